Source: an optimization exercise on an open RTL-to-GDS flow (aim: small area). Production flows keep margins and buffers that such runs may drop. The RTL was checked by simulation tests, not by an equivalence proof against the original design. Runs are listed by start time; runs that overlapped did not see each other's results, and the first one shown may already differ from the original design. The series may have gaps, and a smaller design here may also do less where the tests do not look.

## flow/constraint.sdc

```tcl
create_clock -name core_clock -period 20.0 [get_ports {clk}]
set_input_delay 4.0000 -clock core_clock [delete_from_list [all_inputs] [get_ports {clk}]]
set_output_delay 4.0000 -clock core_clock [all_outputs]
set_load 0.01 [all_outputs]
```

## flow/design.v

```verilog
module line_drawer2
(
	output logic [10:0] x, y,
    output logic done, colour,
	input logic [10:0] x0, y0, x1, y1,
    input logic start, clear,
	input logic clk, reset
);
    logic initRegs, doClear, doLoop;
    logic loopFinished;
    LineDrawerCTRL CTRL(.done, .colour, .initRegs, .doClear, .doLoop, .start, .clear, .loopFinished, .clk, .reset);
    LineDrawerDPTH DPTH(.x, .y, .loopFinished, .x0, .y0, .x1, .y1, .initRegs, .doClear, .doLoop, .clk, .reset);
endmodule
module LineDrawerCTRL
(
    output logic done, colour,
    output logic initRegs, doClear, doLoop,
    input logic start, clear,
    input logic loopFinished,  
	input logic clk, reset
);
    typedef enum { READY, INITLINE, LOOPLINE, INITCLEAR, LOOPCLEAR, DONE, XXX } LineState;
    LineState Present, Next;
    always_ff @(posedge clk)  
        if(reset) Present <= READY;
        else Present <= Next;
    always_comb  
    begin
        Next = XXX;
        case(Present)
            READY:
                if(start & clear) Next = INITCLEAR;
                else if(start & ~clear) Next = INITLINE;
                else Next = READY;  
            INITLINE: Next = LOOPLINE;
            LOOPLINE:
                if(loopFinished) Next = DONE;
                else Next = LOOPLINE;  
            INITCLEAR: Next = LOOPCLEAR;
            LOOPCLEAR:
                if(loopFinished) Next = DONE;
                else Next = LOOPCLEAR;  
            DONE:
                if(start) Next = DONE;  
                else Next = READY;
            default: Next = XXX;
        endcase
    end
    always_comb  
    begin
        done = Present == DONE;
        initRegs = Present == INITCLEAR || Present == INITLINE;
        doClear = Present == INITCLEAR || Present == LOOPCLEAR;
        doLoop = Present == LOOPCLEAR || Present == LOOPLINE;
        colour = ~doClear;
    end
endmodule
module LineDrawerDPTH
(
    output logic [10:0] x, y,
    output logic loopFinished,
	input logic [10:0] x0, y0, x1, y1,
    input logic initRegs, doClear, doLoop,
	input logic clk, reset
);
    logic signed [11:0] DistX, DistY;  
    logic signed [12:0] Error;
    logic signed [13:0] Error2;  
    logic StepXPsv, StepYPsv;  
    localparam WIDTH = 320;
    localparam HEIGHT = 240;
    always_ff @(posedge clk)
    begin
        if(reset)
        begin
            x <= '0;
            y <= '0;
        end
        else
        begin
        if(initRegs)
        begin
            StepXPsv <= (x0 < x1);
            StepYPsv <= (y0 < y1);
            x <= doClear ? '0 : x0;
            y <= doClear ? '0 : y0;
            Error <= DistX + DistY;
        end
        if(doLoop && ~doClear)
        begin
            if(Error2 >= DistY)
            begin
                Error <= Error + DistY;
                x <= (StepXPsv ? x + 1'd1 : x - 1'd1);
            end
            if(Error2 <= DistX)
            begin
                Error <= Error + DistX;
                y <= (StepYPsv ? y + 1'd1 : y - 1'd1);
            end
            if(Error2 >= DistY && Error2 <= DistX) Error <= Error + DistY + DistX;
        end
        if(doLoop && doClear)
        begin
            if(x == WIDTH - 1)
            begin
                x <= '0;
                y <= y + 1'd1;
            end
            else x <= x + 1'd1;
        end
        end
    end
    always_comb
    begin
        DistX = (x1 > x0) ? (x1 - x0) : (x0 - x1);
        DistY = (y1 > y0) ? (y0 - y1) : (y1 - y0);  
        Error2 = Error * 2'd2;
        if(doClear) loopFinished = (x == WIDTH - 1 && y == HEIGHT - 1);
        else loopFinished = (x == x1 && y == y1);
    end
endmodule
module Animation
#(parameter CLOCKDIV = 18, parameter SQSIZE = 64)
(
    output logic [10:0] x, y, 
    output logic colour, GameClock,
    input logic forceClear,
    input logic clk, rst,
	 input logic [7:0] xin, yin, titlex, titley,
	 input logic [79:0] ex, ey
);
    typedef enum { CLEAR, DRAWIN, DRAWLEFT, DRAWTOP, DRAWRIGHT, DRAWBOTTOM, FINISH, WAIT, XXX,
						DrawMarisa, DrawMarisa1, DrawMarisa2, DrawMarisa3, DrawMarisa4, DrawMarisa5, DrawMarisa6, DrawMarisa7, DrawMarisa8, DrawMarisa9, 
						DrawMarisa10, DrawMarisa11, DrawMarisa12, DrawMarisa13, DrawMarisa14, DrawMarisa15, DrawMarisa16, DrawMarisa17, DrawMarisa18, DrawMarisa19, 
						DrawMarisa20, DrawMarisa21, DrawMarisa22, DrawMarisa23, DrawMarisa24, DrawMarisa25, DrawMarisa26, DrawMarisa27, DrawMarisa28, DrawMarisa29, 
						DrawMarisa30, DrawMarisa31, DrawMarisa32, DrawMarisa33, DrawMarisa34,							 
						danmaku11, danmaku12, danmaku13, danmaku14, danmaku51, danmaku52, danmaku53, danmaku54, 
						danmaku21, danmaku22, danmaku23, danmaku24, danmaku61, danmaku62, danmaku63, danmaku64,
						danmaku31, danmaku32, danmaku33, danmaku34, danmaku71, danmaku72, danmaku73, danmaku74,
						danmaku41, danmaku42, danmaku43, danmaku44, danmaku81, danmaku82, danmaku83, danmaku84,	 
						rom1, rom2, rom3, rom4, rom5, rom6, rom7, rom8, rom9, rom10, rom11, rom12, rom13, rom14,	 
						fpga1, fpga2, fpga3, fpga4, fpga5, fpga6, fpga7, fpga8, fpga9, fpga10, 
						fpga11, fpga12, fpga13, fpga14, fpga15, fpga16, fpga17, fpga18, fpga19, fpga20, fpga21,	 
						uw1, uw2, uw3, uw4, uw5, uw6, uw7, uw8, uw9, uw10, 
						uw11, uw12, uw13, uw14, uw15, uw16, uw17, uw18, uw19, uw20, 
						uw21, uw22, uw23, uw24, uw25, uw26, uw27, uw28, uw29, uw30, 
						uw31, uw32, uw33, uw34, uw35, uw36, uw37, uw38, uw39, uw40, uw41, uw42,							 
						name1, name2, name3, name4, name5, name6, name7, name8, name9, name10, 
						name11, name12, name13, name14, name15, name16, name17, name18, name19, name20,
						name21, name22, name23, name24, name25, name26, name27, name28, name29, name30,
						name31, name32, name33, name34, 																				 
						kiri1, kiri2, kiri3, kiri4, kiri5, kiri6, kiri7, kiri8, kiri9, kiri10, 
						kiri11, kiri12, kiri13, kiri14, kiri15, kiri16, kiri17, kiri18, kiri19, kiri20, 
						kiri21, kiri22, kiri23, kiri24, kiri25, kiri26, kiri27, kiri28, kiri29, kiri30, 
						kiri31, kiri32, kiri33, kiri34, kiri35, kiri36, kiri37, kiri38, kiri39, kiri40, 
						kiri41, kiri42, kiri43, kiri44, kiri45, kiri46, kiri47, kiri48, kiri49, kiri50, 
						kiri51, kiri52, kiri53, kiri54, kiri55, kiri56, kiri57, kiri58, kiri59, kiri60, 
						kiri61, kiri62, kiri63, kiri64, kiri65, 																				 
						f1, f2, f3, f4, f5, f6, f7, f8, f9, f10,
						f11, f12, f13, f14, f15, f16, f17, f18, f19, f20,
						f21, f22, f23, f24, f25, f26, f27, f28, f29, f30,
						f31, f32, f33, f34, f35, f36, f37, f38, f39, f40,
						f41, f42, f43, f44, f45, f46, f47, 																			 
						ad1, ad2, ad3, ad4, ad5, ad6, ad7, ad8, ad9, ad10,
						ad11, ad12, ad13, ad14, ad15, ad16, ad17, ad18, ad19, ad20,
						ad21, ad22, ad23, ad24, ad25, ad26, ad27, ad28, ad29, ad30,
						ad31, ad32, ad33, ad34, ad35 																					 
							} AniState;
    AniState Present, Next;
    localparam HALFSQ = SQSIZE / 2;
    logic [10:0] x0, y0, x1, y1;  
	 logic [$clog2(SQSIZE * 4)-1:0] InternalEndpoint;  
    logic [CLOCKDIV-1:0] FrameClock;  
    logic nextFrame, done, start, clear;
    logic movingUp, movingLeft;  
    logic ColourOut;  
    line_drawer2 lines(.x, .y, .done, .colour(ColourOut), .x0, .y0, .x1, .y1, .start, .clear, .clk, .reset(rst));
	 always_ff @(posedge clk)  
        if(rst) Present <= DRAWIN;
        else Present <= Next;
    always_comb  
    begin
        Next = XXX;
        case(Present)
            CLEAR: if(done && ~forceClear) Next = DRAWIN;
                   else Next = CLEAR;  
            DRAWIN: if(done) Next = DRAWLEFT;
                    else Next = DRAWIN;  
            DRAWLEFT: if(done) Next = DRAWTOP;
                      else Next = DRAWLEFT;  
            DRAWTOP: if(done) Next = DRAWRIGHT;
                     else Next = DRAWTOP;  
            DRAWRIGHT: if(done) Next = DRAWBOTTOM;
                       else Next = DRAWRIGHT;  
            DRAWBOTTOM: if(done) Next = DrawMarisa;
                        else Next = DRAWBOTTOM;  
				DrawMarisa: if(done) Next = DrawMarisa1;
								else Next = DrawMarisa;
				DrawMarisa1: if(done) Next = DrawMarisa2;
								else Next = DrawMarisa1;
				DrawMarisa2: if(done) Next = DrawMarisa3;
								else Next = DrawMarisa2;
				DrawMarisa3: if(done) Next = DrawMarisa4;
								else Next = DrawMarisa3;
				DrawMarisa4: if(done) Next = DrawMarisa5;
								else Next = DrawMarisa4;
				DrawMarisa5: if(done) Next = DrawMarisa6;
								else Next = DrawMarisa5;
				DrawMarisa6: if(done) Next = DrawMarisa7;
								else Next = DrawMarisa6;
				DrawMarisa7: if(done) Next = DrawMarisa8;
								else Next = DrawMarisa7;
				DrawMarisa8: if(done) Next = DrawMarisa9;
								else Next = DrawMarisa8;
				DrawMarisa9: if(done) Next = DrawMarisa10;
								else Next = DrawMarisa9;
				DrawMarisa10: if(done) Next = DrawMarisa11;
								else Next = DrawMarisa10;
				DrawMarisa11: if(done) Next = DrawMarisa12;
								else Next = DrawMarisa11;
				DrawMarisa12: if(done) Next = DrawMarisa13;
								else Next = DrawMarisa12;
				DrawMarisa13: if(done) Next = DrawMarisa14;
								else Next = DrawMarisa13;
				DrawMarisa14: if(done) Next = DrawMarisa15;
								else Next = DrawMarisa14;
				DrawMarisa15: if(done) Next = DrawMarisa16;
								else Next = DrawMarisa15;
				DrawMarisa16: if(done) Next = DrawMarisa17;
								else Next = DrawMarisa16;
				DrawMarisa17: if(done) Next = DrawMarisa18;
								else Next = DrawMarisa17;
				DrawMarisa18: if(done) Next = DrawMarisa19;
								else Next = DrawMarisa18;
				DrawMarisa19: if(done) Next = DrawMarisa20;
								else Next = DrawMarisa19;
				DrawMarisa20: if(done) Next = DrawMarisa21;
								else Next = DrawMarisa20;
				DrawMarisa21: if(done) Next = DrawMarisa22;
								else Next = DrawMarisa21;
				DrawMarisa22: if(done) Next = DrawMarisa23;
								else Next = DrawMarisa22;
				DrawMarisa23: if(done) Next = DrawMarisa24;
								else Next = DrawMarisa23;
				DrawMarisa24: if(done) Next = DrawMarisa25;
								else Next = DrawMarisa24;
				DrawMarisa25: if(done) Next = DrawMarisa26;
								else Next = DrawMarisa25;
				DrawMarisa26: if(done) Next = DrawMarisa27;
								else Next = DrawMarisa26;
				DrawMarisa27: if(done) Next = DrawMarisa28;
								else Next = DrawMarisa27;
				DrawMarisa28: if(done) Next = DrawMarisa29;
								else Next = DrawMarisa28;
				DrawMarisa29: if(done) Next = DrawMarisa30;
								else Next = DrawMarisa29;
				DrawMarisa30: if(done) Next = DrawMarisa31;
								else Next = DrawMarisa30;
				DrawMarisa31: if(done) Next = DrawMarisa32;
								else Next = DrawMarisa31;
				DrawMarisa32: if(done) Next = DrawMarisa33;
								else Next = DrawMarisa32;
				DrawMarisa33: if(done) Next = DrawMarisa34;
								else Next = DrawMarisa33;
				DrawMarisa34: if(done) Next = danmaku11;
								else Next = DrawMarisa34;
				danmaku11: if(done) Next = danmaku12;
								else Next = danmaku11;
				danmaku12: if(done) Next = danmaku13;
								else Next = danmaku12;
				danmaku13: if(done) Next = danmaku14;
								else Next = danmaku13;
				danmaku14: if(done) Next = danmaku21;
								else Next = danmaku14;
				danmaku21: if(done) Next = danmaku22;
								else Next = danmaku21;
				danmaku22: if(done) Next = danmaku23;
								else Next = danmaku22;
				danmaku23: if(done) Next = danmaku24;
								else Next = danmaku23;
				danmaku24: if(done) Next = danmaku31;
								else Next = danmaku24;
				danmaku31: if(done) Next = danmaku32;
								else Next = danmaku31;
				danmaku32: if(done) Next = danmaku33;
								else Next = danmaku32;
				danmaku33: if(done) Next = danmaku34;
								else Next = danmaku33;
				danmaku34: if(done) Next = danmaku41;
								else Next = danmaku34;
				danmaku41: if(done) Next = danmaku42;
								else Next = danmaku41;
				danmaku42: if(done) Next = danmaku43;
								else Next = danmaku42;
				danmaku43: if(done) Next = danmaku44;
								else Next = danmaku43;
				danmaku44: if(done) Next = danmaku51;
								else Next = danmaku44;
				danmaku51: if(done) Next = danmaku52;
								else Next = danmaku51;
				danmaku52: if(done) Next = danmaku53;
								else Next = danmaku52;
				danmaku53: if(done) Next = danmaku54;
								else Next = danmaku53;
				danmaku54: if(done) Next = danmaku61;
								else Next = danmaku54;
				danmaku61: if(done) Next = danmaku62;
								else Next = danmaku61;
				danmaku62: if(done) Next = danmaku63;
								else Next = danmaku62;
				danmaku63: if(done) Next = danmaku64;
								else Next = danmaku63;
				danmaku64: if(done) Next = danmaku71;
								else Next = danmaku64;
				danmaku71: if(done) Next = danmaku72;
								else Next = danmaku71;
				danmaku72: if(done) Next = danmaku73;
								else Next = danmaku72;
				danmaku73: if(done) Next = danmaku74;
								else Next = danmaku73;
				danmaku74: if(done) Next = danmaku81;
								else Next = danmaku74;
				danmaku81: if(done) Next = danmaku82;
								else Next = danmaku81;
				danmaku82: if(done) Next = danmaku83;
								else Next = danmaku82;
				danmaku83: if(done) Next = danmaku84;
								else Next = danmaku83;
				danmaku84: if(done) Next = rom1;
								else Next = danmaku84;
				rom1: if(done) Next = rom2;
								else Next = rom1;
				rom2: if(done) Next = rom3;
								else Next = rom2;
				rom3: if(done) Next = rom4;
								else Next = rom3;
				rom4: if(done) Next = rom5;
								else Next = rom4;
				rom5: if(done) Next = rom6;
								else Next = rom5;
				rom6: if(done) Next = rom7;
								else Next = rom6;
				rom7: if(done) Next = rom8;
								else Next = rom7;
				rom8: if(done) Next = rom9;
								else Next = rom8;
				rom9: if(done) Next = rom10;
								else Next = rom9;
				rom10: if(done) Next = rom11;
								else Next = rom10;
				rom11: if(done) Next = rom12;
								else Next = rom11;
				rom12: if(done) Next = rom13;
								else Next = rom12;
				rom13: if(done) Next = rom14;
								else Next = rom13;
				rom14: if(done) Next = fpga1;
								else Next = rom14;				
				fpga1: if(done) Next = fpga2;
								else Next = fpga1;
				fpga2: if(done) Next = fpga3;
								else Next = fpga2;
				fpga3: if(done) Next = fpga4;
								else Next = fpga3;
				fpga4: if(done) Next = fpga5;
								else Next = fpga4;
				fpga5: if(done) Next = fpga6;
								else Next = fpga5;
				fpga6: if(done) Next = fpga7;
								else Next = fpga6;
				fpga7: if(done) Next = fpga8;
								else Next = fpga7;
				fpga8: if(done) Next = fpga9;
								else Next = fpga8;
				fpga9: if(done) Next = fpga10;
								else Next = fpga9;
				fpga10: if(done) Next = fpga11;
								else Next = fpga10;
				fpga11: if(done) Next = fpga12;
								else Next = fpga11;
				fpga12: if(done) Next = fpga13;
								else Next = fpga12;
				fpga13: if(done) Next = fpga14;
								else Next = fpga13;
				fpga14: if(done) Next = fpga15;
								else Next = fpga14;
				fpga15: if(done) Next = fpga16;
								else Next = fpga15;
				fpga16: if(done) Next = fpga17;
								else Next = fpga16;
				fpga17: if(done) Next = fpga18;
								else Next = fpga17;
				fpga18: if(done) Next = fpga19;
								else Next = fpga18;
				fpga19: if(done) Next = fpga20;
								else Next = fpga19;
				fpga20: if(done) Next = fpga21;
								else Next = fpga20;
				fpga21: if(done) Next = uw1;
								else Next = fpga21;
				uw1: if(done) Next = uw2;
								else Next = uw1;
				uw2: if(done) Next = uw3;
								else Next = uw2;
				uw3: if(done) Next = uw4;
								else Next = uw3;
				uw4: if(done) Next = uw5;
								else Next = uw4;
				uw5: if(done) Next = uw6;
								else Next = uw5;
				uw6: if(done) Next = uw7;
								else Next = uw6;
				uw7: if(done) Next = uw8;
								else Next = uw7;
				uw8: if(done) Next = uw9;
								else Next = uw8;
				uw9: if(done) Next = uw10;
								else Next = uw9;
				uw10: if(done) Next = uw11;
								else Next = uw10;
				uw11: if(done) Next = uw12;
								else Next = uw11;
				uw12: if(done) Next = uw13;
								else Next = uw12;
				uw13: if(done) Next = uw14;
								else Next = uw13;
				uw14: if(done) Next = uw15;
								else Next = uw14;
				uw15: if(done) Next = uw16;
								else Next = uw15;
				uw16: if(done) Next = uw17;
								else Next = uw16;
				uw17: if(done) Next = uw18;
								else Next = uw17;
				uw18: if(done) Next = uw19;
								else Next = uw18;
				uw19: if(done) Next = uw20;
								else Next = uw19;
				uw20: if(done) Next = uw21;
								else Next = uw20;
				uw21: if(done) Next = uw22;
								else Next = uw21;
				uw22: if(done) Next = uw23;
								else Next = uw22;
				uw23: if(done) Next = uw24;
								else Next = uw23;
				uw24: if(done) Next = uw25;
								else Next = uw24;
				uw25: if(done) Next = uw26;
								else Next = uw25;
				uw26: if(done) Next = uw27;
								else Next = uw26;
				uw27: if(done) Next = uw28;
								else Next = uw27;
				uw28: if(done) Next = uw29;
								else Next = uw28;
				uw29: if(done) Next = uw30;
								else Next = uw29;
				uw30: if(done) Next = uw31;
								else Next = uw30;
				uw31: if(done) Next = uw32;
								else Next = uw31;
				uw32: if(done) Next = uw33;
								else Next = uw32;
				uw33: if(done) Next = uw34;
								else Next = uw33;
				uw34: if(done) Next = uw35;
								else Next = uw34;
				uw35: if(done) Next = uw36;
								else Next = uw35;
				uw36: if(done) Next = uw37;
								else Next = uw36;
				uw37: if(done) Next = uw38;
								else Next = uw37;
				uw38: if(done) Next = uw39;
								else Next = uw38;
				uw39: if(done) Next = uw40;
								else Next = uw39;
				uw40: if(done) Next = uw41;
								else Next = uw40;
				uw41: if(done) Next = uw42;
								else Next = uw41;
				uw42: if(done) Next = name1;
								else Next = uw42;
				name1: if(done) Next = name2;
								else Next = name1;
				name2: if(done) Next = name3;
								else Next = name2;
				name3: if(done) Next = name4;
								else Next = name3;
				name4: if(done) Next = name5;
								else Next = name4;
				name5: if(done) Next = name6;
								else Next = name5;
				name6: if(done) Next = name7;
								else Next = name6;
				name7: if(done) Next = name8;
								else Next = name7;
				name8: if(done) Next = name9;
								else Next = name8;
				name9: if(done) Next = name10;
								else Next = name9;
				name10: if(done) Next = name11;
								else Next = name10;
				name11: if(done) Next = name12;
								else Next = name11;
				name12: if(done) Next = name13;
								else Next = name12;
				name13: if(done) Next = name14;
								else Next = name13;
				name14: if(done) Next = name15;
								else Next = name14;
				name15: if(done) Next = name16;
								else Next = name15;
				name16: if(done) Next = name17;
								else Next = name16;
				name17: if(done) Next = name18;
								else Next = name17;
				name18: if(done) Next = name19;
								else Next = name18;
				name19: if(done) Next = name20;
								else Next = name19;
				name20: if(done) Next = name21;
								else Next = name20;
				name21: if(done) Next = name22;
								else Next = name21;
				name22: if(done) Next = name23;
								else Next = name22;
				name23: if(done) Next = name24;
								else Next = name23;
				name24: if(done) Next = name25;
								else Next = name24;
				name25: if(done) Next = name26;
								else Next = name25;
				name26: if(done) Next = name27;
								else Next = name26;
				name27: if(done) Next = name28;
								else Next = name27;
				name28: if(done) Next = name29;
								else Next = name28;
				name29: if(done) Next = name30;
								else Next = name29;
				name30: if(done) Next = name31;
								else Next = name30;
				name31: if(done) Next = name32;
								else Next = name31;
				name32: if(done) Next = name33;
								else Next = name32;
				name33: if(done) Next = name34;
								else Next = name33;
				name34: if(done) Next = kiri1;
								else Next = name34;
				kiri1: if(done) Next = kiri2;
								else Next = kiri1;
				kiri2: if(done) Next = kiri3;
								else Next = kiri2;
				kiri3: if(done) Next = kiri4;
								else Next = kiri3;
				kiri4: if(done) Next = kiri5;
								else Next = kiri4;
				kiri5: if(done) Next = kiri6;
								else Next = kiri5;
				kiri6: if(done) Next = kiri7;
								else Next = kiri6;
				kiri7: if(done) Next = kiri8;
								else Next = kiri7;
				kiri8: if(done) Next = kiri9;
								else Next = kiri8;
				kiri9: if(done) Next = kiri10;
								else Next = kiri9;
				kiri10: if(done) Next = kiri11;
								else Next = kiri10;
				kiri11: if(done) Next = kiri12;
								else Next = kiri11;
				kiri12: if(done) Next = kiri13;
								else Next = kiri12;
				kiri13: if(done) Next = kiri14;
								else Next = kiri13;
				kiri14: if(done) Next = kiri15;
								else Next = kiri14;
				kiri15: if(done) Next = kiri16;
								else Next = kiri15;
				kiri16: if(done) Next = kiri17;
								else Next = kiri16;
				kiri17: if(done) Next = kiri18;
								else Next = kiri17;
				kiri18: if(done) Next = kiri19;
								else Next = kiri18;
				kiri19: if(done) Next = kiri20;
								else Next = kiri19;
				kiri20: if(done) Next = kiri21;
								else Next = kiri20;
				kiri21: if(done) Next = kiri22;
								else Next = kiri21;
				kiri22: if(done) Next = kiri23;
								else Next = kiri22;
				kiri23: if(done) Next = kiri24;
								else Next = kiri23;
				kiri24: if(done) Next = kiri25;
								else Next = kiri24;
				kiri25: if(done) Next = kiri26;
								else Next = kiri25;
				kiri26: if(done) Next = kiri27;
								else Next = kiri26;
				kiri27: if(done) Next = kiri28;
								else Next = kiri27;
				kiri28: if(done) Next = kiri29;
								else Next = kiri28;
				kiri29: if(done) Next = kiri30;
								else Next = kiri29;
				kiri30: if(done) Next = kiri31;
								else Next = kiri30;
				kiri31: if(done) Next = kiri32;
								else Next = kiri31;
				kiri32: if(done) Next = kiri33;
								else Next = kiri32;
				kiri33: if(done) Next = kiri34;
								else Next = kiri33;
				kiri34: if(done) Next = kiri35;
								else Next = kiri34;
				kiri35: if(done) Next = kiri36;
								else Next = kiri35;
				kiri36: if(done) Next = kiri37;
								else Next = kiri36;
				kiri37: if(done) Next = kiri38;
								else Next = kiri37;
				kiri38: if(done) Next = kiri39;
								else Next = kiri38;
				kiri39: if(done) Next = kiri40;
								else Next = kiri39;
				kiri40: if(done) Next = kiri41;
								else Next = kiri40;
				kiri41: if(done) Next = kiri42;
								else Next = kiri41;
				kiri42: if(done) Next = kiri43;
								else Next = kiri42;
				kiri43: if(done) Next = kiri44;
								else Next = kiri43;
				kiri44: if(done) Next = kiri45;
								else Next = kiri44;
				kiri45: if(done) Next = kiri46;
								else Next = kiri45;
				kiri46: if(done) Next = kiri47;
								else Next = kiri46;
				kiri47: if(done) Next = kiri48;
								else Next = kiri47;
				kiri48: if(done) Next = kiri49;
								else Next = kiri48;
				kiri49: if(done) Next = kiri50;
								else Next = kiri49;
				kiri50: if(done) Next = kiri51;
								else Next = kiri50;
				kiri51: if(done) Next = kiri52;
								else Next = kiri51;
				kiri52: if(done) Next = kiri53;
								else Next = kiri52;
				kiri53: if(done) Next = kiri54;
								else Next = kiri53;
				kiri54: if(done) Next = kiri55;
								else Next = kiri54;
				kiri55: if(done) Next = kiri56;
								else Next = kiri55;
				kiri56: if(done) Next = kiri57;
								else Next = kiri56;
				kiri57: if(done) Next = kiri58;
								else Next = kiri57;
				kiri58: if(done) Next = kiri59;
								else Next = kiri58;
				kiri59: if(done) Next = kiri60;
								else Next = kiri59;
				kiri60: if(done) Next = kiri61;
								else Next = kiri60;
				kiri61: if(done) Next = kiri62;
								else Next = kiri61;
				kiri62: if(done) Next = kiri63;
								else Next = kiri62;
				kiri63: if(done) Next = kiri64;
								else Next = kiri63;
				kiri64: if(done) Next = kiri65;
								else Next = kiri64;
				kiri65: if(done) Next = f1;
								else Next = kiri65;
				f1: if(done) Next = f2;
								else Next = f1;
				f2: if(done) Next = f3;
								else Next = f2;
				f3: if(done) Next = f4;
								else Next = f3;
				f4: if(done) Next = f5;
								else Next = f4;
				f5: if(done) Next = f6;
								else Next = f5;
				f6: if(done) Next = f7;
								else Next = f6;
				f7: if(done) Next = f8;
								else Next = f7;
				f8: if(done) Next = f9;
								else Next = f8;
				f9: if(done) Next = f10;
								else Next = f9;
				f10: if(done) Next = f11;
								else Next = f10;
				f11: if(done) Next = f12;
								else Next = f11;
				f12: if(done) Next = f13;
								else Next = f12;
				f13: if(done) Next = f14;
								else Next = f13;
				f14: if(done) Next = f15;
								else Next = f14;
				f15: if(done) Next = f16;
								else Next = f15;
				f16: if(done) Next = f17;
								else Next = f16;
				f17: if(done) Next = f18;
								else Next = f17;
				f18: if(done) Next = f19;
								else Next = f18;
				f19: if(done) Next = f20;
								else Next = f19;
				f20: if(done) Next = f21;
								else Next = f20;
				f21: if(done) Next = f22;
								else Next = f21;
				f22: if(done) Next = f23;
								else Next = f22;
				f23: if(done) Next = f24;
								else Next = f23;
				f24: if(done) Next = f25;
								else Next = f24;
				f25: if(done) Next = f26;
								else Next = f25;
				f26: if(done) Next = f27;
								else Next = f26;
				f27: if(done) Next = f28;
								else Next = f27;
				f28: if(done) Next = f29;
								else Next = f28;
				f29: if(done) Next = f30;
								else Next = f29;
				f30: if(done) Next = f31;
								else Next = f30;
				f31: if(done) Next = f32;
								else Next = f31;
				f32: if(done) Next = f33;
								else Next = f32;
				f33: if(done) Next = f34;
								else Next = f33;
				f34: if(done) Next = f35;
								else Next = f34;
				f35: if(done) Next = f36;
								else Next = f35;
				f36: if(done) Next = f37;
								else Next = f36;
				f37: if(done) Next = f38;
								else Next = f37;
				f38: if(done) Next = f39;
								else Next = f38;
				f39: if(done) Next = f40;
								else Next = f39;
				f40: if(done) Next = f41;
								else Next = f40;
				f41: if(done) Next = f42;
								else Next = f41;
				f42: if(done) Next = f43;
								else Next = f42;
				f43: if(done) Next = f44;
								else Next = f43;
				f44: if(done) Next = f45;
								else Next = f44;
				f45: if(done) Next = f46;
								else Next = f45;
				f46: if(done) Next = f47;
								else Next = f46;
				f47: if(done) Next = ad1;
								else Next = f47;
				ad1: if(done) Next = ad2;
								else Next = ad1;
				ad2: if(done) Next = ad3;
								else Next = ad2;
				ad3: if(done) Next = ad4;
								else Next = ad3;
				ad4: if(done) Next = ad5;
								else Next = ad4;
				ad5: if(done) Next = ad6;
								else Next = ad5;		
				ad6: if(done) Next = ad7;
								else Next = ad6;
				ad7: if(done) Next = ad8;
								else Next = ad7;
				ad8: if(done) Next = ad9;
								else Next = ad8;
				ad9: if(done) Next = ad10;
								else Next = ad9;
				ad10: if(done) Next = ad11;
								else Next = ad10;	
				ad11: if(done) Next = ad12;
								else Next = ad11;
				ad12: if(done) Next = ad13;
								else Next = ad12;
				ad13: if(done) Next = ad14;
								else Next = ad13;
				ad14: if(done) Next = ad15;
								else Next = ad14;
				ad15: if(done) Next = ad16;
								else Next = ad15;	
				ad16: if(done) Next = ad17;
								else Next = ad16;
				ad17: if(done) Next = ad18;
								else Next = ad17;
				ad18: if(done) Next = ad19;
								else Next = ad18;
				ad19: if(done) Next = ad20;
								else Next = ad19;
				ad20: if(done) Next = ad21;
								else Next = ad20;	
				ad21: if(done) Next = ad22;
								else Next = ad21;
				ad22: if(done) Next = ad23;
								else Next = ad22;
				ad23: if(done) Next = ad24;
								else Next = ad23;
				ad24: if(done) Next = ad25;
								else Next = ad24;
				ad25: if(done) Next = ad26;
								else Next = ad25;	
				ad26: if(done) Next = ad27;
								else Next = ad26;
				ad27: if(done) Next = ad28;
								else Next = ad27;
				ad28: if(done) Next = ad29;
								else Next = ad28;
				ad29: if(done) Next = ad30;
								else Next = ad29;
				ad30: if(done) Next = ad31;
								else Next = ad30;	
				ad31: if(done) Next = ad32;
								else Next = ad31;
				ad32: if(done) Next = ad33;
								else Next = ad32;
				ad33: if(done) Next = ad34;
								else Next = ad33;
				ad34: if(done) Next = ad35;
								else Next = ad34;
				ad35: if(done) Next = FINISH;
								else Next = ad35;				
            FINISH: Next = WAIT;
            WAIT: if(nextFrame) Next = CLEAR;
                  else Next = WAIT;  
            default: Next = XXX;
        endcase
    end
    always_comb  
    begin
		  GameClock = nextFrame;
        colour = ColourOut & (x < 320 && y < 240);  
        clear = Present == CLEAR;
        start = (Present == CLEAR || Present == DRAWIN || Present == DRAWLEFT || Present == DRAWTOP || Present == DRAWRIGHT || Present == DRAWBOTTOM
					  || Present == DrawMarisa || Present == DrawMarisa1 || Present == DrawMarisa2 || Present == DrawMarisa3 || Present == DrawMarisa4 || Present == DrawMarisa5 || Present == DrawMarisa6 || Present == DrawMarisa7 || Present == DrawMarisa8 || Present == DrawMarisa9 
					  || Present == DrawMarisa10 || Present == DrawMarisa11 || Present == DrawMarisa12 || Present == DrawMarisa13|| Present == DrawMarisa14 || Present == DrawMarisa15 || Present == DrawMarisa16 || Present == DrawMarisa17 || Present == DrawMarisa18 || Present == DrawMarisa19 
					  || Present == DrawMarisa20 || Present == DrawMarisa21 || Present == DrawMarisa22 || Present == DrawMarisa23|| Present == DrawMarisa24 || Present == DrawMarisa25 || Present == DrawMarisa26 || Present == DrawMarisa27 || Present == DrawMarisa28 || Present == DrawMarisa29 
					  || Present == DrawMarisa30 || Present == DrawMarisa31 || Present == DrawMarisa32 || Present == DrawMarisa33|| Present == DrawMarisa34 
					  || Present == danmaku11 || Present == danmaku12 || Present == danmaku13 || Present == danmaku14 || Present == danmaku21 || Present == danmaku22 || Present == danmaku23 || Present == danmaku24 || Present == danmaku31 || Present == danmaku32 
					  || Present == danmaku33 || Present == danmaku34 || Present == danmaku41 || Present == danmaku42 || Present == danmaku43 || Present == danmaku44 || Present == danmaku51 || Present == danmaku52 || Present == danmaku53 || Present == danmaku54 
					  || Present == danmaku61 || Present == danmaku62 || Present == danmaku63 || Present == danmaku64 || Present == danmaku71 || Present == danmaku72 || Present == danmaku73 || Present == danmaku74 || Present == danmaku81 || Present == danmaku82 
					  || Present == danmaku83 || Present == danmaku84
					  || Present == rom1 || Present == rom2 || Present == rom3 || Present == rom4 || Present == rom5 || Present == rom6 || Present == rom7 || Present == rom8 || Present == rom9 || Present == rom10 
					  || Present == rom11 || Present == rom12 || Present == rom13 || Present == rom14 
					  || Present == fpga1 || Present == fpga2 || Present == fpga3 || Present == fpga4 || Present == fpga5 || Present == fpga6 || Present == fpga7 || Present == fpga8 || Present == fpga9 || Present == fpga10 
					  || Present == fpga11 || Present == fpga12 || Present == fpga13 || Present == fpga14 || Present == fpga15 || Present == fpga16 || Present == fpga17 || Present == fpga18 || Present == fpga19 || Present == fpga20 || Present == fpga21 
					  || Present == uw1 || Present == uw2 || Present == uw3 || Present == uw4 || Present == uw5 || Present == uw6 || Present == uw7 || Present == uw8 || Present == uw9 || Present == uw10 
					  || Present == uw11 || Present == uw12 || Present == uw13 || Present == uw14 || Present == uw15 || Present == uw16 || Present == uw17 || Present == uw18 || Present == uw19 || Present == uw20 
					  || Present == uw21 || Present == uw22 || Present == uw23 || Present == uw24 || Present == uw25 || Present == uw26 || Present == uw27 || Present == uw28 || Present == uw29 || Present == uw30 
					  || Present == uw31 || Present == uw32 || Present == uw33 || Present == uw34 || Present == uw35 || Present == uw36 || Present == uw37 || Present == uw38 || Present == uw39 || Present == uw40 
					  || Present == uw41 || Present == uw42 
					  || Present == name1 || Present == name2 || Present == name3 || Present == name4 || Present == name5 || Present == name6 || Present == name7 || Present == name8 || Present == name9 || Present == name10 
					  || Present == name11 || Present == name12 || Present == name13 || Present == name14 || Present == name15 || Present == name16 || Present == name17 || Present == name18 || Present == name19 || Present == name20 
					  || Present == name21 || Present == name22 || Present == name23 || Present == name24 || Present == name25 || Present == name26 || Present == name27 || Present == name28 || Present == name29 || Present == name30 
					  || Present == name31 || Present == name32 || Present == name33 || Present == name34 
					  || Present == kiri1 || Present == kiri2 || Present == kiri3 || Present == kiri4 || Present == kiri5 || Present == kiri6 || Present == kiri7 || Present == kiri8 || Present == kiri9 || Present == kiri10  
					  || Present == kiri11 || Present == kiri12 || Present == kiri13 || Present == kiri14 || Present == kiri15 || Present == kiri16 || Present == kiri17 || Present == kiri18 || Present == kiri19 || Present == kiri20  
					  || Present == kiri21 || Present == kiri22 || Present == kiri23 || Present == kiri24 || Present == kiri25 || Present == kiri26 || Present == kiri27 || Present == kiri28 || Present == kiri29 || Present == kiri30  
					  || Present == kiri31 || Present == kiri32 || Present == kiri33 || Present == kiri34 || Present == kiri35 || Present == kiri36 || Present == kiri37 || Present == kiri38 || Present == kiri39 || Present == kiri40  
					  || Present == kiri41 || Present == kiri42 || Present == kiri43 || Present == kiri44 || Present == kiri45 || Present == kiri46 || Present == kiri47 || Present == kiri48 || Present == kiri49 || Present == kiri50  
					  || Present == kiri51 || Present == kiri52 || Present == kiri53 || Present == kiri54 || Present == kiri55 || Present == kiri56 || Present == kiri57 || Present == kiri58 || Present == kiri59 || Present == kiri60  
					  || Present == kiri61 || Present == kiri62 || Present == kiri63 || Present == kiri64 || Present == kiri65 
					  || Present == f1 || Present == f2 || Present == f3 || Present == f4 || Present == f5 || Present == f6 || Present == f7 || Present == f8 || Present == f9 || Present == f10
					  || Present == f11 || Present == f12 || Present == f13 || Present == f14 || Present == f15 || Present == f16 || Present == f17 || Present == f18 || Present == f19 || Present == f20
					  || Present == f21 || Present == f22 || Present == f23 || Present == f24 || Present == f25 || Present == f26 || Present == f27 || Present == f28 || Present == f29 || Present == f30
					  || Present == f31 || Present == f32 || Present == f33 || Present == f34 || Present == f35 || Present == f36 || Present == f37 || Present == f38 || Present == f39 || Present == f40
					  || Present == f41 || Present == f42 || Present == f43 || Present == f44 || Present == f45 || Present == f46 || Present == f47 
					  || Present == ad1 || Present == ad2 || Present == ad3 || Present == ad4 || Present == ad5 || Present == ad6 || Present == ad7 || Present == ad8 || Present == ad9 || Present == ad10 
					  || Present == ad11 || Present == ad12 || Present == ad13 || Present == ad14 || Present == ad15 || Present == ad16 || Present == ad17 || Present == ad18 || Present == ad19 || Present == ad20 
					  || Present == ad21 || Present == ad22 || Present == ad23 || Present == ad24 || Present == ad25 || Present == ad26 || Present == ad27 || Present == ad28 || Present == ad29 || Present == ad30 
					  || Present == ad31 || Present == ad32 || Present == ad33 || Present == ad34 || Present == ad35 
					  ) & ~done;
        nextFrame = FrameClock[CLOCKDIV-1];
        x0 = '0;
        x1 = '0;
        y0 = '0;
        y1 = '0;
        case(Present)
            DRAWIN:
            begin
				x0 = 200;
				y0 = 0;
				x1 = 200;
				y1 = 239;
            end
            DRAWLEFT:
            begin
				x0 = 0;
				x1 = 0;
				y0 = 0;
				y1 = 239;
            end
            DRAWRIGHT:
            begin
				x0 = 319;
				x1 = 319;
				y0 = 0;
				y1 = 239;
            end
            DRAWTOP:
            begin
				x0 = 0;
				x1 = 319;
				y0 = 0;
				y1 = 0;
            end
            DRAWBOTTOM:
            begin
				x0 = 0;
				x1 = 319;
				y0 = 239;
				y1 = 239;
            end
				DrawMarisa:  
				begin
					x0 = xin;
					x1 = xin;
					y0 = yin;
					y1 = yin;
				end
				DrawMarisa1:
				begin
					x0 = xin;
					x1 = xin-2;
					y0 = yin-16;
					y1 = yin-9;
				end
				DrawMarisa2:
				begin
					x0 = xin;
					x1 = xin+2;
					y0 = yin-16;
					y1 = yin-9;
				end
				DrawMarisa3:
				begin
					x0 = xin-1;
					x1 = xin+1;
					y0 = yin-8;
					y1 = yin-8;
				end
				DrawMarisa4:
				begin
					x0 = xin-2;
					x1 = xin-6;
					y0 = yin-12;
					y1 = yin-8;
				end
				DrawMarisa5:
				begin
					x0 = xin+2;
					x1 = xin+6;
					y0 = yin-12;
					y1 = yin-8;
				end
				DrawMarisa6:
				begin
					x0 = xin-6;
					x1 = xin-3;
					y0 = yin-8;
					y1 = yin-5;
				end
				DrawMarisa7:
				begin
					x0 = xin+6;
					x1 = xin+3;
					y0 = yin-8;
					y1 = yin-5;
				end
				DrawMarisa8:
				begin
					x0 = xin-3;
					x1 = xin+3;
					y0 = yin-5;
					y1 = yin-5;
				end
				DrawMarisa9: 
				begin
					x0 = xin-2;
					x1 = xin-5;
					y0 = yin-5;
					y1 = yin+1;
				end
				DrawMarisa10:
				begin
					x0 = xin+2;
					x1 = xin+5;
					y0 = yin-5;
					y1 = yin+1;
				end
				DrawMarisa11:
				begin
					x0 = xin;
					x1 = xin-4;
					y0 = yin-2;
					y1 = yin+2;
				end
				DrawMarisa12:
				begin
					x0 = xin;
					x1 = xin+4;
					y0 = yin-2;
					y1 = yin+2;
				end
				DrawMarisa13:
				begin
					x0 = xin-1;
					x1 = xin-5;
					y0 = yin+1;
					y1 = yin+9;
				end
				DrawMarisa14:
				begin
					x0 = xin+1;
					x1 = xin+5;
					y0 = yin+1;
					y1 = yin+9;
				end
				DrawMarisa15:
				begin
					x0 = xin-3;
					x1 = xin-2;
					y0 = yin+10;
					y1 = yin+11;
				end
				DrawMarisa16:
				begin
					x0 = xin+3;
					x1 = xin+2;
					y0 = yin+10;
					y1 = yin+11;
				end
				DrawMarisa17:  
				begin
					x0 = xin-1;
					x1 = xin-1;
					y0 = yin+10;
					y1 = yin+12;
				end
				DrawMarisa18:
				begin
					x0 = xin;
					x1 = xin;
					y0 = yin+10;
					y1 = yin+21;
				end
				DrawMarisa19:
				begin
					x0 = xin+1;
					x1 = xin+1;
					y0 = yin+10;
					y1 = yin+12;
				end
				DrawMarisa20:
				begin
					x0 = xin-2;
					x1 = xin-2;
					y0 = yin+11;
					y1 = yin+14;
				end
				DrawMarisa21:
				begin
					x0 = xin+2;
					x1 = xin+2;
					y0 = yin+11;
					y1 = yin+14;
				end
				DrawMarisa22:
				begin
					x0 = xin-3;
					x1 = xin-3;
					y0 = yin+13;
					y1 = yin+19;
				end
				DrawMarisa23:
				begin
					x0 = xin+3;
					x1 = xin+3;
					y0 = yin+13;
					y1 = yin+19;
				end
				DrawMarisa24:
				begin
					x0 = xin-4;
					x1 = xin-4;
					y0 = yin+19;
					y1 = yin+19;
				end
				DrawMarisa25:
				begin
					x0 = xin+4;
					x1 = xin+4;
					y0 = yin+19;
					y1 = yin+19;
				end
				DrawMarisa26: 
				begin
					x0 = xin-1;
					x1 = xin-1;
					y0 = yin+22;
					y1 = yin+23;
				end
				DrawMarisa27:
				begin
					x0 = xin+1;
					x1 = xin+1;
					y0 = yin+22;
					y1 = yin+23;
				end
				DrawMarisa28:
				begin
					x0 = xin-2;
					x1 = xin-2;
					y0 = yin+24;
					y1 = yin+28;
				end
				DrawMarisa29:
				begin
					x0 = xin+2;
					x1 = xin+2;
					y0 = yin+24;
					y1 = yin+28;
				end
				DrawMarisa30:
				begin
					x0 = xin;
					x1 = xin;
					y0 = yin+24;
					y1 = yin+29;
				end
				DrawMarisa31:
				begin
					x0 = xin-1;
					x1 = xin-1;
					y0 = yin+29;
					y1 = yin+31;
				end
				DrawMarisa32:
				begin
					x0 = xin-3;
					x1 = xin-3;
					y0 = yin+29;
					y1 = yin+30;
				end
				DrawMarisa33:
				begin
					x0 = xin+1;
					x1 = xin+1;
					y0 = yin+29;
					y1 = yin+30;
				end
				DrawMarisa34:
				begin
					x0 = xin+3;
					x1 = xin+3;
					y0 = yin+29;
					y1 = yin+30;
				end
				danmaku11:
				begin
					x0 = ex[8*1 +: 8]-5;
					x1 = ex[8*1 +: 8]-5;
					y0 = ey[8*1 +: 8]-5;
					y1 = ey[8*1 +: 8]+5;
				end
				danmaku12:
				begin
					x0 = ex[8*1 +: 8]-5;
					x1 = ex[8*1 +: 8]+5;
					y0 = ey[8*1 +: 8]-5;
					y1 = ey[8*1 +: 8]-5;
				end
				danmaku13:
				begin
					x0 = ex[8*1 +: 8]+5;
					x1 = ex[8*1 +: 8]-5;
					y0 = ey[8*1 +: 8]+5;
					y1 = ey[8*1 +: 8]+5;
				end
				danmaku14:
				begin
					x0 = ex[8*1 +: 8]+5;
					x1 = ex[8*1 +: 8]+5;
					y0 = ey[8*1 +: 8]+5;
					y1 = ey[8*1 +: 8]-5;
				end
				danmaku21:
				begin
					x0 = ex[8*2 +: 8]-5;
					x1 = ex[8*2 +: 8]-5;
					y0 = ey[8*2 +: 8]-5;
					y1 = ey[8*2 +: 8]+5;
				end
				danmaku22:
				begin
					x0 = ex[8*2 +: 8]-5;
					x1 = ex[8*2 +: 8]+5;
					y0 = ey[8*2 +: 8]-5;
					y1 = ey[8*2 +: 8]-5;
				end
				danmaku23:
				begin
					x0 = ex[8*2 +: 8]+5;
					x1 = ex[8*2 +: 8]-5;
					y0 = ey[8*2 +: 8]+5;
					y1 = ey[8*2 +: 8]+5;
				end
				danmaku24:
				begin
					x0 = ex[8*2 +: 8]+5;
					x1 = ex[8*2 +: 8]+5;
					y0 = ey[8*2 +: 8]+5;
					y1 = ey[8*2 +: 8]-5;
				end
				danmaku31:
				begin
					x0 = ex[8*3 +: 8]-5;
					x1 = ex[8*3 +: 8]-5;
					y0 = ey[8*3 +: 8]-5;
					y1 = ey[8*3 +: 8]+5;
				end
				danmaku32:
				begin
					x0 = ex[8*3 +: 8]-5;
					x1 = ex[8*3 +: 8]+5;
					y0 = ey[8*3 +: 8]-5;
					y1 = ey[8*3 +: 8]-5;
				end
				danmaku33:
				begin
					x0 = ex[8*3 +: 8]+5;
					x1 = ex[8*3 +: 8]-5;
					y0 = ey[8*3 +: 8]+5;
					y1 = ey[8*3 +: 8]+5;
				end
				danmaku34:
				begin
					x0 = ex[8*3 +: 8]+5;
					x1 = ex[8*3 +: 8]+5;
					y0 = ey[8*3 +: 8]+5;
					y1 = ey[8*3 +: 8]-5;
				end
				danmaku41:
				begin
					x0 = ex[8*4 +: 8]-5;
					x1 = ex[8*4 +: 8]-5;
					y0 = ey[8*4 +: 8]-5;
					y1 = ey[8*4 +: 8]+5;
				end
				danmaku42:
				begin
					x0 = ex[8*4 +: 8]-5;
					x1 = ex[8*4 +: 8]+5;
					y0 = ey[8*4 +: 8]-5;
					y1 = ey[8*4 +: 8]-5;
				end
				danmaku43:
				begin
					x0 = ex[8*4 +: 8]+5;
					x1 = ex[8*4 +: 8]-5;
					y0 = ey[8*4 +: 8]+5;
					y1 = ey[8*4 +: 8]+5;
				end
				danmaku44:
				begin
					x0 = ex[8*4 +: 8]+5;
					x1 = ex[8*4 +: 8]+5;
					y0 = ey[8*4 +: 8]+5;
					y1 = ey[8*4 +: 8]-5;
				end
				danmaku51:
				begin
					x0 = ex[8*5 +: 8]-5;
					x1 = ex[8*5 +: 8]-5;
					y0 = ey[8*5 +: 8]-5;
					y1 = ey[8*5 +: 8]+5;
				end
				danmaku52:
				begin
					x0 = ex[8*5 +: 8]-5;
					x1 = ex[8*5 +: 8]+5;
					y0 = ey[8*5 +: 8]-5;
					y1 = ey[8*5 +: 8]-5;
				end
				danmaku53:
				begin
					x0 = ex[8*5 +: 8]+5;
					x1 = ex[8*5 +: 8]-5;
					y0 = ey[8*5 +: 8]+5;
					y1 = ey[8*5 +: 8]+5;
				end
				danmaku54:
				begin
					x0 = ex[8*5 +: 8]+5;
					x1 = ex[8*5 +: 8]+5;
					y0 = ey[8*5 +: 8]+5;
					y1 = ey[8*5 +: 8]-5;
				end
				danmaku61:
				begin
					x0 = ex[8*6 +: 8]-5;
					x1 = ex[8*6 +: 8]-5;
					y0 = ey[8*6 +: 8]-5;
					y1 = ey[8*6 +: 8]+5;
				end
				danmaku62:
				begin
					x0 = ex[8*6 +: 8]-5;
					x1 = ex[8*6 +: 8]+5;
					y0 = ey[8*6 +: 8]-5;
					y1 = ey[8*6 +: 8]-5;
				end
				danmaku63:
				begin
					x0 = ex[8*6 +: 8]+5;
					x1 = ex[8*6 +: 8]-5;
					y0 = ey[8*6 +: 8]+5;
					y1 = ey[8*6 +: 8]+5;
				end
				danmaku64:
				begin
					x0 = ex[8*6 +: 8]+5;
					x1 = ex[8*6 +: 8]+5;
					y0 = ey[8*6 +: 8]+5;
					y1 = ey[8*6 +: 8]-5;
				end
				danmaku71:
				begin
					x0 = ex[8*7 +: 8]-5;
					x1 = ex[8*7 +: 8]-5;
					y0 = ey[8*7 +: 8]-5;
					y1 = ey[8*7 +: 8]+5;
				end
				danmaku72:
				begin
					x0 = ex[8*7 +: 8]-5;
					x1 = ex[8*7 +: 8]+5;
					y0 = ey[8*7 +: 8]-5;
					y1 = ey[8*7 +: 8]-5;
				end
				danmaku73:
				begin
					x0 = ex[8*7 +: 8]+5;
					x1 = ex[8*7 +: 8]-5;
					y0 = ey[8*7 +: 8]+5;
					y1 = ey[8*7 +: 8]+5;
				end
				danmaku74:
				begin
					x0 = ex[8*7 +: 8]+5;
					x1 = ex[8*7 +: 8]+5;
					y0 = ey[8*7 +: 8]+5;
					y1 = ey[8*7 +: 8]-5;
				end
				danmaku81:
				begin
					x0 = ex[8*8 +: 8]-5;
					x1 = ex[8*8 +: 8]-5;
					y0 = ey[8*8 +: 8]-5;
					y1 = ey[8*8 +: 8]+5;
				end
				danmaku82:
				begin
					x0 = ex[8*8 +: 8]-5;
					x1 = ex[8*8 +: 8]+5;
					y0 = ey[8*8 +: 8]-5;
					y1 = ey[8*8 +: 8]-5;
				end
				danmaku83:
				begin
					x0 = ex[8*8 +: 8]+5;
					x1 = ex[8*8 +: 8]-5;
					y0 = ey[8*8 +: 8]+5;
					y1 = ey[8*8 +: 8]+5;
				end
				danmaku84:
				begin
					x0 = ex[8*8 +: 8]+5;
					x1 = ex[8*8 +: 8]+5;
					y0 = ey[8*8 +: 8]+5;
					y1 = ey[8*8 +: 8]-5;
				end
				rom1:  
				begin
					x0 = ex[8*9 +: 8];
					x1 = ex[8*9 +: 8]+80;
					y0 = ey[8*9 +: 8];
					y1 = ey[8*9 +: 8];
				end
				rom2:
				begin
					x0 = ex[8*9 +: 8];
					x1 = ex[8*9 +: 8];
					y0 = ey[8*9 +: 8];
					y1 = ey[8*9 +: 8]+40;
				end
				rom3:
				begin
					x0 = ex[8*9 +: 8]+80;
					x1 = ex[8*9 +: 8]+80;
					y0 = ey[8*9 +: 8]+40;
					y1 = ey[8*9 +: 8];
				end
				rom4:
				begin
					x0 = ex[8*9 +: 8]+80;
					x1 = ex[8*9 +: 8];
					y0 = ey[8*9 +: 8]+40;
					y1 = ey[8*9 +: 8]+40;
				end
				rom5:  
				begin
					x0 = ex[8*9 +: 8]+10;
					x1 = ex[8*9 +: 8]+10;
					y0 = ey[8*9 +: 8]+10;
					y1 = ey[8*9 +: 8]+30;
				end
				rom6:
				begin
					x0 = ex[8*9 +: 8]+10;
					x1 = ex[8*9 +: 8]+28;
					y0 = ey[8*9 +: 8]+15;
					y1 = ey[8*9 +: 8]+10;
				end
				rom7:   
				begin
					x0 = ex[8*9 +: 8]+30;
					x1 = ex[8*9 +: 8]+48;
					y0 = ey[8*9 +: 8]+10;
					y1 = ey[8*9 +: 8]+10;
				end
				rom8:
				begin
					x0 = ex[8*9 +: 8]+30;
					x1 = ex[8*9 +: 8]+30;
					y0 = ey[8*9 +: 8]+10;
					y1 = ey[8*9 +: 8]+30;
				end
				rom9:
				begin
					x0 = ex[8*9 +: 8]+48;
					x1 = ex[8*9 +: 8]+48;
					y0 = ey[8*9 +: 8]+30;
					y1 = ey[8*9 +: 8]+10;
				end
				rom10:
				begin
					x0 = ex[8*9 +: 8]+48;
					x1 = ex[8*9 +: 8]+30;
					y0 = ey[8*9 +: 8]+30;
					y1 = ey[8*9 +: 8]+30;
				end
				rom11:  
				begin
					x0 = ex[8*9 +: 8]+50;
					x1 = ex[8*9 +: 8]+55;
					y0 = ey[8*9 +: 8]+30;
					y1 = ey[8*9 +: 8]+10;
				end
				rom12:
				begin
					x0 = ex[8*9 +: 8]+55;
					x1 = ex[8*9 +: 8]+60;
					y0 = ey[8*9 +: 8]+10;
					y1 = ey[8*9 +: 8]+30;
				end
				rom13:
				begin
					x0 = ex[8*9 +: 8]+60;
					x1 = ex[8*9 +: 8]+65;
					y0 = ey[8*9 +: 8]+30;
					y1 = ey[8*9 +: 8]+10;
				end
				rom14:
				begin
					x0 = ex[8*9 +: 8]+65;
					x1 = ex[8*9 +: 8]+70;
					y0 = ey[8*9 +: 8]+10;
					y1 = ey[8*9 +: 8]+30;
				end
				fpga1: 
				begin
					x0 = ex[8*0 +: 8];
					x1 = ex[8*0 +: 8]+70;
					y0 = ey[8*0 +: 8];
					y1 = ey[8*0 +: 8];
				end
				fpga2:
				begin
					x0 = ex[8*0 +: 8];
					x1 = ex[8*0 +: 8];
					y0 = ey[8*0 +: 8];
					y1 = ey[8*0 +: 8]+70;
				end
				fpga3:
				begin
					x0 = ex[8*0 +: 8]+70;
					x1 = ex[8*0 +: 8]+70;
					y0 = ey[8*0 +: 8]+70;
					y1 = ey[8*0 +: 8];
				end
				fpga4:
				begin
					x0 = ex[8*0 +: 8]+70;
					x1 = ex[8*0 +: 8];
					y0 = ey[8*0 +: 8]+70;
					y1 = ey[8*0 +: 8]+70;
				end
				fpga5:  
				begin
					x0 = ex[8*0 +: 8]+10;
					x1 = ex[8*0 +: 8]+30;
					y0 = ey[8*0 +: 8]+10;
					y1 = ey[8*0 +: 8]+10;
				end
				fpga6:
				begin
					x0 = ex[8*0 +: 8]+10;
					x1 = ex[8*0 +: 8]+10;
					y0 = ey[8*0 +: 8]+10;
					y1 = ey[8*0 +: 8]+30;
				end
				fpga7:
				begin
					x0 = ex[8*0 +: 8]+10;
					x1 = ex[8*0 +: 8]+30;
					y0 = ey[8*0 +: 8]+20;
					y1 = ey[8*0 +: 8]+20;
				end
				fpga8:  
				begin
					x0 = ex[8*0 +: 8]+40;
					x1 = ex[8*0 +: 8]+40;
					y0 = ey[8*0 +: 8]+10;
					y1 = ey[8*0 +: 8]+30;
				end
				fpga9:
				begin
					x0 = ex[8*0 +: 8]+40;
					x1 = ex[8*0 +: 8]+60;
					y0 = ey[8*0 +: 8]+10;
					y1 = ey[8*0 +: 8]+13;
				end
				fpga10:
				begin
					x0 = ex[8*0 +: 8]+60;
					x1 = ex[8*0 +: 8]+60;
					y0 = ey[8*0 +: 8]+13;
					y1 = ey[8*0 +: 8]+17;
				end
				fpga11:
				begin
					x0 = ex[8*0 +: 8]+60;
					x1 = ex[8*0 +: 8]+40;
					y0 = ey[8*0 +: 8]+17;
					y1 = ey[8*0 +: 8]+20;
				end
				fpga12:  
				begin
					x0 = ex[8*0 +: 8]+20+10;
					x1 = ex[8*0 +: 8]+10+10;
					y0 = ey[8*0 +: 8]+7+40;
					y1 = ey[8*0 +: 8]+40;
				end
				fpga13:
				begin
					x0 = ex[8*0 +: 8]+10+10;
					x1 = ex[8*0 +: 8]+10;
					y0 = ey[8*0 +: 8]+40;
					y1 = ey[8*0 +: 8]+7+40;
				end
				fpga14:
				begin
					x0 = ex[8*0 +: 8]+10;
					x1 = ex[8*0 +: 8]+10;
					y0 = ey[8*0 +: 8]+7+40;
					y1 = ey[8*0 +: 8]+13+40;
				end
				fpga15:
				begin
					x0 = ex[8*0 +: 8]+10;
					x1 = ex[8*0 +: 8]+10+10;
					y0 = ey[8*0 +: 8]+13+40;
					y1 = ey[8*0 +: 8]+20+40;
				end
				fpga16:
				begin
					x0 = ex[8*0 +: 8]+10+10;
					x1 = ex[8*0 +: 8]+20+10;
					y0 = ey[8*0 +: 8]+20+40;
					y1 = ey[8*0 +: 8]+13+40;
				end
				fpga17:
				begin
					x0 = ex[8*0 +: 8]+20+10;
					x1 = ex[8*0 +: 8]+20+10;
					y0 = ey[8*0 +: 8]+13+40;
					y1 = ey[8*0 +: 8]+20+40;
				end
				fpga18:
				begin
					x0 = ex[8*0 +: 8]+20+10;
					x1 = ex[8*0 +: 8]+10+10;
					y0 = ey[8*0 +: 8]+13+40;
					y1 = ey[8*0 +: 8]+13+40;
				end
				fpga19:  
				begin
					x0 = ex[8*0 +: 8]+40;
					x1 = ex[8*0 +: 8]+50;
					y0 = ey[8*0 +: 8]+60;
					y1 = ey[8*0 +: 8]+40;
				end
				fpga20:
				begin
					x0 = ex[8*0 +: 8]+50;
					x1 = ex[8*0 +: 8]+60;
					y0 = ey[8*0 +: 8]+40;
					y1 = ey[8*0 +: 8]+60;
				end
				fpga21:
				begin
					x0 = ex[8*0 +: 8]+45;
					x1 = ex[8*0 +: 8]+55;
					y0 = ey[8*0 +: 8]+50;
					y1 = ey[8*0 +: 8]+50;
				end
				uw1:  
				begin 
					x0 = 230;
					x1 = 230;
					y0 = 40;
					y1 = 70;
				end
				uw2:
				begin
					x0 = 230;
					x1 = 240;
					y0 = 70;
					y1 = 80;
				end
				uw3:
				begin
					x0 = 240;
					x1 = 248;
					y0 = 80;
					y1 = 80;
				end
				uw4:
				begin
					x0 = 248;
					x1 = 258;
					y0 = 80;
					y1 = 70;
				end
				uw5:
				begin
					x0 = 258;
					x1 = 258;
					y0 = 70;
					y1 = 40;
				end
				uw6:   
				begin
					x0 = 262;
					x1 = 269;
					y0 = 40;
					y1 = 80;
				end
				uw7:
				begin
					x0 = 269;
					x1 = 276;
					y0 = 80;
					y1 = 40;
				end
				uw8:
				begin
					x0 = 276;
					x1 = 283;
					y0 = 40;
					y1 = 80;
				end
				uw9:
				begin
					x0 = 283;
					x1 = 290;
					y0 = 80;
					y1 = 40;
				end
				uw10:  
				begin
					x0 = 217;
					x1 = 217;
					y0 = 90;
					y1 = 110;
				end
				uw11:
				begin
					x0 = 217;
					x1 = 228;
					y0 = 90;
					y1 = 90;
				end
				uw12:
				begin
					x0 = 217;
					x1 = 225;
					y0 = 100;
					y1 = 100;
				end
				uw13:
				begin
					x0 = 217;
					x1 = 228;
					y0 = 110;
					y1 = 110;
				end
				uw14:  
				begin
					x0 = 232;
					x1 = 232;
					y0 = 90;
					y1 = 110;
				end
				uw15:
				begin
					x0 = 232;
					x1 = 243;
					y0 = 90;
					y1 = 90;
				end
				uw16:
				begin
					x0 = 232;
					x1 = 243;
					y0 = 110;
					y1 = 110;
				end
				uw17:  
				begin
					x0 = 247;
					x1 = 247;
					y0 = 90;
					y1 = 110;
				end
				uw18:
				begin
					x0 = 247;
					x1 = 258;
					y0 = 90;
					y1 = 90;
				end
				uw19:
				begin
					x0 = 247;
					x1 = 258;
					y0 = 100;
					y1 = 100;
				end
				uw20:
				begin
					x0 = 247;
					x1 = 258;
					y0 = 110;
					y1 = 110;
				end
				uw21:  
				begin
					x0 = 262;
					x1 = 273;
					y0 = 90;
					y1 = 90;
				end
				uw22:
				begin
					x0 = 262;
					x1 = 273;
					y0 = 100;
					y1 = 100;
				end
				uw23:
				begin
					x0 = 262;
					x1 = 273;
					y0 = 110;
					y1 = 110;
				end
				uw24:
				begin
					x0 = 273;
					x1 = 273;
					y0 = 90;
					y1 = 110;
				end
				uw25:  
				begin
					x0 = 277;
					x1 = 288;
					y0 = 90;
					y1 = 90;
				end
				uw26:
				begin
					x0 = 288;
					x1 = 284;
					y0 = 90;
					y1 = 110;
				end
				uw27:  
				begin
					x0 = 297;
					x1 = 297;
					y0 = 90;
					y1 = 110;
				end
				uw28:  
				begin
					x0 = 232;
					x1 = 243;
					y0 = 120;
					y1 = 120;
				end
				uw29:
				begin
					x0 = 243;
					x1 = 243;
					y0 = 120;
					y1 = 130;
				end
				uw30:
				begin
					x0 = 243;
					x1 = 232;
					y0 = 130;
					y1 = 130;
				end
				uw31:
				begin
					x0 = 232;
					x1 = 232;
					y0 = 130;
					y1 = 140;
				end
				uw32:
				begin
					x0 = 232;
					x1 = 243;
					y0 = 140;
					y1 = 140;
				end
				uw33:  
				begin
					x0 = 247;
					x1 = 258;
					y0 = 120;
					y1 = 120;
				end
				uw34:
				begin
					x0 = 258;
					x1 = 258;
					y0 = 120;
					y1 = 140;
				end
				uw35:
				begin
					x0 = 258;
					x1 = 247;
					y0 = 140;
					y1 = 140;
				end
				uw36:
				begin
					x0 = 247;
					x1 = 247;
					y0 = 140;
					y1 = 120;
				end
				uw37:  
				begin
					x0 = 262;
					x1 = 273;
					y0 = 120;
					y1 = 120;
				end
				uw38:
				begin
					x0 = 273;
					x1 = 272;
					y0 = 120;
					y1 = 130;
				end
				uw39:
				begin
					x0 = 273;
					x1 = 262;
					y0 = 130;
					y1 = 130;
				end
				uw40:
				begin
					x0 = 262;
					x1 = 262;
					y0 = 130;
					y1 = 140;
				end
				uw41:
				begin
					x0 = 263;
					x1 = 273;
					y0 = 140;
					y1 = 140;
				end
				uw42:  
				begin
					x0 = 282;
					x1 = 282;
					y0 = 120;
					y1 = 140;
				end
				name1:  
				begin
					x0 = 217;
					x1 = 228;
					y0 = 150;
					y1 = 150;
				end
				name2:
				begin
					x0 = 228;
					x1 = 217;
					y0 = 150;
					y1 = 170;
				end
				name3:
				begin
					x0 = 217;
					x1 = 228;
					y0 = 170;
					y1 = 170;
				end
				name4:  
				begin
					x0 = 232;
					x1 = 232;
					y0 = 150;
					y1 = 170;
				end
				name5:
				begin
					x0 = 243;
					x1 = 243;
					y0 = 150;
					y1 = 170;
				end
				name6:
				begin
					x0 = 232;
					x1 = 243;
					y0 = 160;
					y1 = 160;
				end
				name7:  
				begin
					x0 = 247;
					x1 = 252;
					y0 = 170;
					y1 = 150;
				end
				name8:
				begin
					x0 = 252;
					x1 = 258;
					y0 = 150;
					y1 = 170;
				end
				name9:
				begin
					x0 = 250;
					x1 = 255;
					y0 = 160;
					y1 = 160;
				end
				name10:  
				begin
					x0 = 262;
					x1 = 262;
					y0 = 170;
					y1 = 150;
				end
				name11:
				begin
					x0 = 262;
					x1 = 273;
					y0 = 150;
					y1 = 170;
				end
				name12:
				begin
					x0 = 273;
					x1 = 273;
					y0 = 150;
					y1 = 170;
				end
				name13:  
				begin
					x0 = 288;
					x1 = 282;
					y0 = 157;
					y1 = 150;
				end
				name14:
				begin
					x0 = 282;
					x1 = 277;
					y0 = 150;
					y1 = 157;
				end
				name15:
				begin
					x0 = 277;
					x1 = 277;
					y0 = 157;
					y1 = 163;
				end
				name16:
				begin
					x0 = 277;
					x1 = 282;
					y0 = 163;
					y1 = 170;
				end
				name17:
				begin
					x0 = 282;
					x1 = 288;
					y0 = 170;
					y1 = 163;
				end
				name18:
				begin
					x0 = 288;
					x1 = 282;
					y0 = 163;
					y1 = 163;
				end
				name19:
				begin
					x0 = 288;
					x1 = 288;
					y0 = 163;
					y1 = 170;
				end
				name20:  
				begin
					x0 = 232;
					x1 = 237;
					y0 = 180;
					y1 = 190;
				end
				name21:
				begin
					x0 = 237;
					x1 = 243;
					y0 = 190;
					y1 = 180;
				end
				name22:
				begin
					x0 = 237;
					x1 = 237;
					y0 = 190;
					y1 = 200;
				end
				name23:  
				begin
					x0 = 252;
					x1 = 252;
					y0 = 180;
					y1 = 200;
				end
				name24:
				begin
					x0 = 250;
					x1 = 254;
					y0 = 180;
					y1 = 180;
				end
				name25:
				begin
					x0 = 250;
					x1 = 254;
					y0 = 200;
					y1 = 200;
				end
				name26:  
				begin
					x0 = 262;
					x1 = 273;
					y0 = 180;
					y1 = 180;
				end
				name27:
				begin
					x0 = 262;
					x1 = 273;
					y0 = 190;
					y1 = 190;
				end
				name28:
				begin
					x0 = 262;
					x1 = 262;
					y0 = 180;
					y1 = 200;
				end
				name29:  
				begin
					x0 = 277;
					x1 = 282;
					y0 = 200;
					y1 = 180;
				end
				name30:
				begin
					x0 = 282;
					x1 = 288;
					y0 = 180;
					y1 = 200;
				end
				name31:
				begin
					x0 = 280;
					x1 = 285;
					y0 = 190;
					y1 = 190;
				end
				name32:  
				begin
					x0 = 292;
					x1 = 292;
					y0 = 180;
					y1 = 200;
				end
				name33:
				begin
					x0 = 292;
					x1 = 303;
					y0 = 180;
					y1 = 200;
				end
				name34:
				begin
					x0 = 303;
					x1 = 303;
					y0 = 180;
					y1 = 200;
				end
				kiri1:  
				begin
					x0 = titlex+2;
					x1 = titlex+2;
					y0 = titley;
					y1 = titley+20;
				end
				kiri2:
				begin
					x0 = titlex+2;
					x1 = titlex+18;
					y0 = titley+12;
					y1 = titley;
				end
				kiri3:
				begin
					x0 = titlex+6;
					x1 = titlex+18;
					y0 = titley+9;
					y1 = titley+20;
				end
				kiri4:  
				begin
					x0 = titlex+30;
					x1 = titlex+30;
					y0 = titley;
					y1 = titley+2;
				end
				kiri5:
				begin
					x0 = titlex+30;
					x1 = titlex+30;
					y0 = titley+6;
					y1 = titley+20;
				end
				kiri6:  
				begin
					x0 = titlex+42;
					x1 = titlex+42;
					y0 = titley;
					y1 = titley+20;
				end
				kiri7:
				begin
					x0 = titlex+42;
					x1 = titlex+58;
					y0 = titley+5;
					y1 = titley;
				end
				kiri8:  
				begin
					x0 = titlex+70;
					x1 = titlex+70;
					y0 = titley;
					y1 = titley+2;
				end
				kiri9:
				begin
					x0 = titlex+70;
					x1 = titlex+70;
					y0 = titley+6;
					y1 = titley+20;
				end
				kiri10:  
				begin
					x0 = titlex+98;
					x1 = titlex+90;
					y0 = titley+7;
					y1 = titley;
				end
				kiri11:
				begin
					x0 = titlex+90;
					x1 = titlex+82;
					y0 = titley;
					y1 = titley+7;
				end
				kiri12:
				begin
					x0 = titlex+82;
					x1 = titlex+98;
					y0 = titley+7;
					y1 = titley+13;
				end
				kiri13:
				begin
					x0 = titlex+98;
					x1 = titlex+90;
					y0 = titley+13;
					y1 = titley+20;
				end
				kiri14:
				begin
					x0 = titlex+90;
					x1 = titlex+82;
					y0 = titley+20;
					y1 = titley+13;
				end
				kiri15:  
				begin
					x0 = titlex+102;
					x1 = titlex+110;
					y0 = titley+7;
					y1 = titley;
				end
				kiri16:
				begin
					x0 = titlex+110;
					x1 = titlex+118;
					y0 = titley;
					y1 = titley+7;
				end
				kiri17:
				begin
					x0 = titlex+118;
					x1 = titlex+118;
					y0 = titley+7;
					y1 = titley+20;
				end
				kiri18:
				begin
					x0 = titlex+102;
					x1 = titlex+110;
					y0 = titley+13;
					y1 = titley+7;
				end
				kiri19:
				begin
					x0 = titlex+110;
					x1 = titlex+118;
					y0 = titley+7;
					y1 = titley+13;
				end
				kiri20:
				begin
					x0 = titlex+118;
					x1 = titlex+110;
					y0 = titley+13;
					y1 = titley+20;
				end
				kiri21:
				begin
					x0 = titlex+110;
					x1 = titlex+102;
					y0 = titley+20;
					y1 = titley+13;
				end
				kiri22:  
				begin
					x0 = titlex+122;
					x1 = titlex+126;
					y0 = titley+20;
					y1 = titley;
				end
				kiri23:
				begin
					x0 = titlex+126;
					x1 = titlex+130;
					y0 = titley;
					y1 = titley+20;
				end
				kiri24:
				begin
					x0 = titlex+130;
					x1 = titlex+138;
					y0 = titley+20;
					y1 = titley;
				end
				kiri25:
				begin
					x0 = titlex+138;
					x1 = titlex+142;
					y0 = titley;
					y1 = titley+20;
				end
				kiri26:  
				begin
					x0 = titlex+142;
					x1 = titlex+150;
					y0 = titley+7;
					y1 = titley;
				end
				kiri27:
				begin
					x0 = titlex+150;
					x1 = titlex+158;
					y0 = titley;
					y1 = titley+7;
				end
				kiri28:
				begin
					x0 = titlex+158;
					x1 = titlex+150;
					y0 = titley+7;
					y1 = titley+13;
				end
				kiri29:
				begin
					x0 = titlex+150;
					x1 = titlex+142;
					y0 = titley+13;
					y1 = titley+7;
				end
				kiri30:
				begin
					x0 = titlex+142;
					x1 = titlex+142;
					y0 = titley+7;
					y1 = titley+13;
				end
				kiri31:
				begin
					x0 = titlex+142;
					x1 = titlex+150;
					y0 = titley+13;
					y1 = titley+20;
				end
				kiri32:
				begin
					x0 = titlex+150;
					x1 = titlex+158;
					y0 = titley+20;
					y1 = titley+13;
				end
				kiri33:   
				begin
					x0 = titlex+2;
					x1 = titlex+6;
					y0 = titley+50;
					y1 = titley+30;
				end
				kiri34:
				begin
					x0 = titlex+6;
					x1 = titlex+10;
					y0 = titley+30;
					y1 = titley+50;
				end
				kiri35:
				begin
					x0 = titlex+10;
					x1 = titlex+14;
					y0 = titley+50;
					y1 = titley+30;
				end
				kiri36:
				begin
					x0 = titlex+14;
					x1 = titlex+18;
					y0 = titley+30;
					y1 = titley+50;
				end
				kiri37:  
				begin
					x0 = titlex+22;
					x1 = titlex+30;
					y0 = titley+37;
					y1 = titley+30;
				end
				kiri38:
				begin
					x0 = titlex+30;
					x1 = titlex+38;
					y0 = titley+30;
					y1 = titley+37;
				end
				kiri39:
				begin
					x0 = titlex+38;
					x1 = titlex+38;
					y0 = titley+37;
					y1 = titley+50;
				end
				kiri40:
				begin
					x0 = titlex+38;
					x1 = titlex+30;
					y0 = titley+43;
					y1 = titley+37;
				end
				kiri41:
				begin
					x0 = titlex+30;
					x1 = titlex+22;
					y0 = titley+37;
					y1 = titley+43;
				end
				kiri42:
				begin
					x0 = titlex+22;
					x1 = titlex+30;
					y0 = titley+43;
					y1 = titley+50;
				end
				kiri43:
				begin
					x0 = titlex+30;
					x1 = titlex+38;
					y0 = titley+50;
					y1 = titley+43;
				end
				kiri44:  
				begin
					x0 = titlex+42;
					x1 = titlex+42;
					y0 = titley+30;
					y1 = titley+50;
				end
				kiri45:
				begin
					x0 = titlex+42;
					x1 = titlex+58;
					y0 = titley+35;
					y1 = titley+30;
				end
				kiri46:  
				begin
					x0 = titlex+70;
					x1 = titlex+70;
					y0 = titley+30;
					y1 = titley+32;
				end
				kiri47:
				begin
					x0 = titlex+70;
					x1 = titlex+70;
					y0 = titley+36;
					y1 = titley+50;
				end
				kiri48:  
				begin
					x0 = titlex+98;
					x1 = titlex+90;
					y0 = titley+37;
					y1 = titley+30;
				end
				kiri49:
				begin
					x0 = titlex+90;
					x1 = titlex+82;
					y0 = titley+30;
					y1 = titley+37;
				end
				kiri50:
				begin
					x0 = titlex+82;
					x1 = titlex+98;
					y0 = titley+37;
					y1 = titley+43;
				end
				kiri51:
				begin
					x0 = titlex+98;
					x1 = titlex+90;
					y0 = titley+43;
					y1 = titley+50;
				end
				kiri52:
				begin
					x0 = titlex+90;
					x1 = titlex+82;
					y0 = titley+50;
					y1 = titley+43;
				end
				kiri53:  
				begin
					x0 = titlex+102;
					x1 = titlex+110;
					y0 = titley+37;
					y1 = titley+30;
				end
				kiri54:
				begin
					x0 = titlex+110;
					x1 = titlex+118;
					y0 = titley+30;
					y1 = titley+37;
				end
				kiri55:
				begin
					x0 = titlex+118;
					x1 = titlex+118;
					y0 = titley+37;
					y1 = titley+50;
				end
				kiri56:
				begin
					x0 = titlex+118;
					x1 = titlex+110;
					y0 = titley+43;
					y1 = titley+37;
				end
				kiri57:
				begin
					x0 = titlex+110;
					x1 = titlex+102;
					y0 = titley+37;
					y1 = titley+43;
				end
				kiri58:
				begin
					x0 = titlex+102;
					x1 = titlex+110;
					y0 = titley+43;
					y1 = titley+50;
				end
				kiri59:
				begin
					x0 = titlex+110;
					x1 = titlex+118;
					y0 = titley+50;
					y1 = titley+43;
				end
				kiri60:  
				begin
					x0 = titlex+130;
					x1 = titlex+125;
					y0 = titley+30;
					y1 = titley+35;
				end
				kiri61:  
				begin
					x0 = titlex+158;
					x1 = titlex+150;
					y0 = titley+37;
					y1 = titley+30;
				end
				kiri62:
				begin
					x0 = titlex+150;
					x1 = titlex+142;
					y0 = titley+30;
					y1 = titley+37;
				end
				kiri63:
				begin
					x0 = titlex+142;
					x1 = titlex+158;
					y0 = titley+37;
					y1 = titley+43;
				end
				kiri64:
				begin
					x0 = titlex+158;
					x1 = titlex+150;
					y0 = titley+43;
					y1 = titley+50;
				end
				kiri65:
				begin
					x0 = titlex+150;
					x1 = titlex+142;
					y0 = titley+50;
					y1 = titley+43;
				end
				f1:  
				begin
					x0 = titlex+2;
					x1 = titlex+38;
					y0 = titley+60;
					y1 = titley+60;
				end
				f2:
				begin
					x0 = titlex+38;
					x1 = titlex+38;
					y0 = titley+60;
					y1 = titley+66;
				end
				f3:
				begin
					x0 = titlex+38;
					x1 = titlex+8;
					y0 = titley+66;
					y1 = titley+66;
				end
				f4:
				begin
					x0 = titlex+8;
					x1 = titlex+8;
					y0 = titley+66;
					y1 = titley+74;
				end
				f5:
				begin
					x0 = titlex+8;
					x1 = titlex+38;
					y0 = titley+74;
					y1 = titley+74;
				end
				f6:
				begin
					x0 = titlex+38;
					x1 = titlex+38;
					y0 = titley+74;
					y1 = titley+80;
				end
				f7:
				begin
					x0 = titlex+38;
					x1 = titlex+8;
					y0 = titley+80;
					y1 = titley+80;
				end
				f8:
				begin
					x0 = titlex+8;
					x1 = titlex+8;
					y0 = titley+80;
					y1 = titley+100;
				end
				f9:
				begin
					x0 = titlex+8;
					x1 = titlex+2;
					y0 = titley+100;
					y1 = titley+100;
				end
				f10:
				begin
					x0 = titlex+2;
					x1 = titlex+2;
					y0 = titley+100;
					y1 = titley+60;
				end
				f11:  
				begin
					x0 = titlex+42;
					x1 = titlex+78;
					y0 = titley+60;
					y1 = titley+60;
				end
				f12:
				begin
					x0 = titlex+78;
					x1 = titlex+78;
					y0 = titley+60;
					y1 = titley+80;
				end
				f13:
				begin
					x0 = titlex+78;
					x1 = titlex+48;
					y0 = titley+80;
					y1 = titley+80;
				end
				f14:
				begin
					x0 = titlex+48;
					x1 = titlex+48;
					y0 = titley+80;
					y1 = titley+100;
				end
				f15:
				begin
					x0 = titlex+48;
					x1 = titlex+42;
					y0 = titley+100;
					y1 = titley+100;
				end
				f16:
				begin
					x0 = titlex+42;
					x1 = titlex+42;
					y0 = titley+100;
					y1 = titley+60;
				end
				f17:
				begin
					x0 = titlex+48;
					x1 = titlex+72;
					y0 = titley+66;
					y1 = titley+66;
				end
				f18:
				begin
					x0 = titlex+72;
					x1 = titlex+72;
					y0 = titley+66;
					y1 = titley+74;
				end
				f19:
				begin
					x0 = titlex+72;
					x1 = titlex+48;
					y0 = titley+74;
					y1 = titley+74;
				end
				f20:
				begin
					x0 = titlex+48;
					x1 = titlex+48;
					y0 = titley+74;
					y1 = titley+66;
				end
				f21:  
				begin
					x0 = titlex+118;
					x1 = titlex+100;
					y0 = titley+68;
					y1 = titley+60;
				end
				f22:
				begin
					x0 = titlex+100;
					x1 = titlex+82;
					y0 = titley+60;
					y1 = titley+74;
				end
				f23:
				begin
					x0 = titlex+82;
					x1 = titlex+82;
					y0 = titley+74;
					y1 = titley+86;
				end
				f24:
				begin
					x0 = titlex+82;
					x1 = titlex+100;
					y0 = titley+86;
					y1 = titley+100;
				end
				f25:
				begin
					x0 = titlex+100;
					x1 = titlex+112;
					y0 = titley+100;
					y1 = titley+92;
				end
				f26:
				begin
					x0 = titlex+112;
					x1 = titlex+112;
					y0 = titley+92;
					y1 = titley+100;
				end
				f27:
				begin
					x0 = titlex+112;
					x1 = titlex+118;
					y0 = titley+100;
					y1 = titley+100;
				end
				f28:
				begin
					x0 = titlex+118;
					x1 = titlex+118;
					y0 = titley+100;
					y1 = titley+80;
				end
				f29:
				begin
					x0 = titlex+118;
					x1 = titlex+100;
					y0 = titley+80;
					y1 = titley+80;
				end
				f30:
				begin
					x0 = titlex+100;
					x1 = titlex+100;
					y0 = titley+80;
					y1 = titley+86;
				end
				f31:
				begin
					x0 = titlex+100;
					x1 = titlex+112;
					y0 = titley+86;
					y1 = titley+86;
				end
				f32:
				begin
					x0 = titlex+112;
					x1 = titlex+100;
					y0 = titley+86;
					y1 = titley+94;
				end
				f33:
				begin
					x0 = titlex+100;
					x1 = titlex+88;
					y0 = titley+94;
					y1 = titley+86;
				end
				f34:
				begin
					x0 = titlex+88;
					x1 = titlex+88;
					y0 = titley+86;
					y1 = titley+74;
				end
				f35:
				begin
					x0 = titlex+88;
					x1 = titlex+100;
					y0 = titley+74;
					y1 = titley+66;
				end
				f36:
				begin
					x0 = titlex+100;
					x1 = titlex+118;
					y0 = titley+66;
					y1 = titley+74;
				end
				f37:
				begin
					x0 = titlex+118;
					x1 = titlex+118;
					y0 = titley+74;
					y1 = titley+68;
				end
				f38:  
				begin
					x0 = titlex+140;
					x1 = titlex+122;
					y0 = titley+60;
					y1 = titley+100;
				end
				f39:
				begin
					x0 = titlex+122;
					x1 = titlex+128;
					y0 = titley+100;
					y1 = titley+100;
				end
				f40:
				begin
					x0 = titlex+128;
					x1 = titlex+132;
					y0 = titley+100;
					y1 = titley+87;
				end
				f41:
				begin
					x0 = titlex+132;
					x1 = titlex+148;
					y0 = titley+87;
					y1 = titley+89;
				end
				f42:
				begin
					x0 = titlex+148;
					x1 = titlex+152;
					y0 = titley+89;
					y1 = titley+100;
				end
				f43:
				begin
					x0 = titlex+152;
					x1 = titlex+158;
					y0 = titley+100;
					y1 = titley+100;
				end
				f44:
				begin
					x0 = titlex+158;
					x1 = titlex+140;
					y0 = titley+100;
					y1 = titley+60;
				end
				f45:
				begin
					x0 = titlex+140;
					x1 = titlex+134;
					y0 = titley+66;
					y1 = titley+83;
				end
				f46:
				begin
					x0 = titlex+134;
					x1 = titlex+146;
					y0 = titley+83;
					y1 = titley+83;
				end
				f47:
				begin
					x0 = titlex+146;
					x1 = titlex+140;
					y0 = titley+83;
					y1 = titley+66;
				end
				ad1:  
				begin
					x0 = titlex+2;
					x1 = titlex+10;
					y0 = titley+130;
					y1 = titley+110;
				end
				ad2:
				begin
					x0 = titlex+10;
					x1 = titlex+18;
					y0 = titley+110;
					y1 = titley+130;
				end
				ad3:
				begin
					x0 = titlex+6;
					x1 = titlex+14;
					y0 = titley+120;
					y1 = titley+120;
				end
				ad4:  
				begin
					x0 = titlex+22;
					x1 = titlex+30;
					y0 = titley+125;
					y1 = titley+120;
				end
				ad5:
				begin
					x0 = titlex+30;
					x1 = titlex+38;
					y0 = titley+120;
					y1 = titley+125;
				end
				ad6:
				begin
					x0 = titlex+38;
					x1 = titlex+30;
					y0 = titley+125;
					y1 = titley+130;
				end
				ad7:
				begin
					x0 = titlex+30;
					x1 = titlex+22;
					y0 = titley+130;
					y1 = titley+125;
				end
				ad8:
				begin
					x0 = titlex+38;
					x1 = titlex+38;
					y0 = titley+110;
					y1 = titley+130;
				end
				ad9:  
				begin
					x0 = titlex+42;
					x1 = titlex+50;
					y0 = titley+110;
					y1 = titley+130;
				end
				ad10:
				begin
					x0 = titlex+50;
					x1 = titlex+58;
					y0 = titley+130;
					y1 = titley+110;
				end
				ad11:  
				begin
					x0 = titlex+62;
					x1 = titlex+70;
					y0 = titley+117;
					y1 = titley+110;
				end
				ad12:
				begin
					x0 = titlex+70;
					x1 = titlex+78;
					y0 = titley+110;
					y1 = titley+117;
				end
				ad13:
				begin
					x0 = titlex+78;
					x1 = titlex+70;
					y0 = titley+117;
					y1 = titley+123;
				end
				ad14:
				begin
					x0 = titlex+70;
					x1 = titlex+62;
					y0 = titley+123;
					y1 = titley+117;
				end
				ad15:
				begin
					x0 = titlex+62;
					x1 = titlex+62;
					y0 = titley+117;
					y1 = titley+123;
				end
				ad16:
				begin
					x0 = titlex+62;
					x1 = titlex+70;
					y0 = titley+123;
					y1 = titley+130;
				end
				ad17:
				begin
					x0 = titlex+70;
					x1 = titlex+78;
					y0 = titley+130;
					y1 = titley+123;
				end
				ad18:   
				begin
					x0 = titlex+82;
					x1 = titlex+82;
					y0 = titley+110;
					y1 = titley+130;
				end
				ad19:
				begin
					x0 = titlex+82;
					x1 = titlex+98;
					y0 = titley+110;
					y1 = titley+130;
				end
				ad20:
				begin
					x0 = titlex+98;
					x1 = titlex+98;
					y0 = titley+110;
					y1 = titley+130;
				end
				ad21:  
				begin
					x0 = titlex+110;
					x1 = titlex+110;
					y0 = titley+110;
					y1 = titley+130;
				end
				ad22:
				begin
					x0 = titlex+106;
					x1 = titlex+114;
					y0 = titley+117;
					y1 = titley+117;
				end
				ad23:
				begin
					x0 = titlex+110;
					x1 = titlex+114;
					y0 = titley+130;
					y1 = titley+130;
				end
				ad24:  
				begin
					x0 = titlex+122;
					x1 = titlex+122;
					y0 = titley+110;
					y1 = titley+130;
				end
				ad25:
				begin
					x0 = titlex+122;
					x1 = titlex+138;
					y0 = titley+130;
					y1 = titley+130;
				end
				ad26:
				begin
					x0 = titlex+138;
					x1 = titlex+138;
					y0 = titley+110;
					y1 = titley+130;
				end
				ad27:  
				begin
					x0 = titlex+142;
					x1 = titlex+142;
					y0 = titley+110;
					y1 = titley+130;
				end
				ad28:
				begin
					x0 = titlex+142;
					x1 = titlex+158;
					y0 = titley+115;
					y1 = titley+110;
				end
				ad29:  
				begin
					x0 = titlex+162;
					x1 = titlex+170;
					y0 = titley+117;
					y1 = titley+110;
				end
				ad30:
				begin
					x0 = titlex+170;
					x1 = titlex+178;
					y0 = titley+110;
					y1 = titley+117;
				end
				ad31:
				begin
					x0 = titlex+178;
					x1 = titlex+170;
					y0 = titley+117;
					y1 = titley+123;
				end
				ad32:
				begin
					x0 = titlex+170;
					x1 = titlex+162;
					y0 = titley+123;
					y1 = titley+117;
				end
				ad33:
				begin
					x0 = titlex+162;
					x1 = titlex+162;
					y0 = titley+117;
					y1 = titley+123;
				end
				ad34:
				begin
					x0 = titlex+162;
					x1 = titlex+170;
					y0 = titley+123;
					y1 = titley+130;
				end
				ad35:
				begin
					x0 = titlex+170;
					x1 = titlex+178;
					y0 = titley+130;
					y1 = titley+123;
				end
        endcase
    end
    always_ff @(posedge clk)  
    begin
        if(rst)
        begin
            InternalEndpoint <= '0;
            FrameClock <= '0;
        end
        else
        begin
            if(FrameClock[CLOCKDIV-1]) FrameClock <= '0;
            else FrameClock <= FrameClock + 1'd1;
            if(Present == FINISH)
            begin
                if(InternalEndpoint == (SQSIZE * 4)) InternalEndpoint <= '0;
                else InternalEndpoint <= InternalEndpoint + 1'd1;
            end
        end
    end
endmodule
```

## flow/run.sh

```bash
#!/bin/bash
# synth_recipe.tcl (not shown) runs the flow's synth.tcl, then flattens the netlist and writes it again
# the make line also repeats each setting of config.mk as NAME=value (left out here)
make -C /OpenROAD-flow-scripts/flow DESIGN_CONFIG=/design/flow/config.mk WORK_HOME=/design/flow/orfs CLKGATE_MAP_FILE= SYNTH_SCRIPT=/design/flow/synth_recipe.tcl finish
```

## flow/config.mk

```make
export PLATFORM = sky130hd
export DESIGN_NAME = Animation
export DESIGN_NICKNAME = Animation
export VERILOG_FILES = /design/flow/design.v
export SDC_FILE = /design/flow/constraint.sdc
export NUM_CORES = 8
export LEC_CHECK = 0
export CAP_MARGIN = 40
export CORE_MARGIN = 2
export CORE_UTILIZATION = 15
export PLACE_DENSITY = 0.3
export SLEW_MARGIN = 20
```

==> reports/qor.yml, run 1 <==
placed_design:
  gp_congestion: 1.14
  dp.cells: 12800
  port_buffers: 218
  pre_cts_ws_ns: 4.03
  dp_hpwl_mm: 632
finish:
  multi_input_area_mm2: 0.0464
  drive_gt1_share_pct: 17.0
  register_area_mm2: 0.00152
  fin_nets: 8930
  stdcell_count: 13000
  fin_util_pct: 19.5
  area_growth_pct: 29.6
  nFillCells: 38500
clock_network:
  postCtsSetupBuffers: 0
  root_buffer: "clkbuf_16"
  cts_resized: 0
  cts-htree-levels: 3
  cts_tree: "yes"
  numCtsBuffers: 9
  clkLatencyLatePin_ns: 0.37
  path_clk_slew_ns: 0.07
  hold_buffers: 0
  clkSinkCount: 67
  clockBufferDepth: 2
run_status:
  outcome: "timing/DRC/antenna clean"
synth:
  async_flop_share_pct: 0
  ys.flop_type: "dfxtp_1"
  synth_cell_types: 135
  syn_inst: 7844
  yosys_warnings: 3
  ys_ff_latch: 67
  avgSynthCellArea_um2: 6.44
  syn-cell-area_mm2: 0.0505
  yosysSeqAreaShare_pct: 2.95
  synth_enable_flop_cells: 15
setup_path:
  end_kind: "flop"
  critical_path_class: "in2reg"
  cp_max_fo: 17
  start_kind: "input pin"
  critical_path.max_stage_delay_ns: 0.74
  crit_top_cell: "a21oi_1"
  critPathBufInv: 9
  cp_top_family: "compound AO/OA/AOI/OAI gates"
  cp.arrival_ns: 16.36
  required_ns: 20.28
  crit_slowest_cell: "clkinv_1"
routing:
  dr.pass1.iters: 12
  drtIter0Drc: 16700
  ant_nets: 0
  drc: 0
  vias: 87800
  wl_per_cell_um: 60.8
  drt_wl_total_mm: 790
  detail_route.vias_per_cell: 6.75
grt:
  grt_pass1_vias: 77000
  met3_usage_pct: 17.1
  grt_antenna_before_repair: 185
  grt_max_degree: 95
  grt.busiest_layer: "met2"
  track_usage_pct: 44.4
  overflow: 0
  grtUsageMet1_pct: 50.6
  grt_pass1_wl_mm: 969
  grt_use_met2_pct: 61.7
timing:
  hold_violations: 0
  finClkSkew_ns: 0.0126
  finalCritPeriodShare_pct: 80.4
  layout_setup_ws_ns: 3.92
  rsz0062_at_grt: "false"
  fin_crit_ns: 16.08
  slew_violations: 0
  final-setup-viol-count: 0
  worstMarginPinSlew_ns: 1.31
  max_freq_mhz: 62.2
  setup_tns_ns: 0
  slew_headroom_pct: 12.5
die:
  die-area_mm2: 0.341
  num_io_pins: 219
  initial_utilization_pct: 15.0
  die_y_um: 584
  core_region_area_mm2: 0.336
  die_x_um: 584
  rows: 213
worst_hold_path:
  hold_path.class: "reg2reg"
run:
  cap_violations: 0
[worst paths after layout]
check	endpoint	slack, ns	depth (start not counted)	from
max reg2reg	lines.DPTH.x[8]$_SDFF_PP0_	6.08	45	Present[6]$_SDFF_PP0_
max	lines.DPTH.y[10]$_SDFF_PP0_	3.92	42	titlex[4]
min reg2reg	FrameClock[0]$_SDFF_PP0_	0.45	1	FrameClock[0]$_SDFF_PP0_
min	FrameClock[0]$_SDFF_PP0_	0.45	1	FrameClock[0]$_SDFF_PP0_
[cell families (layout without fill, tap and decap cells)]
kind of cell | Yosys count | after routing | share of synthesized area (%)
AO/OA/AOI/OAI | 2926 | 2926 | 39.3
AND/OR/NAND/NOR | 2798 | 2798 | 27.8
buffers and inverters | 955 | 1525 | 8.01
XOR/XNOR | 699 | 699 | 12.2
adder cells (fa/ha/maj) | 326 | 326 | 8.25
multiplexers | 73 | 73 | 1.51
flip-flops | 67 | 67 | 2.95
other | 0 | 180 | 0
[flip-flops by register name, summed over array words and instances, names as in the netlist]
register	count
lines.CTRL.Present	3
lines.DPTH.y	11
Present	9
lines.DPTH.StepYPsv	1
lines.DPTH.StepXPsv	1
lines.DPTH.Error	13
lines.DPTH.x	11
FrameClock	18
[Yosys cell counts (91+ instances only)]
cell	number	area [um2]
nor2_1	754	2830
nand2_1	696	2610
a21oi_1	623	3120
o21ai_0	538	2690
xnor2_1	478	4190
clkbuf_1	438	1640
o22ai_1	350	2190
ha_1	314	3930
inv_1	263	987
nor3_1	248	1240
nand3_1	231	1160
xor2_1	217	1900
nor4_1	149	932
nand4_1	144	901
a22oi_1	137	1030
a221oi_1	106	928
a31oi_1	93	582
buf_2	91	455
[cell usage in the layout (no fill, tap or decap), types with 47 or more instances in the layout]
master and n:
or3_1 49, o221ai_1 75, xnor2_1 463, o211ai_1 79, ha_1 314, o22ai_1 345, mux2i_1 55, or4_1 47
diode_2 180, a31oi_1 88, a211oi_1 84, nor2_1 727, a221oi_1 104, and3_1 59, a21o_1 83, a22oi_1 135
nor4_1 125, inv_1 263, clkdlybuf4s50_1 209, o21ai_0 514, a32oi_1 47, nor3_1 219, nand2b_1 59, o2111ai_1 88
nand3_1 227, buf_4 855, xor2_1 211, a2111oi_0 56, a21oi_1 609, nand4_1 144, nand2_1 692, buf_2 56
nor2b_1 77
[layer usage]
| layer | part of all wire [%] | wire [um] |
|---|---|---|
| met5 | 0.060 | 471 |
| met4 | 12 | 97000 |
| met3 | 11 | 88500 |
| met2 | 40 | 312000 |
| met1 | 37 | 292000 |
[per-stage QoR]
step	area (um2)	hold slack [ns]
floorplan	50500	0.413
global placement	61800	0.422
detailed placement	64000	0.435
CTS	64300	0.449
global route	65100	0.489
finish	65500	0.446
[worst register-to-register path: cells and delay by family, from the launching register on]
family                   cells  cell delay, ns
AO/OA/AOI/OAI               18            4.30
multiplexers                 2            0.74
AND/OR/NAND/NOR             13            4.46
adder cells (fa/ha/maj)      3            0.96
XOR/XNOR                     2            0.55
buffers and inverters        7            2.47
flip-flops                   1            0.31
[layout make-up]
cell class | count | area share, %
multi-input combinational | 6822 | 70.9
antenna | 180 | 0.688
clock inverter | 5 | 0.0593
clock buffer | 11 | 0.421
inverter | 282 | 1.62
timing repair buffer | 1227 | 15.6
tap | 4407 | 8.42
sequential | 67 | 2.32
Power of run 1 is not shown: the default activity estimate is doubtful for this run.
==> run 2: changes to the inputs <==
==> flow/design.v (replaced) <==
module line_drawer2
(
    output logic [8:0] px, py,
    output logic on,
    input logic show, clk, active,
    input logic [5:0] c,
    input logic load, vis, xmaj, sx, sy,
    input logic [5:0] n, m,
    input logic [8:0] bx, by
);
    logic signed [6:0] h;
    logic minor, xs, ys, fwd, upd, back, step, dx, dy;
    logic [6:0] c1, n1, n2;
    assign c1 = {1'b0, c};
    assign n1 = {1'b0, n} + 7'd1;
    assign n2 = {1'b0, n} + 7'd2;
    assign minor = h[6];
    assign xs = xmaj | minor;
    assign ys = ~xmaj | minor;
    assign fwd = (c != 6'd0) & (c1 <= n1);
    assign upd = (c != 6'd0) & (c1 <= {1'b0, n});
    assign back = (c1 == n2);
    assign dx = sx ^ back;
    assign dy = sy ^ back;
    assign on = active & vis & show & (c != 6'd0);
    always_ff @(posedge clk)
        if (active) begin
            if (c == 6'd0) begin
                h <= 7'(({1'b0, n} + 7'd1) >> 1) - 7'({1'b0, m}) - 7'd1;
                if (load) begin
                    px <= bx;
                    py <= by;
                end
            end else begin
                if (upd) h <= h + (minor ? 7'({1'b0, n}) : 7'd0) - 7'({1'b0, m});
                if ((fwd | back) & xs) px <= dx ? px + 9'd1 : px - 9'd1;
                if ((fwd | back) & ys) py <= dy ? py + 9'd1 : py - 9'd1;
            end
        end
endmodule
module Animation
(
    output logic [10:0] x, y,
    output logic colour, GameClock,
    input logic forceClear,
    input logic clk, rst,
    input logic [7:0] xin, yin, titlex, titley,
    input logic [79:0] ex, ey
);
    logic [17:0] FrameClock;    
    logic first;                
    always_ff @(posedge clk)
        if (rst) begin
            FrameClock <= '0;
            first <= 1'b1;
        end else begin
            FrameClock <= FrameClock[17] ? 18'd0 : FrameClock + 18'd1;
            if (FrameClock[17]) first <= 1'b0;
        end
    assign GameClock = FrameClock[17];
    logic [8:0] cx;
    logic [7:0] cy;
    logic drawing, show, border;
    assign cx = FrameClock[16:8];
    assign cy = FrameClock[7:0];
    assign drawing = ~FrameClock[17] & FrameClock[16] & (FrameClock[15] | FrameClock[14]);
    assign show = first | ~forceClear;
    assign border = (cx == 9'd0) | (cx == 9'd200) | (cx == 9'd319) | (cy == 8'd0) | (cy == 8'd239);
    logic [19:0] w;
    always_comb begin
        case (FrameClock[15:6])
            10'd256: w = 20'ha0a2d;
            10'd257: w = 20'h49405;
            10'd258: w = 20'h01405;
            10'd259: w = 20'h71405;
            10'd260: w = 20'h09405;
            10'd261: w = 20'h61405;
            10'd262: w = 20'h31405;
            10'd263: w = 20'h41405;
            10'd264: w = 20'ha0a2d;
            10'd265: w = 20'h49405;
            10'd266: w = 20'h01405;
            10'd267: w = 20'h71405;
            10'd268: w = 20'h09405;
            10'd269: w = 20'h61405;
            10'd270: w = 20'h31405;
            10'd271: w = 20'h41405;
            10'd272: w = 20'ha0a2d;
            10'd273: w = 20'h49405;
            10'd274: w = 20'h01405;
            10'd275: w = 20'h71405;
            10'd276: w = 20'h09405;
            10'd277: w = 20'h61405;
            10'd278: w = 20'h31405;
            10'd279: w = 20'h41405;
            10'd280: w = 20'ha0a2d;
            10'd281: w = 20'h49405;
            10'd282: w = 20'h01405;
            10'd283: w = 20'h71405;
            10'd284: w = 20'h09405;
            10'd285: w = 20'h61405;
            10'd286: w = 20'h31405;
            10'd287: w = 20'h41405;
            10'd288: w = 20'ha0a2d;
            10'd289: w = 20'h49405;
            10'd290: w = 20'h01405;
            10'd291: w = 20'h71405;
            10'd292: w = 20'h09405;
            10'd293: w = 20'h61405;
            10'd294: w = 20'h31405;
            10'd295: w = 20'h41405;
            10'd296: w = 20'ha0a2d;
            10'd297: w = 20'h49405;
            10'd298: w = 20'h01405;
            10'd299: w = 20'h71405;
            10'd300: w = 20'h09405;
            10'd301: w = 20'h61405;
            10'd302: w = 20'h31405;
            10'd303: w = 20'h41405;
            10'd304: w = 20'ha0a2d;
            10'd305: w = 20'h49405;
            10'd306: w = 20'h01405;
            10'd307: w = 20'h71405;
            10'd308: w = 20'h09405;
            10'd309: w = 20'h61405;
            10'd310: w = 20'h31405;
            10'd311: w = 20'h41405;
            10'd312: w = 20'ha0a2d;
            10'd313: w = 20'h49405;
            10'd314: w = 20'h01405;
            10'd315: w = 20'h71405;
            10'd316: w = 20'h09405;
            10'd317: w = 20'h61405;
            10'd318: w = 20'h31405;
            10'd319: w = 20'h41405;
            10'd320: w = 20'hcbc00;
            10'd321: w = 20'h79450;
            10'd322: w = 20'h71000;
            10'd323: w = 20'h71450;
            10'd324: w = 20'h43c00;
            10'd325: w = 20'h30800;
            10'd326: w = 20'h5d038;
            10'd327: w = 20'h55038;
            10'd328: w = 20'h5d038;
            10'd329: w = 20'h55038;
            10'd330: w = 20'h0e558;
            10'd331: w = 20'h4a800;
            10'd332: w = 20'h71600;
            10'd333: w = 20'h30800;
            10'd334: w = 20'h71600;
            10'd335: w = 20'h19448;
            10'd336: w = 20'h4a800;
            10'd337: w = 20'h01448;
            10'd338: w = 20'h61600;
            10'd339: w = 20'h49400;
            10'd340: w = 20'h30200;
            10'd341: w = 20'h71400;
            10'd342: w = 20'h09400;
            10'd343: w = 20'h4a800;
            10'd344: w = 20'h21600;
            10'd345: w = 20'h42800;
            10'd346: w = 20'h5a858;
            10'd347: w = 20'h29650;
            10'd348: w = 20'h71600;
            10'd349: w = 20'h19438;
            10'd350: w = 20'h70a00;
            10'd351: w = 20'h09440;
            10'd352: w = 20'h52828;
            10'd353: w = 20'h5a830;
            10'd354: w = 20'h12820;
            10'd355: w = 20'h4a800;
            10'd356: w = 20'h02800;
            10'd357: w = 20'h5a858;
            10'd358: w = 20'h02800;
            10'd359: w = 20'h4a800;
            10'd360: w = 20'h04a78;
            10'd361: w = 20'h48e00;
            10'd362: w = 20'h01a00;
            10'd363: w = 20'h40e30;
            10'd364: w = 20'h48e28;
            10'd365: w = 20'h48c00;
            10'd366: w = 20'h58e28;
            10'd367: w = 20'h50e30;
            10'd368: w = 20'h60c00;
            10'd369: w = 20'h2a888;
            10'd370: w = 20'h4a800;
            10'd371: w = 20'h01400;
            10'd372: w = 20'h71600;
            10'd373: w = 20'h22a50;
            10'd374: w = 20'h4a800;
            10'd375: w = 20'h20400;
            10'd376: w = 20'h70800;
            10'd377: w = 20'h22250;
            10'd378: w = 20'h49400;
            10'd379: w = 20'h02828;
            10'd380: w = 20'h59428;
            10'd381: w = 20'h51430;
            10'd382: w = 20'h30e00;
            10'd383: w = 20'h70800;
            10'd384: w = 20'h01438;
            10'd385: w = 20'h52828;
            10'd386: w = 20'h5a830;
            10'd387: w = 20'h01440;
            10'd388: w = 20'h70a00;
            10'd389: w = 20'h21850;
            10'd390: w = 20'h4a800;
            10'd391: w = 20'h21650;
            10'd392: w = 20'h71600;
            10'd393: w = 20'h21650;
            10'd394: w = 20'h4a800;
            10'd395: w = 20'h02878;
            10'd396: w = 20'h71600;
            10'd397: w = 20'h4a858;
            10'd398: w = 20'h71600;
            10'd399: w = 20'h16420;
            10'd400: w = 20'h71600;
            10'd401: w = 20'h49400;
            10'd402: w = 20'h61600;
            10'd403: w = 20'h49400;
            10'd404: w = 20'h71600;
            10'd405: w = 20'h12820;
            10'd406: w = 20'h71600;
            10'd407: w = 20'h4a800;
            10'd408: w = 20'h61600;
            10'd409: w = 20'h42800;
            10'd410: w = 20'h31e00;
            10'd411: w = 20'h71600;
            10'd412: w = 20'h49408;
            10'd413: w = 20'h03cc8;
            10'd414: w = 20'h71600;
            10'd415: w = 20'h30800;
            10'd416: w = 20'h71600;
            10'd417: w = 20'h11420;
            10'd418: w = 20'h71600;
            10'd419: w = 20'h4a820;
            10'd420: w = 20'h12868;
            10'd421: w = 20'h4a800;
            10'd422: w = 20'h246a0;
            10'd423: w = 20'h71600;
            10'd424: w = 20'h4a800;
            10'd425: w = 20'h234a0;
            10'd426: w = 20'h71600;
            10'd427: w = 20'h23400;
            10'd428: w = 20'h4a800;
            10'd429: w = 20'h71600;
            10'd430: w = 20'h02858;
            10'd431: w = 20'h71600;
            10'd432: w = 20'h23400;
            10'd433: w = 20'h4a800;
            10'd434: w = 20'h71600;
            10'd435: w = 20'h21650;
            10'd436: w = 20'h71000;
            10'd437: w = 20'h01440;
            10'd438: w = 20'h71600;
            10'd439: w = 20'he0001;
            10'd440: w = 20'h28209;
            10'd441: w = 20'h49021;
            10'd442: w = 20'h38409;
            10'd443: w = 20'h78209;
            10'd444: w = 20'h48601;
            10'd445: w = 20'h20209;
            10'd446: w = 20'h48c01;
            10'd447: w = 20'h20201;
            10'd448: w = 20'h60001;
            10'd449: w = 20'h38619;
            10'd450: w = 20'h48201;
            10'd451: w = 20'h28209;
            10'd452: w = 20'h48801;
            10'd453: w = 20'h28209;
            10'd454: w = 20'h48201;
            10'd455: w = 20'h30409;
            10'd456: w = 20'h48401;
            10'd457: w = 20'h30411;
            10'd458: w = 20'h48201;
            10'd459: w = 20'h30409;
            10'd460: w = 20'h48201;
            10'd461: w = 20'h00c19;
            10'd462: w = 20'h48a01;
            10'd463: w = 20'h10a11;
            10'd464: w = 20'h48801;
            10'd465: w = 20'h00c09;
            10'd466: w = 20'h48201;
            10'd467: w = 20'h10819;
            10'd468: w = 20'h60001;
            10'd469: w = 20'h00c09;
            10'd470: w = 20'h48c01;
            10'd471: w = 20'h01221;
            10'd472: w = 20'h48401;
            10'd473: w = 20'h10409;
            10'd474: w = 20'h49601;
            10'd475: w = 20'h11609;
            10'd476: w = 20'h48401;
            10'd477: w = 20'h30411;
            10'd478: w = 20'h68209;
            10'd479: w = 20'h48601;
            10'd480: w = 20'h01a09;
            10'd481: w = 20'h59021;
            10'd482: w = 20'h01629;
            10'd483: w = 20'h68821;
            10'd484: w = 20'h30821;
            10'd485: w = 20'h78821;
            10'd486: w = 20'h00e31;
            10'd487: w = 20'h48c19;
            10'd488: w = 20'h30e31;
            10'd489: w = 20'h58c19;
            10'd490: w = 20'h01231;
            10'd491: w = 20'h70401;
            10'd492: w = 20'h00819;
            10'd493: w = 20'h68821;
            10'd494: w = 20'h78619;
            10'd495: w = 20'h70c01;
            10'd496: w = 20'h00e09;
            10'd497: w = 20'h78821;
            10'd498: w = 20'h68619;
            10'd499: w = 20'h01619;
            10'd500: w = 20'h48e11;
            10'd501: w = 20'h10e11;
            10'd502: w = 20'h58e11;
            10'd503: w = 20'hf5002;
            10'd504: w = 20'h75002;
            10'd505: w = 20'h2bcf2;
            10'd506: w = 20'h5282a;
            10'd507: w = 20'h5a82a;
            10'd508: w = 20'h5282a;
            10'd509: w = 20'h5a82a;
            10'd510: w = 20'h39452;
            10'd511: w = 20'h45002;
            10'd512: w = 20'h2c0f2;
            10'd513: w = 20'h42802;
            10'd514: w = 20'h22402;
            10'd515: w = 20'h72402;
            10'd516: w = 20'h22402;
            10'd517: w = 20'h4a802;
            10'd518: w = 20'h32402;
            10'd519: w = 20'h62402;
            10'd520: w = 20'h228a2;
            10'd521: w = 20'h4a802;
            10'd522: w = 20'h01e02;
            10'd523: w = 20'h7242a;
            10'd524: w = 20'h23852;
            10'd525: w = 20'h4d002;
            10'd526: w = 20'h37a02;
            10'd527: w = 20'h32602;
            10'd528: w = 20'h65002;
            10'd529: w = 20'h65002;
            10'd530: w = 20'hf4603;
            10'd531: w = 20'h74603;
            10'd532: w = 20'h2bc53;
            10'd533: w = 20'h4a803;
            10'd534: w = 20'h0a253;
            10'd535: w = 20'h6143b;
            10'd536: w = 20'h6943b;
            10'd537: w = 20'h48c03;
            10'd538: w = 20'h7943b;
            10'd539: w = 20'h7143b;
            10'd540: w = 20'h48e03;
            10'd541: w = 20'h00e03;
            10'd542: w = 20'h61403;
            10'd543: w = 20'h3a83b;
            10'd544: w = 20'h52853;
            10'd545: w = 20'h5a853;
            10'd546: w = 20'h39453;
            10'd547: w = 20'h44603;
            10'd548: w = 20'h44603;
            10'd549: w = 20'h2bc53;
            10'd550: w = 20'h7a81b;
            10'd551: w = 20'h48803;
            10'd552: w = 20'h6a81b;
            10'd553: w = 20'h23c53;
            10'd554: w = 20'h72803;
            10'd555: w = 20'h22803;
            10'd556: w = 20'h4a803;
            10'd557: w = 20'h01403;
            10'd558: w = 20'h72803;
            10'd559: w = 20'h23ca3;
            10'd560: w = 20'h4c603;
            10'd561: w = 20'h4c603;
            10'd562: w = 20'h35aa3;
            10'd563: w = 20'h71403;
            10'd564: w = 20'h1a87b;
            10'd565: w = 20'h64603;
            10'd566: w = 20'h64603;
            10'd567: w = 20'hb0404;
            10'd568: w = 20'h4a804;
            10'd569: w = 20'h01004;
            10'd570: w = 20'h72064;
            10'd571: w = 20'h2984c;
            10'd572: w = 20'h7985c;
            10'd573: w = 20'h11c64;
            10'd574: w = 20'h49c04;
            10'd575: w = 20'h39854;
            10'd576: w = 20'h4a804;
            10'd577: w = 20'h09404;
            10'd578: w = 20'h74804;
            10'd579: w = 20'h4a804;
            10'd580: w = 20'h63c04;
            10'd581: w = 20'h4a804;
            10'd582: w = 20'h60c04;
            10'd583: w = 20'h45004;
            10'd584: w = 20'h38c34;
            10'd585: w = 20'h73004;
            10'd586: w = 20'h49004;
            10'd587: w = 20'h63004;
            10'd588: w = 20'h41004;
            10'd589: w = 20'h234bc;
            10'd590: w = 20'h7903c;
            10'd591: w = 20'h7103c;
            10'd592: w = 20'h61034;
            10'd593: w = 20'h69034;
            10'd594: w = 20'h00c04;
            10'd595: w = 20'h7103c;
            10'd596: w = 20'h7903c;
            10'd597: w = 20'h49a04;
            10'd598: w = 20'h11e24;
            10'd599: w = 20'h7202c;
            10'd600: w = 20'h31804;
            10'd601: w = 20'h48404;
            10'd602: w = 20'h08804;
            10'd603: w = 20'h49c04;
            10'd604: w = 20'h1b064;
            10'd605: w = 20'h49804;
            10'd606: w = 20'h7a474;
            10'd607: w = 20'h71844;
            10'd608: w = 20'h49004;
            10'd609: w = 20'h70c04;
            10'd610: w = 20'h42804;
            10'd611: w = 20'h62404;
            10'd612: w = 20'h48c04;
            10'd613: w = 20'h71804;
            10'd614: w = 20'h69844;
            10'd615: w = 20'h61844;
            10'd616: w = 20'h41804;
            10'd617: w = 20'h71844;
            10'd618: w = 20'h7a444;
            10'd619: w = 20'h40c04;
            10'd620: w = 20'h62444;
            10'd621: w = 20'h6a474;
            10'd622: w = 20'h13ea4;
            10'd623: w = 20'h7903c;
            10'd624: w = 20'h7103c;
            10'd625: w = 20'h61034;
            10'd626: w = 20'h69034;
            10'd627: w = 20'h00c24;
            10'd628: w = 20'h6103c;
            10'd629: w = 20'h6903c;
            10'd630: w = 20'h7a034;
            10'd631: w = 20'h6903c;
            10'd632: w = 20'h6103c;
            10'd633: w = 20'h32834;
            10'd634: w = 20'h7103c;
            10'd635: w = 20'h7903c;
            10'd636: w = 20'h49a04;
            10'd637: w = 20'h12864;
            10'd638: w = 20'h68a2c;
            10'd639: w = 20'h01e1c;
            10'd640: w = 20'h52824;
            10'd641: w = 20'h5a824;
            10'd642: w = 20'h52844;
            10'd643: w = 20'h5a824;
            10'd644: w = 20'h01a04;
            10'd645: w = 20'h7103c;
            10'd646: w = 20'h7903c;
            10'd647: w = 20'h69034;
            10'd648: w = 20'h61034;
            10'd649: w = 20'h48c04;
            10'd650: w = 20'h7903c;
            10'd651: w = 20'h7103c;
            10'd652: w = 20'h0b004;
            10'd653: w = 20'h6103c;
            10'd654: w = 20'h6903c;
            10'd655: w = 20'h7a034;
            10'd656: w = 20'h6903c;
            10'd657: w = 20'h6103c;
            10'd658: w = 20'h25124;
            10'd659: w = 20'h7103c;
            10'd660: w = 20'h7903c;
            10'd661: w = 20'h49a04;
            10'd662: w = 20'h2203c;
            10'd663: w = 20'h71034;
            10'd664: w = 20'h79034;
            10'd665: w = 20'h6903c;
            10'd666: w = 20'h6103c;
            10'd667: w = 20'h00c24;
            10'd668: w = 20'h6103c;
            10'd669: w = 20'h6903c;
            10'd670: w = 20'h7a034;
            10'd671: w = 20'h6903c;
            10'd672: w = 20'h6103c;
            10'd673: w = 20'h2183c;
            10'd674: w = 20'h49c04;
            10'd675: w = 20'h02804;
            10'd676: w = 20'h48404;
            10'd677: w = 20'h23814;
            10'd678: w = 20'h4a804;
            10'd679: w = 20'h01e04;
            10'd680: w = 20'h7202c;
            10'd681: w = 20'h23804;
            10'd682: w = 20'h48404;
            10'd683: w = 20'h0e0e4;
            10'd684: w = 20'h52824;
            10'd685: w = 20'h5a824;
            10'd686: w = 20'h52824;
            10'd687: w = 20'h5a824;
            10'd688: w = 20'h2a054;
            10'd689: w = 20'h74804;
            10'd690: w = 20'h48c04;
            10'd691: w = 20'h63c04;
            10'd692: w = 20'h49004;
            10'd693: w = 20'h73c04;
            10'd694: w = 20'h48c04;
            10'd695: w = 20'h63c04;
            10'd696: w = 20'h4a804;
            10'd697: w = 20'h60c04;
            10'd698: w = 20'h45004;
            10'd699: w = 20'h1e524;
            10'd700: w = 20'h4a804;
            10'd701: w = 20'h2202c;
            10'd702: w = 20'h7102c;
            10'd703: w = 20'h7902c;
            10'd704: w = 20'h6902c;
            10'd705: w = 20'h6102c;
            10'd706: w = 20'h2202c;
            10'd707: w = 20'h71004;
            10'd708: w = 20'h29854;
            10'd709: w = 20'h52844;
            10'd710: w = 20'h5a844;
            10'd711: w = 20'h330a4;
            10'd712: w = 20'h5a844;
            10'd713: w = 20'h52844;
            10'd714: w = 20'h18e24;
            10'd715: w = 20'h7103c;
            10'd716: w = 20'h7903c;
            10'd717: w = 20'h69034;
            10'd718: w = 20'h61034;
            10'd719: w = 20'h48c04;
            10'd720: w = 20'h7903c;
            10'd721: w = 20'h7103c;
            10'd722: w = 20'h11a24;
            10'd723: w = 20'h4a804;
            10'd724: w = 20'h02804;
            10'd725: w = 20'h5a884;
            10'd726: w = 20'h11a44;
            10'd727: w = 20'h71004;
            10'd728: w = 20'h00e24;
            10'd729: w = 20'h4a804;
            10'd730: w = 20'h70804;
            10'd731: w = 20'h02884;
            10'd732: w = 20'h4a804;
            10'd733: w = 20'h330a4;
            10'd734: w = 20'h4a804;
            10'd735: w = 20'h72004;
            10'd736: w = 20'h11e24;
            10'd737: w = 20'h7202c;
            10'd738: w = 20'h18e24;
            10'd739: w = 20'h7103c;
            10'd740: w = 20'h7903c;
            10'd741: w = 20'h69034;
            10'd742: w = 20'h61034;
            10'd743: w = 20'h48c04;
            10'd744: w = 20'h7903c;
            10'd745: w = 20'h7103c;
            10'd746: w = 20'h2486c;
            10'd747: w = 20'h4a804;
            10'd748: w = 20'h02824;
            10'd749: w = 20'h4a804;
            10'd750: w = 20'h03c84;
            10'd751: w = 20'h70c04;
            10'd752: w = 20'h51a24;
            10'd753: w = 20'h7a014;
            10'd754: w = 20'h59624;
            10'd755: w = 20'h70c04;
            10'd756: w = 20'h45094;
            10'd757: w = 20'h4d094;
            10'd758: w = 20'h12264;
            10'd759: w = 20'h71804;
            10'd760: w = 20'h42234;
            10'd761: w = 20'h4a234;
            default: w = 20'h00000;
        endcase
    end
    logic load, vis, xmaj, sx, sy;
    logic [5:0] n, m;
    logic [2:0] grp;
    assign {load, vis, xmaj, sx, sy, n, m, grp} = w;
    logic [7:0] bx, by;
    logic [2:0] k;
    assign k = FrameClock[11:9];
    always_comb begin
        case (grp)
            3'd0: begin bx = 8'd230; by = 8'd40; end
            3'd1: begin bx = xin; by = yin; end
            3'd2: begin bx = ex[8*9 +: 8]; by = ey[8*9 +: 8]; end
            3'd3: begin bx = ex[8*0 +: 8]; by = ey[8*0 +: 8]; end
            3'd4: begin bx = titlex; by = titley; end
            default: begin bx = ex[8*k + 8 +: 8]; by = ey[8*k + 8 +: 8]; end
        endcase
    end
    logic [8:0] px, py;
    logic on;
    line_drawer2 pen(.px, .py, .on, .show, .clk, .active(drawing), .c(FrameClock[5:0]),
                     .load, .vis, .xmaj, .sx, .sy, .n, .m, .bx({1'b0, bx}), .by({1'b0, by}));
    always_comb begin
        if (on) begin
            x = {2'b00, px};
            y = {2'b00, py};
            colour = 1'b1;
        end else begin
            x = {2'b00, cx};
            y = {2'b00, FrameClock[17], cy};
            colour = border & show;
        end
    end
endmodule
--- a/flow/config.mk
+++ b/flow/config.mk
@@ -5,8 +5,10 @@
 export SDC_FILE = /design/flow/constraint.sdc
 export NUM_CORES = 8
 export LEC_CHECK = 0
+export ABC_AREA = 1
 export CAP_MARGIN = 40
 export CORE_MARGIN = 2
 export CORE_UTILIZATION = 15
 export PLACE_DENSITY = 0.3
 export SLEW_MARGIN = 20
+export SYNTH_MEMORY_MAX_BITS = 65536
==> run 2 against run 1 <==
  * Still clean on timing, DRC and antenna
  * Critical path depth down 36
  * Wire length fell by 87%
  * Clock-buffer cell count fell by 2
==> reports/qor.yml, run 2 <==
routing:
  wl_met1_mm: 45.5  # -84%
  drt_wl_total_mm: 104  # -87%
  dr.pass1.iters: 5  # -7
  top_layer_used: "met5"
  dr_wl_met3_mm: 7.28  # -92%
  drtIter0Drc: 2004  # -88%
  route.met2.wl_mm: 45.3  # -85%
  vias: 18200  # -79%
  detail_route.vias_per_cell: 5.12  # -24%
  ant_nets: 0  # unchanged
  wl_per_cell_um: 29.3  # -52%
  drc: 0  # unchanged
timing:
  rsz0062_at_grt: "false"
  slew_violations: 0  # unchanged
  hold-worst-slack_ns: 0.469  # +0.0222 ns
  setup_tns_ns: 0  # unchanged
  slew_headroom_pct: 44.8  # +32 points
  finalCritPeriodShare_pct: 50.6  # -30 points
  worstMarginPinSlew_ns: 0.818  # -0.495 ns
  max_freq_mhz: 98.9  # +59%
  hold_violations: 0  # unchanged
  final-setup-viol-count: 0  # unchanged
  finClkSkew_ns: 0.00815  # -0.00444 ns
  fin_crit_ns: 10.11  # -5.97 ns
synth:
  synthTopCellsByArea: "nand2_1 22%, nand3_1 9.7%, o21ai_0 8.3%"
  syn-cell-area_mm2: 0.0124  # -75%
  yosysSeqAreaShare_pct: 12.3  # +9.4 points
  synth_enable_flop_cells: 25  # +10
  yosys_warnings: 2  # -1
  ys.flop_type: "dfxtp_1"
  syn_inst: 2320  # -70%
  async_flop_share_pct: 0  # unchanged
  synth_top_area_cell: "nand2_1"
  ys_ff_latch: 64  # -4.5%
  yosysMostFrequentCell: "nand2_1"
  yosys-top-cells-count: "727 x nand2_1, 248 x nor2_1, 240 x nand3_1"
  avgSynthCellArea_um2: 5.35  # -17%
  synth_top_area_share_pct: 22.0  # +14 points
  synth_cell_types: 56  # -59%
finish:
  fin_nets: 2729  # -69%
  layout_common_cells: "727 x nand2_1, 247 x nor2_1, 239 x nand3_1"
  drive_gt1_share_pct: 5.69  # -11 points
  area_growth_pct: 29.1
  final_common_cell: "nand2_1"
  fin_util_pct: 19.6  # +0.060 points
  nFillCells: 9702  # -75%
  largest_reg_flops: 20  # +2
grt:
  overflow: 0  # unchanged
  grt_pass1_vias: 17700  # -77%
  grt_antenna_before_repair: 4  # -98%
  grt_max_degree: 66  # -31%
  grt_pass1_wl_mm: 144  # -85%
  track_usage_pct: 23.7  # -21 points
setup_path:
  reg2reg_depth: 17  # -62%
  start_kind: "input pin"
  critical_path_class: "in2out"
  cp_max_fo: 19  # +2
  required_ns: 16.00  # -4.28 ns
  end_kind: "output pin"
  cp.arrival_ns: 6.11  # -10.25 ns
  r2r_slack_ns: 14.64  # +8.56 ns
clock_network:
  clkSinkCount: 64  # -4.5%
  root_buffer: "clkbuf_16"
  postCtsSetupBuffers: 0  # unchanged
  cts_tree: "yes"
  numCtsBuffers: 9  # unchanged
  path_clk_slew_ns: 0.06  # about the same
  clockBufferDepth: 2  # unchanged
  hold_buffers: 0  # unchanged
  clkLatencyLatePin_ns: 0.35  # -0.02 ns
  cts_resized: 0  # unchanged
  cts-htree-levels: 3  # unchanged
die:
  core_region_area_mm2: 0.0820  # -76%
  die-area_mm2: 0.0851  # -75%
  initial_utilization_pct: 15.1  # +0.097 points
  rows: 105  # -51%
  num_io_pins: 219  # unchanged
  die_x_um: 292  # -50%
  die_y_um: 292  # -50%
placed_design:
  port_buffers: 214  # -1.8%
  gp_congestion: 1.01  # -12%
  dp_hpwl_mm: 80.2  # -87%
run_status:
  outcome: "timing/DRC/antenna clean"
worst_hold_path:
  hold_path.class: "reg2reg"
  hold_path_depth: 2  # +1
run:
  cap_violations: 0  # unchanged
run 2: changes by cell type in the layout (fill, tap and decap cells not counted), moves of 177 or more:
cell,before,now
a21oi_1,609,125
buf_4,855,42
diode_2,180,3
ha_1,314,54
nor2_1,727,247
nor3_1,219,18
o21ai_0,514,205
o22ai_1,345,28
xnor2_1,463,1
xor2_1,211,14
run 2: area by class of cell:
class	count	area (um2)	area share (%)
clock buffers	9	225	1.41
multi-input cells	1916	9510	59.3
inverters	220	826	5.15
repair buffers	262	2540	15.9
diodes	3	7.51	0.0468
well taps	1070	1340	8.35
clock inverters	7	46.3	0.289
flip-flops and latches	64	1530	9.56
run 2: cell families after synthesis:
logic type,Yosys count,synth area share (%)
simple gates,1337,46.1
buf+inv,343,11.4
mux,1,0.0806
other cells,1,0.0302
xor+xnor,15,1.06
flops,64,12.3
compound gates,498,22.4
fa+ha+maj,61,6.57
run 2: metrics by stage:
stage	std cells	setup WS (ns)	cell area, um2
after floorplan	2323	11.18	12400
after global placement	3522	9.62	15600
after detailed placement	3531	9.86	15700
after CTS	3547	9.85	16000
after global routing	3549	9.66	16000
final	3551	9.89	16000
run 2: final timing paths:
check | start | end
worst max-delay path | forceClear | x[6]
worst min-delay path | first$_SDFFE_PP1P_ | first$_SDFFE_PP1P_
worst min register to register | first$_SDFFE_PP1P_ | first$_SDFFE_PP1P_
worst max register to register | FrameClock[9]$_SDFF_PP0_ | w[10]$_DFF_P_
run 2: layer usage:
layer	global-route usage [%]	vias up
met1	31.8	8800
met2	37.2	1076
met3	3.10	255
met4	11.7	2
li1	-	8060
met5	0	-
run 2: critical path: stages:
cell and delay [ns]:
clkdlybuf4s50_1 0.41, nand2_1 0.09, nand4_1 0.48, buf_6 0.36
o21ai_0 0.20, clkdlybuf4s50_1 0.57
Power of run 2 is not shown: the default activity estimate is doubtful for this run.
==> run 3: changes to the inputs <==
==> flow/design.v (replaced) <==
module line_drawer2
(
    output logic [8:0] px, py,
    output logic on,
    input logic clk, zero, clearing, drawing, show,
    input logic [5:0] c,
    input logic load, vis, xmaj, sx, sy,
    input logic [5:0] n, m,
    input logic [7:0] bx, by
);
    logic [6:0] h, t;
    logic c0, minor, fwd, upd, back, ld, mv, xs, ys, dx, dy;
    logic [8:0] pxn, pyn;
    assign c0 = (c == 6'd0);
    assign t = {1'b0, c} + {1'b1, ~n};           
    assign fwd = t[6] | (t == 7'd0);             
    assign upd = t[6];                           
    assign back = (t == 7'd1);                   
    assign minor = h[6];
    assign ld = zero | (drawing & c0 & load);
    assign mv = clearing | (drawing & ~c0 & (fwd | back));
    assign xs = clearing ? (py[7:0] == 8'hff) : (xmaj | minor);
    assign ys = clearing | ~xmaj | minor;
    assign dx = clearing | (sx ^ back);
    assign dy = clearing | (sy ^ back);
    assign pxn = px + {{8{~dx}}, 1'b1};
    assign pyn = py + {{8{~dy}}, 1'b1};
    assign on = drawing & vis & show & ~c0;
    always_ff @(posedge clk) begin
        if (ld) begin
            px <= {1'b0, bx};
            py <= {1'b0, by};
        end else if (mv) begin
            if (xs) px <= pxn;
            if (ys) py <= {pyn[8] & ~clearing, pyn[7:0]};
        end
        if (drawing) begin
            if (c0) h <= {2'b00, n[5:1]} + {1'b1, ~m} + {6'd0, n[0]};
            else if (upd) h <= h + (minor ? {1'b0, n} : 7'd0) + {1'b1, ~m} + 7'd1;
        end
    end
endmodule
module Animation
(
    output logic [10:0] x, y,
    output logic colour, GameClock,
    input logic forceClear,
    input logic clk, rst,
    input logic [7:0] xin, yin, titlex, titley,
    input logic [79:0] ex, ey
);
    logic [17:0] FrameClock;    
    logic first;                
    always_ff @(posedge clk)
        if (rst) begin
            FrameClock <= '0;
            first <= 1'b1;
        end else begin
            FrameClock <= FrameClock[17] ? 18'd0 : FrameClock + 18'd1;
            if (FrameClock[17]) first <= 1'b0;
        end
    assign GameClock = FrameClock[17];
    logic clearing, drawing, zero, show;
    assign drawing = ~FrameClock[17] & FrameClock[16] & (FrameClock[15] | FrameClock[14]);
    assign clearing = ~FrameClock[17] & ~drawing;
    assign zero = rst | FrameClock[17];
    assign show = first | ~forceClear;
    logic [20-1:0] w;
    always_comb begin
        case (FrameClock[15:6])
            10'd256: w = 20'h2f540;
            10'd257: w = 20'h5d038;
            10'd258: w = 20'h55038;
            10'd259: w = 20'h5d038;
            10'd260: w = 20'h55038;
            10'd261: w = 20'h0e558;
            10'd262: w = 20'h4a800;
            10'd263: w = 20'h71600;
            10'd264: w = 20'h30800;
            10'd265: w = 20'h71600;
            10'd266: w = 20'h19448;
            10'd267: w = 20'h4a800;
            10'd268: w = 20'h01448;
            10'd269: w = 20'h61600;
            10'd270: w = 20'h49400;
            10'd271: w = 20'h30200;
            10'd272: w = 20'h71400;
            10'd273: w = 20'h09400;
            10'd274: w = 20'h4a800;
            10'd275: w = 20'h21600;
            10'd276: w = 20'h42800;
            10'd277: w = 20'h5a858;
            10'd278: w = 20'h29650;
            10'd279: w = 20'h71600;
            10'd280: w = 20'h19438;
            10'd281: w = 20'h70a00;
            10'd282: w = 20'h09440;
            10'd283: w = 20'h52828;
            10'd284: w = 20'h5a830;
            10'd285: w = 20'h12820;
            10'd286: w = 20'h4a800;
            10'd287: w = 20'h02800;
            10'd288: w = 20'h5a858;
            10'd289: w = 20'h02800;
            10'd290: w = 20'h4a800;
            10'd291: w = 20'h04a78;
            10'd292: w = 20'h48e00;
            10'd293: w = 20'h01a00;
            10'd294: w = 20'h40e30;
            10'd295: w = 20'h48e28;
            10'd296: w = 20'h48c00;
            10'd297: w = 20'h58e28;
            10'd298: w = 20'h50e30;
            10'd299: w = 20'h60c00;
            10'd300: w = 20'h2a888;
            10'd301: w = 20'h4a800;
            10'd302: w = 20'h01400;
            10'd303: w = 20'h71600;
            10'd304: w = 20'h22a50;
            10'd305: w = 20'h4a800;
            10'd306: w = 20'h20400;
            10'd307: w = 20'h70800;
            10'd308: w = 20'h22250;
            10'd309: w = 20'h49400;
            10'd310: w = 20'h02828;
            10'd311: w = 20'h59428;
            10'd312: w = 20'h51430;
            10'd313: w = 20'h30e00;
            10'd314: w = 20'h70800;
            10'd315: w = 20'h01438;
            10'd316: w = 20'h52828;
            10'd317: w = 20'h5a830;
            10'd318: w = 20'h01440;
            10'd319: w = 20'h70a00;
            10'd320: w = 20'h21850;
            10'd321: w = 20'h4a800;
            10'd322: w = 20'h21650;
            10'd323: w = 20'h71600;
            10'd324: w = 20'h21650;
            10'd325: w = 20'h4a800;
            10'd326: w = 20'h02878;
            10'd327: w = 20'h71600;
            10'd328: w = 20'h4a858;
            10'd329: w = 20'h71600;
            10'd330: w = 20'h16420;
            10'd331: w = 20'h71600;
            10'd332: w = 20'h49400;
            10'd333: w = 20'h61600;
            10'd334: w = 20'h49400;
            10'd335: w = 20'h71600;
            10'd336: w = 20'h12820;
            10'd337: w = 20'h71600;
            10'd338: w = 20'h4a800;
            10'd339: w = 20'h61600;
            10'd340: w = 20'h42800;
            10'd341: w = 20'h31e00;
            10'd342: w = 20'h71600;
            10'd343: w = 20'h49408;
            10'd344: w = 20'h03cc8;
            10'd345: w = 20'h71600;
            10'd346: w = 20'h30800;
            10'd347: w = 20'h71600;
            10'd348: w = 20'h11420;
            10'd349: w = 20'h71600;
            10'd350: w = 20'h4a820;
            10'd351: w = 20'h12868;
            10'd352: w = 20'h4a800;
            10'd353: w = 20'h246a0;
            10'd354: w = 20'h71600;
            10'd355: w = 20'h4a800;
            10'd356: w = 20'h234a0;
            10'd357: w = 20'h71600;
            10'd358: w = 20'h23400;
            10'd359: w = 20'h4a800;
            10'd360: w = 20'h71600;
            10'd361: w = 20'h02858;
            10'd362: w = 20'h71600;
            10'd363: w = 20'h23400;
            10'd364: w = 20'h4a800;
            10'd365: w = 20'h71600;
            10'd366: w = 20'h21650;
            10'd367: w = 20'h71000;
            10'd368: w = 20'h01440;
            10'd369: w = 20'h71600;
            10'd370: w = 20'h16410;
            10'd371: w = 20'h4bc00;
            10'd372: w = 20'h79450;
            10'd373: w = 20'h71000;
            10'd374: w = 20'h71450;
            10'd375: w = 20'h43c00;
            10'd376: w = 20'he0001;
            10'd377: w = 20'h28209;
            10'd378: w = 20'h49021;
            10'd379: w = 20'h38409;
            10'd380: w = 20'h78209;
            10'd381: w = 20'h48601;
            10'd382: w = 20'h20209;
            10'd383: w = 20'h48c01;
            10'd384: w = 20'h20201;
            10'd385: w = 20'h60001;
            10'd386: w = 20'h38619;
            10'd387: w = 20'h48201;
            10'd388: w = 20'h28209;
            10'd389: w = 20'h48801;
            10'd390: w = 20'h28209;
            10'd391: w = 20'h48201;
            10'd392: w = 20'h30409;
            10'd393: w = 20'h48401;
            10'd394: w = 20'h30411;
            10'd395: w = 20'h48201;
            10'd396: w = 20'h30409;
            10'd397: w = 20'h48201;
            10'd398: w = 20'h00c19;
            10'd399: w = 20'h48a01;
            10'd400: w = 20'h10a11;
            10'd401: w = 20'h48801;
            10'd402: w = 20'h00c09;
            10'd403: w = 20'h48201;
            10'd404: w = 20'h10819;
            10'd405: w = 20'h60001;
            10'd406: w = 20'h00c09;
            10'd407: w = 20'h48c01;
            10'd408: w = 20'h01221;
            10'd409: w = 20'h48401;
            10'd410: w = 20'h10409;
            10'd411: w = 20'h49601;
            10'd412: w = 20'h11609;
            10'd413: w = 20'h48401;
            10'd414: w = 20'h30411;
            10'd415: w = 20'h68209;
            10'd416: w = 20'h48601;
            10'd417: w = 20'h01a09;
            10'd418: w = 20'h59021;
            10'd419: w = 20'h01629;
            10'd420: w = 20'h68821;
            10'd421: w = 20'h30821;
            10'd422: w = 20'h78821;
            10'd423: w = 20'h00e31;
            10'd424: w = 20'h48c19;
            10'd425: w = 20'h30e31;
            10'd426: w = 20'h58c19;
            10'd427: w = 20'h01231;
            10'd428: w = 20'h70401;
            10'd429: w = 20'h00819;
            10'd430: w = 20'h68821;
            10'd431: w = 20'h78619;
            10'd432: w = 20'h70c01;
            10'd433: w = 20'h00e09;
            10'd434: w = 20'h78821;
            10'd435: w = 20'h68619;
            10'd436: w = 20'h01619;
            10'd437: w = 20'h48e11;
            10'd438: w = 20'h10e11;
            10'd439: w = 20'h58e11;
            10'd440: w = 20'hf5002;
            10'd441: w = 20'h75002;
            10'd442: w = 20'h2bcf2;
            10'd443: w = 20'h5282a;
            10'd444: w = 20'h5a82a;
            10'd445: w = 20'h5282a;
            10'd446: w = 20'h5a82a;
            10'd447: w = 20'h39452;
            10'd448: w = 20'h45002;
            10'd449: w = 20'h2c0f2;
            10'd450: w = 20'h42802;
            10'd451: w = 20'h22402;
            10'd452: w = 20'h72402;
            10'd453: w = 20'h22402;
            10'd454: w = 20'h4a802;
            10'd455: w = 20'h32402;
            10'd456: w = 20'h62402;
            10'd457: w = 20'h228a2;
            10'd458: w = 20'h4a802;
            10'd459: w = 20'h01e02;
            10'd460: w = 20'h7242a;
            10'd461: w = 20'h23852;
            10'd462: w = 20'h4d002;
            10'd463: w = 20'h37a02;
            10'd464: w = 20'h32602;
            10'd465: w = 20'h65002;
            10'd466: w = 20'h65002;
            10'd467: w = 20'hf4603;
            10'd468: w = 20'h74603;
            10'd469: w = 20'h2bc53;
            10'd470: w = 20'h4a803;
            10'd471: w = 20'h0a253;
            10'd472: w = 20'h6143b;
            10'd473: w = 20'h6943b;
            10'd474: w = 20'h48c03;
            10'd475: w = 20'h7943b;
            10'd476: w = 20'h7143b;
            10'd477: w = 20'h48e03;
            10'd478: w = 20'h00e03;
            10'd479: w = 20'h61403;
            10'd480: w = 20'h3a83b;
            10'd481: w = 20'h52853;
            10'd482: w = 20'h5a853;
            10'd483: w = 20'h39453;
            10'd484: w = 20'h44603;
            10'd485: w = 20'h44603;
            10'd486: w = 20'h2bc53;
            10'd487: w = 20'h7a81b;
            10'd488: w = 20'h48803;
            10'd489: w = 20'h6a81b;
            10'd490: w = 20'h23c53;
            10'd491: w = 20'h72803;
            10'd492: w = 20'h22803;
            10'd493: w = 20'h4a803;
            10'd494: w = 20'h01403;
            10'd495: w = 20'h72803;
            10'd496: w = 20'h23ca3;
            10'd497: w = 20'h4c603;
            10'd498: w = 20'h4c603;
            10'd499: w = 20'h35aa3;
            10'd500: w = 20'h71403;
            10'd501: w = 20'h1a87b;
            10'd502: w = 20'h64603;
            10'd503: w = 20'h64603;
            10'd504: w = 20'hb0404;
            10'd505: w = 20'h4a804;
            10'd506: w = 20'h01004;
            10'd507: w = 20'h72064;
            10'd508: w = 20'h2984c;
            10'd509: w = 20'h7985c;
            10'd510: w = 20'h11c64;
            10'd511: w = 20'h49c04;
            10'd512: w = 20'h39854;
            10'd513: w = 20'h4a804;
            10'd514: w = 20'h09404;
            10'd515: w = 20'h74804;
            10'd516: w = 20'h4a804;
            10'd517: w = 20'h63c04;
            10'd518: w = 20'h4a804;
            10'd519: w = 20'h60c04;
            10'd520: w = 20'h45004;
            10'd521: w = 20'h38c34;
            10'd522: w = 20'h73004;
            10'd523: w = 20'h49004;
            10'd524: w = 20'h63004;
            10'd525: w = 20'h41004;
            10'd526: w = 20'h234bc;
            10'd527: w = 20'h7903c;
            10'd528: w = 20'h7103c;
            10'd529: w = 20'h61034;
            10'd530: w = 20'h69034;
            10'd531: w = 20'h00c04;
            10'd532: w = 20'h7103c;
            10'd533: w = 20'h7903c;
            10'd534: w = 20'h49a04;
            10'd535: w = 20'h11e24;
            10'd536: w = 20'h7202c;
            10'd537: w = 20'h31804;
            10'd538: w = 20'h48404;
            10'd539: w = 20'h08804;
            10'd540: w = 20'h49c04;
            10'd541: w = 20'h1b064;
            10'd542: w = 20'h49804;
            10'd543: w = 20'h7a474;
            10'd544: w = 20'h71844;
            10'd545: w = 20'h49004;
            10'd546: w = 20'h70c04;
            10'd547: w = 20'h42804;
            10'd548: w = 20'h62404;
            10'd549: w = 20'h48c04;
            10'd550: w = 20'h71804;
            10'd551: w = 20'h69844;
            10'd552: w = 20'h61844;
            10'd553: w = 20'h41804;
            10'd554: w = 20'h71844;
            10'd555: w = 20'h7a444;
            10'd556: w = 20'h40c04;
            10'd557: w = 20'h62444;
            10'd558: w = 20'h6a474;
            10'd559: w = 20'h13ea4;
            10'd560: w = 20'h7903c;
            10'd561: w = 20'h7103c;
            10'd562: w = 20'h61034;
            10'd563: w = 20'h69034;
            10'd564: w = 20'h00c24;
            10'd565: w = 20'h6103c;
            10'd566: w = 20'h6903c;
            10'd567: w = 20'h7a034;
            10'd568: w = 20'h6903c;
            10'd569: w = 20'h6103c;
            10'd570: w = 20'h32834;
            10'd571: w = 20'h7103c;
            10'd572: w = 20'h7903c;
            10'd573: w = 20'h49a04;
            10'd574: w = 20'h12864;
            10'd575: w = 20'h68a2c;
            10'd576: w = 20'h01e1c;
            10'd577: w = 20'h52824;
            10'd578: w = 20'h5a824;
            10'd579: w = 20'h52844;
            10'd580: w = 20'h5a824;
            10'd581: w = 20'h01a04;
            10'd582: w = 20'h7103c;
            10'd583: w = 20'h7903c;
            10'd584: w = 20'h69034;
            10'd585: w = 20'h61034;
            10'd586: w = 20'h48c04;
            10'd587: w = 20'h7903c;
            10'd588: w = 20'h7103c;
            10'd589: w = 20'h0b004;
            10'd590: w = 20'h6103c;
            10'd591: w = 20'h6903c;
            10'd592: w = 20'h7a034;
            10'd593: w = 20'h6903c;
            10'd594: w = 20'h6103c;
            10'd595: w = 20'h25124;
            10'd596: w = 20'h7103c;
            10'd597: w = 20'h7903c;
            10'd598: w = 20'h49a04;
            10'd599: w = 20'h2203c;
            10'd600: w = 20'h71034;
            10'd601: w = 20'h79034;
            10'd602: w = 20'h6903c;
            10'd603: w = 20'h6103c;
            10'd604: w = 20'h00c24;
            10'd605: w = 20'h6103c;
            10'd606: w = 20'h6903c;
            10'd607: w = 20'h7a034;
            10'd608: w = 20'h6903c;
            10'd609: w = 20'h6103c;
            10'd610: w = 20'h2183c;
            10'd611: w = 20'h49c04;
            10'd612: w = 20'h02804;
            10'd613: w = 20'h48404;
            10'd614: w = 20'h23814;
            10'd615: w = 20'h4a804;
            10'd616: w = 20'h01e04;
            10'd617: w = 20'h7202c;
            10'd618: w = 20'h23804;
            10'd619: w = 20'h48404;
            10'd620: w = 20'h0e0e4;
            10'd621: w = 20'h52824;
            10'd622: w = 20'h5a824;
            10'd623: w = 20'h52824;
            10'd624: w = 20'h5a824;
            10'd625: w = 20'h2a054;
            10'd626: w = 20'h74804;
            10'd627: w = 20'h48c04;
            10'd628: w = 20'h63c04;
            10'd629: w = 20'h49004;
            10'd630: w = 20'h73c04;
            10'd631: w = 20'h48c04;
            10'd632: w = 20'h63c04;
            10'd633: w = 20'h4a804;
            10'd634: w = 20'h60c04;
            10'd635: w = 20'h45004;
            10'd636: w = 20'h1e524;
            10'd637: w = 20'h4a804;
            10'd638: w = 20'h2202c;
            10'd639: w = 20'h7102c;
            10'd640: w = 20'h7902c;
            10'd641: w = 20'h6902c;
            10'd642: w = 20'h6102c;
            10'd643: w = 20'h2202c;
            10'd644: w = 20'h71004;
            10'd645: w = 20'h29854;
            10'd646: w = 20'h52844;
            10'd647: w = 20'h5a844;
            10'd648: w = 20'h330a4;
            10'd649: w = 20'h5a844;
            10'd650: w = 20'h52844;
            10'd651: w = 20'h18e24;
            10'd652: w = 20'h7103c;
            10'd653: w = 20'h7903c;
            10'd654: w = 20'h69034;
            10'd655: w = 20'h61034;
            10'd656: w = 20'h48c04;
            10'd657: w = 20'h7903c;
            10'd658: w = 20'h7103c;
            10'd659: w = 20'h11a24;
            10'd660: w = 20'h4a804;
            10'd661: w = 20'h02804;
            10'd662: w = 20'h5a884;
            10'd663: w = 20'h11a44;
            10'd664: w = 20'h71004;
            10'd665: w = 20'h00e24;
            10'd666: w = 20'h4a804;
            10'd667: w = 20'h70804;
            10'd668: w = 20'h02884;
            10'd669: w = 20'h4a804;
            10'd670: w = 20'h330a4;
            10'd671: w = 20'h4a804;
            10'd672: w = 20'h72004;
            10'd673: w = 20'h11e24;
            10'd674: w = 20'h7202c;
            10'd675: w = 20'h18e24;
            10'd676: w = 20'h7103c;
            10'd677: w = 20'h7903c;
            10'd678: w = 20'h69034;
            10'd679: w = 20'h61034;
            10'd680: w = 20'h48c04;
            10'd681: w = 20'h7903c;
            10'd682: w = 20'h7103c;
            10'd683: w = 20'h2486c;
            10'd684: w = 20'h4a804;
            10'd685: w = 20'h02824;
            10'd686: w = 20'h4a804;
            10'd687: w = 20'h03c84;
            10'd688: w = 20'h70c04;
            10'd689: w = 20'h51a24;
            10'd690: w = 20'h7a014;
            10'd691: w = 20'h59624;
            10'd692: w = 20'h70c04;
            10'd693: w = 20'h45094;
            10'd694: w = 20'h4d094;
            10'd695: w = 20'h12264;
            10'd696: w = 20'h71804;
            10'd697: w = 20'h42234;
            10'd698: w = 20'h4a234;
            10'd704: w = 20'ha0a2d;
            10'd705: w = 20'h49405;
            10'd706: w = 20'h01405;
            10'd707: w = 20'h71405;
            10'd708: w = 20'h09405;
            10'd709: w = 20'h61405;
            10'd710: w = 20'h31405;
            10'd711: w = 20'h41405;
            10'd712: w = 20'ha0a2d;
            10'd713: w = 20'h49405;
            10'd714: w = 20'h01405;
            10'd715: w = 20'h71405;
            10'd716: w = 20'h09405;
            10'd717: w = 20'h61405;
            10'd718: w = 20'h31405;
            10'd719: w = 20'h41405;
            10'd720: w = 20'ha0a2d;
            10'd721: w = 20'h49405;
            10'd722: w = 20'h01405;
            10'd723: w = 20'h71405;
            10'd724: w = 20'h09405;
            10'd725: w = 20'h61405;
            10'd726: w = 20'h31405;
            10'd727: w = 20'h41405;
            10'd728: w = 20'ha0a2d;
            10'd729: w = 20'h49405;
            10'd730: w = 20'h01405;
            10'd731: w = 20'h71405;
            10'd732: w = 20'h09405;
            10'd733: w = 20'h61405;
            10'd734: w = 20'h31405;
            10'd735: w = 20'h41405;
            10'd736: w = 20'ha0a2d;
            10'd737: w = 20'h49405;
            10'd738: w = 20'h01405;
            10'd739: w = 20'h71405;
            10'd740: w = 20'h09405;
            10'd741: w = 20'h61405;
            10'd742: w = 20'h31405;
            10'd743: w = 20'h41405;
            10'd744: w = 20'ha0a2d;
            10'd745: w = 20'h49405;
            10'd746: w = 20'h01405;
            10'd747: w = 20'h71405;
            10'd748: w = 20'h09405;
            10'd749: w = 20'h61405;
            10'd750: w = 20'h31405;
            10'd751: w = 20'h41405;
            10'd752: w = 20'ha0a2d;
            10'd753: w = 20'h49405;
            10'd754: w = 20'h01405;
            10'd755: w = 20'h71405;
            10'd756: w = 20'h09405;
            10'd757: w = 20'h61405;
            10'd758: w = 20'h31405;
            10'd759: w = 20'h41405;
            10'd760: w = 20'ha0a2d;
            10'd761: w = 20'h49405;
            10'd762: w = 20'h01405;
            10'd763: w = 20'h71405;
            10'd764: w = 20'h09405;
            10'd765: w = 20'h61405;
            10'd766: w = 20'h31405;
            10'd767: w = 20'h41405;
            default: w = '0;
        endcase
    end
    logic load, vis, xmaj, sx, sy;
    logic [5:0] n, m;
    logic [2:0] grp;
    assign {load, vis, xmaj, sx, sy, n, m, grp} = w;
    logic [7:0] bx, by;
    logic [2:0] k, g;
    assign k = FrameClock[11:9];
    assign g = zero ? 3'd0 : grp;
    always_comb begin
        case (g)
            3'd0: begin bx = 8'd0; by = 8'd0; end
            3'd1: begin bx = xin; by = yin; end
            3'd2: begin bx = ex[8*9 +: 8]; by = ey[8*9 +: 8]; end
            3'd3: begin bx = ex[8*0 +: 8]; by = ey[8*0 +: 8]; end
            3'd4: begin bx = titlex; by = titley; end
            default: begin bx = ex[8*k + 8 +: 8]; by = ey[8*k + 8 +: 8]; end
        endcase
    end
    logic [8:0] px, py;
    logic on;
    line_drawer2 pen(.px, .py, .on, .clk, .zero, .clearing, .drawing, .show, .c(FrameClock[5:0]),
                     .load, .vis, .xmaj, .sx, .sy, .n, .m, .bx, .by);
    logic border, hide;
    assign border = (px == 9'd0) | (px == 9'd200) | (px == 9'd319) | (py[7:0] == 8'd0) | (py[7:0] == 8'd239);
    assign hide = ~clearing & ~on;
    assign x = {2'b00, px};
    assign y = {2'b00, py[8] | hide, py[7:0]};
    assign colour = ~clearing | (border & show);
endmodule
--- a/flow/config.mk
+++ b/flow/config.mk
@@ -8,7 +8,7 @@
 export ABC_AREA = 1
 export CAP_MARGIN = 40
 export CORE_MARGIN = 2
-export CORE_UTILIZATION = 15
-export PLACE_DENSITY = 0.3
+export CORE_UTILIZATION = 40
+export PLACE_DENSITY = 0.6
 export SLEW_MARGIN = 20
 export SYNTH_MEMORY_MAX_BITS = 65536
==> run 3 against run 2 <==
  * Still clean
  * Global-route usage grew 22 points
  * Cell area down 7.3%
  * Non-clock buffer count decreased by 15
  * Maximum frequency rose by 7.9%
  * Synthesized area down 0.28%
  * Synthesized cell count is 3.1% lower
  * Worst hold slack better by 0.0063 ns
  * Wire length down 26%
  * Final cell count decreased by 22%
  * Die area fell by 62%
  * Setup slack better by 0.74 ns
  * Critical path type unchanged
  * Largest cell class unchanged
==> reports/qor.yml, run 3 <==
synth:
  synthTopCellsByArea: "nand2_1 21%, nand3_1 12%, nor2_1 7.2%"
  syn-cell-area_mm2: 0.0124  # -0.28%
  yosys-top-cells-count: "682 x nand2_1, 293 x nand3_1, 238 x nor2_1"
  synth_enable_flop_cells: 23  # -8.0%
  synth_top_area_share_pct: 20.7  # -1.3 points
  synth_cell_types: 55  # -1.8%
  syn_inst: 2249  # -3.1%
  ys_ff_latch: 64  # unchanged
  async_flop_share_pct: 0  # unchanged
  ys.flop_type: "dfxtp_1"
  avgSynthCellArea_um2: 5.50  # +2.9%
  yosysMostFrequentCell: "nand2_1"
  yosysSeqAreaShare_pct: 12.2  # -0.13 points
  yosys_warnings: 2  # unchanged
  synth_top_area_cell: "nand2_1"
timing:
  final-setup-viol-count: 0  # unchanged
  finClkSkew_ns: 0.00910  # +0.000947 ns
  slew_violations: 0  # unchanged
  setup_tns_ns: 0  # unchanged
  fin_crit_ns: 9.37  # -0.740 ns
  hold_violations: 0  # unchanged
  max_freq_mhz: 107  # +7.9%
  slew_headroom_pct: 37.3  # -7.5 points
  worstMarginPinSlew_ns: 0.941  # +0.123 ns
  finalCritPeriodShare_pct: 46.9  # -3.7 points
  rsz0062_at_grt: "false"
grt:
  grt_pass1_vias: 16800  # -5.0%
  grt_max_degree: 68  # +3.0%
  grt_antenna_before_repair: 4  # unchanged
  overflow: 0  # unchanged
  grt_pass1_wl_mm: 111  # -23%
  track_usage_pct: 45.6  # +22 points
setup_path:
  cp_max_fo: 2  # -17
  required_ns: 16.00  # about the same
  end_kind: "output pin"
  start_kind: "input pin"
  cp.arrival_ns: 5.37  # -0.74 ns
  critical_path_class: "in2out"
die:
  num_io_pins: 219  # unchanged
  initial_utilization_pct: 40.6  # +25 points
  die-area_mm2: 0.0324  # -62%
  core_region_area_mm2: 0.0305  # -63%
  die_y_um: 180  # -38%
  die_x_um: 180  # -38%
  rows: 64  # -39%
clock_network:
  clkSinkCount: 64  # unchanged
  cts_tree: "yes"
  numCtsBuffers: 9  # unchanged
  path_clk_slew_ns: 0.05  # about the same
  clkLatencyLatePin_ns: 0.34  # about the same
  cts-htree-levels: 3  # unchanged
  clockBufferDepth: 2  # unchanged
  root_buffer: "clkbuf_16"
  hold_buffers: 0  # unchanged
  postCtsSetupBuffers: 0  # unchanged
  cts_resized: 0  # unchanged
routing:
  drtIter0Drc: 2846  # +42%
  drc: 0  # unchanged
  ant_nets: 0  # unchanged
  wl_per_cell_um: 27.6  # -5.6%
  vias: 18000  # -1.2%
  detail_route.vias_per_cell: 6.47  # +26%
  drt_wl_total_mm: 76.8  # -26%
  dr.pass1.iters: 9  # +4
finish:
  fin_nets: 2632  # -3.6%
  area_growth_pct: 20.1
  largest_reg_flops: 20  # unchanged
  layout_common_cells: "682 x nand2_1, 293 x nand3_1, 238 x nor2_1"
  drive_gt1_share_pct: 5.17  # -0.52 points
  final_common_cell: "nand2_1"
placed_design:
  gp_congestion: 1.16  # +15%
  dp_hpwl_mm: 56.6  # -29%
  port_buffers: 214  # unchanged
run:
  cap_violations: 0  # unchanged
worst_hold_path:
  hold_path.class: "reg2reg"
run_status:
  outcome: "timing/DRC/antenna clean"
run 3: changes by cell type after synthesis, sizes merged, moves of 7 or more:
cell    before  now
o221ai       4   21
nor3        22    8
inv        217  207
a21oi      125  107
nand2      740  709
nor2       269  258
o21ai      251  184
clkbuf      62   40
nand3      246  299
a221oi       3   13
o31ai        8    1
buf         61   95
run 3: through the flow:
stage	cells	worst slack, ns	area (um2)	hold WS, ns	util [%]
5_1_grt	2776	10.54	14900	0.504	48.7
3_3_place_gp	2756	10.61	14500	0.464	47.4
2_1_floorplan	2252	11.64	12400	0.445	-
3_5_place_dp	2760	10.65	14500	0.470	47.6
6_report	2779	10.63	14900	0.475	48.7
4_1_cts	2776	10.64	14900	0.477	48.7
run 3: layout make-up:
class | instances | area (um2)
timing repair buffer | 247 | 2410
clock inverter | 7 | 119
clock buffer | 9 | 225
inverter | 208 | 783
tap | 396 | 495
fill | 3324 | 15600
antenna | 3 | 7.51
multi-input combinational | 1845 | 9310
sequential | 64 | 1510
run 3: logic make-up (layout without fill, tap and decap cells):
group | count (synthesis) | after routing | synth area share, %
adder cells (fa/ha/maj) | 62 | 62 | 6.93
AO/OA/AOI/OAI | 423 | 423 | 19.7
buffers and inverters | 343 | 471 | 12.7
XOR/XNOR | 21 | 21 | 1.49
other | 1 | 7 | 0.0303
AND/OR/NAND/NOR | 1334 | 1334 | 46.9
multiplexers | 1 | 1 | 0.0809
flip-flops | 64 | 64 | 12.2
run 3: per-layer routing:
| metal | vias to the layer above | track usage [%] | part of all wire (%) |
|---|---|---|---|
| met4 | 4 | 27.8 | 7.8 |
| met3 | 406 | 17.3 | 14 |
| met5 | - | 0 | 0.049 |
| met1 | 8253 | 56.3 | 37 |
| met2 | 1532 | 66.7 | 41 |
| li1 | 7783 | - | - |
run 3: worst max-delay path: stages:
cell             delay, ns
clkdlybuf4s50_1       0.46
inv_1                 0.05
o21ai_0               0.15
o21ai_0               0.12
nand2_1               0.07
clkdlybuf4s50_1       0.53
run 3: final timing paths:
kind	from	to	slack [ns]	cells past startpoint
max	forceClear	y[8]	10.63	6
min	pen.py[8]$_SDFFE_PN0P_	pen.py[8]$_SDFFE_PN0P_	0.47	2
max reg2reg	FrameClock[9]$_SDFF_PP0_	w[10]$_DFF_P_	15.19	15
min reg2reg	pen.py[8]$_SDFFE_PN0P_	pen.py[8]$_SDFFE_PN0P_	0.47	2
Power of run 3 is not shown: the default activity estimate is doubtful for this run.
==> run 4: changes to the inputs <==
==> flow/flow/run.sh (new file) <==
#!/bin/bash
# Own layout flow: the standard ORFS flow (standard.sh) with two changes:
#  - synthesis maps with an area-oriented ABC script (flow/abc_area.script, used as
#    ABC_AREA=1 selects it) instead of ORFS's; the registers and their names are unchanged;
#  - port buffering uses sky130_fd_sc_hd__buf_1 for the buffer on every input and output port.
# Each tool's full output goes to a log file in the work folder (and ORFS's own logs under orfs/logs).
set -euo pipefail
W=$(pwd)
rm -rf "$W/scripts_abc"
cp -r "$FLOW_HOME/scripts" "$W/scripts_abc"
cp "$W/flow/abc_area.script" "$W/scripts_abc/abc_area.script"
bash "$W/standard.sh" "SCRIPTS_DIR=$W/scripts_abc" \
    "BUFFER_PORTS_ARGS=-buffer_cell sky130_fd_sc_hd__buf_1" finish > "$W/flow_make.log" 2>&1
test -f "$W/out/final.def"
==> flow/flow/abc_area.script (new file) <==
strash
dc2
&get -n
&dch -f
&nf -R 1000 -p -F 8 -A 4 -a -C 32
&put
==> flow/standard.sh (new file) <==
#!/bin/bash
# synth_recipe.tcl (not shown) runs the flow's synth.tcl, then flattens the netlist and writes it again
# the make line also repeats each setting of config.mk as NAME=value (left out here)
make -C /OpenROAD-flow-scripts/flow DESIGN_CONFIG=/design/flow/config.mk WORK_HOME=/design/flow/orfs CLKGATE_MAP_FILE= SYNTH_SCRIPT=/design/flow/synth_recipe.tcl "${@:-finish}"
removed: flow/run.sh
==> run 4 against run 3 <==
  * Setup slack improved by 0.71 ns
  * Synthesized cell count down 38%
  * Die area decreased by 19%
  * Core utilization grew 0.43 points
  * Critical path depth rose by 10
  * Final cell count is 28% lower
  * Via count shrank 14%
==> reports/qor.yml, run 4 <==
routing:
  wl_per_cell_um: 34.6  # +25%
  drtIter0Drc: 3708  # +30%
  dr.pass1.iters: 17  # +8
  drt_wl_total_mm: 69.4  # -9.7%
  drc: 0  # unchanged
  vias: 15400  # -14%
  ant_nets: 0  # unchanged
  detail_route.vias_per_cell: 7.68  # +19%
clock_network:
  hold_buffers: 0  # unchanged
  cts_resized: 0  # unchanged
  postCtsSetupBuffers: 0  # unchanged
  root_buffer: "clkbuf_16"
  path_clk_slew_ns: 0.07  # +0.02 ns
  numCtsBuffers: 9  # unchanged
  cts_tree: "yes"
  cts-htree-levels: 3  # unchanged
  clkSinkCount: 64  # unchanged
  clkLatencyLatePin_ns: 0.35  # about the same
  clockBufferDepth: 2  # unchanged
finish:
  register_area_mm2: 0.00151  # unchanged
  nFillCells: 2504  # -25%
  final_common_cell: "buf_1"
  area_growth_pct: 20.3
  drive_gt1_share_pct: 7.98  # +2.8 points
  multi_input_area_mm2: 0.00813  # -13%
  largest_reg_flops: 20  # unchanged
  fin_nets: 1931  # -27%
  layout_common_cells: "215 x buf_1, 182 x a21oi_1, 164 x nand2_1"
  fin_util_pct: 49.1  # +0.43 points
  fin_area_mm2: 0.0120  # -19%
synth:
  synthSimpleGateAreaFrac_pct: 19.0  # -28 points
  syn_inst: 1388  # -38%
  synth_top_family_by_area: "compound AO/OA/AOI/OAI gates"
  avgSynthCellArea_um2: 7.18  # +30%
  synth_compound_area_share_pct: 43.1  # +23 points
  synthTopCellsByArea: "a21oi_1 9.2%, dfxtp_1 8.2%, o21ai_0 7.8%"
  yosysSeqAreaShare_pct: 15.2  # +3.0 points
  synth_top_area_cell: "a21oi_1"
  synth_xor_area_share_pct: 2.46  # +0.98 points
  yosysMostFrequentCell: "a21oi_1"
  ys.flop_type: "dfxtp_1"
  yosys-top-cells-count: "183 x a21oi_1, 166 x nand2_1, 155 x o21ai_0"
  synth_cell_types: 61  # +11%
  synth_top_area_share_pct: 9.19  # -11 points
  synth_fa_ha_area_share_pct: 8.61  # +1.7 points
  synth_enable_flop_cells: 23  # unchanged
  ys_ff_latch: 64  # unchanged
  syn-cell-area_mm2: 0.00996  # -19%
  yosys_warnings: 2  # unchanged
  synthMuxAreaShare_pct: 7.85  # +7.8 points
  async_flop_share_pct: 0  # unchanged
setup_path:
  end_kind: "flop"
  start_kind: "input pin"
  cp_max_fo: 18  # +16
  r2r_start: "FrameClock[2]$_SDFF_PP0_"
  cp.arrival_ns: 8.88  # +3.51 ns
  required_ns: 20.21  # +4.21 ns
  r2r_slack_ns: 14.34  # -0.85 ns
  cp-startpoint: "rst"
  reg2reg_depth: 12  # -3
  critical_path_class: "in2reg"
  timing.rr.end: "w[9]$_DFF_P_"
grt:
  overflow: 0  # unchanged
  grt_pass1_wl_mm: 99.0  # -11%
  grt_antenna_before_repair: 4  # unchanged
  grt_max_degree: 64  # -5.9%
  grt_pass1_vias: 14400  # -14%
  track_usage_pct: 51.6  # +6.0 points
placed_design:
  place_area_mm2: 0.0116  # -20%
  dp_hpwl_mm: 48.1  # -15%
  port_buffers: 214  # unchanged
  gp_congestion: 1.12  # -3.5%
die:
  num_io_pins: 219  # unchanged
  rows: 57  # -11%
  die-area_mm2: 0.0262  # -19%
  die_x_um: 162  # -10%
  initial_utilization_pct: 40.9  # +0.29 points
  core_region_area_mm2: 0.0244  # -20%
  die_y_um: 162  # -10%
timing:
  max_freq_mhz: 115  # +8.2%
  setup_tns_ns: 0  # unchanged
  rsz0062_at_grt: "false"
  fin_crit_ns: 8.67  # -0.707 ns
  final-setup-viol-count: 0  # unchanged
  worstMarginPinSlew_ns: 1.05  # +0.105 ns
  slew_headroom_pct: 30.0  # -7.2 points
  slew_violations: 0  # unchanged
  finClkSkew_ns: 0.0166  # +0.00750 ns
  hold_violations: 0  # unchanged
  finalCritPeriodShare_pct: 43.3  # -3.5 points
worst_hold_path:
  hold_path_depth: 1  # -1
  min_from: "first$_SDFFE_PP1P_"
  min_to: "first$_SDFFE_PP1P_"
  hold_path.class: "reg2reg"
run_status:
  outcome: "timing/DRC/antenna clean"
run:
  cap_violations: 0  # unchanged
run 4: routing by layer:
layer,routed length (um),vias to the layer above,track usage [%]
li1,-,6124,-
met1,23800,7106,59.9
met2,26600,1619,70.8
met3,12300,551,30.6
met4,6670,8,34.4
met5,76,-,0
run 4: area by class of cell:
| type | instances | share of cell area, % |
|---|---|---|
| Multi-Input combinational cell | 1238 | 67.8 |
| Timing Repair Buffer | 284 | 11.2 |
| Clock inverter | 5 | 0.292 |
| Sequential cell | 64 | 12.6 |
| Antenna cell | 2 | 0.0417 |
| Tap cell | 324 | 3.38 |
| Inverter | 77 | 2.41 |
| Clock buffer | 11 | 2.20 |
run 4: per-stage QoR:
step	worst slack, ns	std cells	hold slack (ns)
6_report	11.33	2005	0.447
2_1_floorplan	10.11	1391	0.417
5_1_grt	11.20	2003	0.475
3_3_place_gp	11.30	1971	0.428
3_5_place_dp	11.40	1979	0.440
4_1_cts	11.40	1995	0.453
run 4: logic make-up (layout without fill, tap and decap cells):
| group | count (synthesis) | count (layout) |
|---|---|---|
| and+or+nand+nor | 437 | 437 |
| buffers and inverters | 89 | 377 |
| muxes | 38 | 38 |
| other | 1 | 6 |
| xor gates and xnor gates | 28 | 28 |
| adders and majority gates | 62 | 62 |
| DFF | 64 | 64 |
| AOI/OAI and AO/OA | 669 | 669 |
run 4: worst max path at each step:
stage,endpoint,depth (start not counted)
final,w[10]$_DFF_P_,16
after global placement,w[11]$_DFF_P_,11
after floorplan,w[10]$_DFF_P_,11
after detailed placement,y[8],5
after global routing,w[10]$_DFF_P_,16
after CTS,y[8],5
run 4: critical path, cell delays in order:
cell and delay [ns]:
buf_1 0.13, or2_0 0.56, or3_1 0.22, buf_4 0.31, clkinv_1 0.53, ha_1 0.41, buf_4 0.20, nand2_1 0.52
nand2_1 0.50, o22ai_1 0.32, o22ai_1 0.11, a311oi_1 0.29, a32o_1 0.19, a21oi_1 0.07, o2111ai_1 0.33, o31ai_1 0.15
Power of run 4 is not shown: the default activity estimate is doubtful for this run.
==> run 5: changes to the inputs <==
==> flow/design.v (replaced) <==
module line_drawer2
(
    output logic [8:0] px, py,
    output logic on,
    input logic clk, zero, ldb, clearing, drawing, show,
    input logic [5:0] c,
    input logic vis, xmaj, sx, sy,
    input logic [5:0] n, m,
    input logic [7:0] bx, by
);
    logic [6:0] h, t;
    logic c0, minor, fwd, upd, back, keep, mv, xs, ys, dx, dy, stx, sty;
    logic [8:0] pxb, pyb, pxn, pyn;
    assign c0 = (c == 6'd0);
    assign t = {1'b0, c} + {1'b1, ~n};           
    assign fwd = t[6] | (t == 7'd0);             
    assign upd = t[6];                           
    assign back = (t == 7'd1);                   
    assign minor = h[6];
    assign keep = ~(zero | ldb);
    assign mv = clearing | (drawing & ~c0 & (fwd | back));
    assign xs = clearing ? (py[7:0] == 8'hff) : (xmaj | minor);
    assign ys = clearing | ~xmaj | minor;
    assign dx = clearing | (sx ^ back);
    assign dy = clearing | (sy ^ back);
    assign stx = keep & mv & xs;
    assign sty = keep & mv & ys;
    assign pxb = {keep & px[8], bx | ({8{keep}} & px[7:0])};
    assign pyb = {keep & py[8], by | ({8{keep}} & py[7:0])};
    assign pxn = pxb + {{8{stx & ~dx}}, stx};
    assign pyn = pyb + {{8{sty & ~dy}}, sty};
    assign on = drawing & vis & show & ~c0;
    logic [6:0] ha, hb, hc, hn;
    logic hcin;
    assign ha = c0 ? {2'b00, n[5:1]} : h;
    assign hb = (c0 | upd) ? {1'b1, ~m} : 7'd0;
    assign hc = (~c0 & upd & minor) ? {1'b0, n} : 7'd0;
    assign hcin = c0 ? n[0] : upd;
    assign hn = ha + hb + hc + {6'd0, hcin};
    always_ff @(posedge clk) begin
        px <= pxn;
        py <= {pyn[8] & ~clearing, pyn[7:0]};
        h <= hn;
    end
endmodule
module Animation
(
    output logic [10:0] x, y,
    output logic colour, GameClock,
    input logic forceClear,
    input logic clk, rst,
    input logic [7:0] xin, yin, titlex, titley,
    input logic [79:0] ex, ey
);
    logic [17:0] FrameClock;    
    logic first;                
    always_ff @(posedge clk)
        if (rst) begin
            FrameClock <= '0;
            first <= 1'b1;
        end else begin
            FrameClock <= FrameClock[17] ? 18'd0 : FrameClock + 18'd1;
            if (FrameClock[17]) first <= 1'b0;
        end
    assign GameClock = FrameClock[17];
    logic clearing, drawing, zero, show;
    assign drawing = ~FrameClock[17] & FrameClock[16] & (FrameClock[15] | FrameClock[14]);
    assign clearing = ~FrameClock[17] & ~drawing;
    assign zero = rst | FrameClock[17];
    assign show = first | ~forceClear;
    logic mblock, mirror;
    logic [9:0] ta;
    assign mblock = (FrameClock[15:5+7] == 4'd11);
    assign mirror = mblock & FrameClock[5+6];
    assign ta = {FrameClock[15:5+7], FrameClock[5+6] & ~mblock, FrameClock[5+5:6]};
    logic [19-1:0] w;
    always_comb begin
        case (ta)
            10'd256: w = 19'h0f540;
            10'd257: w = 19'h38f40;
            10'd258: w = 19'h30f40;
            10'd259: w = 19'h38f40;
            10'd260: w = 19'h30f40;
            10'd261: w = 19'h0d790;
            10'd262: w = 19'h280a0;
            10'd263: w = 19'h39600;
            10'd264: w = 19'h18800;
            10'd265: w = 19'h39600;
            10'd266: w = 19'h19250;
            10'd267: w = 19'h380a0;
            10'd268: w = 19'h01250;
            10'd269: w = 19'h21600;
            10'd270: w = 19'h28050;
            10'd271: w = 19'h18200;
            10'd272: w = 19'h39400;
            10'd273: w = 19'h18050;
            10'd274: w = 19'h380a0;
            10'd275: w = 19'h09600;
            10'd276: w = 19'h200a0;
            10'd277: w = 19'h396a0;
            10'd278: w = 19'h09650;
            10'd279: w = 19'h39600;
            10'd280: w = 19'h18e50;
            10'd281: w = 19'h38a00;
            10'd282: w = 19'h09050;
            10'd283: w = 19'h30aa0;
            10'd284: w = 19'h38ca0;
            10'd285: w = 19'h108a0;
            10'd286: w = 19'h380a0;
            10'd287: w = 19'h100a0;
            10'd288: w = 19'h396a0;
            10'd289: w = 19'h100a0;
            10'd290: w = 19'h380a0;
            10'd291: w = 19'h01f28;
            10'd292: w = 19'h28038;
            10'd293: w = 19'h00068;
            10'd294: w = 19'h20c38;
            10'd295: w = 19'h28a38;
            10'd296: w = 19'h28030;
            10'd297: w = 19'h38a38;
            10'd298: w = 19'h30c38;
            10'd299: w = 19'h20c00;
            10'd300: w = 19'h0a888;
            10'd301: w = 19'h280a0;
            10'd302: w = 19'h00050;
            10'd303: w = 19'h31600;
            10'd304: w = 19'h02a50;
            10'd305: w = 19'h280a0;
            10'd306: w = 19'h08400;
            10'd307: w = 19'h38800;
            10'd308: w = 19'h02250;
            10'd309: w = 19'h28050;
            10'd310: w = 19'h00aa0;
            10'd311: w = 19'h38a50;
            10'd312: w = 19'h30c50;
            10'd313: w = 19'h10e00;
            10'd314: w = 19'h30800;
            10'd315: w = 19'h00e50;
            10'd316: w = 19'h30aa0;
            10'd317: w = 19'h38ca0;
            10'd318: w = 19'h01050;
            10'd319: w = 19'h30a00;
            10'd320: w = 19'h01850;
            10'd321: w = 19'h280a0;
            10'd322: w = 19'h01650;
            10'd323: w = 19'h31600;
            10'd324: w = 19'h01650;
            10'd325: w = 19'h280a0;
            10'd326: w = 19'h01ea0;
            10'd327: w = 19'h31600;
            10'd328: w = 19'h296a0;
            10'd329: w = 19'h39600;
            10'd330: w = 19'h10990;
            10'd331: w = 19'h31600;
            10'd332: w = 19'h38050;
            10'd333: w = 19'h29600;
            10'd334: w = 19'h28050;
            10'd335: w = 19'h39600;
            10'd336: w = 19'h108a0;
            10'd337: w = 19'h31600;
            10'd338: w = 19'h380a0;
            10'd339: w = 19'h29600;
            10'd340: w = 19'h200a0;
            10'd341: w = 19'h11e00;
            10'd342: w = 19'h31600;
            10'd343: w = 19'h28250;
            10'd344: w = 19'h032f0;
            10'd345: w = 19'h31600;
            10'd346: w = 19'h10800;
            10'd347: w = 19'h31600;
            10'd348: w = 19'h10850;
            10'd349: w = 19'h31600;
            10'd350: w = 19'h288a0;
            10'd351: w = 19'h11aa0;
            10'd352: w = 19'h380a0;
            10'd353: w = 19'h046a0;
            10'd354: w = 19'h31600;
            10'd355: w = 19'h380a0;
            10'd356: w = 19'h034a0;
            10'd357: w = 19'h31600;
            10'd358: w = 19'h03400;
            10'd359: w = 19'h280a0;
            10'd360: w = 19'h39600;
            10'd361: w = 19'h016a0;
            10'd362: w = 19'h31600;
            10'd363: w = 19'h03400;
            10'd364: w = 19'h280a0;
            10'd365: w = 19'h39600;
            10'd366: w = 19'h01650;
            10'd367: w = 19'h31000;
            10'd368: w = 19'h01050;
            10'd369: w = 19'h31600;
            10'd370: w = 19'h10590;
            10'd371: w = 19'h380f0;
            10'd372: w = 19'h39450;
            10'd373: w = 19'h39000;
            10'd374: w = 19'h31450;
            10'd375: w = 19'h300f0;
            10'd376: w = 19'h75002;
            10'd377: w = 19'h35002;
            10'd378: w = 19'h0bcf2;
            10'd379: w = 19'h30aa2;
            10'd380: w = 19'h38aa2;
            10'd381: w = 19'h30aa2;
            10'd382: w = 19'h38aa2;
            10'd383: w = 19'h19452;
            10'd384: w = 19'h30142;
            10'd385: w = 19'h0c0f2;
            10'd386: w = 19'h200a2;
            10'd387: w = 19'h02402;
            10'd388: w = 19'h32402;
            10'd389: w = 19'h02402;
            10'd390: w = 19'h280a2;
            10'd391: w = 19'h1a402;
            10'd392: w = 19'h2a402;
            10'd393: w = 19'h028a2;
            10'd394: w = 19'h280a2;
            10'd395: w = 19'h0007a;
            10'd396: w = 19'h3242a;
            10'd397: w = 19'h03852;
            10'd398: w = 19'h28142;
            10'd399: w = 19'h1fa02;
            10'd400: w = 19'h1a602;
            10'd401: w = 19'h2d002;
            10'd402: w = 19'h2d002;
            10'd403: w = 19'h7c603;
            10'd404: w = 19'h3c603;
            10'd405: w = 19'h0bc53;
            10'd406: w = 19'h280a3;
            10'd407: w = 19'h0948b;
            10'd408: w = 19'h2143b;
            10'd409: w = 19'h2943b;
            10'd410: w = 19'h28033;
            10'd411: w = 19'h3943b;
            10'd412: w = 19'h3143b;
            10'd413: w = 19'h3803b;
            10'd414: w = 19'h1003b;
            10'd415: w = 19'h21403;
            10'd416: w = 19'h1a83b;
            10'd417: w = 19'h314a3;
            10'd418: w = 19'h394a3;
            10'd419: w = 19'h19453;
            10'd420: w = 19'h3011b;
            10'd421: w = 19'h3011b;
            10'd422: w = 19'h0bc53;
            10'd423: w = 19'h3a81b;
            10'd424: w = 19'h38023;
            10'd425: w = 19'h2a81b;
            10'd426: w = 19'h03c53;
            10'd427: w = 19'h32803;
            10'd428: w = 19'h02803;
            10'd429: w = 19'h280a3;
            10'd430: w = 19'h00053;
            10'd431: w = 19'h32803;
            10'd432: w = 19'h03ca3;
            10'd433: w = 19'h2811b;
            10'd434: w = 19'h2811b;
            10'd435: w = 19'h15aa3;
            10'd436: w = 19'h31403;
            10'd437: w = 19'h19ea3;
            10'd438: w = 19'h2c603;
            10'd439: w = 19'h2c603;
            10'd440: w = 19'h58404;
            10'd441: w = 19'h380a4;
            10'd442: w = 19'h10044;
            10'd443: w = 19'h32064;
            10'd444: w = 19'h0984c;
            10'd445: w = 19'h3985c;
            10'd446: w = 19'h11874;
            10'd447: w = 19'h38074;
            10'd448: w = 19'h19854;
            10'd449: w = 19'h380a4;
            10'd450: w = 19'h18054;
            10'd451: w = 19'h3c804;
            10'd452: w = 19'h380a4;
            10'd453: w = 19'h2bc04;
            10'd454: w = 19'h280a4;
            10'd455: w = 19'h28c04;
            10'd456: w = 19'h20144;
            10'd457: w = 19'h18c34;
            10'd458: w = 19'h3b004;
            10'd459: w = 19'h38044;
            10'd460: w = 19'h2b004;
            10'd461: w = 19'h20044;
            10'd462: w = 19'h034bc;
            10'd463: w = 19'h3903c;
            10'd464: w = 19'h3103c;
            10'd465: w = 19'h21034;
            10'd466: w = 19'h29034;
            10'd467: w = 19'h00034;
            10'd468: w = 19'h3103c;
            10'd469: w = 19'h3903c;
            10'd470: w = 19'h3806c;
            10'd471: w = 19'h1087c;
            10'd472: w = 19'h3202c;
            10'd473: w = 19'h11804;
            10'd474: w = 19'h38014;
            10'd475: w = 19'h18024;
            10'd476: w = 19'h38074;
            10'd477: w = 19'h198c4;
            10'd478: w = 19'h38064;
            10'd479: w = 19'h3a474;
            10'd480: w = 19'h31844;
            10'd481: w = 19'h38044;
            10'd482: w = 19'h38c04;
            10'd483: w = 19'h300a4;
            10'd484: w = 19'h22404;
            10'd485: w = 19'h28034;
            10'd486: w = 19'h39804;
            10'd487: w = 19'h29844;
            10'd488: w = 19'h21844;
            10'd489: w = 19'h20064;
            10'd490: w = 19'h31844;
            10'd491: w = 19'h3a444;
            10'd492: w = 19'h30034;
            10'd493: w = 19'h22444;
            10'd494: w = 19'h2a474;
            10'd495: w = 19'h128fc;
            10'd496: w = 19'h3903c;
            10'd497: w = 19'h3103c;
            10'd498: w = 19'h21034;
            10'd499: w = 19'h29034;
            10'd500: w = 19'h00834;
            10'd501: w = 19'h2103c;
            10'd502: w = 19'h2903c;
            10'd503: w = 19'h3a034;
            10'd504: w = 19'h2903c;
            10'd505: w = 19'h2103c;
            10'd506: w = 19'h12834;
            10'd507: w = 19'h3103c;
            10'd508: w = 19'h3903c;
            10'd509: w = 19'h3806c;
            10'd510: w = 19'h118a4;
            10'd511: w = 19'h28a2c;
            10'd512: w = 19'h0067c;
            10'd513: w = 19'h308a4;
            10'd514: w = 19'h388a4;
            10'd515: w = 19'h310a4;
            10'd516: w = 19'h388a4;
            10'd517: w = 19'h1006c;
            10'd518: w = 19'h3103c;
            10'd519: w = 19'h3903c;
            10'd520: w = 19'h29034;
            10'd521: w = 19'h21034;
            10'd522: w = 19'h28034;
            10'd523: w = 19'h3903c;
            10'd524: w = 19'h3103c;
            10'd525: w = 19'h180c4;
            10'd526: w = 19'h2103c;
            10'd527: w = 19'h2903c;
            10'd528: w = 19'h3a034;
            10'd529: w = 19'h2903c;
            10'd530: w = 19'h2103c;
            10'd531: w = 19'h05124;
            10'd532: w = 19'h3103c;
            10'd533: w = 19'h3903c;
            10'd534: w = 19'h3806c;
            10'd535: w = 19'h0203c;
            10'd536: w = 19'h31034;
            10'd537: w = 19'h39034;
            10'd538: w = 19'h2903c;
            10'd539: w = 19'h2103c;
            10'd540: w = 19'h00834;
            10'd541: w = 19'h2103c;
            10'd542: w = 19'h2903c;
            10'd543: w = 19'h3a034;
            10'd544: w = 19'h2903c;
            10'd545: w = 19'h2103c;
            10'd546: w = 19'h0183c;
            10'd547: w = 19'h28074;
            10'd548: w = 19'h000a4;
            10'd549: w = 19'h28014;
            10'd550: w = 19'h03814;
            10'd551: w = 19'h280a4;
            10'd552: w = 19'h0007c;
            10'd553: w = 19'h3202c;
            10'd554: w = 19'h03804;
            10'd555: w = 19'h28014;
            10'd556: w = 19'h0b984;
            10'd557: w = 19'h308a4;
            10'd558: w = 19'h388a4;
            10'd559: w = 19'h308a4;
            10'd560: w = 19'h388a4;
            10'd561: w = 19'h0a054;
            10'd562: w = 19'h3c804;
            10'd563: w = 19'h38034;
            10'd564: w = 19'h2bc04;
            10'd565: w = 19'h28044;
            10'd566: w = 19'h3bc04;
            10'd567: w = 19'h38034;
            10'd568: w = 19'h2bc04;
            10'd569: w = 19'h280a4;
            10'd570: w = 19'h28c04;
            10'd571: w = 19'h20144;
            10'd572: w = 19'h1c994;
            10'd573: w = 19'h380a4;
            10'd574: w = 19'h0202c;
            10'd575: w = 19'h3102c;
            10'd576: w = 19'h3902c;
            10'd577: w = 19'h2902c;
            10'd578: w = 19'h2102c;
            10'd579: w = 19'h0202c;
            10'd580: w = 19'h31004;
            10'd581: w = 19'h09854;
            10'd582: w = 19'h310a4;
            10'd583: w = 19'h390a4;
            10'd584: w = 19'h130a4;
            10'd585: w = 19'h390a4;
            10'd586: w = 19'h310a4;
            10'd587: w = 19'h1883c;
            10'd588: w = 19'h3103c;
            10'd589: w = 19'h3903c;
            10'd590: w = 19'h29034;
            10'd591: w = 19'h21034;
            10'd592: w = 19'h28034;
            10'd593: w = 19'h3903c;
            10'd594: w = 19'h3103c;
            10'd595: w = 19'h1086c;
            10'd596: w = 19'h380a4;
            10'd597: w = 19'h100a4;
            10'd598: w = 19'h3a0a4;
            10'd599: w = 19'h1106c;
            10'd600: w = 19'h31004;
            10'd601: w = 19'h0083c;
            10'd602: w = 19'h280a4;
            10'd603: w = 19'h38804;
            10'd604: w = 19'h020a4;
            10'd605: w = 19'h280a4;
            10'd606: w = 19'h130a4;
            10'd607: w = 19'h380a4;
            10'd608: w = 19'h3a004;
            10'd609: w = 19'h1087c;
            10'd610: w = 19'h3202c;
            10'd611: w = 19'h1883c;
            10'd612: w = 19'h3103c;
            10'd613: w = 19'h3903c;
            10'd614: w = 19'h29034;
            10'd615: w = 19'h21034;
            10'd616: w = 19'h28034;
            10'd617: w = 19'h3903c;
            10'd618: w = 19'h3103c;
            10'd619: w = 19'h0486c;
            10'd620: w = 19'h280a4;
            10'd621: w = 19'h008a4;
            10'd622: w = 19'h280a4;
            10'd623: w = 19'h020f4;
            10'd624: w = 19'h30c04;
            10'd625: w = 19'h3086c;
            10'd626: w = 19'h3a014;
            10'd627: w = 19'h3885c;
            10'd628: w = 19'h38c04;
            10'd629: w = 19'h22544;
            10'd630: w = 19'h2a544;
            10'd631: w = 19'h1188c;
            10'd632: w = 19'h31804;
            10'd633: w = 19'h20c8c;
            10'd634: w = 19'h28c8c;
            10'd635: w = 19'h60001;
            10'd636: w = 19'h00629;
            10'd637: w = 19'h30c01;
            10'd638: w = 19'h00819;
            10'd639: w = 19'h30401;
            10'd640: w = 19'h08291;
            10'd641: w = 19'h28059;
            10'd642: w = 19'h08019;
            10'd643: w = 19'h28029;
            10'd644: w = 19'h08201;
            10'd645: w = 19'h28011;
            10'd646: w = 19'h10411;
            10'd647: w = 19'h38009;
            10'd648: w = 19'h00a59;
            10'd649: w = 19'h20001;
            10'd650: w = 19'h11001;
            10'd651: w = 19'h20001;
            10'd652: w = 19'h00001;
            10'd653: w = 19'h00001;
            10'd654: w = 19'h00001;
            10'd655: w = 19'h00001;
            10'd656: w = 19'h00001;
            10'd657: w = 19'h00001;
            10'd658: w = 19'h00001;
            10'd659: w = 19'h00001;
            10'd660: w = 19'h00001;
            10'd661: w = 19'h00001;
            10'd662: w = 19'h00001;
            10'd663: w = 19'h00001;
            10'd664: w = 19'h00001;
            10'd665: w = 19'h00001;
            10'd666: w = 19'h00001;
            10'd667: w = 19'h00001;
            10'd668: w = 19'h00001;
            10'd669: w = 19'h00001;
            10'd670: w = 19'h00001;
            10'd671: w = 19'h00001;
            10'd672: w = 19'h00001;
            10'd673: w = 19'h00001;
            10'd674: w = 19'h00001;
            10'd675: w = 19'h00001;
            10'd676: w = 19'h00001;
            10'd677: w = 19'h00001;
            10'd678: w = 19'h00001;
            10'd679: w = 19'h00001;
            10'd680: w = 19'h00001;
            10'd681: w = 19'h00001;
            10'd682: w = 19'h00001;
            10'd683: w = 19'h00001;
            10'd684: w = 19'h00001;
            10'd685: w = 19'h00001;
            10'd686: w = 19'h00001;
            10'd687: w = 19'h00001;
            10'd688: w = 19'h00001;
            10'd689: w = 19'h00001;
            10'd690: w = 19'h00001;
            10'd691: w = 19'h00001;
            10'd692: w = 19'h00001;
            10'd693: w = 19'h00001;
            10'd694: w = 19'h00001;
            10'd695: w = 19'h00001;
            10'd696: w = 19'h00001;
            10'd697: w = 19'h00001;
            10'd698: w = 19'h00001;
            10'd699: w = 19'h00001;
            10'd700: w = 19'h00001;
            10'd701: w = 19'h00001;
            10'd702: w = 19'h00001;
            10'd703: w = 19'h00001;
            10'd704: w = 19'h48209;
            10'd705: w = 19'h28841;
            10'd706: w = 19'h18409;
            10'd707: w = 19'h38209;
            10'd708: w = 19'h38019;
            10'd709: w = 19'h00209;
            10'd710: w = 19'h28031;
            10'd711: w = 19'h18419;
            10'd712: w = 19'h38009;
            10'd713: w = 19'h08209;
            10'd714: w = 19'h28021;
            10'd715: w = 19'h08209;
            10'd716: w = 19'h28009;
            10'd717: w = 19'h104a1;
            10'd718: w = 19'h38011;
            10'd719: w = 19'h10271;
            10'd720: w = 19'h28821;
            10'd721: w = 19'h10439;
            10'd722: w = 19'h28631;
            10'd723: w = 19'h10669;
            10'd724: w = 19'h28821;
            10'd725: w = 19'h38619;
            10'd726: w = 19'h10659;
            10'd727: w = 19'h28439;
            10'd728: w = 19'h08439;
            10'd729: w = 19'h08439;
            10'd730: w = 19'h08439;
            10'd731: w = 19'h08439;
            10'd732: w = 19'h08439;
            10'd733: w = 19'h08439;
            10'd734: w = 19'h08439;
            10'd735: w = 19'h08439;
            10'd768: w = 19'h40a2d;
            10'd769: w = 19'h28055;
            10'd770: w = 19'h00055;
            10'd771: w = 19'h31405;
            10'd772: w = 19'h18055;
            10'd773: w = 19'h29405;
            10'd774: w = 19'h19405;
            10'd775: w = 19'h30055;
            10'd776: w = 19'h40a2d;
            10'd777: w = 19'h28055;
            10'd778: w = 19'h00055;
            10'd779: w = 19'h31405;
            10'd780: w = 19'h18055;
            10'd781: w = 19'h29405;
            10'd782: w = 19'h19405;
            10'd783: w = 19'h30055;
            10'd784: w = 19'h40a2d;
            10'd785: w = 19'h28055;
            10'd786: w = 19'h00055;
            10'd787: w = 19'h31405;
            10'd788: w = 19'h18055;
            10'd789: w = 19'h29405;
            10'd790: w = 19'h19405;
            10'd791: w = 19'h30055;
            10'd792: w = 19'h40a2d;
            10'd793: w = 19'h28055;
            10'd794: w = 19'h00055;
            10'd795: w = 19'h31405;
            10'd796: w = 19'h18055;
            10'd797: w = 19'h29405;
            10'd798: w = 19'h19405;
            10'd799: w = 19'h30055;
            10'd800: w = 19'h40a2d;
            10'd801: w = 19'h28055;
            10'd802: w = 19'h00055;
            10'd803: w = 19'h31405;
            10'd804: w = 19'h18055;
            10'd805: w = 19'h29405;
            10'd806: w = 19'h19405;
            10'd807: w = 19'h30055;
            10'd808: w = 19'h40a2d;
            10'd809: w = 19'h28055;
            10'd810: w = 19'h00055;
            10'd811: w = 19'h31405;
            10'd812: w = 19'h18055;
            10'd813: w = 19'h29405;
            10'd814: w = 19'h19405;
            10'd815: w = 19'h30055;
            10'd816: w = 19'h40a2d;
            10'd817: w = 19'h28055;
            10'd818: w = 19'h00055;
            10'd819: w = 19'h31405;
            10'd820: w = 19'h18055;
            10'd821: w = 19'h29405;
            10'd822: w = 19'h19405;
            10'd823: w = 19'h30055;
            10'd824: w = 19'h40a2d;
            10'd825: w = 19'h28055;
            10'd826: w = 19'h00055;
            10'd827: w = 19'h31405;
            10'd828: w = 19'h18055;
            10'd829: w = 19'h29405;
            10'd830: w = 19'h19405;
            10'd831: w = 19'h30055;
            default: w = '0;
        endcase
    end
    logic load, vis, xmaj, sx, sy, sx0;
    logic [5:0] ax, ay, n, m;
    logic [2:0] grp;
    assign {load, vis, sx0, sy, ax, ay, grp} = w;
    assign sx = sx0 ^ mirror;
    assign xmaj = (ax >= ay);
    assign n = xmaj ? ax : ay;      
    assign m = xmaj ? ay : ax;      
    logic [7:0] bx, by;
    logic [2:0] k;
    logic [11:0] sel;
    assign k = FrameClock[11:9];
    logic ldb;
    assign ldb = drawing & (FrameClock[5:0] == 6'd0) & load & ~rst;
    always_comb begin
        sel = '0;
        if (ldb)
            case (grp)
                3'd0: ;
                3'd1: sel[0] = 1'b1;
                3'd2: sel[1] = 1'b1;
                3'd3: sel[2] = 1'b1;
                3'd4: sel[3] = 1'b1;
                default: sel[4 + k] = 1'b1;
            endcase
    end
    always_comb begin
        bx = ({8{sel[0]}} & xin) | ({8{sel[1]}} & ex[8*9 +: 8]) | ({8{sel[2]}} & ex[8*0 +: 8]) | ({8{sel[3]}} & titlex);
        by = ({8{sel[0]}} & yin) | ({8{sel[1]}} & ey[8*9 +: 8]) | ({8{sel[2]}} & ey[8*0 +: 8]) | ({8{sel[3]}} & titley);
        for (int i = 0; i < 8; i++) begin
            bx = bx | ({8{sel[4 + i]}} & ex[8*i + 8 +: 8]);
            by = by | ({8{sel[4 + i]}} & ey[8*i + 8 +: 8]);
        end
    end
    logic [8:0] px, py;
    logic on;
    line_drawer2 pen(.px, .py, .on, .clk, .zero, .ldb, .clearing, .drawing, .show, .c(FrameClock[5:0]),
                     .vis, .xmaj, .sx, .sy, .n, .m, .bx, .by);
    logic border, hide;
    assign border = (px == 9'd0) | (px == 9'd200) | (px == 9'd319) | (py[7:0] == 8'd0) | (py[7:0] == 8'd239);
    assign hide = ~clearing & ~on;
    assign x = {2'b00, px};
    assign y = {2'b00, py[8] | hide, py[7:0]};
    assign colour = ~clearing | (border & show);
endmodule
==> flow/flow/run.sh (replaced) <==
#!/bin/bash
# Own layout flow: the standard ORFS flow (standard.sh) with these changes:
#  - synthesis optimises and maps the logic with an area-oriented ABC script
#    (flow/abc_area.script, which ABC_AREA=1 selects) instead of ORFS's;
#  - adders are left to ABC as plain logic (no ADDER_MAP_FILE half/full adder cells, and no
#    Kogge-Stone carry-lookahead map: SYNTH_OPERATIONS_ARGS only repeats -nofsm);
#    the registers, their names and their cells are those of the standard synthesis;
#  - port buffering uses sky130_fd_sc_hd__buf_1 for the buffer on every input and output port.
# Each tool's full output goes to a log file in the work folder (and ORFS's own logs under orfs/logs).
set -euo pipefail
W=$(pwd)
rm -rf "$W/scripts_abc"
cp -r "$FLOW_HOME/scripts" "$W/scripts_abc"
cp "$W/flow/abc_area.script" "$W/scripts_abc/abc_area.script"
bash "$W/standard.sh" "SCRIPTS_DIR=$W/scripts_abc" "ADDER_MAP_FILE=" "SYNTH_OPERATIONS_ARGS=-nofsm" \
    "BUFFER_PORTS_ARGS=-buffer_cell sky130_fd_sc_hd__buf_1" finish > "$W/flow_make.log" 2>&1
test -f "$W/out/final.def"
==> flow/flow/abc_area.script (replaced) <==
strash
&get -n
&deepsyn -T 120
&dch -f
&nf -R 1000 -p -F 8 -A 4 -a -C 32
&put
--- a/flow/config.mk
+++ b/flow/config.mk
@@ -6,9 +6,10 @@
 export NUM_CORES = 8
 export LEC_CHECK = 0
 export ABC_AREA = 1
-export CAP_MARGIN = 40
+export CAP_MARGIN = 10
 export CORE_MARGIN = 2
-export CORE_UTILIZATION = 40
-export PLACE_DENSITY = 0.6
-export SLEW_MARGIN = 20
+export CORE_UTILIZATION = 25
+export GPL_TIMING_DRIVEN = 0
+export PLACE_DENSITY = 0.35
+export SLEW_MARGIN = 10
 export SYNTH_MEMORY_MAX_BITS = 65536
==> run 5 against run 4 <==
  * Die area increased by 23%
  * Core utilization decreased by 18 points
  * Setup slack got worse by 4.7 ns
  * Worst hold slack gained 0.015 ns
  * Sequential cell count is 20 lower
  * Synthesized area down 23%
  * Register-to-register slack lost 7.7 ns
  * Sequential share of layout area shrank 3.4 points
  * Cell area down 20%
  * Critical endpoint is now pen.px[6]$_DFF_P_
==> reports/qor.yml, run 5 <==
synth:
  yosysMostFrequentCell: "nor2_1"
  syn-cell-area_mm2: 0.00771  # -23%
  ys_ff_latch: 44  # -31%
  synth_enable_flop_cells: 0  # -100%
  syn_inst: 1188  # -14%
  ys.flop_type: "dfxtp_1"
  synth_top_area_cell: "dfxtp_1"
  yosys_warnings: 2  # unchanged
  async_flop_share_pct: 0  # unchanged
  yosysSeqAreaShare_pct: 11.4  # -3.7 points
  synth_top_area_share_pct: 11.4  # +2.2 points
  avgSynthCellArea_um2: 6.49  # -9.6%
  yosys-top-cells-count: "156 x nor2_1, 148 x nand2_1, 117 x a21oi_1"
  synthTopCellsByArea: "dfxtp_1 11%, a21oi_1 7.6%, nor2_1 7.6%"
  synth_cell_types: 61  # unchanged
routing:
  wl_per_cell_um: 36.7  # +5.9%
  drtIter0Drc: 2463  # -34%
  ant_nets: 0  # unchanged
  vias: 13300  # -13%
  dr.pass1.iters: 8  # -9
  drc: 0  # unchanged
  detail_route.vias_per_cell: 7.27  # -5.4%
  drt_wl_total_mm: 67.3  # -3.0%
placed_design:
  dp_hpwl_mm: 49.6  # +3.1%
  gp_congestion: 1.11  # -0.90%
  port_buffers: 214  # unchanged
  place_area_mm2: 0.00946  # -19%
die:
  die-area_mm2: 0.0323  # +23%
  die_x_um: 180  # +11%
  rows: 64  # +12%
  num_io_pins: 219  # unchanged
  initial_utilization_pct: 25.3  # -16 points
  die_y_um: 180  # +11%
  core_region_area_mm2: 0.0305  # +25%
clock_network:
  postCtsSetupBuffers: 0  # unchanged
  root_buffer: "clkbuf_16"
  clkLatencyLatePin_ns: 0.31  # -0.04 ns
  cts_tree: "yes"
  path_clk_slew_ns: 0.08  # about the same
  cts_resized: 0  # unchanged
  hold_buffers: 0  # unchanged
  clkSinkCount: 44  # -31%
  cts-htree-levels: 2  # -1
  numCtsBuffers: 5  # -4
  clockBufferDepth: 2  # unchanged
timing:
  rsz0062_at_grt: "false"
  finalCritPeriodShare_pct: 66.7  # +23 points
  slew_headroom_pct: 8.07  # -22 points
  fin_crit_ns: 13.33  # +4.67 ns
  setup_tns_ns: 0  # unchanged
  final-setup-viol-count: 0  # unchanged
  max_freq_mhz: 75.0  # -35%
  finClkSkew_ns: 0.0124  # -0.00415 ns
  hold_violations: 0  # unchanged
  worstMarginPinSlew_ns: 1.37  # +0.328 ns
  slew_violations: 0  # unchanged
finish:
  fin_nets: 1628  # -16%
  area_growth_pct: 24.9
  drive_gt1_share_pct: 5.16  # -2.8 points
  fin_area_mm2: 0.00963  # -20%
  fin_util_pct: 31.6  # -18 points
  nFillCells: 3520  # +41%
  register_area_um2: 891  # -41%
  multi_input_area_mm2: 0.00679  # -17%
  layout_common_cells: "214 x buf_1, 148 x nand2_1, 140 x nor2_1"
  final_common_cell: "buf_1"
  largest_reg_flops: 18  # -10%
setup_path:
  required_ns: 20.19  # -0.02 ns
  cp_max_fo: 26  # +8
  crit_slowest_cell: "nand2_1"
  critical_path_class: "reg2reg"
  cp.arrival_ns: 13.52  # +4.64 ns
  start_kind: "flop"
  critical_path.max_stage_delay_ns: 1.33  # +0.77 ns
  crit_top_cell: "nand2_1"
  end_kind: "flop"
run_status:
  outcome: "timing/DRC/antenna clean"
grt:
  grt_antenna_before_repair: 8  # +4
  track_usage_pct: 39.8  # -12 points
  grt_max_degree: 37  # -42%
  grt_pass1_vias: 12800  # -11%
  grt_pass1_wl_mm: 94.0  # -5.0%
  overflow: 0  # unchanged
run:
  cap_violations: 0  # unchanged
worst_hold_path:
  hold_path.class: "reg2reg"
## run 5: cell types whose count changed after synthesis, sizes merged, moves of 18 or more
cell | before | now
a21oi | 183 | 117
a222oi | 22 | 52
a31oi | 45 | 25
clkinv | 77 | 14
edfxtp | 23 | 0
ha | 51 | 0
mux4 | 32 | 0
nand2 | 166 | 148
nor2b | 6 | 26
o21ai | 155 | 99
o22ai | 49 | 19
## run 5: layout make-up
class                   instances  area share [%]
diodes                          5           0.130
plain buffers                  12           0.935
clock buffers                   6            1.44
clock inverters                 2           0.156
inverters                      14           0.546
multi-input cells            1121            70.5
flip-flops and latches         44            9.25
well taps                     396            5.14
repair buffers                235            11.9
## run 5: worst max-delay path: cells and delay by family, from the launching register on
family          cells  cell delay (ns)
compound gates     17             4.93
simple gates       13             4.04
fa+ha+maj           4             1.63
buf+inv             2             1.00
flops               1             0.79
mux                 1             0.52
xor+xnor            1             0.22
## run 5: worst paths after layout
kind                            start  depth (start not counted)  slack (ns)            endpoint
min                first$_SDFFE_PP1P_                          1        0.46  first$_SDFFE_PP1P_
max          FrameClock[6]$_SDFF_PP0_                         38        6.67   pen.px[6]$_DFF_P_
max reg2reg  FrameClock[6]$_SDFF_PP0_                         38        6.67   pen.px[6]$_DFF_P_
min reg2reg        first$_SDFFE_PP1P_                          1        0.46  first$_SDFFE_PP1P_
## run 5: cells by family (layout without fill, tap and decap cells)
group,after synthesis,count (layout),synth area share (%)
fa+ha+maj,11,11,1.43
mux,6,6,0.779
xor+xnor,50,50,5.68
buf+inv,26,269,1.85
compound gates,499,499,44.8
simple gates,551,551,34.0
flops,44,44,11.4
other cells,1,9,0.0486
## run 5: metrics by stage
step | instances | setup WS, ns | hold slack [ns]
2_1_floorplan | 1191 | 8.46 | 0.427
3_3_place_gp | 1801 | 0.845 | 0.439
3_5_place_dp | 1821 | 7.12 | 0.450
4_1_cts | 1829 | 7.05 | 0.468
5_1_grt | 1834 | 6.21 | 0.503
6_report | 1835 | 6.67 | 0.462
## run 5: layer usage
layer  vias to the layer above  track usage (%)  routed length, um  share of wire (%)
met4                         2             27.3               6100                9.1
li1                       5328                -                  -                  -
met3                       421             15.8               9380                 14
met2                      1281             60.1              28200                 42
met1                      6313             46.0              23600                 35
met5                         -                0                  9              0.013
Power of run 5 is not shown: the default activity estimate is doubtful for this run.
==> run 6: changes to the inputs <==
--- a/flow/config.mk
+++ b/flow/config.mk
@@ -6,10 +6,10 @@
 export NUM_CORES = 8
 export LEC_CHECK = 0
 export ABC_AREA = 1
-export CAP_MARGIN = 10
+export CAP_MARGIN = 0
 export CORE_MARGIN = 2
 export CORE_UTILIZATION = 25
 export GPL_TIMING_DRIVEN = 0
 export PLACE_DENSITY = 0.35
-export SLEW_MARGIN = 10
+export SLEW_MARGIN = 0
 export SYNTH_MEMORY_MAX_BITS = 65536
==> run 6 against run 5 <==
  * The layout now fails its checks (max-capacitance violations, max-slew violations)
  * Synthesized area did not move
  * Sequential cell count did not move
  * First-iteration DRC count rose by 1.5%
  * Critical path type unchanged
  * Largest cell class unchanged
==> reports/qor.yml, run 6 <==
run_status:
  outcome: "complete, but fails checks"
  violations: "max-capacitance violations, max-slew violations"
clock_network:
  cts_resized: 0  # unchanged
  clockBufferDepth: 2  # unchanged
  clkSinkCount: 44  # unchanged
  cts_tree: "yes"
  postCtsSetupBuffers: 0  # unchanged
  root_buffer: "clkbuf_16"
  path_clk_slew_ns: 0.07  # about the same
  clkLatencyLatePin_ns: 0.30  # about the same
  numCtsBuffers: 5  # unchanged
  cts-htree-levels: 2  # unchanged
  hold_buffers: 0  # unchanged
setup_path:
  crit_slowest_cell: "nand2_1"
  required_ns: 20.18  # about the same
  critical_path.max_stage_delay_ns: 1.28  # -0.05 ns
  end_kind: "flop"
  critical_path_class: "reg2reg"
  critPathBufInv: 2  # unchanged
  cp_max_fo: 26  # unchanged
  path_depth: 38  # unchanged
  start_kind: "flop"
  cp_top_family: "compound AO/OA/AOI/OAI gates"
  crit_top_cell: "nand2_1"
  reg2reg_depth: 38  # unchanged
  cp.arrival_ns: 13.49  # -0.03 ns
finish:
  fin_util_pct: 31.3  # -0.22 points
  layout_common_cells: "214 x buf_1, 148 x nand2_1, 146 x nor2_1"
  nFillCells: 3550  # +0.85%
  register_area_um2: 890  # -0.14%
  drive_gt1_share_pct: 4.19  # -0.97 points
  area_growth_pct: 24.0
  multi_input_area_mm2: 0.00676  # -0.37%
  largest_reg_flops: 18  # unchanged
  fin_nets: 1626  # -0.12%
  final_common_cell: "buf_1"
run:
  cap_violations: 4  # +4
grt:
  overflow: 0  # unchanged
  grt_pass1_wl_mm: 94.3  # +0.24%
  grt_antenna_before_repair: 5  # -3
  grt_pass1_vias: 12600  # -1.3%
  grt_max_degree: 39  # +5.4%
  track_usage_pct: 40.0  # +0.20 points
die:
  die_x_um: 180  # unchanged
  num_io_pins: 219  # unchanged
  die_y_um: 180  # unchanged
  rows: 64  # unchanged
  initial_utilization_pct: 25.3  # unchanged
  die-area_mm2: 0.0323  # unchanged
  core_region_area_mm2: 0.0305  # unchanged
timing:
  final-setup-viol-count: 0  # unchanged
  worstMarginPinSlew_ns: 1.58  # +0.203 ns
  layout_setup_ws_ns: 6.70  # +0.0309 ns
  rsz0062_at_grt: "false"
  hold-worst-slack_ns: 0.458  # -0.00433 ns
  slew_headroom_pct: -5.34  # -13 points
  finClkSkew_ns: 0.00636  # -0.00609 ns
  max_freq_mhz: 75.2  # +0.23%
  finalCritPeriodShare_pct: 66.5  # -0.15 points
  setup_tns_ns: 0  # unchanged
  fin_crit_ns: 13.30  # -0.0309 ns
  slew_violations: 35  # +35
  hold_violations: 0  # unchanged
routing:
  vias: 13300  # -0.68%
  ant_nets: 0  # unchanged
  drc: 0  # unchanged
  dr.pass1.iters: 7  # -1
  wl_per_cell_um: 36.9  # +0.71%
  drt_wl_total_mm: 67.7  # +0.60%
  drtIter0Drc: 2501  # +1.5%
  detail_route.vias_per_cell: 7.23  # -0.57%
synth:
  synthTopCellsByArea: "dfxtp_1 11%, a21oi_1 7.6%, nor2_1 7.6%"
  synth_top_area_cell: "dfxtp_1"
  synth_enable_flop_cells: 0  # unchanged
  yosysMostFrequentCell: "nor2_1"
  avgSynthCellArea_um2: 6.49  # unchanged
  syn-cell-area_mm2: 0.00771  # unchanged
  ys.flop_type: "dfxtp_1"
  ys_ff_latch: 44  # unchanged
  async_flop_share_pct: 0  # unchanged
  yosys-top-cells-count: "156 x nor2_1, 148 x nand2_1, 117 x a21oi_1"
  synth_cell_types: 61  # unchanged
  yosys_warnings: 2  # unchanged
  synth_top_area_share_pct: 11.4  # unchanged
  yosysSeqAreaShare_pct: 11.4  # unchanged
  syn_inst: 1188  # unchanged
placed_design:
  dp_hpwl_mm: 49.2  # -0.83%
  port_buffers: 214  # unchanged
  pre_cts_ws_ns: 6.69  # -0.422 ns
  gp_congestion: 1.11  # unchanged
worst_hold_path:
  hold_path.class: "reg2reg"
  hold_path_depth: 1  # unchanged
-- run 6: cell counts after synthesis --
No cell type changed its count.
-- run 6: path summary, 6_finish.rpt --
kind	from	endpoint	slack, ns
max	FrameClock[6]$_SDFF_PP0_	pen.px[6]$_DFF_P_	6.70
min	first$_SDFFE_PP1P_	first$_SDFFE_PP1P_	0.46
max reg2reg	FrameClock[6]$_SDFF_PP0_	pen.px[6]$_DFF_P_	6.70
min reg2reg	first$_SDFFE_PP1P_	first$_SDFFE_PP1P_	0.46
-- run 6: worst reg2reg max path: cells and delay by family (launching register included) --
| family | cells | cell delay [ns] |
|---|---|---|
| xor+xnor | 1 | 0.22 |
| mux | 1 | 0.53 |
| compound gates | 17 | 4.95 |
| buf+inv | 2 | 0.99 |
| simple gates | 13 | 4.06 |
| flops | 1 | 0.81 |
| fa+ha+maj | 4 | 1.62 |
-- run 6: layer usage --
layer	GRT usage (%)	up-vias	wire length, um
li1	-	5309	-
met1	47.3	6285	24400
met2	61.3	1257	28400
met3	13.7	403	9110
met4	26.4	0	5740
met5	0	-	0
-- run 6: layout make-up --
type / count / area share, %
Tap cell: 396 / 5.18
Antenna cell: 5 / 0.131
Sequential cell: 44 / 9.30
Multi-Input combinational cell: 1121 / 70.7
Clock inverter: 2 / 0.366
Inverter: 14 / 0.549
Clock buffer: 6 / 1.35
Timing Repair Buffer: 233 / 11.5
Buffer: 12 / 0.942
-- run 6: cells by family after synthesis --
logic type,after synthesis,synth area share [%]
simple gates,551,34.0
compound gates,499,44.8
xor+xnor,50,5.68
flops,44,11.4
buf+inv,26,1.85
fa+ha+maj,11,1.43
mux,6,0.779
other cells,1,0.0486
-- run 6: metrics by stage --
step | std cells | instance area, um2
final | 1833 | 9560
after global routing | 1831 | 9560
after CTS | 1827 | 9540
after detailed placement | 1819 | 9370
after global placement | 1801 | 9020
after floorplan | 1191 | 7720
Power of run 6 is not shown: the default activity estimate is doubtful for this run.
==> run 7: changes to the inputs <==
==> flow/flow/run.sh (replaced) <==
#!/bin/bash
# Own layout flow: the standard ORFS flow (standard.sh) with these changes:
#  - synthesis optimises and maps the logic with an area-oriented ABC script
#    (flow/abc_area.script, which ABC_AREA=1 selects) instead of ORFS's;
#  - adders are left to ABC as plain logic (no ADDER_MAP_FILE half/full adder cells, and no
#    Kogge-Stone carry-lookahead map: SYNTH_OPERATIONS_ARGS only repeats -nofsm);
#    the registers, their names and their cells are those of the standard synthesis;
#  - port buffering uses sky130_fd_sc_hd__buf_1 for the buffer on every input and output port;
#  - the buffers synthesis puts on pass-through wires are sky130_fd_sc_hd__buf_1 and are removed
#    at floorplan (REMOVE_ABC_BUFFERS), before port buffering;
#  - repair may not use the large buffers (buf_4 and up, bufbuf, bufinv): they are added to the
#    platform's DONT_USE_CELLS list, so repair sizes gates up or uses small buffers.
# Each tool's full output goes to a log file in the work folder (and ORFS's own logs under orfs/logs).
set -euo pipefail
W=$(pwd)
rm -rf "$W/scripts_abc"
cp -r "$FLOW_HOME/scripts" "$W/scripts_abc"
cp "$W/flow/abc_area.script" "$W/scripts_abc/abc_area.script"
DU=$(make -s -C "$FLOW_HOME" DESIGN_CONFIG="$W/config.mk" WORK_HOME="$W/orfs" print-DONT_USE_CELLS 2> "$W/dont_use_print.log" | sed -n 's/^DONT_USE_CELLS: //p')
test -n "$DU"
BIG="sky130_fd_sc_hd__buf_4 sky130_fd_sc_hd__buf_6 sky130_fd_sc_hd__buf_8 sky130_fd_sc_hd__buf_12 sky130_fd_sc_hd__buf_16 sky130_fd_sc_hd__bufbuf_8 sky130_fd_sc_hd__bufbuf_16 sky130_fd_sc_hd__bufinv_8 sky130_fd_sc_hd__bufinv_16"
echo "DONT_USE_CELLS=$DU $BIG" > "$W/dont_use.log"
bash "$W/standard.sh" "SCRIPTS_DIR=$W/scripts_abc" "ADDER_MAP_FILE=" "SYNTH_OPERATIONS_ARGS=-nofsm" \
    "BUFFER_PORTS_ARGS=-buffer_cell sky130_fd_sc_hd__buf_1" \
    "MIN_BUF_CELL_AND_PORTS=sky130_fd_sc_hd__buf_1 A X" "REMOVE_ABC_BUFFERS=1" \
    "DONT_USE_CELLS=$DU $BIG" finish > "$W/flow_make.log" 2>&1
test -f "$W/out/final.def"
--- a/flow/config.mk
+++ b/flow/config.mk
@@ -6,10 +6,11 @@
 export NUM_CORES = 8
 export LEC_CHECK = 0
 export ABC_AREA = 1
-export CAP_MARGIN = 0
+export CAP_MARGIN = 10
 export CORE_MARGIN = 2
 export CORE_UTILIZATION = 25
+export CTS_BUF_LIST = sky130_fd_sc_hd__clkbuf_8
 export GPL_TIMING_DRIVEN = 0
 export PLACE_DENSITY = 0.35
-export SLEW_MARGIN = 0
+export SLEW_MARGIN = 10
 export SYNTH_MEMORY_MAX_BITS = 65536
==> run 7 against run 6 <==
  * Highest routed layer is now met5
  * The run now finishes clean
  * Clock skew increased by 0.0043 ns
  * Sequential share of layout area increased by 0.31 points
  * Clock-buffer cell count decreased by 1
  * Maximum frequency decreased by 4.8%
  * Critical path type unchanged
  * Via count decreased by 0.51%
==> reports/qor.yml, run 7 <==
worst_hold_path:
  hold_path.class: "reg2reg"
  hold_path_depth: 1  # unchanged
run_status:
  outcome: "timing/DRC/antenna clean"
run:
  cap_violations: 0  # -4
grt:
  grt_use_met2_pct: 63.8  # +2.6 points
  grt_pass1_wl_mm: 94.0  # -0.23%
  track_usage_pct: 41.7  # +1.8 points
  grt.busiest_layer: "met2"
  grtUsageMet1_pct: 48.2  # +0.93 points
  grt_max_degree: 40  # +2.6%
  met3_usage_pct: 16.3  # +2.5 points
  grt_pass1_vias: 12300  # -2.4%
  grt_antenna_before_repair: 9  # +4
  overflow: 0  # unchanged
finish:
  fin_area_mm2: 0.00927  # -3.1%
  fin_nets: 1621  # -0.31%
  nFillCells: 3564  # +0.39%
  register_area_um2: 891  # +0.14%
  area_growth_pct: 20.9
  multi_input_area_mm2: 0.00680  # +0.55%
  largest_reg_flops: 18  # unchanged
  layout_common_cells: "214 x buf_1, 148 x nand2_1, 138 x nor2_1"
  drive_gt1_share_pct: 4.77  # +0.58 points
  final_common_cell: "buf_1"
clock_network:
  clkLatencyLatePin_ns: 0.32  # +0.02 ns
  cts_resized: 0  # unchanged
  cts-htree-levels: 2  # unchanged
  clkSinkCount: 44  # unchanged
  cts_tree: "yes"
  postCtsSetupBuffers: 0  # unchanged
  numCtsBuffers: 5  # unchanged
  root_buffer: "clkbuf_8"
  hold_buffers: 0  # unchanged
  path_clk_slew_ns: 0.09  # +0.02 ns
  clockBufferDepth: 2  # unchanged
setup_path:
  end_kind: "flop"
  crit_slowest_cell: "nand2_1"
  cp.arrival_ns: 14.19  # +0.70 ns
  required_ns: 20.21  # +0.03 ns
  cp_max_fo: 30  # +15%
  critical_path_class: "reg2reg"
  reg2reg_depth: 39  # +2.6%
  critical_path.max_stage_delay_ns: 0.82  # -0.46 ns
  start_kind: "flop"
timing:
  worstMarginPinSlew_ns: 1.37  # -0.207 ns
  slew_headroom_pct: 8.37  # +14 points
  fin_crit_ns: 13.98  # +0.672 ns
  setup_tns_ns: 0  # unchanged
  final-setup-viol-count: 0  # unchanged
  layout_setup_ws_ns: 6.02  # -0.672 ns
  finalCritPeriodShare_pct: 69.9  # +3.4 points
  finClkSkew_ns: 0.0107  # +0.00430 ns
  hold-worst-slack_ns: 0.483  # +0.0250 ns
  slew_violations: 0  # -100%
  rsz0062_at_grt: "false"
  hold_violations: 0  # unchanged
  max_freq_mhz: 71.6  # -4.8%
placed_design:
  pre_cts_ws_ns: 6.83  # +0.132 ns
  port_buffers: 214  # unchanged
  dp_hpwl_mm: 51.2  # +4.2%
  place_area_mm2: 0.00917  # -2.2%
  gp_congestion: 1.09  # -2.4%
die:
  die_x_um: 179  # -0.29%
  initial_utilization_pct: 25.2  # -0.082 points
  core_region_area_mm2: 0.0304  # -0.26%
  rows: 64  # unchanged
  die_y_um: 179  # -0.29%
  num_io_pins: 219  # unchanged
  die-area_mm2: 0.0321  # -0.57%
synth:
  syn_inst: 1188  # unchanged
  synth_enable_flop_cells: 0  # unchanged
  syn-cell-area_mm2: 0.00767  # -0.58%
  yosysMostFrequentCell: "nor2_1"
  synth_top_area_share_pct: 11.5  # +0.067 points
  yosys_warnings: 2  # unchanged
  synthTopCellsByArea: "dfxtp_1 11%, a21oi_1 7.6%, nor2_1 7.6%"
  synth_cell_types: 61  # unchanged
  avgSynthCellArea_um2: 6.45  # -0.58%
  synth_top_area_cell: "dfxtp_1"
  async_flop_share_pct: 0  # unchanged
  ys.flop_type: "dfxtp_1"
  ys_ff_latch: 44  # unchanged
  yosys-top-cells-count: "156 x nor2_1, 148 x nand2_1, 117 x a21oi_1"
  yosysSeqAreaShare_pct: 11.5  # +0.067 points
routing:
  ant_nets: 0  # unchanged
  vias: 13200  # -0.51%
  wl_per_cell_um: 37.7  # +2.2%
  drt_wl_total_mm: 69.0  # +1.9%
  drtIter0Drc: 2328  # -6.9%
  detail_route.vias_per_cell: 7.21  # -0.30%
  drc: 0  # unchanged
  dr.pass1.iters: 10  # +3
## run 7: routing by layer
metal	routed length, um	share of wire, %
met1	24600	36
met2	29700	43
met3	9130	13
met4	5580	8.1
met5	27	0.039
## run 7: path summary, 6_finish.rpt
check             slack (ns)                  to                      from
setup / recovery        6.02   pen.px[6]$_DFF_P_  FrameClock[7]$_SDFF_PP0_
hold / removal          0.48  first$_SDFFE_PP1P_        first$_SDFFE_PP1P_
setup reg to reg        6.02   pen.px[6]$_DFF_P_  FrameClock[7]$_SDFF_PP0_
hold reg to reg         0.48  first$_SDFFE_PP1P_        first$_SDFFE_PP1P_
## run 7: cell families (layout without fill, tap and decap cells)
family          after synthesis  count (layout)  synth area share [%]
simple gates                551             551                  34.2
compound gates              499             499                  45.1
xor+xnor                     50              50                  5.71
flops                        44              44                  11.5
buf+inv                      26             261                  1.27
fa+ha+maj                    11              11                  1.44
mux                           6               6                 0.783
other cells                   1              11                0.0489
## run 7: area by class of cell
class                           instances  area share [%]
Inverter                               14           0.567
Multi-Input combinational cell       1121            73.4
Timing Repair Buffer                  240            10.1
Clock inverter                          2          0.0945
Sequential cell                        44            9.61
Tap cell                              396            5.35
Clock buffer                            5           0.743
Antenna cell                            7           0.189
## run 7: metrics by stage
step / utilization [%] / cells
detailed placement: 30.1 / 1815
floorplan: - / 1179
global placement: 29.4 / 1789
global route: 30.4 / 1826
CTS: 30.4 / 1822
finish: 30.5 / 1829
## run 7: critical path, delay by kind of cell (launching register included)
| kind | cells | cell delay [ns] |
|---|---|---|
| AOI/OAI and AO/OA | 17 | 5.09 |
| xor gates and xnor gates | 1 | 0.22 |
| adders and majority gates | 5 | 1.94 |
| buffers and inverters | 2 | 1.55 |
| DFF | 1 | 0.69 |
| muxes | 1 | 0.51 |
| and+or+nand+nor | 13 | 3.78 |
Power of run 7 is not shown: the default activity estimate is doubtful for this run.

## afterwards: timing with drivers on the ports
The results above use ideal ports. As a check the final layouts listed here were re-extracted and re-timed, cells and wires unchanged.
Step 1, drivers: a clkbuf_16 drives clk and a buf_2 each remaining input, both assumed.
Step 2, shift: input delay + t, output delay - t, t = (earliest + latest rising clock arrival at the registers) / 2. This alone moves slack from input paths to output paths.
Slacks: ideal ports / drivers / drivers and shift; pairs: ideal ports / drivers.
run	shift t [ns]	slack for setup (ns)	worst setup path at the end	clock arrival spread, ns
run 1	0.401	3.917 / 3.933 / 3.532	input to register	0.012 / 0.013
run 2	0.395	9.885 / 9.850 / 9.850	input to output	0.008 / 0.008
run 3	0.387	10.625 / 10.596 / 10.596	input to output	0.009 / 0.010
run 4	0.394	11.332 / 11.354 / 10.960	input to register	0.017 / 0.017
run 5	0.349	6.665 / 6.665 / 6.665	register to register	0.013 / 0.012
run 6	0.342	6.696 / 6.696 / 6.696	register to register	0.007 / 0.007
run 7	0.355	6.024 / 6.024 / 6.024	register to register	0.011 / 0.011
The setup slack of run 1, which loses most, moves by +0.016 ns with the drivers and by -0.385 ns with both steps.
